This is an optimization exercise on Yosys and OpenROAD, whose aim is small area, not a production implementation. The RTL was checked by simulation tests, not by an equivalence proof against the original design. The runs stand in the order in which they began. Some may have run side by side, so a run need not build on the results above it, and the first need not be the original design. Some runs may be left out. An edit can pass the tests and still lose a function that they never use.

==> flow/design.v <==
`timescale 1ns / 100ps
module ee354_debouncer(CLK, RESET, PB, DPB, SCEN, MCEN, CCEN);
input	CLK, RESET;
input PB;
output DPB;
output SCEN, MCEN, CCEN;
parameter N_dc = 7;
(* fsm_encoding = "user" *)
reg [5:0] state;
reg [N_dc-1:0] debounce_count;
reg [3:0] MCEN_count;
assign {DPB, SCEN, MCEN, CCEN} = state[5:2];
localparam
 INI        = 6'b000000,
 W84        = 6'b000001,
 SCEN_st    = 6'b111100,
 WS         = 6'b100000,
 MCEN_st    = 6'b101100,
 CCEN_st    = 6'b100100,
 MCEN_cont  = 6'b101101,
 CCR        = 6'b100001,
 WFCR       = 6'b100010;
always @ (posedge CLK, posedge RESET)
	begin : State_Machine
		if (RESET)
		   begin
		      state <= INI;
		      debounce_count <= 0;
		      MCEN_count <= 4'd0;
		   end
		else 
		   begin
			   case (state)
				   INI: begin					
					     debounce_count <= 0;
					     MCEN_count <= 0;  
					     if (PB)
						   begin
							   state <= W84;
						   end
			            end
			       W84: begin
					     debounce_count <= debounce_count + 1;
			             if (!PB)
			              begin
			                state <= INI;
			              end
				         else if (debounce_count[N_dc-5]) 
				          begin
				            state <= SCEN_st;
				          end
				        end
				   SCEN_st: begin
					     debounce_count <= 0;
				         MCEN_count <= MCEN_count + 1;
				         state <= WS;
				        end
				   WS:  begin
					     debounce_count <= debounce_count + 1;
				         if (!PB)
				           begin
							state <= CCR;
						   end	
				         else if (debounce_count[N_dc-1]) 
				           begin
						    state <= MCEN_st;
						   end
				        end
				   MCEN_st: begin
					     debounce_count <= 0;
				         MCEN_count <= MCEN_count + 1;
				         state <= CCEN_st;
				        end
				   CCEN_st: begin
					     debounce_count <= debounce_count + 1;
				         if (!PB)
				          begin
						   state <= CCR;
						  end
				         else if (debounce_count[N_dc-1]) 
				          begin
				            if (MCEN_count == 4'b1000)
				                begin
									state <= MCEN_cont;
								end
				            else
				                begin
									state <= MCEN_st;
								end
				          end
				        end
				   MCEN_cont: begin
					     if (!PB)
				          begin
						   state <= CCR;
						  end
				        end
				   CCR: begin
					     debounce_count <= 0;
				         MCEN_count <= 0;
				         state <= WFCR;
				        end
				   WFCR: begin
					     debounce_count <= debounce_count + 1;
				         if (PB)
				           begin
							state <= WS;
						   end
				         else if (debounce_count[N_dc-5]) 
				           begin
							state <= INI;
						   end
				         end
				endcase		    
	      end
	end  
endmodule  
module mastermind_core(
    input  wire        Clk,
    input  wire        Reset,
    input  wire [11:0] correct_answer,   
    input  wire [2:0]  current_color,     
    input  wire        confirm_color,
    input  wire        check_guess,
    input  wire        BtnL,
    input  wire        BtnR,
    output reg  [1:0]  index,         
    output reg  [2:0]  guess_num,
    output reg  [11:0] current_guess,
    output wire        q_Start,
    output wire        q_Input,
    output wire        q_Check,
    output wire        q_DoneC,
    output wire        q_DoneNC
);
    reg  [4:0] state;
    assign { q_Start, q_Input, q_Check, q_DoneC, q_DoneNC } = state;
    reg [11:0] target;
    wire all_filled = 
        current_guess[ 2:0] != 3'd0 &&
        current_guess[ 5:3] != 3'd0 &&
        current_guess[ 8:6] != 3'd0 &&
        current_guess[11:9] != 3'd0;
    localparam 
      START   = 5'b10000,
      INPUT   = 5'b01000,
      CHECK   = 5'b00100,
      DONEC   = 5'b00010,
      DONENC  = 5'b00001;
    always @(posedge Clk or posedge Reset) begin
        if (Reset) begin
            state         <= START;
            index         <= 2'd0;
            guess_num     <= 3'd0;
            target        <= 12'd0;
            current_guess <= 12'd0;
        end else begin
            case (state)
              START: begin
                state         <= INPUT;
                index         <= 2'd0;
                guess_num     <= 3'd0;
                target        <= correct_answer;
                current_guess <= 12'd0;   
              end
              INPUT: begin
                if (check_guess && all_filled)
                  state <= CHECK;
                if (BtnR && index != 2'b11)
                  index <= index + 1;
                else if (BtnL && index != 2'b00)
                  index <= index - 1;
                if (confirm_color)
                  current_guess[index*3 +: 3] <= current_color;
              end
              CHECK: begin
                if (current_guess == target)
                  state <= DONEC;
                else if (guess_num == 3'd5)
                  state <= DONENC;
                else begin
                  current_guess <= 12'd0;
                  state     <= INPUT;
                  guess_num <= guess_num + 1;
                end
              end
              DONEC: begin end 
              DONENC: begin end
              default: state <= START;
            endcase
        end
    end
endmodule
`timescale 1ns / 1ps
module mastermind_vga (
    input            clk,
    input            bright,
    input      [9:0] hCount,
    input      [9:0] vCount,
    input     [71:0] matrix_flat,
    input      [2:0] guess_num,
    input            q_Input,
    input      [1:0] cursor_index,
    input      [2:0] current_color,
    input            q_DoneC,         
    output reg [3:0] vgaR,
    output reg [3:0] vgaG,
    output reg [3:0] vgaB
);
  wire [11:0] matrix [0:5];
  genvar i;
  generate
    for (i = 0; i < 6; i = i + 1)
      assign matrix[i] = matrix_flat[i*12 +:12];
  endgenerate
  localparam COLS=4, ROWS=6;
  localparam SLOT_W=48, SLOT_H=48, MARGIN=16;
  localparam X0=300, Y0=50;
  localparam GRID_W = COLS*(SLOT_W+MARGIN)-MARGIN;
  localparam GRID_H = ROWS*(SLOT_H+MARGIN)-MARGIN;
  integer row, col, x0_slot, y0_slot, dx, dy;
  reg [11:0] fill_color;
  always @(posedge clk) begin
    if (!bright) begin
      vgaR <= 0; vgaG <= 0; vgaB <= 0;
    end else if (q_DoneC) begin
      vgaR <= 4'h0; 
      vgaG <= 4'hF; 
      vgaB <= 4'h0;
    end else begin
      fill_color = 12'h000;
      if (hCount>=X0 && hCount<X0+GRID_W &&
          vCount>=Y0 && vCount<Y0+GRID_H) begin
        col     = (hCount - X0)/(SLOT_W+MARGIN);
        row     = (vCount - Y0)/(SLOT_H+MARGIN);
        x0_slot = X0 + col*(SLOT_W+MARGIN);
        y0_slot = Y0 + row*(SLOT_H+MARGIN);
        dx      = hCount - x0_slot;
        dy      = vCount - y0_slot;
        if ((dx-24)*(dx-24)+(dy-24)*(dy-24) <= 256 &&
            matrix[row][col*3 +:3] != 3'd0) begin
          case (matrix[row][col*3 +:3])
            3'b001: fill_color = 12'h00F;
            3'b010: fill_color = 12'h0F0;
            3'b011: fill_color = 12'h0FF;
            3'b100: fill_color = 12'hF00;
            3'b101: fill_color = 12'hFF0;
            3'b110: fill_color = 12'hF0F;
          endcase
        end else if ((dx-24)*(dx-24)+(dy-24)*(dy-24) <= 256 &&
                     row==guess_num && col==cursor_index && q_Input) begin
          case (current_color)
            3'b001: fill_color = 12'h00F;
            3'b010: fill_color = 12'h0F0;
            3'b011: fill_color = 12'h0FF;
            3'b100: fill_color = 12'hF00;
            3'b101: fill_color = 12'hFF0;
            3'b110: fill_color = 12'hF0F;
          endcase
        end else if (row==guess_num && q_Input) begin
          if (dx<2||dx>=SLOT_W-2||dy<2||dy>=SLOT_H-2)
            fill_color = 12'hFFF;
        end
      end
      vgaR <= fill_color[11:8];
      vgaG <= fill_color[ 7:4];
      vgaB <= fill_color[ 3:0];
    end
  end
endmodule
`timescale 1ns / 1ps
module display_controller(
	input clk,
	input reset,
	output hSync, vSync,
	output reg bright,
	output reg[9:0] hCount, 
	output reg [9:0] vCount  
	);
	always @ (posedge clk or posedge reset)
		begin
		if (reset)
			begin
			hCount <= 0;
			vCount <= 0;
			end
		else if (hCount < 10'd799)
			begin
			hCount <= hCount + 1;
			end
		else if (vCount < 10'd524)
			begin
			hCount <= 0;
			vCount <= vCount + 1;
			end
		else
			begin
			hCount <= 0;
			vCount <= 0;
			end
		end
	assign hSync = (hCount < 96) ? 1:0;
	assign vSync = (vCount < 2) ? 1:0;
	always @(posedge clk or posedge reset)
		begin
		if (reset)
			bright <= 0;
		else if(hCount > 10'd143 && hCount < 10'd784 && vCount > 10'd34 && vCount < 10'd516)
			bright <= 1;
		else
			bright <= 0;
		end	
endmodule
`timescale 1ns / 1ps
module ee354_mastermind_top_A7(
    input  wire       ClkPort,
    input  wire       Reset,
    input  wire       BtnL, BtnU, BtnD, BtnR, BtnC,
    input  wire       Sw5, Sw4, Sw3, Sw2, Sw1, Sw0,
    input  wire [11:0] Answer,
    output wire       hSync, vSync,
    output wire [3:0] vgaR, vgaG, vgaB
);
  wire sys_clk = ClkPort;
  wire reset_db;
  ee354_debouncer #(.N_dc(8)) db_reset(
    .CLK(sys_clk), .RESET(Reset), .PB(BtnU), .SCEN(reset_db)
  );
  wire game_reset = reset_db | Reset;
  wire btn_reset  = BtnU | Reset;
  wire confirm_color, confirm_guess, left_db, right_db;
  ee354_debouncer #(.N_dc(8)) db_color (
    .CLK(sys_clk), .RESET(btn_reset), .PB(BtnD), .SCEN(confirm_color)
  );
  ee354_debouncer #(.N_dc(8)) db_guess (
    .CLK(sys_clk), .RESET(btn_reset), .PB(BtnC), .SCEN(confirm_guess)
  );
  ee354_debouncer #(.N_dc(8)) db_right(
    .CLK(sys_clk), .RESET(btn_reset), .PB(BtnR), .SCEN(right_db)
  );
  ee354_debouncer #(.N_dc(8)) db_left (
    .CLK(sys_clk), .RESET(btn_reset), .PB(BtnL), .SCEN(left_db)
  );
  wire [1:0]  cursor_index;
  wire [2:0]  guessNumber;
  wire [11:0] current_guess;
  wire        q_Start, q_Input, q_Check, q_DoneC, q_DoneNC;
  wire [11:0] correct_answer = Answer;
  reg  [2:0]  current_color;
  always @(posedge sys_clk or posedge game_reset) begin
    if (game_reset)
      current_color <= 3'd0;
    else if (q_Input)
      case ({Sw5,Sw4,Sw3,Sw2,Sw1,Sw0})
        6'b000001: current_color <= 3'b001;
        6'b000010: current_color <= 3'b010;
        6'b000100: current_color <= 3'b011;
        6'b001000: current_color <= 3'b100;
        6'b010000: current_color <= 3'b101;
        6'b100000: current_color <= 3'b110;
        default:   current_color <= 3'b000;
      endcase
  end
  mastermind_core core_u(
    .Clk            (sys_clk),
    .Reset          (game_reset),
    .correct_answer (correct_answer),
    .current_color  (current_color),
    .confirm_color  (confirm_color),
    .check_guess    (confirm_guess),
    .BtnL           (left_db),
    .BtnR           (right_db),
    .index          (cursor_index),
    .guess_num      (guessNumber),
    .current_guess  (current_guess),
    .q_Start        (q_Start),
    .q_Input        (q_Input),
    .q_Check        (q_Check),
    .q_DoneC        (q_DoneC),
    .q_DoneNC       (q_DoneNC)
  );
  reg [11:0] matrix [0:5];
  integer r;
  always @(posedge sys_clk or posedge game_reset) begin
    if (game_reset) begin
      for (r = 0; r < 6; r = r + 1)
        matrix[r] <= 12'd0;
    end else if (confirm_color && q_Input) begin
      matrix[guessNumber][cursor_index*3 +: 3] <= current_color;
    end
  end
  reg [71:0] matrix_flat;
  integer m;
  always @(posedge sys_clk or posedge game_reset) begin
    if (game_reset) begin
      matrix_flat <= 72'd0;
    end else begin
      for (m = 0; m < 6; m = m + 1) begin
        matrix_flat[m*12 +: 12] <= matrix[m];
      end
    end
  end
  wire        bright;
  wire [9:0]  hc, vc;
  display_controller dc(
    .clk    (sys_clk),
    .reset  (Reset),
    .hSync  (hSync),
    .vSync  (vSync),
    .bright (bright),
    .hCount (hc),
    .vCount (vc)
  );
  mastermind_vga mg_vga(
    .clk           (sys_clk),
    .bright        (bright),
    .hCount        (hc),
    .vCount        (vc),
    .matrix_flat   (matrix_flat),
    .guess_num     (guessNumber),
    .q_Input       (q_Input),
    .cursor_index  (cursor_index),
    .current_color (current_color),
    .q_DoneC       (q_DoneC),       
    .vgaR          (vgaR),
    .vgaG          (vgaG),
    .vgaB          (vgaB)
  );
endmodule
==> flow/run.sh <==
#!/bin/bash
# synth_recipe.tcl (not shown) runs the flow's synth.tcl, then flattens the netlist and writes it again
# the make line also repeats each setting of config.mk as NAME=value (left out here)
make -C /OpenROAD-flow-scripts/flow DESIGN_CONFIG=/design/flow/config.mk WORK_HOME=/design/flow/orfs CLKGATE_MAP_FILE= SYNTH_SCRIPT=/design/flow/synth_recipe.tcl finish
==> flow/config.mk <==
export PLATFORM = sky130hd
export DESIGN_NAME = ee354_mastermind_top_A7
export DESIGN_NICKNAME = ee354_mastermind_top_A7
export VERILOG_FILES = /design/flow/design.v
export SDC_FILE = /design/flow/constraint.sdc
export NUM_CORES = 4
export LEC_CHECK = 0
export CAP_MARGIN = 20
export CORE_MARGIN = 2
export CORE_UTILIZATION = 40
export PLACE_DENSITY = 0.6
export SLEW_MARGIN = 20
==> flow/constraint.sdc <==
create_clock -name core_clock -period 14.0 [get_ports {ClkPort}]
set_input_delay 2.8000 -clock core_clock [delete_from_list [all_inputs] [get_ports {ClkPort}]]
set_output_delay 2.8000 -clock core_clock [all_outputs]
set_load 0.01 [all_outputs]
==> notes.md, run 1 <==
GRT:
- The largest net degree at the start of global routing is 79.
- The via count of the first global-routing pass is 32800.
- The initial antenna violation count came to 3.
- The total overflow left after global routing is 0.
- Global routing used 21.6% of the available tracks across all layers.
- The wire length of the first global-routing pass is 186 mm.

Setup path:
- The depth of the worst register-to-register path is 49.
- The startpoint type of the worst setup path is a register.
- The slack of the worst reg-to-reg path is 0.73 ns.
- The maximum net fanout on the critical path is 16.
- The slowest stage of the critical path is the sky130_fd_sc_hd__fa_1 cell.
- The sum of buffers and inverters on the critical path is 12.
- STA puts the critical path data arrival time at 13.73 ns.
- The critical path's largest stage delay is 0.66 ns.
- The worst setup path is captured at a register.
- The family of cells with the greatest summed delay on the critical path is adder cells.
- STA puts the critical path data required time at 14.47 ns.
- The category of the critical setup timing path is reg -> reg.
- The launch point of the worst reg-to-reg path is dc.hCount[4].
- The cell repeated most along the worst path is sky130_fd_sc_hd__fa_1.
- The destination of the worst register-to-register timing path is mg_vga.vgaR[2].

Finish:
- The net count of the finished layout is 5768.
- The area growth from synthesis to layout is 7.95%.
- Cells with a size suffix above 1 make up 4.67% of the layout.

STA:
- Setup repair after global routing left no endpoint under its margin.
- The number of pins with negative max-slew slack in the final report is 0.
- The transition time of the tightest slew-check pin is 1.06 ns.
- The maximum clock rate is 75.4 MHz.
- The minimum clock period after layout is 13.27 ns.
- Clock skew on the completed layout was measured at 0.0436 ns.
- After routing, the total negative slack on setup checks comes to 0 ns.
- The final hold violation count was 0.
- The number of setup violations in the final report is 0.
- Headroom to the max-slew limit came out at 27.7%.
- Dividing the final minimum period by the clock period gives 94.8%.

Synthesis:
- The synthesized area per cell is 9.33 µm².
- Sequential cells were found to cover 17.2% of the synthesized design area.
- The number of distinct standard cells referenced by the synthesized netlist is 97.
- The number of flip-flops and latches in the synthesized netlist is 295.
- The synthesized design contains 0 enable-type register cells.
- During synthesis, Yosys emitted a total of 6 warnings.
- The most common flop cell mapped by yosys is sky130_fd_sc_hd__dfrtp_1.
- Synthesis handed over a netlist of 4603 instances.
- The post-synthesis net count is 5767.
- The share of flip-flops with an asynchronous set or reset is 99.0%.
- The mapped netlist covers 42900 µm².

Worst hold path:
- The number of cells on the worst hold path is 0.
- In this run the worst hold path is classified as reg -> reg.
- The startpoint identified for the worst hold timing path is matrix[0][9].
- The worst hold path endpoint is matrix_flat[9].

Floorplanning:
- In this run the horizontal extent of the chip is 332 µm.
- The number of top-level pins is 39.
- The initial core utilization is 40.2%.
- The die covers 110000 µm².
- The core box area is 107000 µm².
- In this run the vertical extent of the chip is 332 µm.
- The floorplan has 120 rows.

Route:
- For this block, the routed nets add up to 115 mm of wire.
- The per-cell routed wire length is 19.1 µm.
- The number of design rule violations left after detail routing is 0.
- The total via count after detailed routing is 30500.
- The detailed router finished its first iteration with 2049 violations.
- The number of antenna-violating nets in the routed design is 0.
- The length of the first detailed-routing pass in iterations is 5.
- The detailed-routed wire length on met2 is 57.3 mm.
- In the final routing, the length of wire on met1 measures 46.5 mm.
- The highest metal layer carrying signal wires in the routed design is met5.
- The average via count per standard cell is 5.06.
- The met3 routed wirelength is 5.52 mm.

CTS:
- The TritonCTS clock tree is built.
- The number of buffers created by CTS is 30.
- For the worst-skew pair, the clock arrives at the later sink with an insertion delay of 0.60 ns.
- The buffer levels on the longest clock path is 3.
- The tree is rooted in a sky130_fd_sc_hd__clkbuf_16.
- The clock edge transition at the registers on the reported setup and hold paths is 0.07 ns.
- CTS built an H-tree with a depth of 1.
- The number of clock sinks seen by CTS is 295.
- The number of hold buffers added after CTS is 0.

Placement:
- The last weighted congestion value of the routability-driven placer is 0.949.
- The count of port buffers added during placement is 38.
- The placed wire-length estimate after detailed placement is 96.2 mm.

Run status:
- The run finished with no timing, DRC or antenna violations.

Job:
- Across the run, the number of max-cap violations was 0.
## metrics by stage
| stage | setup WS, ns | utilization, % | hold slack, ns | std cells | cell area [µm²] |
|---|---|---|---|---|---|
| floorplan | 0.426 | - | 0.354 | 4603 | 42900 |
| global placement | 0.480 | 42.2 | 0.357 | 5971 | 45000 |
| detailed placement | 0.227 | 42.2 | 0.360 | 5971 | 45100 |
| CTS | 0.195 | 43.3 | 0.351 | 6027 | 46300 |
| global route | 0.0251 | 43.4 | 0.377 | 6032 | 46400 |
| finish | 0.734 | 43.4 | 0.349 | 6033 | 46400 |
## worst max path at each step
stage | start | end | cells after the start
after floorplan | Reset | core_u.current_guess[0] | 1
after global placement | dc.hCount[4] | mg_vga.vgaR[2] | 48
after detailed placement | dc.hCount[4] | mg_vga.vgaR[2] | 48
after CTS | dc.hCount[4] | mg_vga.vgaR[2] | 48
after global routing | dc.hCount[4] | mg_vga.vgaG[2] | 51
final | dc.hCount[4] | mg_vga.vgaR[2] | 49
## cell usage after synthesis (7+ instances only)
| master | instances | area [µm²] |
|---|---|---|
| sky130_fd_sc_hd__a211oi_1 | 13 | 97.6 |
| sky130_fd_sc_hd__a21o_1 | 25 | 188 |
| sky130_fd_sc_hd__a21oi_1 | 82 | 410 |
| sky130_fd_sc_hd__a221o_1 | 7 | 70.1 |
| sky130_fd_sc_hd__a31oi_1 | 20 | 125 |
| sky130_fd_sc_hd__and2_1 | 17 | 106 |
| sky130_fd_sc_hd__and3_1 | 15 | 93.8 |
| sky130_fd_sc_hd__buf_1 | 9 | 33.8 |
| sky130_fd_sc_hd__buf_2 | 14 | 70.1 |
| sky130_fd_sc_hd__buf_4 | 12 | 90.1 |
| sky130_fd_sc_hd__clkbuf_1 | 108 | 405 |
| sky130_fd_sc_hd__dfrtp_1 | 291 | 7280 |
| sky130_fd_sc_hd__fa_1 | 793 | 15900 |
| sky130_fd_sc_hd__ha_1 | 346 | 4330 |
| sky130_fd_sc_hd__inv_1 | 1185 | 4450 |
| sky130_fd_sc_hd__inv_2 | 7 | 26.3 |
| sky130_fd_sc_hd__mux2_2 | 25 | 282 |
| sky130_fd_sc_hd__mux2i_1 | 18 | 180 |
| sky130_fd_sc_hd__nand2_1 | 422 | 1580 |
| sky130_fd_sc_hd__nand2b_1 | 36 | 225 |
| sky130_fd_sc_hd__nand3_1 | 56 | 280 |
| sky130_fd_sc_hd__nand3b_1 | 8 | 60.1 |
| sky130_fd_sc_hd__nand4_1 | 23 | 144 |
| sky130_fd_sc_hd__nand4b_1 | 11 | 96.3 |
| sky130_fd_sc_hd__nor2_1 | 305 | 1140 |
| sky130_fd_sc_hd__nor2b_1 | 21 | 131 |
| sky130_fd_sc_hd__nor3_1 | 58 | 290 |
| sky130_fd_sc_hd__nor4_1 | 23 | 144 |
| sky130_fd_sc_hd__nor4b_1 | 9 | 78.8 |
| sky130_fd_sc_hd__o21a_1 | 9 | 67.6 |
| sky130_fd_sc_hd__o21ai_0 | 249 | 1250 |
| sky130_fd_sc_hd__o21ai_1 | 7 | 35.0 |
| sky130_fd_sc_hd__o22ai_1 | 23 | 144 |
| sky130_fd_sc_hd__o31ai_1 | 16 | 120 |
| sky130_fd_sc_hd__or2_2 | 9 | 56.3 |
| sky130_fd_sc_hd__or3_1 | 12 | 75.1 |
| sky130_fd_sc_hd__or4_1 | 8 | 60.1 |
| sky130_fd_sc_hd__xnor2_1 | 101 | 885 |
| sky130_fd_sc_hd__xor2_1 | 62 | 543 |
## layout by cell type (no fill, tap or decap), types with 62 or more instances in the layout
cell type / Yosys / layout
sky130_fd_sc_hd__ha_1: 346 / 346
sky130_fd_sc_hd__xor2_1: 62 / 62
sky130_fd_sc_hd__o21ai_0: 249 / 249
sky130_fd_sc_hd__nor2_1: 305 / 301
sky130_fd_sc_hd__buf_4: 12 / 76
sky130_fd_sc_hd__inv_1: 1185 / 1183
sky130_fd_sc_hd__dfrtp_1: 291 / 291
sky130_fd_sc_hd__xnor2_1: 101 / 101
sky130_fd_sc_hd__nand2_1: 422 / 421
sky130_fd_sc_hd__a21oi_1: 82 / 80
sky130_fd_sc_hd__fa_1: 793 / 793
## registers in the layout, indices dropped and copies added (netlist names), 10 cells and up
signal and cells:
dc.hCount 10, matrix 72, matrix_flat 72, core_u.current_guess 12, dc.vCount 10, core_u.target 12
## what timing repair did
action                     CTS  global route
gates resized for setup      0            16
buffers inserted             0             4
setup endpoints to repair    0             3
## area by class of cell
class	count	area, µm²
flip-flops and latches	295	7370
well taps	1403	1760
clock inverters	20	378
repair buffers	115	971
multi-input cells	2966	30600
inverters	1196	4490
clock buffers	36	823
fillers	10500	60400
diodes	2	5.00
## kinds of logic after synthesis
| group | share of synthesized area [%] |
|---|---|
| AO/OA/AOI/OAI | 8.22 |
| multiplexers | 1.08 |
| XOR/XNOR | 3.45 |
| AND/OR/NAND/NOR | 11.1 |
| buffers and inverters | 11.9 |
| adder cells (fa/ha/maj) | 47.0 |
| flip-flops | 17.2 |
## routing by layer
layer | vias to the layer above | track usage (%)
li1 | 14100 | -
met1 | 15500 | 27.1
met2 | 769 | 37.6
met3 | 206 | 2.53
met4 | 2 | 9.01
met5 | - | 0
Power of run 1 is not shown: the default activity estimate is doubtful for this run.
==> run 2, diff against run 1 <==
==> flow/design.v (replaced) <==
module ee354_debouncer(CLK, RESET, PB, SCEN);
  input  CLK, RESET, PB;
  output SCEN;
  localparam [2:0]
    INI   = 3'd0,
    W84   = 3'd1,
    WS    = 3'd2,
    MCEN  = 3'd3,
    CCEN  = 3'd4,
    MCONT = 3'd5,
    CCR   = 3'd6,
    WFCR  = 3'd7;
  reg       scen;       
  reg [2:0] st;         
  reg [7:0] cnt;        
  reg [3:0] mc;         
  assign SCEN = scen;
  always @(posedge CLK or posedge RESET) begin
    if (RESET) begin
      scen <= 1'b0;
      st   <= INI;
    end else if (scen) begin
      scen <= 1'b0;
      st   <= WS;
    end else begin
      case (st)
        INI:   if (PB) st <= W84;
        W84:   if (!PB) st <= INI;
               else if (cnt[3]) begin scen <= 1'b1; st <= INI; end
        WS:    if (!PB) st <= CCR;
               else if (cnt[7]) st <= MCEN;
        MCEN:  st <= CCEN;
        CCEN:  if (!PB) st <= CCR;
               else if (cnt[7]) st <= (mc == 4'd8) ? MCONT : MCEN;
        MCONT: if (!PB) st <= CCR;
        CCR:   st <= WFCR;
        WFCR:  if (PB) st <= WS;
               else if (cnt[3]) st <= INI;
      endcase
    end
  end
  wire clr_cnt = scen | (st == INI) | (st == MCEN) | (st == CCR);
  wire clr_mc  = !scen & ((st == INI) | (st == CCR));
  wire inc_mc  = scen | (st == MCEN);
  always @(posedge CLK) begin
    if (clr_cnt) cnt <= 8'd0;
    else         cnt <= cnt + 8'd1;
    if (clr_mc)      mc <= 4'd0;
    else if (inc_mc) mc <= mc + 4'd1;
  end
endmodule
module mastermind_core(
    input  wire        Clk,
    input  wire        Reset,
    input  wire [11:0] correct_answer,
    input  wire [2:0]  current_color,
    input  wire        confirm_color,
    input  wire        check_guess,
    input  wire        BtnL,
    input  wire        BtnR,
    output reg  [1:0]  index,
    output reg  [2:0]  guess_num,
    output wire        q_Input,
    output wire        q_DoneC,
    output reg  [11:0] cgd,
    output reg  [59:0] frozen
);
    localparam [2:0] START = 3'b000, INPUT = 3'b001, CHECK = 3'b010,
                     DONEC = 3'b100, DONENC = 3'b110;
    reg [2:0]  state;
    reg [11:0] target;
    reg [11:0] current_guess;
    assign q_Input = state[0];
    assign q_DoneC = state[2] & ~state[1];
    wire is_start = (state == START);
    wire is_check = (state == CHECK);
    wire all_filled =
        current_guess[ 2:0] != 3'd0 &&
        current_guess[ 5:3] != 3'd0 &&
        current_guess[ 8:6] != 3'd0 &&
        current_guess[11:9] != 3'd0;
    wire match  = (current_guess == target);
    wire commit = is_check && !match && guess_num != 3'd5;
    always @(posedge Clk or posedge Reset) begin
        if (Reset) begin
            state     <= START;
            guess_num <= 3'd0;
            cgd       <= 12'd0;
        end else begin
            case (state)
              START:  state <= INPUT;
              INPUT:  if (check_guess && all_filled) state <= CHECK;
              CHECK:  if (match) state <= DONEC;
                      else if (guess_num == 3'd5) state <= DONENC;
                      else state <= INPUT;
              DONEC:  ;
              DONENC: ;
              default: state <= START;
            endcase
            if (commit) guess_num <= guess_num + 3'd1;
            cgd <= (is_start || commit) ? 12'd0 : current_guess;
        end
    end
    integer k;
    always @(posedge Clk) begin
        if (is_start) begin
            index         <= 2'd0;
            target        <= correct_answer;
            current_guess <= 12'd0;
        end else if (q_Input) begin
            if (BtnR && index != 2'b11)
              index <= index + 2'd1;
            else if (BtnL && index != 2'b00)
              index <= index - 2'd1;
            if (confirm_color)
              current_guess[index*3 +: 3] <= current_color;
        end else if (commit) begin
            current_guess <= 12'd0;
        end
        for (k = 0; k < 5; k = k + 1)
            if (commit && guess_num == k)
                frozen[k*12 +: 12] <= current_guess;
    end
endmodule
module mastermind_vga (
    input             clk,
    input             bright,
    input       [9:0] hc,
    input       [9:0] vc,
    input      [59:0] frozen,
    input      [11:0] cgd,
    input       [2:0] guess_num,
    input             q_Input,
    input       [1:0] cursor_index,
    input       [2:0] current_color,
    input             q_DoneC,
    output reg        r, g, b
);
  wire [1:0] col = hc[7:6];
  wire [2:0] row = vc[8:6];
  wire [5:0] dx  = hc[5:0];
  wire [5:0] dy  = vc[5:0];
  wire in_x = hc[9] & ~hc[8] & ~(col == 2'd3 && dx >= 6'd48);
  wire in_y = vc[9] & (row < 3'd5 || (row == 3'd5 && dy < 6'd48));
  wire in_grid = in_x & in_y;
  wire [5:0] adx = dx[5] ? dx - 6'd24 : (dx >= 6'd24 ? dx - 6'd24 : 6'd24 - dx);
  wire [5:0] ady = dy[5] ? dy - 6'd24 : (dy >= 6'd24 ? dy - 6'd24 : 6'd24 - dy);
  reg  [4:0] half;
  always @* begin
    case (ady[4:0])
      5'd0: half = 5'd16;
      5'd1, 5'd2, 5'd3, 5'd4, 5'd5: half = 5'd15;
      5'd6, 5'd7: half = 5'd14;
      5'd8, 5'd9: half = 5'd13;
      5'd10: half = 5'd12;
      5'd11: half = 5'd11;
      5'd12: half = 5'd10;
      5'd13: half = 5'd9;
      5'd14: half = 5'd7;
      5'd15: half = 5'd5;
      default: half = 5'd0;
    endcase
  end
  wire circ = (ady <= 6'd16) && (adx <= {1'b0, half});
  reg [2:0] peg;
  always @* begin
    if (row < guess_num)
      peg = frozen[row*12 + col*3 +: 3];
    else if (row == guess_num)
      peg = cgd[col*3 +: 3];
    else
      peg = 3'd0;
  end
  wire active = q_Input && (row == guess_num);
  wire cursor = active && (col == cursor_index);
  wire border = (dx < 6'd2) || (dx >= 6'd46) || (dy < 6'd2) || (dy >= 6'd46);
  reg [2:0] c;
  always @* begin
    if (circ && peg != 3'd0)  c = peg;
    else if (circ && cursor)  c = current_color;
    else                      c = 3'd0;
  end
  wire cr = (c == 3'd4) || (c == 3'd5) || (c == 3'd6);
  wire cg = (c == 3'd2) || (c == 3'd3) || (c == 3'd5);
  wire cb = (c == 3'd1) || (c == 3'd3) || (c == 3'd6);
  wire white = active && border;
  always @(posedge clk) begin
    r <= bright & ~q_DoneC & in_grid & (cr | white);
    g <= bright & (q_DoneC | (in_grid & (cg | white)));
    b <= bright & ~q_DoneC & in_grid & (cb | white);
  end
endmodule
module display_controller(
  input            clk,
  input            reset,
  output           hSync, vSync,
  output           bright,
  output reg [9:0] hc,
  output reg [9:0] vc
);
  localparam [9:0] H0 = 10'd212, V0 = 10'd462;
  wire h_end = (hc == 10'd1011);    
  wire v_end = (vc == 10'd986);     
  always @(posedge clk or posedge reset) begin
    if (reset) begin
      hc <= H0;
      vc <= V0;
    end else if (!h_end) begin
      hc <= hc + 10'd1;
    end else begin
      hc <= H0;
      vc <= v_end ? V0 : vc + 10'd1;
    end
  end
  assign hSync = (hc < 10'd308);    
  assign vSync = (vc < 10'd464);    
  assign bright = (hc >= 10'd357) && (hc <= 10'd996) &&    
                  (vc >= 10'd497) && (vc <= 10'd977);      
endmodule
`timescale 1ns / 1ps
module ee354_mastermind_top_A7(
    input  wire       ClkPort,
    input  wire       Reset,
    input  wire       BtnL, BtnU, BtnD, BtnR, BtnC,
    input  wire       Sw5, Sw4, Sw3, Sw2, Sw1, Sw0,
    input  wire [11:0] Answer,
    output wire       hSync, vSync,
    output wire [3:0] vgaR, vgaG, vgaB
);
  wire sys_clk = ClkPort;
  wire reset_db;
  ee354_debouncer db_reset(
    .CLK(sys_clk), .RESET(Reset), .PB(BtnU), .SCEN(reset_db)
  );
  wire game_reset = reset_db | Reset;
  wire btn_reset  = BtnU | Reset;
  wire confirm_color, confirm_guess, left_db, right_db;
  ee354_debouncer db_color (
    .CLK(sys_clk), .RESET(btn_reset), .PB(BtnD), .SCEN(confirm_color)
  );
  ee354_debouncer db_guess (
    .CLK(sys_clk), .RESET(btn_reset), .PB(BtnC), .SCEN(confirm_guess)
  );
  ee354_debouncer db_right(
    .CLK(sys_clk), .RESET(btn_reset), .PB(BtnR), .SCEN(right_db)
  );
  ee354_debouncer db_left (
    .CLK(sys_clk), .RESET(btn_reset), .PB(BtnL), .SCEN(left_db)
  );
  wire [1:0]  cursor_index;
  wire [2:0]  guessNumber;
  wire        q_Input, q_DoneC;
  wire [11:0] cgd;
  wire [59:0] frozen;
  reg  [2:0]  current_color;
  always @(posedge sys_clk or posedge game_reset) begin
    if (game_reset)
      current_color <= 3'd0;
    else if (q_Input)
      case ({Sw5,Sw4,Sw3,Sw2,Sw1,Sw0})
        6'b000001: current_color <= 3'b001;
        6'b000010: current_color <= 3'b010;
        6'b000100: current_color <= 3'b011;
        6'b001000: current_color <= 3'b100;
        6'b010000: current_color <= 3'b101;
        6'b100000: current_color <= 3'b110;
        default:   current_color <= 3'b000;
      endcase
  end
  mastermind_core core_u(
    .Clk            (sys_clk),
    .Reset          (game_reset),
    .correct_answer (Answer),
    .current_color  (current_color),
    .confirm_color  (confirm_color),
    .check_guess    (confirm_guess),
    .BtnL           (left_db),
    .BtnR           (right_db),
    .index          (cursor_index),
    .guess_num      (guessNumber),
    .q_Input        (q_Input),
    .q_DoneC        (q_DoneC),
    .cgd            (cgd),
    .frozen         (frozen)
  );
  wire       bright;
  wire [9:0] hc, vc;
  display_controller dc(
    .clk    (sys_clk),
    .reset  (Reset),
    .hSync  (hSync),
    .vSync  (vSync),
    .bright (bright),
    .hc     (hc),
    .vc     (vc)
  );
  wire r, g, b;
  mastermind_vga mg_vga(
    .clk           (sys_clk),
    .bright        (bright),
    .hc            (hc),
    .vc            (vc),
    .frozen        (frozen),
    .cgd           (cgd),
    .guess_num     (guessNumber),
    .q_Input       (q_Input),
    .cursor_index  (cursor_index),
    .current_color (current_color),
    .q_DoneC       (q_DoneC),
    .r             (r),
    .g             (g),
    .b             (b)
  );
  assign vgaR = {4{r}};
  assign vgaG = {4{g}};
  assign vgaB = {4{b}};
endmodule
==> run 2 against run 1 <==
Net effect:
- register-to-register slack better by 8.4 ns
- critical path depth down 42
- first-iteration DRC count down 66%
- synthesized area down 71%
- die area down 71%
- clock skew down 0.034 ns
- synthesized cell count down 72%
- worst setup slack better by 7.4 ns
- sequential share of layout area up 22 points
- critical path type is now reg -> out
==> notes.md, run 2 <==
Run status:
- The flow ran to the end and the layout has no timing, DRC or antenna violations.

CTS:
- The TritonCTS clock tree is built.
- The number of H-tree branching levels is 1.
- The number of hold buffers added after CTS is 0.
- The number of clock sinks seen by CTS is 210.
- After clock tree synthesis, the clock-pin slew on the worst setup and hold paths is 0.06 ns.
- The buffer levels on the longest clock path is 3.
- The post-cts repair resize count is 0.
- The number of buffers created by CTS is 24.
- Buffers added to address setup during post-CTS repair amount to 0.
- The clock insertion delay at the later pin of the skew report is 0.52 ns.
- The root cell of the clock tree is sky130_fd_sc_hd__clkbuf_16.

Route:
- The total via count after detailed routing is 9372.
- In the final routed layout, each cell accounts on average for 16.0 µm.
- The total routed wirelength is 27.0 mm.
- For this block, the initial DRC count from the detailed router was 695.
- The number of antenna-violating nets in the routed design is 0.
- The number of design rule violations left after detail routing is 0.
- In the routed layout, each cell is associated on average with a via count of 5.54.
- For this run, the detailed router's first-pass iteration total came to 5.

Setup path:
- The critical path capture point type is an output port.
- The arrival time of the worst setup path is 3.07 ns.
- The slack of the worst reg-to-reg path is 9.14 ns.
- The category of the critical setup timing path is reg -> out.
- The maximum net fanout on the critical path is 56.
- Tracing the worst setup path back leads to its startpoint at dc.hc[6].
- Data on the critical path is required at its endpoint by 11.20 ns.
- The worst register-to-register path begins at dc.hc[6].
- The startpoint type of the worst setup path is a register.

Synthesis:
- The count of flip-flops with a built-in enable after synthesis is 72.
- In the synthesized netlist the dominant register cell turns out to be sky130_fd_sc_hd__dfxtp_1.
- For this run, the register share of the synthesized area comes to 42.5%.
- The synthesized design devotes to its leading area cell type 17.5% of total area.
- Synthesis produced a netlist whose cell count is 1284.
- The cell type with the largest total area after synthesis is sky130_fd_sc_hd__edfxtp_1.
- Dividing the synthesized area by the synthesized cell count gives 9.60 µm².
- The leading cell type by number of instances after synthesis is sky130_fd_sc_hd__nor2_1.
- The post-synthesis net count is 1369.
- The number of flip-flops and latches in the synthesized netlist is 210.
- The commonest cells after synthesis are sky130_fd_sc_hd__nor2_1, sky130_fd_sc_hd__nand2_1, sky130_fd_sc_hd__o21ai_0.
- In the post-synthesis netlist, the biggest area contributors are sky130_fd_sc_hd__edfxtp_1, sky130_fd_sc_hd__dfxtp_1, sky130_fd_sc_hd__dfrtp_1.
- The share of flip-flops with an asynchronous set or reset is 29.0%.
- The number of distinct standard cells referenced by the synthesized netlist is 80.
- The synthesized netlist occupies a cell area of 12300 µm².
- The warning count from the yosys run is 5.

Finish:
- The number of antenna repair diodes is 0.
- Registers take 5240 µm².
- Counting the fill cells in the layout gives 2869.
- The share of post-route cells with drive strength above 1 is 8.56%.
- The final layout contains 1363 nets.
- The multi-input combinational cells in the finished layout cover a total of 6460 µm².
- The flip-flop count of the largest register after layout is 60.
- core_u.frozen holds more flip-flops than any other register.
- Leaving out fill and tap cells, the most frequent cells in the layout are sky130_fd_sc_hd__nor2_1, sky130_fd_sc_hd__nand2_1, sky130_fd_sc_hd__o21ai_0.
- The commonest non-fill, non-tap cell in the layout is sky130_fd_sc_hd__nor2_1.
- The post-synthesis to final-layout area growth is 11.3%.
- The finished layout cell area is 13700 µm².

STA:
- The number of pins with negative max-slew slack in the final report is 0.
- The setup TNS is 0 ns.
- Based on the critical path, the design can be clocked at up to 170 MHz.
- On the final layout, the worst clock skew is 0.00939 ns.
- Setup violations remaining at the end of the flow were counted as 0.
- The final hold violation count is 0.
- For the pin with the worst max-slew slack, the measured transition is 1.07 ns.
- In this run the tightest slew margin relative to its limit is 28.8%.
- The smallest clock period supported by the final layout is computed as 5.87 ns.
- Of the available clock period, the critical path in the final layout requires 41.9%.
- Setup repair after global routing left no endpoint under its margin.

GRT:
- The wire length of the first global-routing pass is 45.2 mm.
- The initial antenna violation count is 0.
- The via count of the first global-routing pass is 8844.
- The total global routing overflow is 0.
- Entering global routing, the biggest net connects 57 pins.
- The total global routing track utilization is 16.5%.

Floorplanning:
- The full die area is 32200 µm².
- Row generation in the floorplan step produced 64 rows.
- The overall die width is 180 µm.
- For this design the top-level I/O count stands at 39.
- The initial core utilization is 40.5%.
- The core region is 30400 µm².
- The vertical extent of the die is 180 µm.

Job:
- The tool flagged a number of max-cap violations equal to 0.

Placement:
- The post-placement cell area is 12900 µm².
- The last weighted congestion value of the routability-driven placer is 0.854.
- The count of port buffers added during placement is 38.
- Summed over all nets, the half-perimeter wirelength after detailed placement is 18.8 mm.

Worst hold path:
- The startpoint identified for the worst hold timing path is db_reset.cnt[0].
- The min-delay analysis places its worst path in the category reg -> reg.
## run 2: through the flow
step	hold slack, ns	cells	utilization (%)	setup slack, ns
detailed placement	0.428	1647	42.3	8.60
finish	0.454	1692	45.1	8.13
floorplan	0.413	1284	-	9.54
CTS	0.458	1691	45.0	8.04
global route	0.498	1692	45.1	7.89
global placement	0.426	1646	42.2	8.64
## run 2: cell type report
type	count	share of cell area (%)
tap	396	3.61
clock inverter	12	1.19
sequential	210	38.2
multi-input combinational	933	47.1
timing repair buffer	45	3.21
clock buffer	32	4.90
inverter	64	1.75
## run 2: worst paths after layout
path                                        to  cells past startpoint
max                                      hSync                      7
min                            db_reset.cnt[0]                      1
max reg2reg                           mg_vga.b                     14
min reg2reg                    db_reset.cnt[0]                      1
max in group asynchronous             dc.hc[2]                      3
min in group asynchronous  core_u.guess_num[0]                      1
## run 2: layer usage
metal	vias up	global-route usage [%]	wire length (µm)
met5	-	0	0
met4	0	3.35	481
met3	34	2.49	1240
met2	184	27.0	12700
met1	4508	23.3	12700
li1	4646	-	-
## run 2: critical path, cell delays in order (launching register included)
cell,delay (ns)
sky130_fd_sc_hd__dfstp_2,0.51
sky130_fd_sc_hd__buf_4,0.65
sky130_fd_sc_hd__inv_1,0.25
sky130_fd_sc_hd__ha_1,0.27
sky130_fd_sc_hd__o21ai_0,0.06
sky130_fd_sc_hd__o21ai_0,0.09
sky130_fd_sc_hd__a21oi_1,0.15
sky130_fd_sc_hd__clkdlybuf4s50_1,0.55
## run 2: logic make-up (layout without fill, tap and decap cells)
kind of cell             count (synthesis)  count (layout)  share of synthesized area [%]
AO/OA/AOI/OAI                          284             284                           15.0
XOR/XNOR                                70              70                           4.97
adder cells (fa/ha/maj)                 62              62                           6.38
buffers and inverters                  141             153                           5.15
flip-flops                             210             210                           42.5
multiplexers                            59              59                           7.77
AND/OR/NAND/NOR                        458             458                           18.2
Power of run 2 is not shown: the default activity estimate is doubtful for this run.
==> run 3, diff against run 2 <==
--- a/flow/design.v
+++ b/flow/design.v
@@ -2,19 +2,21 @@
   input  CLK, RESET, PB;
   output SCEN;
   localparam [2:0]
-    INI   = 3'd0,
-    W84   = 3'd1,
+    INI   = 3'd7,
+    W84   = 3'd4,
     WS    = 3'd2,
-    MCEN  = 3'd3,
-    CCEN  = 3'd4,
-    MCONT = 3'd5,
-    CCR   = 3'd6,
-    WFCR  = 3'd7;
+    MCEN  = 3'd0,
+    CCEN  = 3'd3,
+    MCONT = 3'd1,
+    CCR   = 3'd5,
+    WFCR  = 3'd6;
   reg       scen;       
   reg [2:0] st;         
   reg [7:0] cnt;        
-  reg [3:0] mc;         
+  reg [2:0] mc;         
   assign SCEN = scen;
+  wire t8   = cnt[7];
+  wire t128 = cnt[7] & cnt[5] & cnt[4] & cnt[2] & cnt[1];
   always @(posedge CLK or posedge RESET) begin
     if (RESET) begin
       scen <= 1'b0;
@@ -26,16 +28,16 @@
       case (st)
         INI:   if (PB) st <= W84;
         W84:   if (!PB) st <= INI;
-               else if (cnt[3]) begin scen <= 1'b1; st <= INI; end
+               else if (t8) begin scen <= 1'b1; st <= INI; end
         WS:    if (!PB) st <= CCR;
-               else if (cnt[7]) st <= MCEN;
+               else if (t128) st <= MCEN;
         MCEN:  st <= CCEN;
         CCEN:  if (!PB) st <= CCR;
-               else if (cnt[7]) st <= (mc == 4'd8) ? MCONT : MCEN;
+               else if (t128) st <= (mc == 3'd0) ? MCONT : MCEN;
         MCONT: if (!PB) st <= CCR;
         CCR:   st <= WFCR;
         WFCR:  if (PB) st <= WS;
-               else if (cnt[3]) st <= INI;
+               else if (t8) st <= INI;
       endcase
     end
   end
@@ -44,9 +46,9 @@
   wire inc_mc  = scen | (st == MCEN);
   always @(posedge CLK) begin
     if (clr_cnt) cnt <= 8'd0;
-    else         cnt <= cnt + 8'd1;
-    if (clr_mc)      mc <= 4'd0;
-    else if (inc_mc) mc <= mc + 4'd1;
+    else         cnt <= {cnt[6:0], ~(cnt[7] ^ cnt[4])};
+    if (clr_mc)      mc <= 3'd0;
+    else if (inc_mc) mc <= mc + 3'd1;
   end
 endmodule
 module mastermind_core(
@@ -62,18 +64,28 @@
     output reg  [2:0]  guess_num,
     output wire        q_Input,
     output wire        q_DoneC,
-    output reg  [11:0] cgd,
+    output reg  [11:0] board,
     output reg  [59:0] frozen
 );
     localparam [2:0] START = 3'b000, INPUT = 3'b001, CHECK = 3'b010,
                      DONEC = 3'b100, DONENC = 3'b110;
     reg [2:0]  state;
     reg [11:0] target;
-    reg [11:0] current_guess;
+    reg        pv;         
+    reg [1:0]  pcol;       
+    reg [2:0]  pcolor;     
     assign q_Input = state[0];
     assign q_DoneC = state[2] & ~state[1];
     wire is_start = (state == START);
     wire is_check = (state == CHECK);
+    reg [11:0] current_guess;
+    integer j;
+    always @* begin
+        current_guess = board;
+        for (j = 0; j < 4; j = j + 1)
+            if (pv && pcol == j)
+                current_guess[j*3 +: 3] = pcolor;
+    end
     wire all_filled =
         current_guess[ 2:0] != 3'd0 &&
         current_guess[ 5:3] != 3'd0 &&
@@ -85,7 +97,8 @@
         if (Reset) begin
             state     <= START;
             guess_num <= 3'd0;
-            cgd       <= 12'd0;
+            board     <= 12'd0;
+            pv        <= 1'b0;
         end else begin
             case (state)
               START:  state <= INPUT;
@@ -98,24 +111,22 @@
               default: state <= START;
             endcase
             if (commit) guess_num <= guess_num + 3'd1;
-            cgd <= (is_start || commit) ? 12'd0 : current_guess;
+            board <= (is_start || commit) ? 12'd0 : current_guess;
+            pv    <= q_Input && confirm_color;
         end
     end
     integer k;
     always @(posedge Clk) begin
+        pcol   <= index;
+        pcolor <= current_color;
         if (is_start) begin
-            index         <= 2'd0;
-            target        <= correct_answer;
-            current_guess <= 12'd0;
+            index  <= 2'd0;
+            target <= correct_answer;
         end else if (q_Input) begin
             if (BtnR && index != 2'b11)
               index <= index + 2'd1;
             else if (BtnL && index != 2'b00)
               index <= index - 2'd1;
-            if (confirm_color)
-              current_guess[index*3 +: 3] <= current_color;
-        end else if (commit) begin
-            current_guess <= 12'd0;
         end
         for (k = 0; k < 5; k = k + 1)
             if (commit && guess_num == k)
@@ -128,7 +139,7 @@
     input       [9:0] hc,
     input       [9:0] vc,
     input      [59:0] frozen,
-    input      [11:0] cgd,
+    input      [11:0] board,
     input       [2:0] guess_num,
     input             q_Input,
     input       [1:0] cursor_index,
@@ -143,33 +154,36 @@
   wire in_x = hc[9] & ~hc[8] & ~(col == 2'd3 && dx >= 6'd48);
   wire in_y = vc[9] & (row < 3'd5 || (row == 3'd5 && dy < 6'd48));
   wire in_grid = in_x & in_y;
-  wire [5:0] adx = dx[5] ? dx - 6'd24 : (dx >= 6'd24 ? dx - 6'd24 : 6'd24 - dx);
-  wire [5:0] ady = dy[5] ? dy - 6'd24 : (dy >= 6'd24 ? dy - 6'd24 : 6'd24 - dy);
-  reg  [4:0] half;
+  wire [5:0] ax = (dx < 6'd24) ? (6'd24 - dx) : (dx - 6'd24);
+  wire [5:0] ay = (dy < 6'd24) ? (6'd24 - dy) : (dy - 6'd24);
+  reg [4:0] half;    
   always @* begin
-    case (ady[4:0])
-      5'd0: half = 5'd16;
+    case (ay[4:0])
+      5'd0:                         half = 5'd16;
       5'd1, 5'd2, 5'd3, 5'd4, 5'd5: half = 5'd15;
-      5'd6, 5'd7: half = 5'd14;
-      5'd8, 5'd9: half = 5'd13;
-      5'd10: half = 5'd12;
-      5'd11: half = 5'd11;
-      5'd12: half = 5'd10;
-      5'd13: half = 5'd9;
-      5'd14: half = 5'd7;
-      5'd15: half = 5'd5;
-      default: half = 5'd0;
+      5'd6, 5'd7:                   half = 5'd14;
+      5'd8, 5'd9:                   half = 5'd13;
+      5'd10:                        half = 5'd12;
+      5'd11:                        half = 5'd11;
+      5'd12:                        half = 5'd10;
+      5'd13:                        half = 5'd9;
+      5'd14:                        half = 5'd7;
+      5'd15:                        half = 5'd5;
+      default:                      half = 5'd0;
     endcase
   end
-  wire circ = (ady <= 6'd16) && (adx <= {1'b0, half});
+  wire circ = (ay <= 6'd16) && (ax <= {1'b0, half});
+  wire [3:0] cs = 4'b1 << col;
+  wire [7:0] rs = 8'b1 << row;
   reg [2:0] peg;
+  integer i, j;
   always @* begin
-    if (row < guess_num)
-      peg = frozen[row*12 + col*3 +: 3];
-    else if (row == guess_num)
-      peg = cgd[col*3 +: 3];
-    else
-      peg = 3'd0;
+    peg = 3'd0;
+    for (i = 0; i < 5; i = i + 1)
+      for (j = 0; j < 4; j = j + 1)
+        peg = peg | ({3{rs[i] & cs[j] & (i < guess_num)}} & frozen[i*12 + j*3 +: 3]);
+    for (j = 0; j < 4; j = j + 1)
+      peg = peg | ({3{(row == guess_num) & cs[j]}} & board[j*3 +: 3]);
   end
   wire active = q_Input && (row == guess_num);
   wire cursor = active && (col == cursor_index);
@@ -250,7 +264,7 @@
   wire [1:0]  cursor_index;
   wire [2:0]  guessNumber;
   wire        q_Input, q_DoneC;
-  wire [11:0] cgd;
+  wire [11:0] board;
   wire [59:0] frozen;
   reg  [2:0]  current_color;
   always @(posedge sys_clk or posedge game_reset) begin
@@ -280,7 +294,7 @@
     .guess_num      (guessNumber),
     .q_Input        (q_Input),
     .q_DoneC        (q_DoneC),
-    .cgd            (cgd),
+    .board            (board),
     .frozen         (frozen)
   );
   wire       bright;
@@ -301,7 +315,7 @@
     .hc            (hc),
     .vc            (vc),
     .frozen        (frozen),
-    .cgd           (cgd),
+    .board           (board),
     .guess_num     (guessNumber),
     .q_Input       (q_Input),
     .cursor_index  (cursor_index),
==> run 3 against run 2 <==
Net effect:
- first-iteration DRC count is 35% lower
- cell area is 20% lower
- critical path type unchanged
- clock skew is 0.0052 ns higher
- utilization is 0.081 points higher
- register-to-register slack better by 0.81 ns
==> notes.md, run 3 <==
GRT:
- The first global-routing pass estimated 33.9 mm of wire.
- The initial antenna violation count is 0.
- Across every metal layer, demand over resource in global routing totals 16.3%.
- The via count of the first global-routing pass is 6606.
- Entering global routing, the biggest net connects 36 pins.
- The total global routing overflow is 0.

Route:
- The length of the first detailed-routing pass in iterations is 5.
- In the routed layout, each cell is associated on average with a via count of 5.35.
- The per-cell routed wire length is 15.6 µm.
- The number of antenna-violating nets in the routed design is 0.
- The total routed wirelength is 20.2 mm.
- The number of design rule violations left after detail routing is 0.
- The total via count after detailed routing is 6934.
- The detailed router finished its first iteration with 450 violations.

CTS:
- The tree is rooted in a sky130_fd_sc_hd__clkbuf_16.
- In this run the deepest clock path goes through 2 buffers.
- At the later pin of the worst-skew pair, clock insertion delay measures 0.44 ns.
- The TritonCTS clock tree is built.
- The number of clock sinks seen by CTS is 199.
- The number of buffers created by CTS is 17.
- The clock edge transition at the registers on the reported setup and hold paths is 0.07 ns.
- In this run the number of H-tree levels came out at 4.
- The number of hold buffers added after CTS is 0.
- The post-cts repair resize count is 0.
- The number of setup buffers added after CTS is 0.

Setup path:
- Along the worst path, the maximum fanout reaches 35.
- Traced cell by cell, the critical path runs through nor2_1 -> o21ai_0 -> a21oi_1 -> clkdlybuf4s50_1.
- STA puts the critical path data required time at 11.20 ns.
- The worst setup path is captured at an output port.
- The arrival time of the worst setup path is 2.36 ns.
- The slowest cell on the critical path is sky130_fd_sc_hd__dfstp_2.
- The category of the critical setup timing path is reg -> out.
- The slack of the worst reg-to-reg path is 9.95 ns.
- The worst setup path is launched from a register.
- For this run, the slowest stage of the critical path takes 1.01 ns.
- The family of cells with the greatest summed delay on the critical path is flip-flops.
- Counting both buffers and inverters, the worst setup path holds a total of 1.

Synthesis:
- The count of flip-flops with a built-in enable after synthesis is 72.
- Counting every net in the synthesized netlist gives 1014.
- Sequential elements use 51.0% of the synthesized area.
- The cell area after technology mapping is 9890 µm².
- The most common flop cell mapped by yosys is sky130_fd_sc_hd__edfxtp_1.
- The number of flip-flops and latches in the synthesized netlist is 199.
- Synthesis handed over a netlist of 958 instances.
- By instance count, the leading cell after synthesis is sky130_fd_sc_hd__nor2_1.
- The share of synthesized area in the top cell type comes to 21.9%.
- The share of flip-flops with an asynchronous set or reset is 31.2%.
- The number of different library cells used by synthesis comes to 75.
- The biggest area contributor in the post-synthesis netlist is sky130_fd_sc_hd__edfxtp_1.
- The warning count from the yosys run is 5.
- By count the netlist is led by sky130_fd_sc_hd__nor2_1, sky130_fd_sc_hd__edfxtp_1, sky130_fd_sc_hd__dfxtp_1.
- Ranked by total cell area, the synthesized netlist is headed by sky130_fd_sc_hd__edfxtp_1, sky130_fd_sc_hd__dfxtp_1, sky130_fd_sc_hd__dfrtp_1.
- The synthesized area per cell is 10.3 µm².

STA:
- The transition time of the tightest slew-check pin is 0.954 ns.
- Subtracting the final worst setup slack from the clock period gives 5.16 ns.
- Headroom to the max-slew limit came out at 36.3%.
- The setup TNS is 0 ns.
- The clock skew is 0.0146 ns.
- Setup repair after global routing left no endpoint under its margin.
- The maximum clock rate is 194 MHz.
- The number of pins with negative max-slew slack in the final report is 0.
- The final hold violation count is 0.
- The number of setup violations in the final report is 0.
- The worst path uses 36.8% of the clock period.

Floorplanning:
- The number of top-level pins is 39.
- The initial core utilization is 40.7%.
- The floorplan step defined a die boundary enclosing 26000 µm².
- The core region is 24300 µm².
- The vertical extent of the die is 161 µm.
- The row count is 57.
- The floorplan step set the die width to 161 µm.

Finish:
- In the final layout, the registers with the most flip-flops are core_u.frozen: 60 flops, core_u.board: 12 flops, core_u.target: 12 flops.
- The register with the most flip-flops in the layout has 60 of them.
- The register with the most flip-flops is core_u.frozen.
- The number of antenna diodes in the final layout is 0.
- The net count of the finished layout is 1015.
- The library cell used most frequently in the layout, excluding fill and tap cells, is sky130_fd_sc_hd__nor2_1.
- Compared with the post-synthesis result, the final layout area differs by 11.1%.
- The share of post-route cells with drive strength above 1 is 8.85%.
- In the layout the commonest cells are sky130_fd_sc_hd__nor2_1, sky130_fd_sc_hd__edfxtp_1, sky130_fd_sc_hd__dfxtp_1.

Worst hold path:
- The tightest min-delay check is of the reg -> reg type.

Job:
- The max-cap check violation count is 0.

Placement:
- The placed wire-length estimate after detailed placement is 14.4 mm.
- The count of port buffers added during placement is 38.
- Routability-driven placement finished with a final weighted congestion of 0.832.

Run status:
- The run finished with no timing, DRC or antenna violations.
run 3: layer usage:
layer	routed length, µm	up-vias	GRT usage, %
met5	0	-	0
met4	291	0	5.36
met3	701	19	3.42
met2	9440	124	25.8
met1	9790	3354	22.3
li1	-	3437	-
run 3: kinds of logic (layout without fill, tap and decap cells):
group / count (synthesis) / count (layout) / synth area share [%]
AOI/OAI and AO/OA: 197 / 197 / 13.2
xor gates and xnor gates: 40 / 40 / 3.62
adders and majority gates: 31 / 31 / 3.92
buffers and inverters: 111 / 125 / 4.96
DFF: 199 / 199 / 51.0
muxes: 32 / 32 / 4.44
and+or+nand+nor: 348 / 348 / 18.9
run 3: worst paths after layout:
| path | end | startpoint | cells past startpoint |
|---|---|---|---|
| worst min-delay path | core_u.pcolor[2] | current_color[2] | 0 |
| worst max register to register | mg_vga.b | dc.vc[1] | 15 |
| min in group asynchronous | current_color[0] | db_reset.scen | 1 |
| worst max-delay path | hSync | dc.hc[6] | 4 |
| worst min register to register | core_u.pcolor[2] | current_color[2] | 0 |
| max in group asynchronous | dc.hc[9] | Reset | 2 |
run 3: final cells by class:
type	instances	area [µm²]
fill	2274	13300
sequential	199	5050
multi-input combinational	648	4360
clock buffer	23	499
timing repair buffer	43	418
tap	324	405
inverter	50	188
clock inverter	9	63.8
run 3: worst reg2reg max path: stages (launching register included):
cell and delay, ns:
sky130_fd_sc_hd__dfstp_2 0.59, sky130_fd_sc_hd__inv_1 0.11, sky130_fd_sc_hd__ha_1 0.23, sky130_fd_sc_hd__inv_1 0.10, sky130_fd_sc_hd__o21ai_0 0.08, sky130_fd_sc_hd__a21oi_1 0.24
sky130_fd_sc_hd__a21boi_0 0.41, sky130_fd_sc_hd__o21ai_0 0.20, sky130_fd_sc_hd__ha_1 0.33, sky130_fd_sc_hd__a21o_1 0.17, sky130_fd_sc_hd__a221o_1 0.33, sky130_fd_sc_hd__a221oi_1 0.27
sky130_fd_sc_hd__nor4b_4 0.39, sky130_fd_sc_hd__o21ai_2 0.12, sky130_fd_sc_hd__and4_1 0.21, sky130_fd_sc_hd__o21a_1 0.18
run 3: stage by stage:
step	instance area, µm²	utilization, %	hold WS (ns)	setup WS (ns)	cells
floorplan	9890	-	0.347	10.05	958
global placement	10400	42.8	0.407	9.34	1264
detailed placement	10400	42.8	0.412	9.32	1264
CTS	11000	45.1	0.434	8.84	1296
global route	11000	45.2	0.446	8.73	1296
finish	11000	45.2	0.422	8.84	1296
Power of run 3 is not shown: the default activity estimate is doubtful for this run.
==> run 4, diff against run 3 <==
--- a/flow/design.v
+++ b/flow/design.v
@@ -148,46 +148,80 @@
     output reg        r, g, b
 );
   wire [1:0] col = hc[7:6];
+  wire [5:0] hx  = hc[5:0];
   wire [2:0] row = vc[8:6];
-  wire [5:0] dx  = hc[5:0];
   wire [5:0] dy  = vc[5:0];
-  wire in_x = hc[9] & ~hc[8] & ~(col == 2'd3 && dx >= 6'd48);
+  wire in_x = hc[9] & ~hc[8] & (hc[7:3] != 5'd0) & (hc[7:3] != 5'd31);
   wire in_y = vc[9] & (row < 3'd5 || (row == 3'd5 && dy < 6'd48));
   wire in_grid = in_x & in_y;
-  wire [5:0] ax = (dx < 6'd24) ? (6'd24 - dx) : (dx - 6'd24);
-  wire [5:0] ay = (dy < 6'd24) ? (6'd24 - dy) : (dy - 6'd24);
-  reg [4:0] half;    
+  reg       on_line;
+  reg [4:0] half;       
   always @* begin
-    case (ay[4:0])
-      5'd0:                         half = 5'd16;
-      5'd1, 5'd2, 5'd3, 5'd4, 5'd5: half = 5'd15;
-      5'd6, 5'd7:                   half = 5'd14;
-      5'd8, 5'd9:                   half = 5'd13;
-      5'd10:                        half = 5'd12;
-      5'd11:                        half = 5'd11;
-      5'd12:                        half = 5'd10;
-      5'd13:                        half = 5'd9;
-      5'd14:                        half = 5'd7;
-      5'd15:                        half = 5'd5;
-      default:                      half = 5'd0;
+    on_line = 1'b0; half = 5'd0;
+    case (dy)
+      6'd8: begin on_line = 1'b1; half = 5'd0; end
+      6'd9: begin on_line = 1'b1; half = 5'd5; end
+      6'd10: begin on_line = 1'b1; half = 5'd7; end
+      6'd11: begin on_line = 1'b1; half = 5'd9; end
+      6'd12: begin on_line = 1'b1; half = 5'd10; end
+      6'd13: begin on_line = 1'b1; half = 5'd11; end
+      6'd14: begin on_line = 1'b1; half = 5'd12; end
+      6'd15: begin on_line = 1'b1; half = 5'd13; end
+      6'd16: begin on_line = 1'b1; half = 5'd13; end
+      6'd17: begin on_line = 1'b1; half = 5'd14; end
+      6'd18: begin on_line = 1'b1; half = 5'd14; end
+      6'd19: begin on_line = 1'b1; half = 5'd15; end
+      6'd20: begin on_line = 1'b1; half = 5'd15; end
+      6'd21: begin on_line = 1'b1; half = 5'd15; end
+      6'd22: begin on_line = 1'b1; half = 5'd15; end
+      6'd23: begin on_line = 1'b1; half = 5'd15; end
+      6'd24: begin on_line = 1'b1; half = 5'd16; end
+      6'd25: begin on_line = 1'b1; half = 5'd15; end
+      6'd26: begin on_line = 1'b1; half = 5'd15; end
+      6'd27: begin on_line = 1'b1; half = 5'd15; end
+      6'd28: begin on_line = 1'b1; half = 5'd15; end
+      6'd29: begin on_line = 1'b1; half = 5'd15; end
+      6'd30: begin on_line = 1'b1; half = 5'd14; end
+      6'd31: begin on_line = 1'b1; half = 5'd14; end
+      6'd32: begin on_line = 1'b1; half = 5'd13; end
+      6'd33: begin on_line = 1'b1; half = 5'd13; end
+      6'd34: begin on_line = 1'b1; half = 5'd12; end
+      6'd35: begin on_line = 1'b1; half = 5'd11; end
+      6'd36: begin on_line = 1'b1; half = 5'd10; end
+      6'd37: begin on_line = 1'b1; half = 5'd9; end
+      6'd38: begin on_line = 1'b1; half = 5'd7; end
+      6'd39: begin on_line = 1'b1; half = 5'd5; end
+      6'd40: begin on_line = 1'b1; half = 5'd0; end
+      default: ;
     endcase
   end
-  wire circ = (ay <= 6'd16) && (ax <= {1'b0, half});
+  wire       sx = hx[5];
+  wire [4:0] fx = sx ? hx[4:0] : ~hx[4:0];
+  reg lt, eq;
+  integer i;
+  always @* begin
+    lt = 1'b0; eq = 1'b1;
+    for (i = 4; i >= 0; i = i - 1) begin
+      lt = lt | (eq & ~fx[i] & half[i]);
+      eq = eq & ~(fx[i] ^ half[i]);
+    end
+  end
+  wire circ = on_line & (lt | (sx & eq));
   wire [3:0] cs = 4'b1 << col;
   wire [7:0] rs = 8'b1 << row;
-  reg [2:0] peg;
-  integer i, j;
+  reg  [2:0] peg;
+  integer j, k;
   always @* begin
     peg = 3'd0;
-    for (i = 0; i < 5; i = i + 1)
-      for (j = 0; j < 4; j = j + 1)
-        peg = peg | ({3{rs[i] & cs[j] & (i < guess_num)}} & frozen[i*12 + j*3 +: 3]);
-    for (j = 0; j < 4; j = j + 1)
-      peg = peg | ({3{(row == guess_num) & cs[j]}} & board[j*3 +: 3]);
+    for (j = 0; j < 5; j = j + 1)
+      for (k = 0; k < 4; k = k + 1)
+        peg = peg | ({3{rs[j] & cs[k] & (j < guess_num)}} & frozen[j*12 + k*3 +: 3]);
+    for (k = 0; k < 4; k = k + 1)
+      peg = peg | ({3{(row == guess_num) & cs[k]}} & board[k*3 +: 3]);
   end
   wire active = q_Input && (row == guess_num);
   wire cursor = active && (col == cursor_index);
-  wire border = (dx < 6'd2) || (dx >= 6'd46) || (dy < 6'd2) || (dy >= 6'd46);
+  wire border = (hx < 6'd10) || (hx >= 6'd54) || (dy < 6'd2) || (dy >= 6'd46);
   reg [2:0] c;
   always @* begin
     if (circ && peg != 3'd0)  c = peg;
@@ -212,8 +246,8 @@
   output reg [9:0] hc,
   output reg [9:0] vc
 );
-  localparam [9:0] H0 = 10'd212, V0 = 10'd462;
-  wire h_end = (hc == 10'd1011);    
+  localparam [9:0] H0 = 10'd220, V0 = 10'd462;
+  wire h_end = (hc == 10'd1019);    
   wire v_end = (vc == 10'd986);     
   always @(posedge clk or posedge reset) begin
     if (reset) begin
@@ -226,9 +260,9 @@
       vc <= v_end ? V0 : vc + 10'd1;
     end
   end
-  assign hSync = (hc < 10'd308);    
+  assign hSync = (hc < 10'd316);    
   assign vSync = (vc < 10'd464);    
-  assign bright = (hc >= 10'd357) && (hc <= 10'd996) &&    
+  assign bright = (hc >= 10'd365) && (hc <= 10'd1004) &&    
                   (vc >= 10'd497) && (vc <= 10'd977);      
 endmodule
 `timescale 1ns / 1ps
==> run 4 against run 3 <==
Net effect:
- still clean
- fmax is 1.2% higher
- synthesized cell count is 3.3% lower
- die area decreased by 1.2%
- critical endpoint unchanged
==> notes.md, run 4 <==
CTS:
- The TritonCTS clock tree is built.
- The number of buffers created by CTS is 17.
- The number of H-tree branching levels is 4.
- Buffers added to address setup during post-CTS repair amount to 0.
- The longest clock path from root to sink contains 2 buffers.
- The post-cts repair resize count is 0.
- The root cell of the clock tree is sky130_fd_sc_hd__clkbuf_16.
- Clock-pin slew was measured on the worst setup and hold paths at 0.07 ns.
- For the worst-skew pair, the clock arrives at the later sink with an insertion delay of 0.44 ns.
- The number of clock sinks seen by CTS is 199.
- The number of hold buffers added after CTS is 0.

Run status:
- The flow ran to the end and the layout has no timing, DRC or antenna violations.

STA:
- The setup TNS is 0 ns.
- Setup violations remaining at the end of the flow were counted as 0.
- Derived from the worst setup path, the maximum achievable clock frequency is 196 MHz.
- Between clock sinks in the finished design, the worst skew comes to 0.0187 ns.
- The share of the clock period used by the worst path is 36.4%.
- The final hold violation count is 0.
- The number of pins with negative max-slew slack in the final report is 0.
- Setup repair after global routing left no endpoint under its margin.
- Subtracting the final worst setup slack from the clock period gives 5.10 ns.
- For the pin with the worst max-slew slack, the measured transition is 0.985 ns.
- In this run the tightest slew margin relative to its limit is 34.3%.

Floorplanning:
- The number of top-level pins is 39.
- From left edge to right edge, the die measures 160 µm.
- The core box area is 24200 µm².
- The die is 160 µm tall.
- The initial utilization of the core area, before any placement, comes to 40.4%.
- In this run the core area contains 57 standard-cell rows.
- The full die area is 25700 µm².

Synthesis:
- The synthesized area per cell is 10.6 µm².
- The commonest cells after synthesis are sky130_fd_sc_hd__nor2_1, sky130_fd_sc_hd__edfxtp_1, sky130_fd_sc_hd__dfxtp_1.
- The most common flop cell mapped by yosys is sky130_fd_sc_hd__edfxtp_1.
- The share of flip-flops with an asynchronous set or reset is 31.2%.
- In the post-synthesis netlist, the biggest area contributors are sky130_fd_sc_hd__edfxtp_1, sky130_fd_sc_hd__dfxtp_1, sky130_fd_sc_hd__dfrtp_1.
- The number of distinct standard cells referenced by the synthesized netlist is 76.
- After synthesis the cells add up to 9770 µm².
- The synthesized design contains 72 enable-type register cells.
- The area fraction of the dominant cell type after synthesis is 22.1%.
- The warning count from the yosys run is 5.
- Of the synthesized area, sequential elements account for 51.7%.
- The cell type with the largest total area after synthesis is sky130_fd_sc_hd__edfxtp_1.
- The most common cell in the synthesized netlist is sky130_fd_sc_hd__nor2_1.
- The number of flip-flops and latches in the synthesized netlist is 199.
- The synthesized instance count is 926.
- When the netlist entered floorplanning its net count stood at 980.

Finish:
- The area growth from synthesis to layout is 11.5%.
- The register with the most flip-flops in the layout has 60 of them.
- The share of post-route cells with drive strength above 1 is 9.93%.
- The largest registers in the layout are core_u.frozen: 60 flops, core_u.board: 12 flops, core_u.target: 12 flops.
- In the final layout, the multi-input gates occupy 4270 µm².
- The net count of the finished layout is 988.
- More flip-flops sit in one register than any other, and that register is core_u.frozen.
- The commonest non-fill, non-tap cell in the layout is sky130_fd_sc_hd__nor2_1.
- The area of all sequential standard cells is 5050 µm².
- The filler cells instantiated in the layout total 2282.
- The top cell types in the final layout, fill and taps aside, are sky130_fd_sc_hd__nor2_1, sky130_fd_sc_hd__edfxtp_1, sky130_fd_sc_hd__dfxtp_1.
- The number of antenna diodes in the final layout is 0.

Route:
- In the routed layout, each cell is associated on average with a via count of 5.26.
- The first detailed-routing pass ran for 5 iterations.
- After detailed routing, the average wire length per cell comes to 15.6 µm.
- Once detail routing completed, the nets flagged for antenna violations numbered 0.
- The total via count after detailed routing is 6691.
- In the routed design, unresolved DRC markers number 0.
- For this block, the initial DRC count from the detailed router was 576.
- The total routed wirelength is 19.9 mm.

Setup path:
- For the worst setup path, the data arrival time is 2.30 ns.
- The slack of the worst reg-to-reg path is 10.49 ns.
- Of all nets on the critical path, the largest fanout is 28.
- The worst register-to-register path begins at core_u.pv.
- The category of the critical setup timing path is reg -> out.
- The destination of the worst register-to-register timing path is core_u.frozen[34].
- STA puts the critical path data required time at 11.20 ns.
- STA classifies the critical path endpoint as an output port.
- The depth of the worst register-to-register path is 8.
- The worst setup path is launched from a register.

Worst hold path:
- The class of the worst hold path is reg -> reg.
- The worst hold path endpoint is core_u.pcolor[1].
- Counting instances, the worst hold path has a depth of 0.
- The startpoint identified for the worst hold timing path is current_color[1].

GRT:
- The total overflow left after global routing is 0.
- The largest net degree at the start of global routing is 29.
- The first global-routing pass estimated 33.2 mm of wire.
- The initial antenna violation count came to 0.
- The total global routing track utilization is 16.1%.
- The via count of the first global-routing pass was 6519.

Placement:
- Once detailed placement completed, the half-perimeter wirelength came to 14.1 mm.
- The last weighted congestion value of the routability-driven placer is 0.825.
- The count of port buffers added during placement is 38.

Job:
- The max-cap check violation count is 0.
[run 4: changes by cell type after synthesis, moves of 5 or more]
| cell | delta |
|---|---|
| sky130_fd_sc_hd__a211oi_1 | +5 |
| sky130_fd_sc_hd__nor2b_1 | +6 |
| sky130_fd_sc_hd__nand3b_1 | -9 |
| sky130_fd_sc_hd__and2_1 | +6 |
| sky130_fd_sc_hd__a221o_1 | -5 |
| sky130_fd_sc_hd__o21ai_0 | -17 |
| sky130_fd_sc_hd__nand3_1 | -7 |
| sky130_fd_sc_hd__clkbuf_1 | -5 |
| sky130_fd_sc_hd__nor2_1 | -5 |
| sky130_fd_sc_hd__nor3_1 | -6 |
[run 4: layer usage]
layer | vias up | track usage (%) | part of all wire (%)
li1 | 3316 | - | -
met1 | 3232 | 21.6 | 48
met2 | 117 | 26.4 | 48
met3 | 26 | 2.86 | 3.0
met4 | 0 | 5.65 | 1.6
met5 | - | 0 | 0
[run 4: cells by family (layout without fill, tap and decap cells)]
| family | after synthesis | count (layout) | synth area share (%) |
|---|---|---|---|
| xor+xnor | 43 | 43 | 3.86 |
| mux | 38 | 38 | 5.46 |
| fa+ha+maj | 30 | 30 | 3.82 |
| buf+inv | 104 | 125 | 4.74 |
| simple gates | 334 | 334 | 18.2 |
| compound gates | 178 | 178 | 12.3 |
| flops | 199 | 199 | 51.7 |
[run 4: how the worst max path moves through the flow]
stage             start     to  depth (start not counted)
2_1_floorplan  dc.hc[3]  hSync                          6
6_report       dc.hc[6]  hSync                          4
4_1_cts        dc.hc[6]  hSync                          4
3_3_place_gp   dc.hc[6]  hSync                          4
5_1_grt        dc.hc[6]  hSync                          4
3_5_place_dp   dc.hc[6]  hSync                          4
[run 4: worst max-delay path, stage by stage, from the launching register on]
cell	delay, ns
sky130_fd_sc_hd__dfstp_2	0.98
sky130_fd_sc_hd__nor2_1	0.20
sky130_fd_sc_hd__nand2_1	0.11
sky130_fd_sc_hd__a21oi_1	0.08
sky130_fd_sc_hd__clkdlybuf4s50_1	0.50
[run 4: layout make-up]
| type | count | area share (%) |
|---|---|---|
| clock buffers | 18 | 4.13 |
| clock inverters | 14 | 1.02 |
| inverters | 50 | 1.72 |
| multi-input cells | 623 | 39.2 |
| flip-flops and latches | 199 | 46.3 |
| well taps | 324 | 3.72 |
| repair buffers | 43 | 3.84 |
[run 4: through the flow]
stage | instances | area [µm²] | hold WS, ns | util (%) | setup WS (ns)
after detailed placement | 1239 | 10300 | 0.392 | 42.7 | 9.36
after floorplan | 926 | 9770 | 0.347 | - | 9.90
after global routing | 1271 | 10900 | 0.423 | 45.1 | 8.75
final | 1271 | 10900 | 0.418 | 45.1 | 8.90
after CTS | 1271 | 10900 | 0.415 | 45.1 | 8.88
after global placement | 1239 | 10300 | 0.408 | 42.7 | 9.37
Power of run 4 is not shown: the default activity estimate is doubtful for this run.
==> run 5, diff against run 4 <==
==> flow/flow/run.sh (new file) <==
#!/bin/bash
# Own layout flow: the standard flow (standard.sh) with these changes to
# how the layout is made:
#  - after the standard synthesis (unchanged), its combinational cells are
#    mapped again for area by ABC (remap.tcl); registers keep their
#    instances, names and cell types;
#  - ports are buffered with buf_1 instead of the resizer's default pick;
#  - CTS uses small clock buffers and inserts no dummy loads.
# Logs: flow_synth.log, flow_comb_cells.log, flow_remap.log, flow_layout.log
# in this folder, and
# the ORFS logs under orfs/logs.
set -euo pipefail
here=$(pwd)
res="$here/orfs/results/${FLOW_PLATFORM}/ee354_mastermind_top_A7/base"
bash standard.sh synth > "$here/flow_synth.log" 2>&1
cp "$res/1_2_yosys.v" "$here/standard_synth.v"
export LIB="$FLOW_HOME/platforms/sky130hd/lib/sky130_fd_sc_hd__tt_025C_1v80.lib"
export COMB_CELLS="$here/comb_cells.v"
yosys -c "$here/flow/comb_cells.tcl" > "$here/flow_comb_cells.log" 2>&1
NET_IN="$here/standard_synth.v" NET_OUT="$here/remapped.v" TOP="$FLOW_TOP" \
ABC_SCRIPT="$here/flow/area.abc" \
DONT_USE="sky130_fd_sc_hd__probe_p_8 sky130_fd_sc_hd__probec_p_8 sky130_fd_sc_hd__lpflow_*" \
  yosys -c "$here/flow/remap.tcl" > "$here/flow_remap.log" 2>&1
cp "$here/remapped.v" "$res/1_2_yosys.v"
rm -f "$res/1_synth.odb" "$res/1_synth.sdc"
export BUFFER_PORTS_ARGS="-buffer_cell sky130_fd_sc_hd__buf_1"
export CTS_ARGS="-sink_clustering_enable -repair_clock_nets -dont_use_dummy_load -sink_clustering_size 12 -buf_list {sky130_fd_sc_hd__clkbuf_8 sky130_fd_sc_hd__clkbuf_4 sky130_fd_sc_hd__clkbuf_2}"
bash standard.sh > "$here/flow_layout.log" 2>&1
==> flow/flow/area.abc (new file) <==
strash; balance; rewrite; refactor; balance; rewrite; rewrite -z; balance; refactor -z; rewrite -z; balance; dch -f; amap; topo; dnsize
==> flow/flow/comb_cells.tcl (new file) <==
# Write Verilog models of the platform's combinational cells from their
# liberty functions (env: LIB, COMB_CELLS).
yosys read_liberty -ignore_miss_func $::env(LIB)
yosys delete sky130_fd_sc_hd__df* sky130_fd_sc_hd__edf* sky130_fd_sc_hd__sdf* sky130_fd_sc_hd__sedf* sky130_fd_sc_hd__dl* sky130_fd_sc_hd__conb_1 sky130_fd_sc_hd__lpflow* sky130_fd_sc_hd__probe* sky130_fd_sc_hd__ebuf* sky130_fd_sc_hd__einv*
yosys write_verilog -noattr $::env(COMB_CELLS)
==> flow/flow/remap.tcl (new file) <==
# Re-map the combinational logic of the standard synthesis netlist for area.
# Sequential cells stay as they are (same instances, names and cell types);
# every other cell is read as its liberty function and mapped again by ABC.
# env: LIB, NET_IN, NET_OUT, TOP, ABC_SCRIPT, DONT_USE, COMB_CELLS
#   COMB_CELLS: Verilog models of the combinational cells (written by
#   comb_cells.tcl from the liberty file)
yosys read_liberty -lib $::env(LIB)
yosys read_verilog -overwrite $::env(COMB_CELLS)
yosys read_verilog $::env(NET_IN)
yosys hierarchy -top $::env(TOP)
yosys flatten
yosys hierarchy -top $::env(TOP)
yosys delete t:\$scopeinfo
yosys techmap
yosys opt_clean -purge
set du {}
foreach c $::env(DONT_USE) { lappend du -dont_use $c }
yosys abc -script $::env(ABC_SCRIPT) -liberty $::env(LIB) {*}$du
yosys opt_clean -purge
yosys splitnets
yosys opt_clean -purge
yosys hilomap -singleton -hicell sky130_fd_sc_hd__conb_1 HI -locell sky130_fd_sc_hd__conb_1 LO
yosys insbuf -buf sky130_fd_sc_hd__buf_1 A X
yosys tee -o $::env(NET_OUT).stat stat -liberty $::env(LIB)
yosys write_verilog -noattr -nohex -nodec $::env(NET_OUT)
==> flow/standard.sh (new file) <==
#!/bin/bash
# synth_recipe.tcl (not shown) runs the flow's synth.tcl, then flattens the netlist and writes it again
# the make line also repeats each setting of config.mk as NAME=value (left out here)
make -C /OpenROAD-flow-scripts/flow DESIGN_CONFIG=/design/flow/config.mk WORK_HOME=/design/flow/orfs CLKGATE_MAP_FILE= SYNTH_SCRIPT=/design/flow/synth_recipe.tcl "${@:-finish}"
removed: flow/run.sh
==> run 5 against run 4 <==
Net effect:
- still clean
- global-route usage up 1.4 points
- highest routed layer unchanged
- final cell count down 5.2%
- cell area down 15%
==> notes.md, run 5 <==
Placement:
- OpenSTA, run right after detailed placement, puts the worst setup slack at 9.80 ns.
- The HPWL after detailed placement is 13.7 mm.
- The count of port buffers added during placement is 38.
- The last weighted congestion value of the routability-driven placer is 0.878.

Finish:
- Ranked by flip-flop count, first place goes to core_u.frozen.
- Summing all multi-input logic gate instances after layout gives 2980 µm².
- Leaving out fill and tap cells, the most frequent cells in the layout are sky130_fd_sc_hd__nor2_1, sky130_fd_sc_hd__clkinv_1, sky130_fd_sc_hd__edfxtp_1.
- Summing all flip-flop and latch instances after layout gives 5050 µm².
- 0 antenna diodes ended up in the layout.
- The net count of the finished layout is 957.
- Compared with the post-synthesis result, the final layout area differs by 9.15%.
- The register with the most flip-flops in the layout has 60 of them.
- After filler insertion, the fill cell instance count of the layout stands at 2052.
- Leaving out fill and tap cells, the most frequent cell in the layout is sky130_fd_sc_hd__nor2_1.
- The share of post-route cells with drive strength above 1 is 6.24%.
- The largest registers in the layout are core_u.frozen: 60 flops, core_u.board: 12 flops, core_u.target: 12 flops.

STA:
- The final worst setup slack is 9.35 ns.
- The final hold violation count is 0.
- The maximum clock rate is 215 MHz.
- At the pin with the least slew margin, the transition time is 1.05 ns.
- The clock skew is 0.0215 ns.
- The minimum clock period after layout is 4.65 ns.
- The remaining max-slew budget at the tightest pin is 29.3%.
- The setup TNS is 0 ns.
- The number of pins with negative max-slew slack in the final report is 0.
- The number of setup violations in the final report is 0.
- The share of the clock period used by the worst path is 33.2%.
- Setup repair after global routing left no endpoint under its margin.

Route:
- The number of antenna-violating nets in the routed design is 0.
- Dividing the detail-routed via count by the number of cells gives 5.49.
- The number of design rule violations left after detail routing is 0.
- The total routed wirelength is 18.8 mm.
- For this block, the initial DRC count from the detailed router was 615.
- Summing over every cut layer, the via total after detailed routing is 6615.
- For this run, the detailed router's first-pass iteration total came to 5.
- Dividing the detail-routed wire length by the instance count gives 15.6 µm.

Synthesis:
- When the netlist entered floorplanning its net count stood at 902.
- The warning count from the yosys run is 5.
- The synthesized instance count is 877.
- The synthesized netlist occupies a cell area of 8510 µm².
- Averaged over all synthesized cells, the footprint is 9.70 µm².

CTS:
- The number of clock sinks seen by CTS is 199.
- In this run the deepest clock path goes through 2 buffers.
- The post-cts repair resize count is 0.
- TritonCTS built the clock tree.
- The number of buffers created by CTS is 17.
- After clock tree synthesis, the setup repair step added 0 buffers.
- The clock tree synthesis step divided the H-tree into 4 levels.
- Clock-pin slew was measured on the worst setup and hold paths at 0.08 ns.
- The cell sitting at the root of the clock tree is a sky130_fd_sc_hd__clkbuf_8.
- The clock insertion delay at the later pin of the skew report is 0.46 ns.
- Hold repair after CTS inserted 0 buffers.

Setup path:
- The depth of the worst register-to-register path is 16.
- The launch point of the worst reg-to-reg path is core_u.pv.
- The critical path's largest stage delay is 0.42 ns.
- STA puts the critical path data required time at 11.20 ns.
- The critical path is of the reg -> out type.
- The slowest stage of the critical path belongs to the cell sky130_fd_sc_hd__dfstp_2.
- Of all nets on the critical path, the largest fanout is 15.
- The endpoint identified for the worst register-to-register timing path is core_u.frozen[47].
- STA classifies the critical path endpoint as an output port.
- The arrival time of the worst setup path is 1.85 ns.
- The cell repeated most along the worst path is sky130_fd_sc_hd__nor2_1.
- The startpoint type of the worst setup path is a register.
- The signal on the critical path passes through nor2_1 -> buf_4 -> clkinv_1 -> a31oi_1 -> nor2_1 -> nor2_1 -> buf_1.
- The slack of the worst reg-to-reg path is 9.76 ns.
- The family of cells with the greatest summed delay on the critical path is buffers and inverters.
- Counting both buffers and inverters, the worst setup path holds a total of 3.

GRT:
- Global routing used 17.5% of the available tracks across all layers.
- Global routing finished with a remaining overflow of 0.
- The wire length of the first global-routing pass is 31.0 mm.
- The largest net degree at the start of global routing is 25.
- The initial antenna violation count is 0.
- The via count of the first global-routing pass was 6180.

Worst hold path:
- The number of cells on the worst hold path is 0.
- In this run the worst hold path is classified as reg -> reg.
- The startpoint of the lowest-slack hold path is current_color[1].
- The worst hold path terminates at core_u.pcolor[1].

Floorplanning:
- The initial utilization of the core area, before any placement, comes to 40.6%.
- The floorplan has 53 rows.
- The die covers 22500 µm².
- The die is 150 µm wide.
- In this run the count of I/O pins placed on the die edge is 39.
- The vertical extent of the die is 150 µm.
- After floorplanning, the core was sized to cover 21000 µm².

Run status:
- The flow ran to the end and the layout has no timing, DRC or antenna violations.

Job:
- Max-cap violations in this run came to 0.
## run 5: worst max-delay path by stage
| stage | from | endpoint | depth (start not counted) |
|---|---|---|---|
| 6_report | dc.hc[7] | hSync | 7 |
| 3_5_place_dp | core_u.pv | core_u.frozen[37] | 16 |
| 3_3_place_gp | dc.hc[7] | hSync | 7 |
| 4_1_cts | dc.hc[7] | hSync | 7 |
| 2_1_floorplan | dc.hc[7] | hSync | 5 |
| 5_1_grt | dc.hc[6] | hSync | 7 |
## run 5: layout make-up
class	count	area share (%)
Inverter	123	4.97
Multi-Input combinational cell	543	32.1
Timing Repair Buffer	48	2.36
Clock buffer	17	2.52
Sequential cell	199	54.3
Tap cell	275	3.70
## run 5: worst register-to-register path, cell delays in order (launching register included)
cell and delay, ns:
sky130_fd_sc_hd__dfrtp_1 0.34, sky130_fd_sc_hd__clkinv_1 0.10, sky130_fd_sc_hd__nor3_1 0.41, sky130_fd_sc_hd__clkinv_1 0.20, sky130_fd_sc_hd__o22ai_1 0.20, sky130_fd_sc_hd__clkinv_1 0.27
sky130_fd_sc_hd__nand2_1 0.13, sky130_fd_sc_hd__o21ai_0 0.08, sky130_fd_sc_hd__o211ai_1 0.08, sky130_fd_sc_hd__a2111oi_0 0.09, sky130_fd_sc_hd__nand4b_1 0.12, sky130_fd_sc_hd__nor4_1 0.09
sky130_fd_sc_hd__nor3_1 0.32, sky130_fd_sc_hd__nand3_1 0.19, sky130_fd_sc_hd__nor3_1 0.29, sky130_fd_sc_hd__clkinv_1 0.14, sky130_fd_sc_hd__nor2_1 0.80
## run 5: metrics by stage
step                      area [µm²]  utilization, %  cells  hold WS (ns)
after floorplan                 8510               -    877         0.354
after global placement          9030            43.1   1186         0.358
after detailed placement        9040            43.1   1187         0.363
after CTS                       9270            44.3   1204         0.388
after global routing            9290            44.3   1205         0.395
final                           9290            44.3   1205         0.380
## run 5: layer usage
layer / share of wire [%] / vias to the layer above / global-route usage (%) / routed length, µm
met4: 1.3 / 0 / 4.39 / 242
met3: 6.0 / 19 / 3.90 / 1120
met2: 47 / 181 / 28.1 / 8740
li1: - / 3266 / - / -
met1: 46 / 3149 / 24.1 / 8680
met5: 0 / - / 0 / 0
Power of run 5 is not shown: the default activity estimate is doubtful for this run.
==> run 6, diff against run 5 <==
--- a/flow/flow/run.sh
+++ b/flow/flow/run.sh
@@ -24,5 +24,5 @@
 cp "$here/remapped.v" "$res/1_2_yosys.v"
 rm -f "$res/1_synth.odb" "$res/1_synth.sdc"
 export BUFFER_PORTS_ARGS="-buffer_cell sky130_fd_sc_hd__buf_1"
-export CTS_ARGS="-sink_clustering_enable -repair_clock_nets -dont_use_dummy_load -sink_clustering_size 12 -buf_list {sky130_fd_sc_hd__clkbuf_8 sky130_fd_sc_hd__clkbuf_4 sky130_fd_sc_hd__clkbuf_2}"
+export CTS_ARGS="-sink_clustering_enable -repair_clock_nets -dont_use_dummy_load -sink_clustering_size 16 -buf_list {sky130_fd_sc_hd__clkbuf_8 sky130_fd_sc_hd__clkbuf_4}"
 bash standard.sh > "$here/flow_layout.log" 2>&1
--- a/flow/config.mk
+++ b/flow/config.mk
@@ -7,6 +7,6 @@
 export LEC_CHECK = 0
 export CAP_MARGIN = 20
 export CORE_MARGIN = 2
-export CORE_UTILIZATION = 40
-export PLACE_DENSITY = 0.6
+export CORE_UTILIZATION = 65
+export PLACE_DENSITY = 0.8
 export SLEW_MARGIN = 20
==> run 6 against run 5 <==
Net effect:
- fmax fell by 8.0%
- sequential share of layout area increased by 0.93 points
- utilization grew 27 points
- global-route usage up 10 points
- largest cell class unchanged
- final cell count is 8.7% lower
- worst setup slack worse by 0.41 ns
- die area is 38% lower
- still clean
==> notes.md, run 6 <==
Run status:
- The flow ran to the end and the layout has no timing, DRC or antenna violations.

CTS:
- In this run the number of H-tree levels came out at 4.
- Hold repair after CTS inserted 0 buffers.
- The post-CTS repair timing setup buffer count is 0.
- The post-cts repair resize count is 0.
- The buffer levels on the longest clock path is 2.
- In this run the clock root is driven by a sky130_fd_sc_hd__clkbuf_8.
- Clock-pin slew was measured on the worst setup and hold paths at 0.09 ns.
- The TritonCTS clock tree is built.
- For the worst-skew pair, the clock arrives at the later sink with an insertion delay of 0.46 ns.
- The number of buffers created by CTS is 17.
- The number of clock sinks seen by CTS is 199.

Setup path:
- The worst register-to-register path ends at core_u.frozen[47].
- Following the worst setup path forward leads to its endpoint at hSync.
- The required time of the worst setup path is 11.20 ns.
- Tracing the worst setup path back leads to its startpoint at dc.hc[7].
- The arrival time of the worst setup path is 2.25 ns.
- For flop-to-flop paths, the worst setup slack is 9.68 ns.
- For the worst flop-to-flop path, the logic depth is 16.
- The launch point of the worst reg-to-reg path is core_u.pv.
- The worst setup path is launched from a register.
- In this run the worst path has a maximum fanout of 15.
- The worst setup path is captured at an output port.
- The category of the critical setup timing path is reg -> out.

Route:
- In the routed layout, each cell is associated on average with a via count of 6.18.
- The count of nets left with antenna violations once routing finished came out at 0.
- The number of design rule violations left after detail routing is 0.
- The first TritonRoute pass finished after 5 iterations.
- The detailed router finished its first iteration with 855 violations.
- After detailed routing, the average wire length per cell comes to 16.8 µm.
- The total via count after detailed routing is 6803.
- Wires add up to 18.5 mm.

Floorplanning:
- In this run the horizontal extent of the chip is 118 µm.
- Row generation in the floorplan step produced 41 rows.
- The die is 118 µm tall.
- For this configuration, the core starts out at a cell density of 66.9%.
- The floorplan step defined a core boundary enclosing 12700 µm².
- 39 I/O pins were placed.
- The full die area is 14000 µm².

STA:
- The minimum clock period after layout is 5.05 ns.
- Setup total negative slack on the finished layout was measured at 0 ns.
- The final hold violation count is 0.
- Clock skew on the completed layout was measured at 0.0287 ns.
- Setup repair after global routing left no endpoint under its margin.
- For this run, the top clock speed supported by timing is 198 MHz.
- Setup violations remaining at the end of the flow were counted as 0.
- The worst path uses 36.1% of the clock period.
- The number of pins with negative max-slew slack in the final report came to 0.
- The transition time of the tightest slew-check pin is 1.05 ns.
- The remaining max-slew budget at the tightest pin is 29.3%.

Finish:
- Counting flops per register, the top entry is core_u.frozen.
- After the last flow step, the layout net total stands at 955.
- The post-synthesis to final-layout area growth is 7.31%.
- The register with the most flip-flops in the layout has 60 of them.
- The largest registers in the layout are core_u.frozen: 60 flops, core_u.board: 12 flops, core_u.target: 12 flops.
- 0 antenna diodes ended up in the layout.
- In the layout the commonest cells are sky130_fd_sc_hd__nor2_1, sky130_fd_sc_hd__clkinv_1, sky130_fd_sc_hd__edfxtp_1.
- The post-route netlist has 5.93% of its cells at a drive strength greater than 1.
- The commonest non-fill, non-tap cell in the layout is sky130_fd_sc_hd__nor2_1.

GRT:
- The initial antenna violation count is 0.
- The via count of the first global-routing pass is 6381.
- The largest net degree at the start of global routing is 25.
- Global routing used 27.6% of the available tracks across all layers.
- The first global-routing pass estimated 30.6 mm of wire.
- The total global routing overflow is 0.

Job:
- The max-cap check violation count is 0.

Synthesis:
- The post-synthesis net count is 902.
- After synthesis the cells add up to 8510 µm².
- Averaged over all synthesized cells, the footprint is 9.70 µm².
- Yosys printed 5 warnings.
- Synthesis produced a netlist whose cell count is 877.

Worst hold path:
- The tightest min-delay check is of the reg -> reg type.

Placement:
- Detailed placement ended at an HPWL of 13.6 mm.
- In this run the tool buffered the top-level ports with 38 buffer cells.
- The last weighted congestion value of the routability-driven placer is 0.909.
==> run 6: routing by layer <==
layer,global-route usage (%),vias to the layer above,share of wire (%)
met5,0,-,0
met3,6.23,37,7.9
met1,36.3,3190,42
met2,45.5,313,48
met4,9.30,0,2.0
li1,-,3263,-
==> run 6: worst max-delay path, stage by stage (launching register included) <==
cell                       delay [ns]
sky130_fd_sc_hd__dfstp_2         0.42
sky130_fd_sc_hd__nor2_2          0.58
sky130_fd_sc_hd__clkinv_1        0.31
sky130_fd_sc_hd__a31oi_1         0.21
sky130_fd_sc_hd__nor2_1          0.05
sky130_fd_sc_hd__nor2_1          0.08
sky130_fd_sc_hd__buf_1           0.16
==> run 6: worst min-delay path by stage <==
stage                        to  depth (start not counted)             start
2_1_floorplan  core_u.pcolor[1]                          0  current_color[1]
3_3_place_gp   core_u.pcolor[1]                          0  current_color[1]
3_5_place_dp   core_u.pcolor[2]                          0  current_color[2]
4_1_cts        core_u.pcolor[2]                          0  current_color[2]
5_1_grt        core_u.pcolor[2]                          0  current_color[2]
6_report       core_u.pcolor[2]                          0  current_color[2]
==> run 6: area by class of cell <==
| cell class | instances | area (µm²) |
|---|---|---|
| fill | 958 | 3590 |
| clock buffer | 17 | 234 |
| inverter | 123 | 462 |
| timing repair buffer | 46 | 200 |
| multi-input combinational | 543 | 2970 |
| sequential | 199 | 5050 |
| tap | 172 | 215 |
==> run 6: per-stage QoR <==
| step | instances | hold slack [ns] | utilization, % | area, µm² | setup WS, ns |
|---|---|---|---|---|---|
| global placement | 1081 | 0.359 | 69.8 | 8870 | 9.10 |
| floorplan | 877 | 0.354 | - | 8510 | 9.67 |
| global route | 1100 | 0.405 | 71.8 | 9130 | 8.78 |
| detailed placement | 1081 | 0.364 | 69.8 | 8870 | 9.06 |
| CTS | 1098 | 0.386 | 71.6 | 9110 | 8.57 |
| finish | 1100 | 0.381 | 71.8 | 9130 | 8.95 |
Power of run 6 is not shown: the default activity estimate is doubtful for this run.
==> run 7, diff against run 6 <==
--- a/flow/design.v
+++ b/flow/design.v
@@ -2,18 +2,22 @@
   input  CLK, RESET, PB;
   output SCEN;
   localparam [2:0]
-    INI   = 3'd7,
-    W84   = 3'd4,
-    WS    = 3'd2,
-    MCEN  = 3'd0,
-    CCEN  = 3'd3,
-    MCONT = 3'd1,
-    CCR   = 3'd5,
-    WFCR  = 3'd6;
+    INI   = 3'd2,
+    W84   = 3'd3,
+    WS    = 3'd5,
+    MCEN  = 3'd4,
+    CCEN  = 3'd7,
+    MCONT = 3'd6,
+    CCR   = 3'd0,
+    WFCR  = 3'd1;
   reg       scen;       
   reg [2:0] st;         
-  reg [7:0] cnt;        
-  reg [2:0] mc;         
+  localparam [7:0] CNT_INV = 8'h55;
+  localparam [2:0] MC_INV  = 3'd5;
+  reg  [7:0] cnt_q;
+  reg  [2:0] mc_q;
+  wire [7:0] cnt = cnt_q ^ CNT_INV;    
+  wire [2:0] mc  = mc_q ^ MC_INV;      
   assign SCEN = scen;
   wire t8   = cnt[7];
   wire t128 = cnt[7] & cnt[5] & cnt[4] & cnt[2] & cnt[1];
@@ -45,10 +49,10 @@
   wire clr_mc  = !scen & ((st == INI) | (st == CCR));
   wire inc_mc  = scen | (st == MCEN);
   always @(posedge CLK) begin
-    if (clr_cnt) cnt <= 8'd0;
-    else         cnt <= {cnt[6:0], ~(cnt[7] ^ cnt[4])};
-    if (clr_mc)      mc <= 3'd0;
-    else if (inc_mc) mc <= mc + 3'd1;
+    if (clr_cnt) cnt_q <= CNT_INV;
+    else         cnt_q <= {cnt[6:0], ~(cnt[7] ^ cnt[4])} ^ CNT_INV;
+    if (clr_mc)      mc_q <= MC_INV;
+    else if (inc_mc) mc_q <= (mc + 3'd1) ^ MC_INV;
   end
 endmodule
 module mastermind_core(
@@ -207,18 +211,10 @@
     end
   end
   wire circ = on_line & (lt | (sx & eq));
-  wire [3:0] cs = 4'b1 << col;
-  wire [7:0] rs = 8'b1 << row;
-  reg  [2:0] peg;
-  integer j, k;
-  always @* begin
-    peg = 3'd0;
-    for (j = 0; j < 5; j = j + 1)
-      for (k = 0; k < 4; k = k + 1)
-        peg = peg | ({3{rs[j] & cs[k] & (j < guess_num)}} & frozen[j*12 + k*3 +: 3]);
-    for (k = 0; k < 4; k = k + 1)
-      peg = peg | ({3{(row == guess_num) & cs[k]}} & board[k*3 +: 3]);
-  end
+  wire [71:0] rows  = {board, frozen};
+  wire [2:0]  row_s = (row == guess_num) ? 3'd5 : row;    
+  wire [11:0] row_w = rows[row_s*12 +: 12];
+  wire [2:0]  peg   = (row <= guess_num) ? row_w[col*3 +: 3] : 3'd0;
   wire active = q_Input && (row == guess_num);
   wire cursor = active && (col == cursor_index);
   wire border = (hx < 6'd10) || (hx >= 6'd54) || (dy < 6'd2) || (dy >= 6'd46);
==> run 7 against run 6 <==
Net effect:
- still clean
- critical path depth is the same
- via count grew 1.1%
- clock skew grew 0.013 ns
- worst setup slack gained 0.40 ns
- global-route usage grew 0.19 points
- final cell count grew 0.91%
- highest routed layer unchanged
==> notes.md, run 7 <==
Setup path:
- On the worst path, the slowest cell contributes a delay of 0.58 ns.
- The depth of the worst register-to-register path is 13.
- The critical path goes through clkinv_1 -> nor2_1 -> nand2_1 -> o21ai_0 -> a21oi_1 -> buf_1.
- Along the worst path, the maximum fanout reaches 5.
- The startpoint type of the worst setup path is a register.
- The launch point of the worst reg-to-reg path is core_u.pv.
- The slack of the worst reg-to-reg path is 9.56 ns.
- The critical path capture point type is an output port.
- In this run the critical register-to-register path is captured at core_u.frozen[3].
- The required time of the worst setup path is 11.20 ns.
- The slowest stage of the critical path is the sky130_fd_sc_hd__dfstp_2 cell.
- The category of the critical setup timing path is reg -> out.
- The arrival time of the worst setup path is 1.85 ns.

STA:
- The worst path in the final design needs a cycle of 4.65 ns, including I/O delays and setup.
- The transition time of the tightest slew-check pin is 1.06 ns.
- Setup repair after global routing left no endpoint under its margin.
- Derived from the worst setup path, the maximum achievable clock frequency is 215 MHz.
- On the final layout, the worst clock skew is 0.0413 ns.
- The number of pins with negative max-slew slack in the final report came to 0.
- The worst pin sits at a relative slew slack of 29.1%.
- Setup violations remaining at the end of the flow were counted as 0.
- The final hold violation count is 0.
- The share of the clock period used by the worst path is 33.2%.
- The setup TNS is 0 ns.
- The worst hold slack after final layout is 0.377 ns.

Route:
- The total routed wirelength is 19.1 mm.
- The total via count after detailed routing is 6875.
- The number of antenna-violating nets in the routed design is 0.
- The length of the first detailed-routing pass in iterations is 6.
- For this run, design rule violations remaining after detail routing come to 0.
- After detailed routing, the number of vias per cell comes to 6.19.
- After detailed routing, the average wire length per cell comes to 17.2 µm.
- The detailed router finished its first iteration with 773 violations.

GRT:
- The largest net degree at the start of global routing is 25.
- The initial antenna violation count came to 0.
- The wire length of the first global-routing pass is 31.3 mm.
- Across every metal layer, demand over resource in global routing totals 27.8%.
- After global routing the overflow that remains totals 0.
- The via count of the first global-routing pass came to 6607.

Worst hold path:
- The class of the worst hold path is reg -> reg.
- The worst hold path endpoint is db_reset.cnt_q[4].
- The startpoint of the lowest-slack hold path is db_reset.cnt_q[3].
- Counting instances, the worst hold path has a depth of 1.

CTS:
- Buffers inserted to repair hold after CTS numbered 0.
- The clock insertion delay at the later pin of the skew report is 0.47 ns.
- The number of H-tree branching levels is 4.
- Once the clock tree was built, the resizer swapped 0 gates to a different size.
- Clock-pin slew was measured on the worst setup and hold paths at 0.10 ns.
- Buffers inserted during clock tree synthesis total 17.
- The clock passes through at most 2 buffers.
- The tree is rooted in a sky130_fd_sc_hd__clkbuf_8.
- The number of setup buffers added after CTS is 0.
- CTS saw 199 sinks.
- The TritonCTS clock tree is built.

Placement:
- Once detailed placement completed, the half-perimeter wirelength came to 14.1 mm.
- The last weighted congestion value of the routability-driven placer is 0.968.
- Once placement completed, the tool counted placed cells totaling 1093.
- Summing all placed instances gives a cell area of 8940 µm².
- The count of port buffers added during placement is 38.

Finish:
- In the layout the commonest cells are sky130_fd_sc_hd__nor2_1, sky130_fd_sc_hd__clkinv_1, sky130_fd_sc_hd__edfxtp_1.
- The post-synthesis to final-layout area growth is 6.85%.
- The library cell used most frequently in the layout, excluding fill and tap cells, is sky130_fd_sc_hd__nor2_1.
- The finished layout cell area is 9180 µm².
- The net count of the finished layout is 965.
- Of the cells placed in the final design, the portion with a size suffix greater than 1 is 4.16%.
- The largest registers in the layout are core_u.frozen: 60 flops, core_u.board: 12 flops, core_u.target: 12 flops.
- 0 antenna diodes ended up in the layout.
- The register with the most flip-flops in the layout has 60 of them.
- The finished layout holds 1110 standard cells, fillers aside.
- The register with the most flip-flops is core_u.frozen.

Floorplanning:
- The initial utilization of the core area, before any placement, comes to 67.2%.
- The core region is 12800 µm².
- The row count is 41.
- The number of top-level pins is 39.
- The die covers 14200 µm².
- Measured along the y axis, the die boundary spans 119 µm.
- The overall die width is 119 µm.

Synthesis:
- The cell area after technology mapping is 8590 µm².
- When the netlist entered floorplanning its net count stood at 916.
- During synthesis, Yosys emitted a total of 5 warnings.
- The cell count after synthesis came out at 891.
- A synthesized cell averages 9.64 µm².

Run status:
- The run finished with no timing, DRC or antenna violations.

Job:
- The max-cap check violation count is 0.
run 7: worst max-delay path, delay by kind of cell (launching register included):
kind | cells | cell delay, ns
compound gates | 2 | 0.27
buf+inv | 2 | 0.23
flops | 1 | 0.58
simple gates | 2 | 0.30
run 7: through the flow:
step / utilization (%) / setup slack [ns]
floorplan: - / 9.99
global placement: 69.9 / 9.77
detailed placement: 70.0 / 9.54
CTS: 71.8 / 9.34
global route: 71.8 / 9.08
finish: 71.8 / 9.35
run 7: cell type report:
| class | count | area [µm²] |
|---|---|---|
| fillers | 935 | 3600 |
| inverters | 139 | 522 |
| repair buffers | 42 | 173 |
| well taps | 172 | 215 |
| multi-input cells | 541 | 3000 |
| clock buffers | 17 | 234 |
| flip-flops and latches | 199 | 5030 |
run 7: worst max-delay path by stage:
stage,start,endpoint,slack (ns),cells after the start
2_1_floorplan,dc.hc[6],hSync,9.99,3
3_3_place_gp,dc.vc[6],mg_vga.g,9.77,11
3_5_place_dp,dc.vc[6],mg_vga.g,9.54,11
4_1_cts,dc.hc[4],hSync,9.34,6
5_1_grt,core_u.pv,core_u.frozen[6],9.08,13
6_report,dc.hc[4],hSync,9.35,6
run 7: routing by layer:
metal / up-vias / part of all wire [%] / global-route usage, %
li1: 3266 / - / -
met1: 3249 / 42 / 35.5
met2: 327 / 49 / 47.2
met3: 33 / 7.5 / 7.33
met4: 0 / 1.9 / 6.99
met5: - / 0 / 0
Power of run 7 is not shown: the default activity estimate is doubtful for this run.
==> run 8, diff against run 7 <==
==> flow/flow/run.sh (replaced) <==
#!/bin/bash
# Own layout flow: the standard flow (standard.sh) with these changes to
# how the layout is made:
#  - after the standard synthesis (unchanged), its combinational cells are
#    mapped again for area by ABC (remap.tcl) with each of the scripts
#    area*.abc, and the smallest result is kept; registers keep their
#    instances, names and cell types;
#  - ports are buffered with buf_1 instead of the resizer's default pick;
#  - CTS uses small clock buffers and inserts no dummy loads.
# Logs (in this folder): flow_synth.log, flow_comb_cells.log,
# flow_remap_<script>.log, flow_layout.log; the ORFS logs are under orfs/logs.
set -euo pipefail
here=$(pwd)
res="$here/orfs/results/${FLOW_PLATFORM}/ee354_mastermind_top_A7/base"
bash standard.sh synth > "$here/flow_synth.log" 2>&1
cp "$res/1_2_yosys.v" "$here/standard_synth.v"
export LIB="$FLOW_HOME/platforms/sky130hd/lib/sky130_fd_sc_hd__tt_025C_1v80.lib"
export COMB_CELLS="$here/comb_cells.v"
yosys -c "$here/flow/comb_cells.tcl" > "$here/flow_comb_cells.log" 2>&1
best=""; best_area=""
for s in "$here"/flow/area*.abc; do
  n=$(basename "$s" .abc)
  NET_IN="$here/standard_synth.v" NET_OUT="$here/remapped_$n.v" TOP="$FLOW_TOP" \
  ABC_SCRIPT="$s" \
  DONT_USE="sky130_fd_sc_hd__probe_p_8 sky130_fd_sc_hd__probec_p_8 sky130_fd_sc_hd__lpflow_*" \
    yosys -c "$here/flow/remap.tcl" > "$here/flow_remap_$n.log" 2>&1
  a=$(awk '/Chip area/ {print $NF}' "$here/remapped_$n.v.stat" | tail -1)
  echo "$n: $a" >> "$here/flow_remap_choice.log"
  if [[ -z "$best" ]] || awk -v a="$a" -v b="$best_area" 'BEGIN {exit !(a < b)}'; then
    best="$n"; best_area="$a"
  fi
done
echo "kept $best ($best_area)" >> "$here/flow_remap_choice.log"
cp "$here/remapped_$best.v" "$res/1_2_yosys.v"
rm -f "$res/1_synth.odb" "$res/1_synth.sdc"
export BUFFER_PORTS_ARGS="-buffer_cell sky130_fd_sc_hd__buf_1"
export CTS_ARGS="-sink_clustering_enable -repair_clock_nets -dont_use_dummy_load -sink_clustering_size 10 -sink_clustering_max_diameter 50 -buf_list {sky130_fd_sc_hd__clkbuf_8 sky130_fd_sc_hd__clkbuf_4} -sink_clustering_buffer sky130_fd_sc_hd__clkbuf_4"
bash standard.sh > "$here/flow_layout.log" 2>&1
==> flow/flow/area1.abc (new file) <==
strash; balance; rewrite; refactor; balance; rewrite; rewrite -z; balance; refactor -z; rewrite -z; balance; dch -f; amap; topo; dnsize
==> flow/flow/area2.abc (new file) <==
strash; balance -l; resub -K 6 -l; rewrite -l; resub -K 6 -N 2 -l; refactor -l; resub -K 8 -l; balance -l; resub -K 8 -N 2 -l; rewrite -l; resub -K 10 -l; rewrite -z -l; resub -K 10 -N 2 -l; balance -l; resub -K 12 -l; refactor -z -l; resub -K 12 -N 2 -l; rewrite -z -l; balance -l; dch -f; amap; topo; dnsize
==> flow/flow/area3.abc (new file) <==
strash; balance -l; resub -K 6 -l; rewrite -l; resub -K 6 -N 2 -l; refactor -l; resub -K 8 -l; balance -l; resub -K 8 -N 2 -l; rewrite -l; resub -K 10 -l; rewrite -z -l; resub -K 10 -N 2 -l; balance -l; resub -K 12 -l; refactor -z -l; resub -K 12 -N 2 -l; rewrite -z -l; balance -l; strash; balance -l; resub -K 6 -l; rewrite -l; resub -K 6 -N 2 -l; refactor -l; resub -K 8 -l; balance -l; resub -K 8 -N 2 -l; rewrite -l; resub -K 10 -l; rewrite -z -l; resub -K 10 -N 2 -l; balance -l; resub -K 12 -l; refactor -z -l; resub -K 12 -N 2 -l; rewrite -z -l; balance -l; dch -f; amap; topo; dnsize
==> flow/flow/area4.abc (new file) <==
strash; balance; rewrite; refactor; balance; rewrite; rewrite -z; balance; refactor -z; rewrite -z; balance; strash; balance; rewrite; refactor; balance; rewrite; rewrite -z; balance; refactor -z; rewrite -z; balance; dch -f; amap; topo; dnsize
removed: flow/flow/area.abc
==> run 8 against run 7 <==
Net effect:
- fmax fell by 7.9%
- global-route usage rose by 0.51 points
- register-to-register slack improved by 0.21 ns
- cell area fell by 0.48%
- clock skew fell by 0.015 ns
- sequential share of layout area rose by 0.26 points
- still clean
- count of clock-buffer cells in the layout did not move
- non-clock buffer count rose by 1
- worst setup slack got worse by 0.40 ns
- worst hold slack got worse by 0.0057 ns
- critical path depth fell by 2
==> notes.md, run 8 <==
Route:
- For this block, the via count after detailed routing is 6835.
- Once detail routing completed, the nets flagged for antenna violations numbered 0.
- Dividing the detail-routed wire length by the instance count gives 17.1 µm.
- The first detailed-routing pass ran for 6 iterations.
- For this block, the initial DRC count from the detailed router was 871.
- The number of design rule violations left after detail routing is 0.
- In the routed layout, each cell is associated on average with a via count of 6.20.
- The total routed wirelength is 18.9 mm.

Worst hold path:
- The class of the worst hold path is reg -> reg.
- The startpoint identified for the worst hold timing path is current_color[2].
- Counting instances, the worst hold path has a depth of 0.
- The worst hold path endpoint is core_u.pcolor[2].

STA:
- Counting I/O delays and the setup requirement, the final critical path takes 5.05 ns.
- At the pin with the least slew margin, the transition time is 1.07 ns.
- The clock skew is 0.0264 ns.
- The maximum clock rate is 198 MHz.
- The number of pins with negative max-slew slack in the final report is 0.
- Setup repair after global routing left no endpoint under its margin.
- The setup TNS is 0 ns.
- The remaining max-slew budget at the tightest pin is 28.2%.
- Setup violations remaining at the end of the flow were counted as 0.
- In the finished design, the share of the clock period the worst path needs comes to 36.1%.
- The final hold violation count came to 0.

Finish:
- From synthesis to final layout, the design area changed by 6.94%.
- Cells fill 71.8% of the core in the end.
- The finished layout cell area is 9130 µm².
- The register with the most flip-flops is core_u.frozen.
- The count of filler cells inserted in the layout is 946.
- In the layout the commonest cells are sky130_fd_sc_hd__nor2_1, sky130_fd_sc_hd__clkinv_1, sky130_fd_sc_hd__edfxtp_1.
- The largest registers in the layout are core_u.frozen: 60 flops, core_u.board: 12 flops, core_u.target: 12 flops.
- The number of antenna repair diodes is 0.
- The register with the most flip-flops in the layout has 60 of them.
- After the last flow step, the layout net total stands at 958.
- The library cell used most frequently in the layout, excluding fill and tap cells, is sky130_fd_sc_hd__nor2_1.
- The post-route netlist has 4.30% of its cells at a drive strength greater than 1.

Setup path:
- The endpoint identified for the worst register-to-register timing path is dc.vc[9].
- The launch point of the worst reg-to-reg path is dc.hc[6].
- The depth of the worst register-to-register path is 14.
- The arrival time of the worst setup path is 2.25 ns.
- STA puts the critical path data required time at 11.20 ns.
- The worst setup path is captured at an output port.
- The startpoint type of the worst setup path is a register.
- The setup path with the least slack is of type reg -> out.
- Along the worst path, the maximum fanout reaches 12.
- The slack of the worst reg-to-reg path is 9.77 ns.

Synthesis:
- The cell area that synthesis handed to floorplanning was 8540 µm².
- Averaged over all synthesized cells, the footprint is 9.67 µm².
- The warning count from the yosys run is 5.
- The number of nets in the synthesized netlist is 908.
- The synthesized instance count is 883.

CTS:
- At the later pin of the worst-skew pair, clock insertion delay measures 0.46 ns.
- The tree is rooted in a sky130_fd_sc_hd__clkbuf_8.
- The number of H-tree branching levels is 4.
- Clock-pin slew was measured on the worst setup and hold paths at 0.09 ns.
- The number of buffers created by CTS is 17.
- The number of hold buffers added after CTS is 0.
- The post-cts repair resize count is 0.
- The clock net in this run drives a total of 199 sinks.
- TritonCTS built the clock tree.
- The post-CTS repair timing setup buffer count is 0.
- In this run the deepest clock path goes through 2 buffers.

Floorplanning:
- The core box area is 12700 µm².
- The initial utilization of the core area, before any placement, comes to 67.1%.
- The row count is 41.
- 39 I/O pins were placed.
- Measured along the x axis, the die boundary spans 119 µm.
- The die covers 14100 µm².
- From bottom edge to top edge, the die measures 119 µm.

GRT:
- The via count of the first global-routing pass is 6512.
- Entering global routing, the biggest net connects 26 pins.
- The wire length of the first global-routing pass is 31.6 mm.
- The total global routing overflow is 0.
- The total global routing track utilization is 28.3%.
- The initial antenna violation count is 0.

Run status:
- The run finished with no timing, DRC or antenna violations.

Job:
- Across the run, the number of max-cap violations was 0.

Placement:
- Input and output buffers added on the ports amount to 38.
- The last weighted congestion value of the routability-driven placer is 0.911.
- The placed instances occupy a cell area of 8900 µm².
- Detailed placement finished with a half-perimeter wire length of 14.2 mm.
-- run 8: critical path, stage by stage, from the launching register on --
cell,delay [ns]
sky130_fd_sc_hd__dfstp_2,0.40
sky130_fd_sc_hd__nor2_1,0.74
sky130_fd_sc_hd__o21ai_0,0.21
sky130_fd_sc_hd__a21oi_1,0.26
sky130_fd_sc_hd__buf_1,0.18
-- run 8: layout make-up --
type                            count  area, µm²  share of cell area [%]
Tap cell                          172        215                    2.36
Inverter                          135        507                    5.55
Clock buffer                       17        234                    2.56
Timing Repair Buffer               43        184                    2.01
Sequential cell                   199       5030                    55.1
Multi-Input combinational cell    537       2960                    32.4
-- run 8: worst max-delay path by stage --
stage | start | to | slack [ns] | cells past startpoint
6_report | dc.hc[7] | hSync | 8.95 | 4
5_1_grt | dc.hc[7] | hSync | 8.79 | 4
4_1_cts | dc.hc[7] | hSync | 8.90 | 4
3_5_place_dp | dc.hc[6] | hSync | 9.41 | 4
3_3_place_gp | dc.hc[7] | hSync | 9.45 | 4
2_1_floorplan | dc.hc[7] | hSync | 9.98 | 3
-- run 8: per-stage QoR --
stage	cells	setup WS, ns	hold slack, ns
3_3_place_gp	1085	9.45	0.347
3_5_place_dp	1086	9.41	0.361
5_1_grt	1103	8.79	0.369
2_1_floorplan	883	9.98	0.343
6_report	1103	8.95	0.371
4_1_cts	1103	8.90	0.372
-- run 8: metal layers --
| layer | wire length (µm) | GRT usage (%) | share of wire [%] |
|---|---|---|---|
| met5 | 0 | 0 | 0 |
| met4 | 365 | 9.08 | 1.9 |
| met3 | 1340 | 6.37 | 7.1 |
| met2 | 9200 | 46.8 | 49 |
| met1 | 7980 | 37.2 | 42 |
Power of run 8 is not shown: the default activity estimate is doubtful for this run.
==> run 9, diff against run 8 <==
==> flow/flow/run.sh (replaced) <==
#!/bin/bash
# Own layout flow: the standard flow (standard.sh) with these changes to
# how the layout is made:
#  - after the standard synthesis (unchanged), its combinational cells are
#    mapped again for area by ABC (remap.tcl).  Each pass maps the best
#    netlist so far with each script area*.abc and keeps the smallest result;
#    passes repeat while they improve (at most 6).  Registers keep their
#    instances, names and cell types; each pass is an exact re-mapping of the
#    same logic;
#  - ports are buffered with buf_1 instead of the resizer's default pick;
#  - CTS uses small clock buffers and inserts no dummy loads.
# Logs (in this folder): flow_synth.log, flow_comb_cells.log,
# flow_remap_<pass>_<script>.log, flow_remap_choice.log, flow_layout.log;
# the ORFS logs are under orfs/logs.
set -euo pipefail
here=$(pwd)
res="$here/orfs/results/${FLOW_PLATFORM}/ee354_mastermind_top_A7/base"
bash standard.sh synth > "$here/flow_synth.log" 2>&1
cp "$res/1_2_yosys.v" "$here/standard_synth.v"
export LIB="$FLOW_HOME/platforms/sky130hd/lib/sky130_fd_sc_hd__tt_025C_1v80.lib"
export COMB_CELLS="$here/comb_cells.v"
yosys -c "$here/flow/comb_cells.tcl" > "$here/flow_comb_cells.log" 2>&1
mkdir -p "$here/remap"
cur="$here/standard_synth.v"; cur_area=""
for pass in 1 2 3 4 5 6; do
  pbest=""; parea=""
  for s in "$here"/flow/area*.abc; do
    n="p${pass}_$(basename "$s" .abc)"
    NET_IN="$cur" NET_OUT="$here/remap/$n.v" TOP="$FLOW_TOP" ABC_SCRIPT="$s" \
    DONT_USE="sky130_fd_sc_hd__probe_p_8 sky130_fd_sc_hd__probec_p_8 sky130_fd_sc_hd__lpflow_*" \
      yosys -c "$here/flow/remap.tcl" > "$here/flow_remap_$n.log" 2>&1
    a=$(awk '/Chip area/ {print $NF}' "$here/remap/$n.v.stat" | tail -1)
    echo "$n: $a" >> "$here/flow_remap_choice.log"
    if [[ -z "$pbest" ]] || awk -v a="$a" -v b="$parea" 'BEGIN {exit !(a < b)}'; then
      pbest="$n"; parea="$a"
    fi
  done
  if [[ -n "$cur_area" ]] && ! awk -v a="$parea" -v b="$cur_area" 'BEGIN {exit !(a < b)}'; then
    break
  fi
  cur="$here/remap/$pbest.v"; cur_area="$parea"
  echo "pass $pass: kept $pbest ($parea)" >> "$here/flow_remap_choice.log"
done
cp "$cur" "$here/remapped.v"
cp "$cur" "$res/1_2_yosys.v"
rm -f "$res/1_synth.odb" "$res/1_synth.sdc"
export BUFFER_PORTS_ARGS="-buffer_cell sky130_fd_sc_hd__buf_1"
export CTS_ARGS="-sink_clustering_enable -repair_clock_nets -dont_use_dummy_load -sink_clustering_size 16 -buf_list {sky130_fd_sc_hd__clkbuf_8 sky130_fd_sc_hd__clkbuf_4}"
bash standard.sh > "$here/flow_layout.log" 2>&1
==> flow/flow/area5.abc (new file) <==
strash; balance -l; resub -K 6 -l; rewrite -l; resub -K 6 -N 2 -l; refactor -l; resub -K 8 -l; balance -l; resub -K 8 -N 2 -l; rewrite -l; resub -K 10 -l; rewrite -z -l; resub -K 10 -N 2 -l; balance -l; resub -K 12 -l; refactor -z -l; resub -K 12 -N 2 -l; rewrite -z -l; balance -l; &get -n; &st; &dch -f; &nf -R 1000; &put; topo; dnsize
==> flow/flow/area6.abc (new file) <==
strash; balance -l; resub -K 6 -l; rewrite -l; resub -K 6 -N 2 -l; refactor -l; resub -K 8 -l; balance -l; resub -K 8 -N 2 -l; rewrite -l; resub -K 10 -l; rewrite -z -l; resub -K 10 -N 2 -l; balance -l; resub -K 12 -l; refactor -z -l; resub -K 12 -N 2 -l; rewrite -z -l; balance -l; strash; balance -l; resub -K 6 -l; rewrite -l; resub -K 6 -N 2 -l; refactor -l; resub -K 8 -l; balance -l; resub -K 8 -N 2 -l; rewrite -l; resub -K 10 -l; rewrite -z -l; resub -K 10 -N 2 -l; balance -l; resub -K 12 -l; refactor -z -l; resub -K 12 -N 2 -l; rewrite -z -l; balance -l; &get -n; &st; &dch -f; &nf -R 1000; &put; topo; dnsize
==> flow/flow/area7.abc (new file) <==
strash; balance -l; resub -K 6 -l; rewrite -l; resub -K 6 -N 2 -l; refactor -l; resub -K 8 -l; balance -l; resub -K 8 -N 2 -l; rewrite -l; resub -K 10 -l; rewrite -z -l; resub -K 10 -N 2 -l; balance -l; resub -K 12 -l; refactor -z -l; resub -K 12 -N 2 -l; rewrite -z -l; balance -l; &get -n; &st; &dc2; &dch -f; &nf -R 1000; &put; topo; dnsize
==> flow/flow/area8.abc (new file) <==
strash; balance -l; resub -K 6 -l; rewrite -l; resub -K 6 -N 2 -l; refactor -l; resub -K 8 -l; balance -l; resub -K 8 -N 2 -l; rewrite -l; resub -K 10 -l; rewrite -z -l; resub -K 10 -N 2 -l; balance -l; resub -K 12 -l; refactor -z -l; resub -K 12 -N 2 -l; rewrite -z -l; balance -l; dch -f; amap; topo; dnsize; strash; strash; balance -l; resub -K 6 -l; rewrite -l; resub -K 6 -N 2 -l; refactor -l; resub -K 8 -l; balance -l; resub -K 8 -N 2 -l; rewrite -l; resub -K 10 -l; rewrite -z -l; resub -K 10 -N 2 -l; balance -l; resub -K 12 -l; refactor -z -l; resub -K 12 -N 2 -l; rewrite -z -l; balance -l; &get -n; &st; &dch -f; &nf -R 1000; &put; topo; dnsize
==> run 9 against run 8 <==
Net effect:
- utilization down 0.46 points
- via count up 0.40%
- sequential cell count unchanged
- non-clock buffer count is 1 higher
- first-iteration DRC count up 8.4%
- final cell count down 1.5%
- synthesized area decreased by 2.1%
- critical endpoint unchanged
==> notes.md, run 9 <==
Job:
- Across the run, the number of max-cap violations was 0.

GRT:
- Entering global routing, the biggest net connects 25 pins.
- Global routing used 28.9% of the available tracks across all layers.
- The first global-routing pass estimated 31.8 mm of wire.
- The initial antenna violation count was 0.
- For this run the aggregate overflow at the end of global routing stands at 0.
- The via count of the first global-routing pass is 6528.

Route:
- The number of antenna-violating nets in the routed design is 0.
- Using the TritonRoute via totals, the vias-per-cell ratio works out to 6.31.
- The number of DRC markers after the initial detailed-route iteration is 944.
- The routed layout has 6862 vias.
- After detailed routing, the average wire length per cell comes to 17.8 µm.
- The length of the first detailed-routing pass in iterations is 10.
- In the routed design, unresolved DRC markers number 0.
- The total routed wirelength is 19.4 mm.

Setup path:
- The worst register-to-register path ends at core_u.frozen[41].
- STA classifies the critical path endpoint as an output port.
- STA puts the critical path data required time at 11.20 ns.
- The depth of the worst register-to-register path is 14.
- The arrival time of the worst setup path is 2.13 ns.
- The launch point of the worst reg-to-reg path is core_u.pcol[0].
- STA classifies the critical path startpoint as a register.
- The category of the critical setup timing path is reg -> out.
- Along the worst path, the maximum fanout reaches 11.
- Across all register-to-register paths, the minimum setup slack is 9.82 ns.
- The most critical setup path has its startpoint at dc.hc[6].

Synthesis:
- After synthesis the cells add up to 8360 µm².
- The warning count from the yosys run is 5.
- Counting every instance in the synthesized netlist gives 866.
- The synthesized area per cell is 9.65 µm².
- The post-synthesis net count is 891.

STA:
- The final critical path takes up 35.2% of the cycle.
- Between clock sinks in the finished design, the worst skew comes to 0.0350 ns.
- The remaining max-slew budget at the tightest pin is 34.9%.
- Setup violations remaining at the end of the flow were counted as 0.
- The final hold violation count is 0.
- The transition time of the tightest slew-check pin is 0.972 ns.
- The number of pins with negative max-slew slack in the final report is 0.
- Setup repair after global routing left no endpoint under its margin.
- After layout, the minimum clock period comes to 4.93 ns.
- The maximum clock rate is 203 MHz.
- The setup TNS is 0 ns.

CTS:
- The number of buffers created by CTS is 17.
- The number of hold buffers added after CTS is 0.
- The buffer levels on the longest clock path is 2.
- The root cell of the clock tree is sky130_fd_sc_hd__clkbuf_8.
- The number of gates resized after CTS was 0.
- TritonCTS built the clock tree.
- At the later pin of the worst-skew pair, clock insertion delay measures 0.47 ns.
- Clock-pin slew was measured on the worst setup and hold paths at 0.10 ns.
- The number of clock sinks seen by CTS is 199.
- The post-CTS repair timing setup buffer count is 0.
- The number of H-tree branching levels is 4.

Finish:
- Cells with a size suffix above 1 make up 4.59% of the layout.
- Counting flops per register, the top entry is core_u.frozen.
- Relative to the synthesized area, the layout overhead comes to 7.23%.
- The count of filler cells inserted in the layout is 927.
- The number of antenna repair diodes is 0.
- Across the whole layout, storage elements account for 5030 µm².
- The commonest non-fill, non-tap cell in the layout is sky130_fd_sc_hd__nor2_1.
- The flip-flop count of the largest register after layout is 60.
- At the end of the flow, the number of nets in the layout was 942.
- In the layout the commonest cells are sky130_fd_sc_hd__nor2_1, sky130_fd_sc_hd__clkinv_1, sky130_fd_sc_hd__edfxtp_1.
- The multi-input gate area in the final layout is 2840 µm².
- The largest registers in the layout are core_u.frozen: 60 flops, core_u.board: 12 flops, core_u.target: 12 flops.

Placement:
- Detailed placement finished with a half-perimeter wire length of 14.1 mm.
- The last weighted congestion value of the routability-driven placer is 1.02.
- The count of port buffers added during placement is 38.

Worst hold path:
- The class of the worst hold path is reg -> reg.
- The number of cells on the worst hold path is 1.
- The path with the worst hold slack has its endpoint at db_guess.cnt_q[4].
- The startpoint identified for the worst hold timing path is db_guess.cnt_q[3].

Floorplanning:
- The core region is 12600 µm².
- From bottom edge to top edge, the die measures 117 µm.
- The initial core utilization is 66.5%.
- The die covers 13800 µm².
- The number of top-level pins is 39.
- From left edge to right edge, the die measures 117 µm.
- The floorplan has 41 rows.

Run status:
- The flow ran to the end and the layout has no timing, DRC or antenna violations.
-- run 9: changes by cell type in the layout (fill, tap and decap cells not counted), moves of 8 or more --
cell and delta:
sky130_fd_sc_hd__a211oi_1 -8, sky130_fd_sc_hd__nand2_1 +13, sky130_fd_sc_hd__clkinv_1 -15, sky130_fd_sc_hd__a22oi_1 -14, sky130_fd_sc_hd__or2_0 -16
-- run 9: per-stage QoR --
step / area, µm² / cells / utilization, % / hold WS [ns] / worst slack, ns
finish: 8960 / 1087 / 71.3 / 0.345 / 9.07
global route: 8960 / 1087 / 71.3 / 0.358 / 8.90
CTS: 8960 / 1087 / 71.3 / 0.350 / 9.09
detailed placement: 8730 / 1070 / 69.4 / 0.348 / 9.58
global placement: 8720 / 1070 / 69.4 / 0.345 / 9.62
floorplan: 8360 / 866 / - / 0.343 / 10.05
-- run 9: how the worst max path moves through the flow --
stage,endpoint
3_3_place_gp,hSync
3_5_place_dp,hSync
6_report,hSync
2_1_floorplan,core_u.board[0]
5_1_grt,hSync
4_1_cts,hSync
-- run 9: layout make-up --
cell class | instances | area share (%)
flip-flops and latches | 199 | 56.2
clock buffers | 17 | 2.61
inverters | 120 | 5.02
repair buffers | 44 | 2.09
multi-input cells | 535 | 31.7
well taps | 172 | 2.40
-- run 9: critical path: stages, from the launching register on --
cell and delay, ns:
sky130_fd_sc_hd__dfstp_2 0.43, sky130_fd_sc_hd__nor2_1 0.66, sky130_fd_sc_hd__o21ai_0 0.19, sky130_fd_sc_hd__a31oi_1 0.21, sky130_fd_sc_hd__buf_1 0.18
-- run 9: routing by layer --
metal / track usage [%] / routed length [µm]
met5: 0 / 0
met4: 8.89 / 410
met3: 5.89 / 1800
met2: 47.7 / 9330
met1: 39.0 / 7810
Power of run 9 is not shown: the default activity estimate is doubtful for this run.
==> run 10, diff against run 9 <==
--- a/flow/design.v
+++ b/flow/design.v
@@ -2,22 +2,18 @@
   input  CLK, RESET, PB;
   output SCEN;
   localparam [2:0]
-    INI   = 3'd2,
-    W84   = 3'd3,
-    WS    = 3'd5,
-    MCEN  = 3'd4,
-    CCEN  = 3'd7,
-    MCONT = 3'd6,
-    CCR   = 3'd0,
-    WFCR  = 3'd1;
+    INI   = 3'd7,
+    W84   = 3'd4,
+    WS    = 3'd2,
+    MCEN  = 3'd0,
+    CCEN  = 3'd3,
+    MCONT = 3'd1,
+    CCR   = 3'd5,
+    WFCR  = 3'd6;
   reg       scen;       
   reg [2:0] st;         
-  localparam [7:0] CNT_INV = 8'h55;
-  localparam [2:0] MC_INV  = 3'd5;
-  reg  [7:0] cnt_q;
-  reg  [2:0] mc_q;
-  wire [7:0] cnt = cnt_q ^ CNT_INV;    
-  wire [2:0] mc  = mc_q ^ MC_INV;      
+  reg [7:0] cnt;        
+  reg [2:0] mc;         
   assign SCEN = scen;
   wire t8   = cnt[7];
   wire t128 = cnt[7] & cnt[5] & cnt[4] & cnt[2] & cnt[1];
@@ -49,10 +45,10 @@
   wire clr_mc  = !scen & ((st == INI) | (st == CCR));
   wire inc_mc  = scen | (st == MCEN);
   always @(posedge CLK) begin
-    if (clr_cnt) cnt_q <= CNT_INV;
-    else         cnt_q <= {cnt[6:0], ~(cnt[7] ^ cnt[4])} ^ CNT_INV;
-    if (clr_mc)      mc_q <= MC_INV;
-    else if (inc_mc) mc_q <= (mc + 3'd1) ^ MC_INV;
+    if (clr_cnt) cnt <= 8'd0;
+    else         cnt <= {cnt[6:0], ~(cnt[7] ^ cnt[4])};
+    if (clr_mc)      mc <= 3'd0;
+    else if (inc_mc) mc <= mc + 3'd1;
   end
 endmodule
 module mastermind_core(
@@ -211,10 +207,18 @@
     end
   end
   wire circ = on_line & (lt | (sx & eq));
-  wire [71:0] rows  = {board, frozen};
-  wire [2:0]  row_s = (row == guess_num) ? 3'd5 : row;    
-  wire [11:0] row_w = rows[row_s*12 +: 12];
-  wire [2:0]  peg   = (row <= guess_num) ? row_w[col*3 +: 3] : 3'd0;
+  wire [3:0] cs = 4'b1 << col;
+  wire [7:0] rs = 8'b1 << row;
+  reg  [2:0] peg;
+  integer j, k;
+  always @* begin
+    peg = 3'd0;
+    for (j = 0; j < 5; j = j + 1)
+      for (k = 0; k < 4; k = k + 1)
+        peg = peg | ({3{rs[j] & cs[k] & (j < guess_num)}} & frozen[j*12 + k*3 +: 3]);
+    for (k = 0; k < 4; k = k + 1)
+      peg = peg | ({3{(row == guess_num) & cs[k]}} & board[k*3 +: 3]);
+  end
   wire active = q_Input && (row == guess_num);
   wire cursor = active && (col == cursor_index);
   wire border = (hx < 6'd10) || (hx >= 6'd54) || (dy < 6'd2) || (dy >= 6'd46);
==> run 10 against run 9 <==
Net effect:
- global-route usage fell by 0.88 points
- sequential cell count did not move
- worst hold slack improved by 0.042 ns
- still clean
- die area rose by 0.78%
==> notes.md, run 10 <==
Setup path:
- The startpoint identified for the worst register-to-register timing path is dc.vc[8].
- For this design, the slowest cell found on the critical path is sky130_fd_sc_hd__dfstp_2.
- The slack of the worst reg-to-reg path is 9.82 ns.
- On the critical path the largest part of the delay comes from simple AND/OR/NAND/NOR gates.
- Of all nets on the critical path, the largest fanout is 8.
- The most critical setup path has its startpoint at dc.vc[7].
- The worst register-to-register path ends at mg_vga.g.
- The critical path capture point type is an output port.
- The critical path is of the reg -> out type.
- STA puts the critical path data arrival time at 1.92 ns.
- The worst setup path is launched from a register.
- The critical path's largest stage delay is 0.60 ns.
- The critical path goes through nand2_1 -> nor2_1 -> clkinv_1 -> nor2_1 -> nor2_1 -> buf_1.
- The depth of the worst register-to-register path is 17.
- In this design, the critical path's most frequently occurring cell is sky130_fd_sc_hd__nor2_1.
- The required time of the worst setup path is 11.20 ns.
- Together, buffers and inverters on the worst path number 2.

Placement:
- After legalization and detailed placement, the total HPWL measured 13.8 mm.
- The last weighted congestion value of the routability-driven placer is 1.03.
- The post-placement cell area is 8800 µm².
- During placement, the flow inserted port buffers numbering 38.

Floorplanning:
- In this run the core area contains 41 standard-cell rows.
- The initial core utilization is 66.8%.
- The core box area is 12600 µm².
- 39 I/O pins were placed.
- The vertical extent of the die is 118 µm.
- The full die area is 13900 µm².
- From left edge to right edge, the die measures 118 µm.

STA:
- The setup TNS is 0 ns.
- The number of pins with negative max-slew slack in the final report is 0.
- The transition time of the tightest slew-check pin is 1.02 ns.
- Setup repair after global routing left no endpoint under its margin.
- Measured against its own limit, the worst slew margin works out to 31.9%.
- The share of the clock period used by the worst path is 33.7%.
- The final hold violation count came to 0.
- The routed design could run at a clock period as short as 4.72 ns.
- Across the routed clock network, the largest skew measured is 0.0266 ns.
- The number of setup violations in the final report is 0.
- The maximum clock rate is 212 MHz.
- Hold is met by 0.387 ns.

CTS:
- The number of clock sinks seen by CTS is 199.
- The clock edge transition at the registers on the reported setup and hold paths is 0.09 ns.
- The number of hold buffers added after CTS is 0.
- The TritonCTS clock tree is built.
- Post-CTS repair changed the size of 0 cells.
- The clock tree synthesis step divided the H-tree into 4 levels.
- In this run the deepest clock path goes through 2 buffers.
- The post-CTS repair timing setup buffer count is 0.
- The root cell of the clock tree is sky130_fd_sc_hd__clkbuf_8.
- Clock latency on the worst-skew pair, taken at its later pin, is 0.45 ns.
- The number of buffers created by CTS is 17.

Finish:
- The register with the most flip-flops is core_u.frozen.
- After the last flow step, the layout net total stands at 941.
- The largest registers in the layout are core_u.frozen: 60 flops, core_u.board: 12 flops, core_u.target: 12 flops.
- The finished layout cell area is 9040 µm².
- The share of post-route cells with drive strength above 1 is 5.80%.
- The layout has 967 filler cells.
- The flip-flop count of the largest register after layout is 60.
- The repair_antennas step left the layout with diodes totalling 0.
- The area of all sequential standard cells is 5050 µm².
- The multi-input combinational cells in the finished layout cover a total of 2850 µm².
- The post-synthesis to final-layout area growth is 7.26%.
- The library cells used most frequently in the layout, excluding fill and tap cells, are sky130_fd_sc_hd__nor2_1, sky130_fd_sc_hd__clkinv_1, sky130_fd_sc_hd__edfxtp_1.
- The library cell used most frequently in the layout, excluding fill and tap cells, is sky130_fd_sc_hd__nor2_1.

Route:
- After the first detailed-routing iteration, the DRC count stood at 766.
- Detailed routing inserted a total of 6809 vias.
- After detailed routing, the met2 layer carries 9.22 mm of wire.
- The number of design rule violations left after detail routing is 0.
- Once detail routing completed, the nets flagged for antenna violations numbered 0.
- In the final routed layout, each cell accounts on average for 17.1 µm.
- The highest layer touched by signal routing is met4.
- The total routed wirelength is 18.5 mm.
- The met3 routed wirelength is 1.37 mm.
- In the final routing, the length of wire on met1 measures 7.57 mm.
- After detailed routing, the number of vias per cell comes to 6.27.
- Before antenna repair, the detailed router went through 6 iterations.

GRT:
- The initial antenna violation count is 0.
- The total global routing overflow is 0.
- For this run, the total global-route usage over all layers was measured as 28.0%.
- Entering global routing, the biggest net connects 25 pins.
- The via count of the first global-routing pass is 6735.
- The wire length of the first global-routing pass is 31.3 mm.

Worst hold path:
- The number of cells on the worst hold path is 0.
- The class of the worst hold path is reg -> reg.
- The worst hold path begins at current_color[2].
- The worst hold path endpoint is core_u.pcolor[2].

Synthesis:
- The synthesized area per cell is 9.75 µm².
- Summing every instance area after synthesis gives 8430 µm².
- The synthesized instance count is 864.
- Synthesis produced a netlist with a net count of 889.
- For this run, the number of Yosys warnings is 5.

Run status:
- The run finished with no timing, DRC or antenna violations.

Job:
- The max-cap check violation count is 0.
[run 10: cell count changes in the layout (fill, tap and decap cells not counted), sizes merged, moves of 9 or more]
| cell | change |
|---|---|
| a21oi | -12 |
| clkinv | +12 |
| dfrtp | -10 |
| dfstp | +10 |
| nand2 | -15 |
| nor2b | +19 |
| nor3 | -9 |
[run 10: final cells by class]
cell class	count	area share (%)
repair buffers	45	2.16
clock buffers	17	2.59
well taps	172	2.38
inverters	132	5.48
multi-input cells	521	31.6
flip-flops and latches	199	55.8
[run 10: per-stage QoR]
stage	setup WS, ns	instances	util [%]
5_1_grt	9.11	1086	71.6
3_5_place_dp	9.78	1069	69.7
3_3_place_gp	9.84	1069	69.7
6_report	9.28	1086	71.6
4_1_cts	9.31	1086	71.6
2_1_floorplan	9.92	864	-
[run 10: per-layer routing]
layer / global-route usage, % / vias up
li1: - / 3182
met1: 35.9 / 3265
met2: 47.9 / 314
met3: 5.72 / 48
met4: 9.34 / 0
met5: 0 / -
[run 10: worst max-delay path by stage]
stage,to,slack [ns],depth (start not counted)
after floorplan,hSync,9.92,3
after global placement,vSync,9.84,6
after detailed placement,vSync,9.78,6
after CTS,vSync,9.31,6
after global routing,vSync,9.11,6
final,vSync,9.28,6
Power of run 10 is not shown: the default activity estimate is doubtful for this run.
==> run 11, diff against run 10 <==
--- a/flow/design.v
+++ b/flow/design.v
@@ -2,18 +2,22 @@
   input  CLK, RESET, PB;
   output SCEN;
   localparam [2:0]
-    INI   = 3'd7,
-    W84   = 3'd4,
-    WS    = 3'd2,
-    MCEN  = 3'd0,
-    CCEN  = 3'd3,
-    MCONT = 3'd1,
-    CCR   = 3'd5,
-    WFCR  = 3'd6;
+    INI   = 3'd2,
+    W84   = 3'd3,
+    WS    = 3'd5,
+    MCEN  = 3'd4,
+    CCEN  = 3'd7,
+    MCONT = 3'd6,
+    CCR   = 3'd0,
+    WFCR  = 3'd1;
   reg       scen;       
   reg [2:0] st;         
-  reg [7:0] cnt;        
-  reg [2:0] mc;         
+  localparam [7:0] CNT_INV = 8'h55;
+  localparam [2:0] MC_INV  = 3'd5;
+  reg  [7:0] cnt_q;
+  reg  [2:0] mc_q;
+  wire [7:0] cnt = cnt_q ^ CNT_INV;    
+  wire [2:0] mc  = mc_q ^ MC_INV;      
   assign SCEN = scen;
   wire t8   = cnt[7];
   wire t128 = cnt[7] & cnt[5] & cnt[4] & cnt[2] & cnt[1];
@@ -45,10 +49,10 @@
   wire clr_mc  = !scen & ((st == INI) | (st == CCR));
   wire inc_mc  = scen | (st == MCEN);
   always @(posedge CLK) begin
-    if (clr_cnt) cnt <= 8'd0;
-    else         cnt <= {cnt[6:0], ~(cnt[7] ^ cnt[4])};
-    if (clr_mc)      mc <= 3'd0;
-    else if (inc_mc) mc <= mc + 3'd1;
+    if (clr_cnt) cnt_q <= CNT_INV;
+    else         cnt_q <= {cnt[6:0], ~(cnt[7] ^ cnt[4])} ^ CNT_INV;
+    if (clr_mc)      mc_q <= MC_INV;
+    else if (inc_mc) mc_q <= (mc + 3'd1) ^ MC_INV;
   end
 endmodule
 module mastermind_core(
@@ -207,18 +211,10 @@
     end
   end
   wire circ = on_line & (lt | (sx & eq));
-  wire [3:0] cs = 4'b1 << col;
-  wire [7:0] rs = 8'b1 << row;
-  reg  [2:0] peg;
-  integer j, k;
-  always @* begin
-    peg = 3'd0;
-    for (j = 0; j < 5; j = j + 1)
-      for (k = 0; k < 4; k = k + 1)
-        peg = peg | ({3{rs[j] & cs[k] & (j < guess_num)}} & frozen[j*12 + k*3 +: 3]);
-    for (k = 0; k < 4; k = k + 1)
-      peg = peg | ({3{(row == guess_num) & cs[k]}} & board[k*3 +: 3]);
-  end
+  wire [71:0] rows  = {board, frozen};
+  wire [2:0]  row_s = (row == guess_num) ? 3'd5 : row;    
+  wire [11:0] row_w = rows[row_s*12 +: 12];
+  wire [2:0]  peg   = (row <= guess_num) ? row_w[col*3 +: 3] : 3'd0;
   wire active = q_Input && (row == guess_num);
   wire cursor = active && (col == cursor_index);
   wire border = (hx < 6'd10) || (hx >= 6'd54) || (dy < 6'd2) || (dy >= 6'd46);
==> flow/flow/run.sh (replaced) <==
#!/bin/bash
# Own layout flow: the standard flow (standard.sh) with these changes to
# how the layout is made:
#  - after the standard synthesis (unchanged), its combinational cells are
#    mapped again for area by ABC (remap.tcl).  Each pass maps the best
#    netlist so far with every script area*.abc and deep*.abc (up to 4 at a
#    time) and keeps the smallest result; passes repeat while they improve
#    (at most 5).  Registers keep their instances, names and cell types;
#    each pass is an exact re-mapping of the same logic;
#  - ports are buffered with buf_1 instead of the resizer's default pick;
#  - CTS uses small clock buffers and inserts no dummy loads.
# Logs (in this folder): flow_synth.log, flow_comb_cells.log,
# remap/<pass>_<script>.log, flow_remap_choice.log, flow_layout.log;
# the ORFS logs are under orfs/logs.
set -euo pipefail
here=$(pwd)
res="$here/orfs/results/${FLOW_PLATFORM}/ee354_mastermind_top_A7/base"
bash standard.sh synth > "$here/flow_synth.log" 2>&1
cp "$res/1_2_yosys.v" "$here/standard_synth.v"
export LIB="$FLOW_HOME/platforms/sky130hd/lib/sky130_fd_sc_hd__tt_025C_1v80.lib"
export COMB_CELLS="$here/comb_cells.v"
export TOP="$FLOW_TOP"
export DONT_USE="sky130_fd_sc_hd__probe_p_8 sky130_fd_sc_hd__probec_p_8 sky130_fd_sc_hd__lpflow_*"
yosys -c "$here/flow/comb_cells.tcl" > "$here/flow_comb_cells.log" 2>&1
mkdir -p "$here/remap"
remap_one() {  # remap_one INPUT SCRIPT NAME
  NET_IN="$1" ABC_SCRIPT="$2" NET_OUT="$here/remap/$3.v" \
    yosys -c "$here/flow/remap.tcl" > "$here/remap/$3.log" 2>&1 || true
}
cur="$here/standard_synth.v"; cur_area=""
for pass in 1 2 3 4 5; do
  n=0
  for s in "$here"/flow/area*.abc "$here"/flow/deep*.abc; do
    remap_one "$cur" "$s" "p${pass}_$(basename "$s" .abc)" &
    n=$((n + 1))
    if (( n % 4 == 0 )); then wait; fi
  done
  wait
  pbest=""; parea=""
  for st in "$here"/remap/p${pass}_*.v.stat; do
    a=$(awk '/Chip area/ {print $NF}' "$st" | tail -1)
    [[ -n "$a" && -s "${st%.stat}" ]] || continue
    echo "$(basename "${st%.v.stat}"): $a" >> "$here/flow_remap_choice.log"
    if [[ -z "$pbest" ]] || awk -v a="$a" -v b="$parea" 'BEGIN {exit !(a < b)}'; then
      pbest="$(basename "${st%.v.stat}")"; parea="$a"
    fi
  done
  if [[ -z "$pbest" ]]; then break; fi
  if [[ -n "$cur_area" ]] && ! awk -v a="$parea" -v b="$cur_area" 'BEGIN {exit !(a < b)}'; then
    break
  fi
  cur="$here/remap/$pbest.v"; cur_area="$parea"
  echo "pass $pass: kept $pbest ($parea)" >> "$here/flow_remap_choice.log"
done
cp "$cur" "$here/remapped.v"
cp "$cur" "$res/1_2_yosys.v"
rm -f "$res/1_synth.odb" "$res/1_synth.sdc"
export BUFFER_PORTS_ARGS="-buffer_cell sky130_fd_sc_hd__buf_1"
export CTS_ARGS="-sink_clustering_enable -repair_clock_nets -dont_use_dummy_load -sink_clustering_size 16 -buf_list {sky130_fd_sc_hd__clkbuf_8 sky130_fd_sc_hd__clkbuf_4}"
bash standard.sh > "$here/flow_layout.log" 2>&1
==> flow/flow/deep1.abc (new file) <==
strash; &get -n; &deepsyn -T 20 -S 1; &put; &get -n; &st; &dch -f; &nf -R 1000; &put; topo; dnsize
==> flow/flow/deep2.abc (new file) <==
strash; &get -n; &deepsyn -T 20 -S 2; &put; &get -n; &st; &dch -f; &nf -R 1000; &put; topo; dnsize
==> flow/flow/deep3.abc (new file) <==
strash; &get -n; &deepsyn -T 20 -S 3; &put; &get -n; &st; &dch -f; &nf -R 1000; &put; topo; dnsize
==> flow/flow/deep4.abc (new file) <==
strash; &get -n; &deepsyn -T 20 -S 4; &put; &get -n; &st; &dch -f; &nf -R 1000; &put; topo; dnsize
==> flow/flow/deep5.abc (new file) <==
strash; &get -n; &deepsyn -T 20 -S 5; &put; dch -f; amap; topo; dnsize
==> flow/flow/deep6.abc (new file) <==
strash; &get -n; &deepsyn -T 20 -S 6; &put; dch -f; amap; topo; dnsize
==> run 11 against run 10 <==
Net effect:
- first-iteration DRC count fell by 24%
- clock skew down 0.0051 ns
- register-to-register slack worse by 0.04 ns
- fmax grew 9.1%
- critical endpoint unchanged
- die area down 3.4%
- synthesized cell count down 10%
- critical path depth down 2
==> notes.md, run 11 <==
GRT:
- Across every metal layer, demand over resource in global routing totals 26.0%.
- The initial antenna violation count is 0.
- The via count of the first global-routing pass is 5486.
- Entering global routing, the biggest net connects 25 pins.
- The first global-routing pass estimated 26.5 mm of wire.
- The total global routing overflow is 0.

Route:
- The number of antenna-violating nets in the routed design is 0.
- Summing over every cut layer, the via total after detailed routing is 5954.
- The length of the first detailed-routing pass in iterations is 6.
- The number of DRC markers after the initial detailed-route iteration is 580.
- The average via count per standard cell is 6.00.
- The per-cell routed wire length is 16.5 µm.
- In the routed design, unresolved DRC markers number 0.
- After detailed routing, the total wire length is 16.3 mm.

CTS:
- Clock latency on the worst-skew pair, taken at its later pin, is 0.48 ns.
- In this run the deepest clock path goes through 2 buffers.
- After clock tree synthesis, the repair step resized 0 gates.
- In this run, CTS created clock tree buffers numbering 17.
- The H-tree was split into 4 levels.
- The TritonCTS clock tree is built.
- The tree is rooted in a sky130_fd_sc_hd__clkbuf_8.
- The post-CTS repair timing setup buffer count is 0.
- The number of clock sinks seen by CTS is 199.
- The number of hold buffers added after CTS is 0.
- The clock edge transition at the registers on the reported setup and hold paths is 0.09 ns.

Floorplanning:
- After floorplanning, the core was sized to cover 12100 µm².
- The number of top-level pins is 39.
- The overall die width is 116 µm.
- The floorplan step defined a die boundary enclosing 13400 µm².
- The row count is 40.
- The initial utilization of the core area, before any placement, comes to 67.1%.
- The vertical extent of the die is 116 µm.

Finish:
- The commonest non-fill, non-tap cell in the layout is sky130_fd_sc_hd__nor2_1.
- Ranked by flip-flop count, first place goes to core_u.frozen.
- With fillers left out, the area of the finished cells amounts to 8740 µm².
- The count of filler cells inserted in the layout is 911.
- The post-synthesis to final-layout area growth is 7.45%.
- In the final layout, the share of cells above drive strength 1 is 4.98%.
- The net count of the finished layout is 851.
- 0 antenna diodes ended up in the layout.
- The multi-input gate area in the final layout is 2970 µm².
- In the layout the commonest cells are sky130_fd_sc_hd__nor2_1, sky130_fd_sc_hd__nand2_1, sky130_fd_sc_hd__edfxtp_1.
- The register with the most flip-flops in the layout has 60 of them.
- In the final layout, flip-flops and latches occupy 5030 µm².
- In the final layout, the registers with the most flip-flops are core_u.frozen: 60 flops, core_u.board: 12 flops, core_u.target: 12 flops.

Placement:
- The post-placement cell area is 8490 µm².
- Port buffering added 38 buffers.
- The last weighted congestion value of the routability-driven placer is 0.900.
- Summed over all nets, the half-perimeter wirelength after detailed placement is 11.8 mm.
- The pre-CTS setup slack is 9.88 ns.

STA:
- For this run, the top clock speed supported by timing is 231 MHz.
- Clock skew on the completed layout was measured at 0.0216 ns.
- For the pin with the worst max-slew slack, the measured transition is 0.998 ns.
- The remaining max-slew budget at the tightest pin is 33.3%.
- The minimum clock period after layout is 4.32 ns.
- Setup repair after global routing left no endpoint under its margin.
- Setup violations remaining at the end of the flow were counted as 0.
- The final hold violation count is 0.
- The setup TNS is 0 ns.
- In the post-route analysis, the smallest setup slack over all paths is 9.68 ns.
- On the final layout, the worst hold slack is 0.370 ns.
- The number of pins with negative max-slew slack in the final report is 0.
- Of the available clock period, the critical path in the final layout requires 30.9%.

Setup path:
- The startpoint type of the worst setup path is a register.
- The arrival time of the worst setup path is 1.52 ns.
- STA puts the critical path data required time at 11.20 ns.
- The category of the critical setup timing path is reg -> out.
- The maximum net fanout on the critical path is 6.
- The critical path capture point type is an output port.

Run status:
- The run finished with no timing, DRC or antenna violations.

Worst hold path:
- In this run the worst hold path is classified as reg -> reg.

Synthesis:
- The synthesized instance count is 775.
- The post-synthesis net count is 800.
- In this run the cell area of the synthesized design comes to 8130 µm².
- Yosys printed 5 warnings.
- A synthesized cell averages 10.5 µm².

Job:
- The tool flagged a number of max-cap violations equal to 0.
run 11: cell count changes in the layout (fill, tap and decap cells not counted), moves of 10 or more:
cell,previous run,this run
sky130_fd_sc_hd__a21oi_1,33,61
sky130_fd_sc_hd__a221oi_1,15,2
sky130_fd_sc_hd__a22oi_1,15,3
sky130_fd_sc_hd__clkinv_1,132,27
sky130_fd_sc_hd__dfrtp_1,36,46
sky130_fd_sc_hd__dfstp_2,26,16
sky130_fd_sc_hd__mux2i_1,0,13
sky130_fd_sc_hd__nand2_1,52,89
sky130_fd_sc_hd__nand3_1,15,28
sky130_fd_sc_hd__nor2_1,145,116
sky130_fd_sc_hd__nor2b_1,24,6
sky130_fd_sc_hd__o22ai_1,27,6
sky130_fd_sc_hd__xnor2_1,0,20
sky130_fd_sc_hd__xor2_1,0,15
run 11: cell type report:
cell class	instances	share of cell area, %
repair buffers	44	2.15
inverters	27	1.16
clock buffers	17	2.68
well taps	168	2.41
flip-flops and latches	199	57.6
multi-input cells	537	34.0
run 11: path summary, 6_finish.rpt:
check | start | to | slack (ns) | depth (start not counted)
setup / recovery | dc.vc[6] | vSync | 9.68 | 4
hold / removal | db_reset.cnt_q[3] | db_reset.cnt_q[4] | 0.37 | 1
setup reg to reg | core_u.pv | core_u.frozen[42] | 9.78 | 12
hold reg to reg | db_reset.cnt_q[3] | db_reset.cnt_q[4] | 0.37 | 1
max in group asynchronous | Reset | core_u.board[3] | 11.07 | 2
min in group asynchronous | db_reset.scen | current_color[2] | 0.56 | 1
run 11: per-layer routing:
metal | global-route usage, % | up-vias | wire (µm)
met1 | 34.6 | 2828 | 7130
met5 | 0 | - | 0
met3 | 6.69 | 44 | 902
li1 | - | 2875 | -
met4 | 10.8 | 0 | 391
met2 | 41.3 | 207 | 7900
run 11: worst max-delay path: stages (launching register included):
cell and delay, ns:
sky130_fd_sc_hd__dfstp_2 0.59, sky130_fd_sc_hd__nand3_1 0.14, sky130_fd_sc_hd__nor2_1 0.15, sky130_fd_sc_hd__nor2_1 0.05, sky130_fd_sc_hd__buf_1 0.13
run 11: metrics by stage:
| stage | util (%) | cells |
|---|---|---|
| 6_report | 72.1 | 992 |
| 3_5_place_dp | 70.1 | 975 |
| 3_3_place_gp | 70.1 | 975 |
| 4_1_cts | 72.1 | 992 |
| 5_1_grt | 72.1 | 992 |
| 2_1_floorplan | - | 775 |
Power of run 11 is not shown: the default activity estimate is doubtful for this run.
==> run 12, diff against run 11 <==
--- a/flow/flow/run.sh
+++ b/flow/flow/run.sh
@@ -2,11 +2,11 @@
 # Own layout flow: the standard flow (standard.sh) with these changes to
 # how the layout is made:
 #  - after the standard synthesis (unchanged), its combinational cells are
-#    mapped again for area by ABC (remap.tcl).  Each pass maps the best
-#    netlist so far with every script area*.abc and deep*.abc (up to 4 at a
-#    time) and keeps the smallest result; passes repeat while they improve
-#    (at most 5).  Registers keep their instances, names and cell types;
-#    each pass is an exact re-mapping of the same logic;
+#    mapped again for area by ABC (remap.tcl).  Each of 5 passes maps the
+#    previous pass's smallest netlist with every script area*.abc and
+#    deep*.abc (up to 4 at a time); the smallest netlist of all passes is
+#    kept.  Registers keep their instances, names and cell types; each pass
+#    is an exact re-mapping of the same logic;
 #  - ports are buffered with buf_1 instead of the resizer's default pick;
 #  - CTS uses small clock buffers and inserts no dummy loads.
 # Logs (in this folder): flow_synth.log, flow_comb_cells.log,
@@ -27,7 +27,8 @@
   NET_IN="$1" ABC_SCRIPT="$2" NET_OUT="$here/remap/$3.v" \
     yosys -c "$here/flow/remap.tcl" > "$here/remap/$3.log" 2>&1 || true
 }
-cur="$here/standard_synth.v"; cur_area=""
+cur="$here/standard_synth.v"
+best="$cur"; best_area=""
 for pass in 1 2 3 4 5; do
   n=0
   for s in "$here"/flow/area*.abc "$here"/flow/deep*.abc; do
@@ -46,12 +47,13 @@
     fi
   done
   if [[ -z "$pbest" ]]; then break; fi
-  if [[ -n "$cur_area" ]] && ! awk -v a="$parea" -v b="$cur_area" 'BEGIN {exit !(a < b)}'; then
-    break
+  cur="$here/remap/$pbest.v"
+  if [[ -z "$best_area" ]] || awk -v a="$parea" -v b="$best_area" 'BEGIN {exit !(a < b)}'; then
+    best="$cur"; best_area="$parea"
   fi
-  cur="$here/remap/$pbest.v"; cur_area="$parea"
-  echo "pass $pass: kept $pbest ($parea)" >> "$here/flow_remap_choice.log"
+  echo "pass $pass: $pbest ($parea); best so far $(basename "$best") ($best_area)" >> "$here/flow_remap_choice.log"
 done
+cur="$best"
 cp "$cur" "$here/remapped.v"
 cp "$cur" "$res/1_2_yosys.v"
 rm -f "$res/1_synth.odb" "$res/1_synth.sdc"
==> run 12 against run 11 <==
Net effect:
- still clean
- clock skew is 0.0087 ns higher
- first-iteration DRC count is 5.7% lower
- sequential share of layout area is 0.082 points lower
- worst setup slack worse by 0.23 ns
- cell area is 0.14% higher
- fmax is 5.0% lower
- die area is 0.19% lower
- critical path depth is 2 higher
- synthesized cell count is 1.0% lower
- worst hold slack worse by 0.010 ns
- utilization is 0.10 points higher
- critical path type unchanged
- largest cell class unchanged
- highest routed layer unchanged
==> notes.md, run 12 <==
Floorplanning:
- The initial core utilization is 67.0%.
- After floorplanning, the core was sized to cover 12100 µm².
- The row count is 40.
- The die is 116 µm tall.
- Pin placement for this block handled 39 I/O pins.
- The die covers 13400 µm².
- From left edge to right edge, the die measures 116 µm.

Route:
- The pre-antenna-repair detailed-routing pass consisted of 6 iterations.
- The number of DRC markers after the initial detailed-route iteration is 547.
- Dividing the detail-routed wire length by the instance count gives 16.8 µm.
- Using the TritonRoute via totals, the vias-per-cell ratio works out to 6.11.
- The total routed wirelength is 16.6 mm.
- After detailed routing, the number of remaining DRC violations is 0.
- The number of antenna-violating nets in the routed design is 0.
- The routed layout has 6033 vias.

Finish:
- The commonest non-fill, non-tap cell in the layout is sky130_fd_sc_hd__nor2_1.
- After routing the design area is 8750 µm².
- The post-route core utilization is 72.3%.
- The area growth from synthesis to layout is 7.82%.
- The net count of the finished layout is 846.
- The post-route netlist has 5.62% of its cells at a drive strength greater than 1.
- The largest registers in the layout are core_u.frozen: 60 flops, core_u.board: 12 flops, core_u.target: 12 flops.
- The flip-flop count of the largest register after layout is 60.
- Leaving out fill and tap cells, the most frequent cells in the layout are sky130_fd_sc_hd__nor2_1, sky130_fd_sc_hd__nand2_1, sky130_fd_sc_hd__edfxtp_1.
- The count of filler cells inserted in the layout is 912.
- The number of antenna repair diodes is 0.
- The register with the most flip-flops is core_u.frozen.
- The number of non-filler instances in the completed layout is 987.

Worst hold path:
- The class of the worst hold path is reg -> reg.
- Counting instances, the worst hold path has a depth of 1.

Setup path:
- The slowest cell on the critical path is sky130_fd_sc_hd__dfstp_2.
- The worst setup path is launched from a register.
- The category of the critical setup timing path is reg -> out.
- The cell repeated most along the worst path is sky130_fd_sc_hd__nor2_1.
- At the worst endpoint, the required time is 11.20 ns.
- In this run the worst path has a maximum fanout of 16.
- The arrival time of the worst setup path is 1.75 ns.
- Traced cell by cell, the critical path runs through nor2_1 -> buf_4 -> nor2b_1 -> nor2_1 -> o21a_1 -> buf_1.
- The critical path ends at hSync.
- The depth of the worst register-to-register path is 9.
- The worst setup path is captured at an output port.
- The endpoint identified for the worst register-to-register timing path is core_u.frozen[9].
- The critical path's largest stage delay is 0.61 ns.
- The slack of the worst reg-to-reg path is 10.35 ns.
- The most critical setup path has its startpoint at dc.hc[6].
- In this run the critical register-to-register path is launched from core_u.pv.

CTS:
- The TritonCTS clock tree is built.
- The later pin in the worst-skew pair is clocked with a latency of 0.47 ns.
- The number of hold buffers added after CTS is 0.
- The number of buffers created by CTS is 17.
- After clock tree synthesis, the repair step resized 0 gates.
- In this run the post-CTS setup repair buffer count came out at 0.
- The number of H-tree branching levels is 4.
- The buffer levels on the longest clock path is 2.
- The clock net in this run drives a total of 199 sinks.
- The root cell of the clock tree is sky130_fd_sc_hd__clkbuf_8.
- Clock-pin slew was measured on the worst setup and hold paths at 0.09 ns.

Placement:
- The placed instances occupy a cell area of 8510 µm².
- Routability-driven placement finished with a final weighted congestion of 0.897.
- The number of placed cells counting well taps is 970.
- In this run the tool buffered the top-level ports with 38 buffer cells.
- The placed wire-length estimate after detailed placement is 12.0 mm.

GRT:
- The first global-routing pass estimated 27.2 mm of wire.
- The initial antenna violation count came to 0.
- Entering global routing, the biggest net connects 25 pins.
- Across every metal layer, demand over resource in global routing totals 26.4%.
- The via count of the first global-routing pass is 5650.
- The total global routing overflow is 0.

STA:
- The routed design could run at a clock period as short as 4.55 ns.
- The final hold violation count is 0.
- The transition time of the tightest slew-check pin is 0.902 ns.
- The share of the clock period used by the worst path is 32.5%.
- Between clock sinks in the finished design, the worst skew comes to 0.0302 ns.
- The number of pins with negative max-slew slack in the final report is 0.
- The number of setup violations in the final report is 0.
- Setup repair after global routing left no endpoint under its margin.
- The maximum clock rate is 220 MHz.
- The setup TNS is 0 ns.
- Measured against its own limit, the worst slew margin works out to 39.4%.

Job:
- The max-cap check violation count is 0.

Synthesis:
- The cell area after technology mapping is 8120 µm².
- The synthesized area per cell is 10.6 µm².
- The post-synthesis net count is 792.
- The cell count after synthesis came out at 767.
- The warning count from the yosys run is 5.

Run status:
- The flow ran to the end and the layout has no timing, DRC or antenna violations.
[run 12: worst max-delay path, delay by kind of cell, from the launching register on]
family                 cells  cell delay (ns)
and+or+nand+nor            3             0.25
AOI/OAI and AO/OA          1             0.12
DFF                        1             0.61
buffers and inverters      2             0.33
[run 12: worst min-delay path by stage]
| stage | endpoint | startpoint | slack (ns) |
|---|---|---|---|
| 2_1_floorplan | db_color.cnt_q[4] | db_color.cnt_q[3] | 0.34 |
| 3_3_place_gp | db_reset.cnt_q[4] | db_reset.cnt_q[3] | 0.35 |
| 3_5_place_dp | db_left.cnt_q[4] | db_left.cnt_q[3] | 0.35 |
| 4_1_cts | db_color.cnt_q[4] | db_color.cnt_q[3] | 0.36 |
| 5_1_grt | db_color.cnt_q[4] | db_color.cnt_q[3] | 0.37 |
| 6_report | db_color.cnt_q[4] | db_color.cnt_q[3] | 0.36 |
[run 12: per-stage QoR]
stage          setup WS (ns)  hold WS (ns)
4_1_cts                 9.44         0.362
2_1_floorplan           9.88         0.343
3_3_place_gp            9.94         0.345
6_report                9.45         0.360
3_5_place_dp            9.93         0.353
5_1_grt                 9.34         0.373
[run 12: layer usage]
layer | wire [µm] | vias up | GRT usage [%] | part of all wire [%]
met2 | 8210 | 219 | 43.0 | 49
met5 | 0 | - | 0 | 0
li1 | - | 2879 | - | -
met1 | 6980 | 2900 | 34.9 | 42
met4 | 448 | 0 | 11.3 | 2.7
met3 | 970 | 35 | 5.49 | 5.8
[run 12: area by class of cell]
cell class | instances | area (µm²) | area share [%]
inverter | 33 | 124 | 1.42
tap | 168 | 210 | 2.40
timing repair buffer | 47 | 210 | 2.40
clock buffer | 17 | 234 | 2.67
multi-input combinational | 523 | 2940 | 33.6
sequential | 199 | 5030 | 57.5
Power of run 12 is not shown: the default activity estimate is doubtful for this run.

-- port drivers added, routing unchanged --
The flow's constraints put no driver on any port. The routed layouts listed below were extracted and timed again, unchanged, in two steps.
Step 1, drivers: a clkbuf_16 drives ClkPort and a buf_2 each remaining input, both assumed.
Step 2 times the ports against the registers' clock, not the clock port: input delays grow and output delays shrink by t, the midpoint of the rising clock arrivals with the driver on.
Three values: ideal ports, drivers, drivers and shift; two values: the first two.
run	shift t [ns]	setup WS [ns]	clock arrival spread, ns
run 1	0.635	0.734 / 0.734 / 0.734	0.044 / 0.044
run 2	0.558	8.127 / 8.081 / 8.639	0.010 / 0.009
run 3	0.476	8.841 / 8.795 / 9.272	0.015 / 0.015
run 4	0.477	8.901 / 8.853 / 9.330	0.019 / 0.019
run 5	0.483	9.352 / 9.313 / 9.760	0.021 / 0.021
run 6	0.482	8.946 / 8.907 / 9.388	0.030 / 0.029
run 7	0.486	9.349 / 9.311 / 9.556	0.042 / 0.042
run 8	0.486	8.947 / 8.909 / 9.396	0.027 / 0.027
run 9	0.488	9.072 / 9.036 / 9.524	0.039 / 0.038
run 10	0.479	9.282 / 9.244 / 9.723	0.030 / 0.030
run 11	0.502	9.676 / 9.638 / 9.777	0.029 / 0.029
run 12	0.496	9.449 / 9.410 / 9.906	0.030 / 0.030
After both steps setup and hold are still met in every run listed.
